What follows belongs to an exercise in optimizing a design on an open flow for small area; a production flow would make more cautious choices. RTL that was checked went through simulation tests only; none was proved equivalent to the original. Order is by start time. A run may have started before the one above it ended, and the first run may already hold edits. The series may have gaps, and a smaller design here may also do less where the tests do not look. No functional check of the RTL was part of runs 3 to 5. Power and IR drop assume default switching activity.

==> design.v <==
localparam [5:0] INSTR_ADD   = 6'h01;
localparam [5:0] INSTR_SUB   = 6'h02;
localparam [5:0] INSTR_XOR   = 6'h03;
localparam [5:0] INSTR_OR    = 6'h04;
localparam [5:0] INSTR_AND   = 6'h05;
localparam [5:0] INSTR_SLL   = 6'h06;
localparam [5:0] INSTR_SRL   = 6'h07;
localparam [5:0] INSTR_SRA   = 6'h08;
localparam [5:0] INSTR_SLT   = 6'h09;
localparam [5:0] INSTR_SLTU  = 6'h0A;
localparam [5:0] INSTR_ADDI  = 6'h0B;
localparam [5:0] INSTR_XORI  = 6'h0C;
localparam [5:0] INSTR_ORI   = 6'h0D;
localparam [5:0] INSTR_ANDI  = 6'h0E;
localparam [5:0] INSTR_SLLI  = 6'h0F;
localparam [5:0] INSTR_SRLI  = 6'h10;
localparam [5:0] INSTR_SRAI  = 6'h11;
localparam [5:0] INSTR_SLTI  = 6'h12;
localparam [5:0] INSTR_SLTIU = 6'h13;
localparam [5:0] INSTR_LB    = 6'h14;
localparam [5:0] INSTR_LH    = 6'h15;
localparam [5:0] INSTR_LW    = 6'h16;
localparam [5:0] INSTR_LBU   = 6'h17;
localparam [5:0] INSTR_LHU   = 6'h18;
localparam [5:0] INSTR_SB    = 6'h19;
localparam [5:0] INSTR_SH    = 6'h1A;
localparam [5:0] INSTR_SW    = 6'h1B;
localparam [5:0] INSTR_BEQ   = 6'h1C;
localparam [5:0] INSTR_BNE   = 6'h1D;
localparam [5:0] INSTR_BLT   = 6'h1E;
localparam [5:0] INSTR_BGE   = 6'h1F;
localparam [5:0] INSTR_BLTU  = 6'h20;
localparam [5:0] INSTR_BGEU  = 6'h21;
localparam [5:0] INSTR_JAL   = 6'h22;
localparam [5:0] INSTR_JALR  = 6'h23;
localparam [5:0] INSTR_LUI   = 6'h24;
localparam [5:0] INSTR_AUIPC = 6'h25;
localparam [5:0] INSTR_FENCE_I = 6'h26;
localparam [5:0] INSTR_CSRRW  = 6'h27;
localparam [5:0] INSTR_CSRRS  = 6'h28;
localparam [5:0] INSTR_CSRRC  = 6'h29;
localparam [5:0] INSTR_CSRRWI = 6'h2A;
localparam [5:0] INSTR_CSRRSI = 6'h2B;
localparam [5:0] INSTR_CSRRCI = 6'h2C;
localparam [5:0] INSTR_MRET    = 6'h2D;
localparam [5:0] INSTR_ECALL   = 6'h2E;
localparam [5:0] INSTR_EBREAK  = 6'h2F;
localparam [5:0] INSTR_INVALID = 6'h00;
module pc(
   input clk,
   input rst,
   input j_signal,
   input stall,          
   input [31:0] jump,
   output[31:0] out
);
   reg [31:0] next_pc;
    always @ (posedge clk) begin
        if(rst)
            next_pc <= 32'b0;
        else if(j_signal) begin
            next_pc <= jump;
        end
        else if(stall) begin
            next_pc <= next_pc;
        end
        else begin
            next_pc <= next_pc + 32'h4;
        end
    end
    assign out = next_pc;
endmodule
module IF_ID(
    input wire clk,
    input wire rst,
    input wire [31:0] pc_in,
    input wire [31:0] instruction_in,
    input wire stall,                    
    output reg [31:0] pc_out,
    output reg [31:0] instruction_out
);
    always @(posedge clk or posedge rst) begin
        if (rst) begin
            pc_out <= 32'b0;
            instruction_out <= 32'b0;
        end else if (stall) begin
            pc_out <= pc_out;
            instruction_out <= instruction_out;
        end else begin
            pc_out <= pc_in;
            instruction_out <= instruction_in;
        end
    end
endmodule
`default_nettype none
module decoder (
    input  wire [31:0] instr,
    output wire [ 4:0] rs2,
    output wire [ 4:0] rs1,
    output wire [31:0] imm,
    output wire [ 4:0] rd,
    output wire rs1_valid,
    output wire rs2_valid,
    output wire rd_valid,
    output wire [6:0] opcode,
    output reg  [5:0] instr_id   
);
localparam [5:0] INSTR_ADD   = 6'h01;
localparam [5:0] INSTR_SUB   = 6'h02;
localparam [5:0] INSTR_XOR   = 6'h03;
localparam [5:0] INSTR_OR    = 6'h04;
localparam [5:0] INSTR_AND   = 6'h05;
localparam [5:0] INSTR_SLL   = 6'h06;
localparam [5:0] INSTR_SRL   = 6'h07;
localparam [5:0] INSTR_SRA   = 6'h08;
localparam [5:0] INSTR_SLT   = 6'h09;
localparam [5:0] INSTR_SLTU  = 6'h0A;
localparam [5:0] INSTR_ADDI  = 6'h0B;
localparam [5:0] INSTR_XORI  = 6'h0C;
localparam [5:0] INSTR_ORI   = 6'h0D;
localparam [5:0] INSTR_ANDI  = 6'h0E;
localparam [5:0] INSTR_SLLI  = 6'h0F;
localparam [5:0] INSTR_SRLI  = 6'h10;
localparam [5:0] INSTR_SRAI  = 6'h11;
localparam [5:0] INSTR_SLTI  = 6'h12;
localparam [5:0] INSTR_SLTIU = 6'h13;
localparam [5:0] INSTR_LB    = 6'h14;
localparam [5:0] INSTR_LH    = 6'h15;
localparam [5:0] INSTR_LW    = 6'h16;
localparam [5:0] INSTR_LBU   = 6'h17;
localparam [5:0] INSTR_LHU   = 6'h18;
localparam [5:0] INSTR_SB    = 6'h19;
localparam [5:0] INSTR_SH    = 6'h1A;
localparam [5:0] INSTR_SW    = 6'h1B;
localparam [5:0] INSTR_BEQ   = 6'h1C;
localparam [5:0] INSTR_BNE   = 6'h1D;
localparam [5:0] INSTR_BLT   = 6'h1E;
localparam [5:0] INSTR_BGE   = 6'h1F;
localparam [5:0] INSTR_BLTU  = 6'h20;
localparam [5:0] INSTR_BGEU  = 6'h21;
localparam [5:0] INSTR_JAL   = 6'h22;
localparam [5:0] INSTR_JALR  = 6'h23;
localparam [5:0] INSTR_LUI   = 6'h24;
localparam [5:0] INSTR_AUIPC = 6'h25;
localparam [5:0] INSTR_FENCE_I = 6'h26;
localparam [5:0] INSTR_CSRRW  = 6'h27;
localparam [5:0] INSTR_CSRRS  = 6'h28;
localparam [5:0] INSTR_CSRRC  = 6'h29;
localparam [5:0] INSTR_CSRRWI = 6'h2A;
localparam [5:0] INSTR_CSRRSI = 6'h2B;
localparam [5:0] INSTR_CSRRCI = 6'h2C;
localparam [5:0] INSTR_MRET    = 6'h2D;
localparam [5:0] INSTR_ECALL   = 6'h2E;
localparam [5:0] INSTR_EBREAK  = 6'h2F;
localparam [5:0] INSTR_INVALID = 6'h00;
    wire is_r_instr, is_u_instr, is_s_instr, is_b_instr, is_j_instr, is_i_instr, is_csr_instr;
    wire [2:0] func3;
    wire [6:0] func7;
    assign opcode = instr[6:0];
    assign is_i_instr = (opcode == 7'b0000011) || (opcode == 7'b0010011) || (opcode == 7'b1100111) ? 1'b1 : 1'b0;
    assign is_u_instr = (opcode == 7'b0010111) || (opcode == 7'b0110111) ? 1'b1 : 1'b0;
    assign is_b_instr = (opcode == 7'b1100011) ? 1'b1 : 1'b0;
    assign is_j_instr = (opcode == 7'b1101111) ? 1'b1 : 1'b0;
    assign is_s_instr = (opcode == 7'b0100011) ? 1'b1 : 1'b0;
    assign is_r_instr = (opcode == 7'b0110011) || (opcode == 7'b0100111) || (opcode == 7'b1010011) ? 1'b1 : 1'b0;
    assign is_csr_instr = (opcode == 7'b1110011) ? 1'b1 : 1'b0;   
    assign rs2 = (is_r_instr || is_s_instr || is_b_instr) ? instr[24:20] : 5'b0;
    assign rs1 = (is_r_instr || is_s_instr || is_b_instr || is_i_instr || is_csr_instr) ? instr[19:15] : 5'b0;
    assign rd = (is_r_instr || is_u_instr || is_j_instr || is_i_instr || is_csr_instr) ? instr[11:7] : 5'b0;
    assign func3 = instr[14:12];
    assign func7 = is_r_instr ? instr[31:25] : 7'b0;
    assign rs1_valid = is_r_instr || is_i_instr || is_s_instr || is_b_instr || 
                      (is_csr_instr && (func3[2] == 1'b0));   
    assign rs2_valid = is_r_instr || is_s_instr || is_b_instr;   
    assign rd_valid = is_r_instr || is_u_instr || is_j_instr || is_i_instr || is_csr_instr;   
    assign imm = 
        is_i_instr ? { {21{instr[31]}}, instr[30:20] } :
        is_s_instr ? { {21{instr[31]}}, instr[30:25], instr[11:7] } :
        is_b_instr ? { {20{instr[31]}}, instr[7], instr[30:25], instr[11:8], 1'b0 } :
        is_u_instr ? { instr[31:12], 12'b0 } :
        is_j_instr ? { {12{instr[31]}}, instr[19:12], instr[20], instr[30:25], instr[24:21], 1'b0 } :
        is_csr_instr ? { 20'b0, instr[31:20] } :   
        32'b0;
    always @(*) begin
        case (opcode)
            7'b0110011: begin   
                case ({
                    func7, func3
                })
                    {7'h00, 3'h0} : instr_id = INSTR_ADD;
                    {7'h20, 3'h0} : instr_id = INSTR_SUB;
                    {7'h00, 3'h4} : instr_id = INSTR_XOR;
                    {7'h00, 3'h6} : instr_id = INSTR_OR;
                    {7'h00, 3'h7} : instr_id = INSTR_AND;
                    {7'h00, 3'h1} : instr_id = INSTR_SLL;
                    {7'h00, 3'h5} : instr_id = INSTR_SRL;
                    {7'h20, 3'h5} : instr_id = INSTR_SRA;
                    {7'h00, 3'h2} : instr_id = INSTR_SLT;
                    {7'h00, 3'h3} : instr_id = INSTR_SLTU;
                    default:        instr_id = INSTR_INVALID;
                endcase
            end
            7'b0010011: begin   
                case (func3)
                    3'h0: instr_id = INSTR_ADDI;
                    3'h4: instr_id = INSTR_XORI;
                    3'h6: instr_id = INSTR_ORI;
                    3'h7: instr_id = INSTR_ANDI;
                    3'h1: instr_id = (imm[11:5] == 7'h00) ? INSTR_SLLI : INSTR_INVALID;
                    3'h5:
                    instr_id = (imm[11:5] == 7'h00) ? INSTR_SRLI : 
                              (imm[11:5] == 7'h20) ? INSTR_SRAI : INSTR_INVALID;
                    3'h2: instr_id = INSTR_SLTI;
                    3'h3: instr_id = INSTR_SLTIU;
                    default: instr_id = INSTR_INVALID;
                endcase
            end
            7'b0000011: begin   
                case (func3)
                    3'h0: instr_id = INSTR_LB;
                    3'h1: instr_id = INSTR_LH;
                    3'h2: instr_id = INSTR_LW;
                    3'h4: instr_id = INSTR_LBU;
                    3'h5: instr_id = INSTR_LHU;
                    default: instr_id = INSTR_INVALID;
                endcase
            end
            7'b0100011: begin   
                case (func3)
                    3'h0: instr_id = INSTR_SB;
                    3'h1: instr_id = INSTR_SH;
                    3'h2: instr_id = INSTR_SW;
                    default: instr_id = INSTR_INVALID;
                endcase
            end
            7'b1100011: begin   
                case (func3)
                    3'h0: instr_id = INSTR_BEQ;
                    3'h1: instr_id = INSTR_BNE;
                    3'h4: instr_id = INSTR_BLT;
                    3'h5: instr_id = INSTR_BGE;
                    3'h6: instr_id = INSTR_BLTU;
                    3'h7: instr_id = INSTR_BGEU;
                    default: instr_id = INSTR_INVALID;
                endcase
            end
            7'b1101111: instr_id = INSTR_JAL;
            7'b1100111: instr_id = INSTR_JALR;
            7'b0110111: instr_id = INSTR_LUI;
            7'b0010111: instr_id = INSTR_AUIPC;
            7'b0001111: begin
                case (func3)
                    3'h1: instr_id = INSTR_FENCE_I;
                    default: instr_id = INSTR_INVALID;
                endcase
            end
            7'b1110011: begin   
                if (instr == 32'h30200073) begin       
                    instr_id = INSTR_MRET;
                end else if (instr == 32'h00000073) begin   
                    instr_id = INSTR_ECALL;
                end else if (instr == 32'h00100073) begin   
                    instr_id = INSTR_EBREAK;
                end else begin
                    case (func3)
                        3'h1: instr_id = INSTR_CSRRW;
                        3'h2: instr_id = INSTR_CSRRS;
                        3'h3: instr_id = INSTR_CSRRC;
                        3'h5: instr_id = INSTR_CSRRWI;
                        3'h6: instr_id = INSTR_CSRRSI;
                        3'h7: instr_id = INSTR_CSRRCI;
                        default: instr_id = INSTR_INVALID;
                    endcase
                end
            end
            default:    instr_id = INSTR_INVALID;
        endcase
    end
endmodule
`default_nettype none
module load_use_detector (
    input wire [4:0] rs1_id,
    input wire [4:0] rs2_id,
    input wire rs1_valid_id,
    input wire rs2_valid_id,
    input wire [5:0] instr_id_ex,
    input wire [4:0] rd_ex,
    input wire rd_valid_ex,
    output reg stall_pipeline
);
localparam [5:0] INSTR_ADD   = 6'h01;
localparam [5:0] INSTR_SUB   = 6'h02;
localparam [5:0] INSTR_XOR   = 6'h03;
localparam [5:0] INSTR_OR    = 6'h04;
localparam [5:0] INSTR_AND   = 6'h05;
localparam [5:0] INSTR_SLL   = 6'h06;
localparam [5:0] INSTR_SRL   = 6'h07;
localparam [5:0] INSTR_SRA   = 6'h08;
localparam [5:0] INSTR_SLT   = 6'h09;
localparam [5:0] INSTR_SLTU  = 6'h0A;
localparam [5:0] INSTR_ADDI  = 6'h0B;
localparam [5:0] INSTR_XORI  = 6'h0C;
localparam [5:0] INSTR_ORI   = 6'h0D;
localparam [5:0] INSTR_ANDI  = 6'h0E;
localparam [5:0] INSTR_SLLI  = 6'h0F;
localparam [5:0] INSTR_SRLI  = 6'h10;
localparam [5:0] INSTR_SRAI  = 6'h11;
localparam [5:0] INSTR_SLTI  = 6'h12;
localparam [5:0] INSTR_SLTIU = 6'h13;
localparam [5:0] INSTR_LB    = 6'h14;
localparam [5:0] INSTR_LH    = 6'h15;
localparam [5:0] INSTR_LW    = 6'h16;
localparam [5:0] INSTR_LBU   = 6'h17;
localparam [5:0] INSTR_LHU   = 6'h18;
localparam [5:0] INSTR_SB    = 6'h19;
localparam [5:0] INSTR_SH    = 6'h1A;
localparam [5:0] INSTR_SW    = 6'h1B;
localparam [5:0] INSTR_BEQ   = 6'h1C;
localparam [5:0] INSTR_BNE   = 6'h1D;
localparam [5:0] INSTR_BLT   = 6'h1E;
localparam [5:0] INSTR_BGE   = 6'h1F;
localparam [5:0] INSTR_BLTU  = 6'h20;
localparam [5:0] INSTR_BGEU  = 6'h21;
localparam [5:0] INSTR_JAL   = 6'h22;
localparam [5:0] INSTR_JALR  = 6'h23;
localparam [5:0] INSTR_LUI   = 6'h24;
localparam [5:0] INSTR_AUIPC = 6'h25;
localparam [5:0] INSTR_FENCE_I = 6'h26;
localparam [5:0] INSTR_CSRRW  = 6'h27;
localparam [5:0] INSTR_CSRRS  = 6'h28;
localparam [5:0] INSTR_CSRRC  = 6'h29;
localparam [5:0] INSTR_CSRRWI = 6'h2A;
localparam [5:0] INSTR_CSRRSI = 6'h2B;
localparam [5:0] INSTR_CSRRCI = 6'h2C;
localparam [5:0] INSTR_MRET    = 6'h2D;
localparam [5:0] INSTR_ECALL   = 6'h2E;
localparam [5:0] INSTR_EBREAK  = 6'h2F;
localparam [5:0] INSTR_INVALID = 6'h00;
    wire is_load_in_ex;
    assign is_load_in_ex = (instr_id_ex == INSTR_LB) || 
                           (instr_id_ex == INSTR_LH) || 
                           (instr_id_ex == INSTR_LW) || 
                           (instr_id_ex == INSTR_LBU) || 
                           (instr_id_ex == INSTR_LHU);
    always @(*) begin
        stall_pipeline = 1'b0;
        if (is_load_in_ex && rd_valid_ex && (rd_ex != 5'b0)) begin
            if ((rs1_valid_id && (rs1_id == rd_ex)) || 
                (rs2_valid_id && (rs2_id == rd_ex))) begin
                stall_pipeline = 1'b1;
            end
        end
    end
endmodule
`default_nettype none
module registerfile (
    input wire clk,
    input wire rst,
    input wire [4:0] rs1,
    input wire [4:0] rs2,
    input wire rs1_valid,
    input wire rs2_valid,
    input wire [4:0] rd,
    input wire wr_en,
    input wire [31:0] rd_value,
    output reg [31:0] rs1_value,
    output reg [31:0] rs2_value
);
    reg [31:0] register_file[31:0];
    integer i;
    always @(*) begin
        if (rs1_valid) begin
            if (rs1 == rd && wr_en && rd != 5'b0) begin
                rs1_value = rd_value;  
            end else begin
                rs1_value = register_file[rs1];
            end
        end else begin
            rs1_value = 32'b0;
        end
        if (rs2_valid) begin
            if (rs2 == rd && wr_en && rd != 5'b0) begin
                rs2_value = rd_value;  
            end else begin
                rs2_value = register_file[rs2];
            end
        end else begin
            rs2_value = 32'b0;
        end
    end
    always @(posedge clk or posedge rst) begin
        if (rst) begin
            for (i = 0; i < 32; i = i + 1) begin
                register_file[i] <= 32'b0;
            end
        end else begin
            register_file[0] <= 32'b0;
            if (wr_en && rd != 5'b0) begin
                register_file[rd] <= rd_value;
            end
        end
    end
endmodule
module ID_EX(
    input wire clk,
    input wire rst,
    input wire rs1_valid_in,
    input wire rs2_valid_in,
    input wire rd_valid_in,
    input wire [31:0] imm_in,
    input wire [4:0] rs1_addr_in,
    input wire [4:0] rs2_addr_in,
    input wire [4:0] rd_addr_in,
    input wire [6:0] opcode_in,
    input wire [5:0] instr_id_in,
    input wire [31:0] pc_in,
    input wire [31:0] rs1_value_in,
    input wire [31:0] rs2_value_in,
    input wire stall,                
    output reg rs1_valid_out,
    output reg rs2_valid_out,
    output reg rd_valid_out,
    output reg [31:0] imm_out,
    output reg [4:0] rs1_addr_out,
    output reg [4:0] rs2_addr_out,
    output reg [4:0] rd_addr_out,
    output reg [6:0] opcode_out,
    output reg [5:0] instr_id_out,
    output reg [31:0] pc_out,
    output reg [31:0] rs1_value_out,
    output reg [31:0] rs2_value_out
);
    always @(posedge clk or posedge rst) begin
        if (rst) begin
            rs1_valid_out <= 1'b0;
            rs2_valid_out <= 1'b0;
            rd_valid_out <= 1'b0;
            imm_out <= 32'b0;
            rs1_addr_out <= 5'b0;
            rs2_addr_out <= 5'b0;
            rd_addr_out <= 5'b0;
            opcode_out <= 7'b0;
            instr_id_out <= 6'b0;
            pc_out <= 32'b0;
            rs1_value_out <= 32'b0;
            rs2_value_out <= 32'b0;
        end else if (stall) begin
            rs1_valid_out <= 1'b0;
            rs2_valid_out <= 1'b0;
            rd_valid_out <= 1'b0;
            imm_out <= 32'b0;
            rs1_addr_out <= 5'b0;
            rs2_addr_out <= 5'b0;
            rd_addr_out <= 5'b0;
            opcode_out <= 7'b0;
            instr_id_out <= 6'b0;
            pc_out <= pc_in;         
            rs1_value_out <= 32'b0;
            rs2_value_out <= 32'b0;
        end else begin
            rs1_valid_out <= rs1_valid_in;
            rs2_valid_out <= rs2_valid_in;
            rd_valid_out <= rd_valid_in;
            imm_out <= imm_in;
            rs1_addr_out <= rs1_addr_in;
            rs2_addr_out <= rs2_addr_in;
            rd_addr_out <= rd_addr_in;
            opcode_out <= opcode_in;
            instr_id_out <= instr_id_in;
            pc_out <= pc_in;
            rs1_value_out <= rs1_value_in;
            rs2_value_out <= rs2_value_in;
        end
    end
endmodule
`default_nettype none
module forwarding_unit (
    input wire [4:0] rs1_addr_ex,
    input wire [4:0] rs2_addr_ex,
    input wire rs1_valid_ex,
    input wire rs2_valid_ex,
    input wire [4:0] rd_addr_mem,
    input wire rd_valid_mem,
    input wire [5:0] instr_id_mem,
    input wire [4:0] rd_addr_wb,
    input wire rd_valid_wb,
    input wire wr_en_wb,
    output reg [1:0] forward_a,  
    output reg [1:0] forward_b   
);
localparam [5:0] INSTR_ADD   = 6'h01;
localparam [5:0] INSTR_SUB   = 6'h02;
localparam [5:0] INSTR_XOR   = 6'h03;
localparam [5:0] INSTR_OR    = 6'h04;
localparam [5:0] INSTR_AND   = 6'h05;
localparam [5:0] INSTR_SLL   = 6'h06;
localparam [5:0] INSTR_SRL   = 6'h07;
localparam [5:0] INSTR_SRA   = 6'h08;
localparam [5:0] INSTR_SLT   = 6'h09;
localparam [5:0] INSTR_SLTU  = 6'h0A;
localparam [5:0] INSTR_ADDI  = 6'h0B;
localparam [5:0] INSTR_XORI  = 6'h0C;
localparam [5:0] INSTR_ORI   = 6'h0D;
localparam [5:0] INSTR_ANDI  = 6'h0E;
localparam [5:0] INSTR_SLLI  = 6'h0F;
localparam [5:0] INSTR_SRLI  = 6'h10;
localparam [5:0] INSTR_SRAI  = 6'h11;
localparam [5:0] INSTR_SLTI  = 6'h12;
localparam [5:0] INSTR_SLTIU = 6'h13;
localparam [5:0] INSTR_LB    = 6'h14;
localparam [5:0] INSTR_LH    = 6'h15;
localparam [5:0] INSTR_LW    = 6'h16;
localparam [5:0] INSTR_LBU   = 6'h17;
localparam [5:0] INSTR_LHU   = 6'h18;
localparam [5:0] INSTR_SB    = 6'h19;
localparam [5:0] INSTR_SH    = 6'h1A;
localparam [5:0] INSTR_SW    = 6'h1B;
localparam [5:0] INSTR_BEQ   = 6'h1C;
localparam [5:0] INSTR_BNE   = 6'h1D;
localparam [5:0] INSTR_BLT   = 6'h1E;
localparam [5:0] INSTR_BGE   = 6'h1F;
localparam [5:0] INSTR_BLTU  = 6'h20;
localparam [5:0] INSTR_BGEU  = 6'h21;
localparam [5:0] INSTR_JAL   = 6'h22;
localparam [5:0] INSTR_JALR  = 6'h23;
localparam [5:0] INSTR_LUI   = 6'h24;
localparam [5:0] INSTR_AUIPC = 6'h25;
localparam [5:0] INSTR_FENCE_I = 6'h26;
localparam [5:0] INSTR_CSRRW  = 6'h27;
localparam [5:0] INSTR_CSRRS  = 6'h28;
localparam [5:0] INSTR_CSRRC  = 6'h29;
localparam [5:0] INSTR_CSRRWI = 6'h2A;
localparam [5:0] INSTR_CSRRSI = 6'h2B;
localparam [5:0] INSTR_CSRRCI = 6'h2C;
localparam [5:0] INSTR_MRET    = 6'h2D;
localparam [5:0] INSTR_ECALL   = 6'h2E;
localparam [5:0] INSTR_EBREAK  = 6'h2F;
localparam [5:0] INSTR_INVALID = 6'h00;
    localparam NO_FORWARDING = 2'b00;    
    localparam FORWARD_FROM_MEM = 2'b01;  
    localparam FORWARD_FROM_WB = 2'b10;   
    wire is_mem_load;
    assign is_mem_load = (instr_id_mem == INSTR_LB) || 
                         (instr_id_mem == INSTR_LH) || 
                         (instr_id_mem == INSTR_LW) || 
                         (instr_id_mem == INSTR_LBU) || 
                         (instr_id_mem == INSTR_LHU);
    always @(*) begin
        forward_a = NO_FORWARDING;
        forward_b = NO_FORWARDING;
        if (rs1_valid_ex) begin
            if (rd_valid_mem && (rd_addr_mem != 5'b0) && (rd_addr_mem == rs1_addr_ex) && !is_mem_load) begin
                forward_a = FORWARD_FROM_MEM;
            end
            else if (rd_valid_wb && wr_en_wb && (rd_addr_wb != 5'b0) && (rd_addr_wb == rs1_addr_ex)) begin
                forward_a = FORWARD_FROM_WB;
            end
        end
        if (rs2_valid_ex) begin
            if (rd_valid_mem && (rd_addr_mem != 5'b0) && (rd_addr_mem == rs2_addr_ex) && !is_mem_load) begin
                forward_b = FORWARD_FROM_MEM;
            end
            else if (rd_valid_wb && wr_en_wb && (rd_addr_wb != 5'b0) && (rd_addr_wb == rs2_addr_ex)) begin
                forward_b = FORWARD_FROM_WB;
            end
        end
    end
endmodule
`default_nettype none
module interrupt_controller (
    input wire clk,
    input wire rst,
    input wire timer_interrupt,
    input wire software_interrupt,
    input wire external_interrupt,
    input wire [31:0] mstatus,
    input wire [31:0] mie,
    input wire [31:0] mip,
    output reg interrupt_pending,
    output reg [31:0] interrupt_cause,
    input wire interrupt_taken,
    input wire [31:0] current_pc,
    output reg [31:0] interrupt_pc
);
    localparam MACHINE_SOFTWARE_INTERRUPT = 32'h80000003;
    localparam MACHINE_TIMER_INTERRUPT    = 32'h80000007;
    localparam MACHINE_EXTERNAL_INTERRUPT = 32'h8000000B;
    wire msie = mie[3];   
    wire mtie = mie[7];   
    wire meie = mie[11];  
    wire mie_global = mstatus[3];  
    wire msip = mip[3];   
    wire mtip = mip[7];   
    wire meip = mip[11];  
    always @(*) begin
        interrupt_pending = 1'b0;
        interrupt_cause = 32'b0;
        interrupt_pc = current_pc;
        if (mie_global) begin
            if (meip && meie) begin
                interrupt_pending = 1'b1;
                interrupt_cause = MACHINE_EXTERNAL_INTERRUPT;
            end else if (mtip && mtie) begin
                interrupt_pending = 1'b1;
                interrupt_cause = MACHINE_TIMER_INTERRUPT;
            end else if (msip && msie) begin
                interrupt_pending = 1'b1;
                interrupt_cause = MACHINE_SOFTWARE_INTERRUPT;
            end
        end
    end
endmodule
`default_nettype none
module csr_file (
    input wire clk,
    input wire rst,
    input wire [11:0] csr_addr,
    input wire [31:0] write_data,
    input wire write_enable,
    input wire read_enable,
    output reg [31:0] read_data,
    output wire csr_valid,
    input wire interrupt_pending,
    input wire [31:0] interrupt_cause_in,
    input wire [31:0] interrupt_pc_in,
    input wire interrupt_taken,
    input wire mret_instruction,
    input wire ecall_exception,
    input wire ebreak_exception,
    input wire timer_interrupt,
    input wire software_interrupt,
    input wire external_interrupt,
    output wire [31:0] mstatus_out,
    output wire [31:0] mie_out,
    output wire [31:0] mip_out,
    output wire [31:0] mtvec_out,
    output wire [31:0] mepc_out
);
    localparam CSR_MSTATUS   = 12'h300;
    localparam CSR_MISA      = 12'h301;
    localparam CSR_MIE       = 12'h304;
    localparam CSR_MTVEC     = 12'h305;
    localparam CSR_MSCRATCH  = 12'h340;
    localparam CSR_MEPC      = 12'h341;
    localparam CSR_MCAUSE    = 12'h342;
    localparam CSR_MTVAL     = 12'h343;
    localparam CSR_MIP       = 12'h344;
    localparam CSR_CYCLE     = 12'hC00;
    localparam CSR_CYCLEH    = 12'hC80;
    reg [31:0] mstatus;
    reg [31:0] misa;
    reg [31:0] mie;
    reg [31:0] mtvec;
    reg [31:0] mscratch;
    reg [31:0] mepc;
    reg [31:0] mcause;
    reg [31:0] mtval;
    reg [31:0] mip;
    reg [63:0] cycle_counter;
    assign mstatus_out = mstatus;
    assign mie_out = mie;
    assign mip_out = mip;
    assign mtvec_out = mtvec;
    assign mepc_out = mepc;
    assign csr_valid = (csr_addr == CSR_MSTATUS) || (csr_addr == CSR_MISA) ||
                       (csr_addr == CSR_MIE) || (csr_addr == CSR_MTVEC) ||
                       (csr_addr == CSR_MSCRATCH) || (csr_addr == CSR_MEPC) ||
                       (csr_addr == CSR_MCAUSE) || (csr_addr == CSR_MTVAL) ||
                       (csr_addr == CSR_MIP) || (csr_addr == CSR_CYCLE) ||
                       (csr_addr == CSR_CYCLEH);
    always @(posedge clk or posedge rst) begin
        if (rst) begin
            mstatus <= 32'h00001800;   
            misa <= 32'h40000100;      
            mie <= 32'h0;
            mtvec <= 32'h0;
            mscratch <= 32'h0;
            mepc <= 32'h0;
            mcause <= 32'h0;
            mtval <= 32'h0;
            mip <= 32'h0;
            cycle_counter <= 64'h0;
        end else begin
            cycle_counter <= cycle_counter + 1;
            mip[3] <= software_interrupt;   
            mip[7] <= timer_interrupt;      
            mip[11] <= external_interrupt;  
            if (interrupt_taken) begin
                mepc <= interrupt_pc_in;         
                mcause <= interrupt_cause_in;    
                mstatus[7] <= mstatus[3];         
                mstatus[3] <= 1'b0;               
            end
            else if (mret_instruction) begin
                mstatus[3] <= mstatus[7];         
                mstatus[7] <= 1'b1;               
            end
            else if (ecall_exception) begin
                mepc <= interrupt_pc_in;          
                mcause <= 32'h0000000B;           
                mstatus[7] <= mstatus[3];         
                mstatus[3] <= 1'b0;               
            end
            else if (ebreak_exception) begin
                mepc <= interrupt_pc_in;          
                mcause <= 32'h00000003;           
                mstatus[7] <= mstatus[3];         
                mstatus[3] <= 1'b0;               
            end
            else if (write_enable && csr_valid) begin
                case (csr_addr)
                    CSR_MSTATUS:  mstatus <= write_data;
                    CSR_MIE:      mie <= write_data;
                    CSR_MTVEC:    mtvec <= write_data;
                    CSR_MSCRATCH: mscratch <= write_data;
                    CSR_MEPC:     mepc <= write_data;
                    CSR_MCAUSE:   mcause <= write_data;
                    CSR_MTVAL:    mtval <= write_data;
                    CSR_MIP:      mip <= (mip & 32'h888) | (write_data & 32'h777);
                    default: ;
                endcase
            end
        end
    end
    always @(*) begin
        if (read_enable && csr_valid) begin
            case (csr_addr)
                CSR_MSTATUS:  read_data = mstatus;
                CSR_MISA:     read_data = misa;
                CSR_MIE:      read_data = mie;
                CSR_MTVEC:    read_data = mtvec;
                CSR_MSCRATCH: read_data = mscratch;
                CSR_MEPC:     read_data = mepc;
                CSR_MCAUSE:   read_data = mcause;
                CSR_MTVAL:    read_data = mtval;
                CSR_MIP:      read_data = mip;
                CSR_CYCLE:    read_data = cycle_counter[31:0];
                CSR_CYCLEH:   read_data = cycle_counter[63:32];
                default:      read_data = 32'h0;
            endcase
        end else begin
            read_data = 32'h0;
        end
    end
endmodule
`default_nettype none
module csr_exec (
    input wire [5:0] instr_id,
    input wire [31:0] rs1_value,
    input wire [4:0] rs1_addr,      
    input wire [31:0] csr_read_data,
    output reg [31:0] csr_write_data,
    output reg csr_write_enable,
    output reg [31:0] rd_value
);
localparam [5:0] INSTR_ADD   = 6'h01;
localparam [5:0] INSTR_SUB   = 6'h02;
localparam [5:0] INSTR_XOR   = 6'h03;
localparam [5:0] INSTR_OR    = 6'h04;
localparam [5:0] INSTR_AND   = 6'h05;
localparam [5:0] INSTR_SLL   = 6'h06;
localparam [5:0] INSTR_SRL   = 6'h07;
localparam [5:0] INSTR_SRA   = 6'h08;
localparam [5:0] INSTR_SLT   = 6'h09;
localparam [5:0] INSTR_SLTU  = 6'h0A;
localparam [5:0] INSTR_ADDI  = 6'h0B;
localparam [5:0] INSTR_XORI  = 6'h0C;
localparam [5:0] INSTR_ORI   = 6'h0D;
localparam [5:0] INSTR_ANDI  = 6'h0E;
localparam [5:0] INSTR_SLLI  = 6'h0F;
localparam [5:0] INSTR_SRLI  = 6'h10;
localparam [5:0] INSTR_SRAI  = 6'h11;
localparam [5:0] INSTR_SLTI  = 6'h12;
localparam [5:0] INSTR_SLTIU = 6'h13;
localparam [5:0] INSTR_LB    = 6'h14;
localparam [5:0] INSTR_LH    = 6'h15;
localparam [5:0] INSTR_LW    = 6'h16;
localparam [5:0] INSTR_LBU   = 6'h17;
localparam [5:0] INSTR_LHU   = 6'h18;
localparam [5:0] INSTR_SB    = 6'h19;
localparam [5:0] INSTR_SH    = 6'h1A;
localparam [5:0] INSTR_SW    = 6'h1B;
localparam [5:0] INSTR_BEQ   = 6'h1C;
localparam [5:0] INSTR_BNE   = 6'h1D;
localparam [5:0] INSTR_BLT   = 6'h1E;
localparam [5:0] INSTR_BGE   = 6'h1F;
localparam [5:0] INSTR_BLTU  = 6'h20;
localparam [5:0] INSTR_BGEU  = 6'h21;
localparam [5:0] INSTR_JAL   = 6'h22;
localparam [5:0] INSTR_JALR  = 6'h23;
localparam [5:0] INSTR_LUI   = 6'h24;
localparam [5:0] INSTR_AUIPC = 6'h25;
localparam [5:0] INSTR_FENCE_I = 6'h26;
localparam [5:0] INSTR_CSRRW  = 6'h27;
localparam [5:0] INSTR_CSRRS  = 6'h28;
localparam [5:0] INSTR_CSRRC  = 6'h29;
localparam [5:0] INSTR_CSRRWI = 6'h2A;
localparam [5:0] INSTR_CSRRSI = 6'h2B;
localparam [5:0] INSTR_CSRRCI = 6'h2C;
localparam [5:0] INSTR_MRET    = 6'h2D;
localparam [5:0] INSTR_ECALL   = 6'h2E;
localparam [5:0] INSTR_EBREAK  = 6'h2F;
localparam [5:0] INSTR_INVALID = 6'h00;
    wire [31:0] uimm = {27'b0, rs1_addr};  
    always @(*) begin
        csr_write_data = 32'b0;
        csr_write_enable = 1'b0;
        rd_value = csr_read_data;  
        case (instr_id)
            INSTR_CSRRW: begin
                csr_write_data = rs1_value;
                csr_write_enable = 1'b1;
            end
            INSTR_CSRRS: begin
                csr_write_data = csr_read_data | rs1_value;
                csr_write_enable = (rs1_addr != 5'b0);  
            end
            INSTR_CSRRC: begin
                csr_write_data = csr_read_data & (~rs1_value);
                csr_write_enable = (rs1_addr != 5'b0);  
            end
            INSTR_CSRRWI: begin
                csr_write_data = uimm;
                csr_write_enable = 1'b1;
            end
            INSTR_CSRRSI: begin
                csr_write_data = csr_read_data | uimm;
                csr_write_enable = (rs1_addr != 5'b0);  
            end
            INSTR_CSRRCI: begin
                csr_write_data = csr_read_data & (~uimm);
                csr_write_enable = (rs1_addr != 5'b0);  
            end
            default: begin
                csr_write_data = 32'b0;  
                csr_write_enable = 1'b0;  
            end
        endcase
    end
endmodule
`default_nettype none
module alu (
    input wire [31:0] rs1,
    input wire [31:0] rs2,
    input wire [31:0] imm,
    input wire [ 5:0] instr_id,
    input wire [31:0] pc_input,
    output reg [31:0] ALUoutput
);
localparam [5:0] INSTR_ADD   = 6'h01;
localparam [5:0] INSTR_SUB   = 6'h02;
localparam [5:0] INSTR_XOR   = 6'h03;
localparam [5:0] INSTR_OR    = 6'h04;
localparam [5:0] INSTR_AND   = 6'h05;
localparam [5:0] INSTR_SLL   = 6'h06;
localparam [5:0] INSTR_SRL   = 6'h07;
localparam [5:0] INSTR_SRA   = 6'h08;
localparam [5:0] INSTR_SLT   = 6'h09;
localparam [5:0] INSTR_SLTU  = 6'h0A;
localparam [5:0] INSTR_ADDI  = 6'h0B;
localparam [5:0] INSTR_XORI  = 6'h0C;
localparam [5:0] INSTR_ORI   = 6'h0D;
localparam [5:0] INSTR_ANDI  = 6'h0E;
localparam [5:0] INSTR_SLLI  = 6'h0F;
localparam [5:0] INSTR_SRLI  = 6'h10;
localparam [5:0] INSTR_SRAI  = 6'h11;
localparam [5:0] INSTR_SLTI  = 6'h12;
localparam [5:0] INSTR_SLTIU = 6'h13;
localparam [5:0] INSTR_LB    = 6'h14;
localparam [5:0] INSTR_LH    = 6'h15;
localparam [5:0] INSTR_LW    = 6'h16;
localparam [5:0] INSTR_LBU   = 6'h17;
localparam [5:0] INSTR_LHU   = 6'h18;
localparam [5:0] INSTR_SB    = 6'h19;
localparam [5:0] INSTR_SH    = 6'h1A;
localparam [5:0] INSTR_SW    = 6'h1B;
localparam [5:0] INSTR_BEQ   = 6'h1C;
localparam [5:0] INSTR_BNE   = 6'h1D;
localparam [5:0] INSTR_BLT   = 6'h1E;
localparam [5:0] INSTR_BGE   = 6'h1F;
localparam [5:0] INSTR_BLTU  = 6'h20;
localparam [5:0] INSTR_BGEU  = 6'h21;
localparam [5:0] INSTR_JAL   = 6'h22;
localparam [5:0] INSTR_JALR  = 6'h23;
localparam [5:0] INSTR_LUI   = 6'h24;
localparam [5:0] INSTR_AUIPC = 6'h25;
localparam [5:0] INSTR_FENCE_I = 6'h26;
localparam [5:0] INSTR_CSRRW  = 6'h27;
localparam [5:0] INSTR_CSRRS  = 6'h28;
localparam [5:0] INSTR_CSRRC  = 6'h29;
localparam [5:0] INSTR_CSRRWI = 6'h2A;
localparam [5:0] INSTR_CSRRSI = 6'h2B;
localparam [5:0] INSTR_CSRRCI = 6'h2C;
localparam [5:0] INSTR_MRET    = 6'h2D;
localparam [5:0] INSTR_ECALL   = 6'h2E;
localparam [5:0] INSTR_EBREAK  = 6'h2F;
localparam [5:0] INSTR_INVALID = 6'h00;
    always @(*) begin
        case (instr_id)
            INSTR_ADD:   ALUoutput = $signed(rs1) + $signed(rs2);    
            INSTR_SUB:   ALUoutput = $signed(rs1) - $signed(rs2);    
            INSTR_XOR:   ALUoutput = rs1 ^ rs2;    
            INSTR_OR:    ALUoutput = rs1 | rs2;    
            INSTR_AND:   ALUoutput = rs1 & rs2;    
            INSTR_SLL:   ALUoutput = rs1 << rs2[4:0];   
            INSTR_SRL:   ALUoutput = rs1 >> rs2[4:0];   
            INSTR_SRA:   ALUoutput = $signed(rs1) >>> rs2[4:0];   
            INSTR_SLT:   ALUoutput = {31'b0, $signed(rs1) < $signed(rs2)};   
            INSTR_SLTU:  ALUoutput = {31'b0, rs1 < rs2};   
            INSTR_ADDI:  ALUoutput = $signed(rs1) + $signed(imm);   
            INSTR_XORI:  ALUoutput = rs1 ^ imm;   
            INSTR_ORI:   ALUoutput = rs1 | imm;   
            INSTR_ANDI:  ALUoutput = rs1 & imm;   
            INSTR_SLLI:  ALUoutput = rs1 << imm[4:0];   
            INSTR_SRLI:  ALUoutput = rs1 >> imm[4:0];   
            INSTR_SRAI:  ALUoutput = $signed(rs1) >>> imm[4:0];   
            INSTR_SLTI:  ALUoutput = {31'b0, $signed(rs1) < $signed(imm)};   
            INSTR_SLTIU: ALUoutput = {31'b0, rs1 < imm};   
            default:     ALUoutput = 0;   
        endcase
    end
endmodule
`default_nettype none
module execution_unit(
    input wire [31:0] rs1,
    input wire [31:0] rs2,
    input wire [31:0] imm,
    input wire [4:0] rs1_addr,
    input wire [4:0] rs2_addr,
    input wire [6:0] opcode,
    input wire [5:0] instr_id,
    input wire rs1_valid,
    input wire rs2_valid,
    input wire [31:0] pc_input,
    input wire [1:0] forward_a,
    input wire [1:0] forward_b,
    input wire [31:0] ex_mem_result,
    input wire [31:0] mem_wb_result,
    input wire [31:0] csr_read_data,
    input wire csr_valid,
    output wire [11:0] csr_addr,
    output wire csr_read_enable,
    output wire [31:0] csr_write_data,
    output wire csr_write_enable,
    output reg [31:0] exec_output,
    output reg jump_signal,
    output reg [31:0] jump_addr,
    output reg [31:0] mem_addr,
    output reg [31:0] rs1_value_out,
    output reg [31:0] rs2_value_out,
    output reg flush_pipeline,
    input wire interrupt_pending,
    input wire [31:0] interrupt_cause,
    input wire [31:0] mtvec,
    input wire [31:0] mepc,
    output reg interrupt_taken,
    output reg mret_instruction,
    output reg ecall_exception,
    output reg ebreak_exception
);
localparam [5:0] INSTR_ADD   = 6'h01;
localparam [5:0] INSTR_SUB   = 6'h02;
localparam [5:0] INSTR_XOR   = 6'h03;
localparam [5:0] INSTR_OR    = 6'h04;
localparam [5:0] INSTR_AND   = 6'h05;
localparam [5:0] INSTR_SLL   = 6'h06;
localparam [5:0] INSTR_SRL   = 6'h07;
localparam [5:0] INSTR_SRA   = 6'h08;
localparam [5:0] INSTR_SLT   = 6'h09;
localparam [5:0] INSTR_SLTU  = 6'h0A;
localparam [5:0] INSTR_ADDI  = 6'h0B;
localparam [5:0] INSTR_XORI  = 6'h0C;
localparam [5:0] INSTR_ORI   = 6'h0D;
localparam [5:0] INSTR_ANDI  = 6'h0E;
localparam [5:0] INSTR_SLLI  = 6'h0F;
localparam [5:0] INSTR_SRLI  = 6'h10;
localparam [5:0] INSTR_SRAI  = 6'h11;
localparam [5:0] INSTR_SLTI  = 6'h12;
localparam [5:0] INSTR_SLTIU = 6'h13;
localparam [5:0] INSTR_LB    = 6'h14;
localparam [5:0] INSTR_LH    = 6'h15;
localparam [5:0] INSTR_LW    = 6'h16;
localparam [5:0] INSTR_LBU   = 6'h17;
localparam [5:0] INSTR_LHU   = 6'h18;
localparam [5:0] INSTR_SB    = 6'h19;
localparam [5:0] INSTR_SH    = 6'h1A;
localparam [5:0] INSTR_SW    = 6'h1B;
localparam [5:0] INSTR_BEQ   = 6'h1C;
localparam [5:0] INSTR_BNE   = 6'h1D;
localparam [5:0] INSTR_BLT   = 6'h1E;
localparam [5:0] INSTR_BGE   = 6'h1F;
localparam [5:0] INSTR_BLTU  = 6'h20;
localparam [5:0] INSTR_BGEU  = 6'h21;
localparam [5:0] INSTR_JAL   = 6'h22;
localparam [5:0] INSTR_JALR  = 6'h23;
localparam [5:0] INSTR_LUI   = 6'h24;
localparam [5:0] INSTR_AUIPC = 6'h25;
localparam [5:0] INSTR_FENCE_I = 6'h26;
localparam [5:0] INSTR_CSRRW  = 6'h27;
localparam [5:0] INSTR_CSRRS  = 6'h28;
localparam [5:0] INSTR_CSRRC  = 6'h29;
localparam [5:0] INSTR_CSRRWI = 6'h2A;
localparam [5:0] INSTR_CSRRSI = 6'h2B;
localparam [5:0] INSTR_CSRRCI = 6'h2C;
localparam [5:0] INSTR_MRET    = 6'h2D;
localparam [5:0] INSTR_ECALL   = 6'h2E;
localparam [5:0] INSTR_EBREAK  = 6'h2F;
localparam [5:0] INSTR_INVALID = 6'h00;
reg [31:0] rs1_value;
reg [31:0] rs2_value;
assign rs1_value_out = rs1_value;
assign rs2_value_out = rs2_value;
localparam NO_FORWARDING = 2'b00;
localparam FORWARD_FROM_MEM = 2'b01;
localparam FORWARD_FROM_WB = 2'b10;
assign csr_addr = imm[11:0];   
assign csr_read_enable = (instr_id == INSTR_CSRRW) || (instr_id == INSTR_CSRRS) || 
                        (instr_id == INSTR_CSRRC) || (instr_id == INSTR_CSRRWI) || 
                        (instr_id == INSTR_CSRRSI) || (instr_id == INSTR_CSRRCI);
wire [31:0] csr_rd_value;
csr_exec csr_exec_inst (
    .instr_id(instr_id),
    .rs1_value(rs1_value),
    .rs1_addr(rs1_addr),
    .csr_read_data(csr_read_data),
    .csr_write_data(csr_write_data),
    .csr_write_enable(csr_write_enable),
    .rd_value(csr_rd_value)
);
always @(*) begin
    case (forward_a)
        NO_FORWARDING: rs1_value = rs1;
        FORWARD_FROM_MEM: rs1_value = ex_mem_result;
        FORWARD_FROM_WB: rs1_value = mem_wb_result;
        default: rs1_value = rs1;
    endcase
    case (forward_b)
        NO_FORWARDING: rs2_value = rs2;
        FORWARD_FROM_MEM: rs2_value = ex_mem_result;
        FORWARD_FROM_WB: rs2_value = mem_wb_result;
        default: rs2_value = rs2;
    endcase
end
wire [31:0] alu_result;
alu alu_inst(
    .rs1(rs1_value),
    .rs2(rs2_value),
    .imm(imm),
    .instr_id(instr_id),
    .pc_input(jump_addr),
    .ALUoutput(alu_result)
);
always @(*) begin
    exec_output = 0;
    jump_signal = 0;
    jump_addr = 0;
    mem_addr = 0;
    flush_pipeline = 0;
    interrupt_taken = 0;
    mret_instruction = 0;
    ecall_exception = 0;
    ebreak_exception = 0;
    if (interrupt_pending) begin
        jump_signal = 1;
        jump_addr = mtvec;   
        flush_pipeline = 1;
        interrupt_taken = 1;
    end else begin
        case (opcode)
            7'b0110011: begin  
            exec_output = alu_result;
            end
            7'b0010011: begin  
            exec_output = alu_result;
            end
            7'b0000011: begin  
            mem_addr = rs1_value + imm;
            end
            7'b0100011: begin  
            mem_addr = rs1_value + imm;
            end
            7'b1100011: begin  
            case (instr_id)
                6'h1C: begin  
                    if (rs1_value == rs2_value) begin
                        jump_signal = 1;
                        jump_addr = pc_input + imm;
                        flush_pipeline = 1;
                    end
                end
                6'h1D: begin  
                    if (rs1_value != rs2_value) begin
                        jump_signal = 1;
                        jump_addr = pc_input + imm;
                        flush_pipeline = 1;
                    end
                end
                6'h1E: begin  
                    if ($signed(rs1_value) < $signed(rs2_value)) begin
                        jump_signal = 1;
                        jump_addr = pc_input + imm;
                        flush_pipeline = 1;
                    end
                end
                6'h1F: begin  
                    if ($signed(rs1_value) >= $signed(rs2_value)) begin
                        jump_signal = 1;
                        jump_addr = pc_input + imm;
                        flush_pipeline = 1;
                    end
                end
                6'h20: begin  
                    if (rs1_value < rs2_value) begin
                        jump_signal = 1;
                        jump_addr = pc_input + imm;
                        flush_pipeline = 1;
                    end
                end
                6'h21: begin  
                    if (rs1_value >= rs2_value) begin
                        jump_signal = 1;
                        jump_addr = pc_input + imm;
                        flush_pipeline = 1;
                    end
                end
                default: begin
                end
            endcase
            end
            7'b1101111: begin  
            jump_signal = 1;
            jump_addr = pc_input + imm;
            exec_output = pc_input + 4;
            flush_pipeline = 1;
            end
            7'b1100111: begin  
            jump_signal = 1;
            jump_addr = (rs1_value + imm) & 32'hFFFFFFFE;
            exec_output = pc_input + 4;
            flush_pipeline = 1;
            end
            7'b0110111: begin  
            exec_output = imm;
            end
            7'b0010111: begin  
            exec_output = pc_input + imm;
            end
            7'b1110011: begin  
            case (instr_id)
                INSTR_MRET: begin
                    jump_signal = 1;
                    jump_addr = mepc;   
                    flush_pipeline = 1;
                    mret_instruction = 1;
                end
                INSTR_ECALL: begin
                    jump_signal = 1;
                    jump_addr = mtvec;   
                    flush_pipeline = 1;
                    ecall_exception = 1;
                end
                INSTR_EBREAK: begin
                    jump_signal = 1;
                    jump_addr = mtvec;   
                    flush_pipeline = 1;
                    ebreak_exception = 1;
                end
                default: begin
                    exec_output = csr_rd_value;   
                end
            endcase
            end
            7'b0001111: begin  
            if (instr_id == INSTR_FENCE_I) begin
                flush_pipeline = 1;
            end
            end
            default: begin
            end
        endcase
    end
end
endmodule
module EX_MEM (
    input wire clk,
    input wire rst,
    input wire [4:0] rs1_addr_in,
    input wire [4:0] rs2_addr_in,
    input wire [4:0] rd_addr_in,
    input wire [31:0] rs1_value_in,
    input wire [31:0] rs2_value_in,
    input wire [31:0] pc_in,
    input wire [31:0] mem_addr_in,
    input wire [31:0] exec_output_in,
    input wire jump_signal_in,
    input wire [31:0] jump_addr_in,
    input wire [5:0] instr_id_in,
    input wire rd_valid_in,
    output reg [4:0] rs1_addr_out,
    output reg [4:0] rs2_addr_out,
    output reg [4:0] rd_addr_out,
    output reg [31:0] rs1_value_out,
    output reg [31:0] rs2_value_out,
    output reg [31:0] pc_out,
    output reg [31:0] mem_addr_out,
    output reg [31:0] exec_output_out,
    output reg jump_signal_out,
    output reg [31:0] jump_addr_out,
    output reg [5:0] instr_id_out,
    output reg rd_valid_out
);
    always @(posedge clk or posedge rst) begin
        if (rst) begin
            rs1_addr_out <= 5'b0;
            rs2_addr_out <= 5'b0;
            rd_addr_out <= 5'b0;
            rs1_value_out <= 32'b0;
            rs2_value_out <= 32'b0;
            pc_out <= 32'b0;
            mem_addr_out <= 32'b0;
            exec_output_out <= 32'b0;
            jump_signal_out <= 1'b0;
            jump_addr_out <= 32'b0;
            instr_id_out <= 6'b0;
            rd_valid_out <= 1'b0;
        end else begin
            rs1_addr_out <= rs1_addr_in;
            rs2_addr_out <= rs2_addr_in;
            rd_addr_out <= rd_addr_in;
            rs1_value_out <= rs1_value_in;
            rs2_value_out <= rs2_value_in;
            pc_out <= pc_in;
            mem_addr_out <= mem_addr_in;
            exec_output_out <= exec_output_in;
            jump_signal_out <= jump_signal_in;
            jump_addr_out <= jump_addr_in;
            instr_id_out <= instr_id_in;    
            rd_valid_out <= rd_valid_in;   
        end
    end
endmodule
`default_nettype none
module memory_unit (
    input wire [5:0] instr_id,
    input wire [31:0] rs2_value,
    input wire [31:0] mem_addr,
    output wire wr_enable,
    output wire read_enable,
    output wire [31:0] wr_data,
    output wire [31:0] read_addr,
    output wire [31:0] wr_addr,
    output wire [3:0] write_byte_enable,   
    output wire [2:0] load_type            
);
localparam [5:0] INSTR_ADD   = 6'h01;
localparam [5:0] INSTR_SUB   = 6'h02;
localparam [5:0] INSTR_XOR   = 6'h03;
localparam [5:0] INSTR_OR    = 6'h04;
localparam [5:0] INSTR_AND   = 6'h05;
localparam [5:0] INSTR_SLL   = 6'h06;
localparam [5:0] INSTR_SRL   = 6'h07;
localparam [5:0] INSTR_SRA   = 6'h08;
localparam [5:0] INSTR_SLT   = 6'h09;
localparam [5:0] INSTR_SLTU  = 6'h0A;
localparam [5:0] INSTR_ADDI  = 6'h0B;
localparam [5:0] INSTR_XORI  = 6'h0C;
localparam [5:0] INSTR_ORI   = 6'h0D;
localparam [5:0] INSTR_ANDI  = 6'h0E;
localparam [5:0] INSTR_SLLI  = 6'h0F;
localparam [5:0] INSTR_SRLI  = 6'h10;
localparam [5:0] INSTR_SRAI  = 6'h11;
localparam [5:0] INSTR_SLTI  = 6'h12;
localparam [5:0] INSTR_SLTIU = 6'h13;
localparam [5:0] INSTR_LB    = 6'h14;
localparam [5:0] INSTR_LH    = 6'h15;
localparam [5:0] INSTR_LW    = 6'h16;
localparam [5:0] INSTR_LBU   = 6'h17;
localparam [5:0] INSTR_LHU   = 6'h18;
localparam [5:0] INSTR_SB    = 6'h19;
localparam [5:0] INSTR_SH    = 6'h1A;
localparam [5:0] INSTR_SW    = 6'h1B;
localparam [5:0] INSTR_BEQ   = 6'h1C;
localparam [5:0] INSTR_BNE   = 6'h1D;
localparam [5:0] INSTR_BLT   = 6'h1E;
localparam [5:0] INSTR_BGE   = 6'h1F;
localparam [5:0] INSTR_BLTU  = 6'h20;
localparam [5:0] INSTR_BGEU  = 6'h21;
localparam [5:0] INSTR_JAL   = 6'h22;
localparam [5:0] INSTR_JALR  = 6'h23;
localparam [5:0] INSTR_LUI   = 6'h24;
localparam [5:0] INSTR_AUIPC = 6'h25;
localparam [5:0] INSTR_FENCE_I = 6'h26;
localparam [5:0] INSTR_CSRRW  = 6'h27;
localparam [5:0] INSTR_CSRRS  = 6'h28;
localparam [5:0] INSTR_CSRRC  = 6'h29;
localparam [5:0] INSTR_CSRRWI = 6'h2A;
localparam [5:0] INSTR_CSRRSI = 6'h2B;
localparam [5:0] INSTR_CSRRCI = 6'h2C;
localparam [5:0] INSTR_MRET    = 6'h2D;
localparam [5:0] INSTR_ECALL   = 6'h2E;
localparam [5:0] INSTR_EBREAK  = 6'h2F;
localparam [5:0] INSTR_INVALID = 6'h00;
assign read_enable = (instr_id == INSTR_LB) || (instr_id == INSTR_LH) || (instr_id == INSTR_LW) || (instr_id == INSTR_LBU) || (instr_id == INSTR_LHU) ? 1'b1 : 1'b0;
assign wr_enable = (instr_id == INSTR_SB) || (instr_id == INSTR_SH) || (instr_id == INSTR_SW) ? 1'b1 : 1'b0;
assign wr_addr = mem_addr;
assign read_addr = mem_addr;
assign write_byte_enable = 
    (instr_id == INSTR_SB) ? 4'b0001 :   
    (instr_id == INSTR_SH) ? (
        (mem_addr[0] == 1'b0) ? 4'b0011 : 4'b0000   
    ) :
    (instr_id == INSTR_SW) ? (
        (mem_addr[1:0] == 2'b00) ? 4'b1111 : 4'b0000   
    ) : 4'b0000;
assign load_type = 
    (instr_id == INSTR_LB)  ? 3'b000 :
    (instr_id == INSTR_LH)  ? 3'b001 :
    (instr_id == INSTR_LW)  ? 3'b010 :
    (instr_id == INSTR_LBU) ? 3'b100 :
    (instr_id == INSTR_LHU) ? 3'b101 :
    3'b111;
assign wr_data = 
    (instr_id == INSTR_SB) ? {24'b0, rs2_value[7:0]} :
    (instr_id == INSTR_SH) ? {16'b0, rs2_value[15:0]} :
    (instr_id == INSTR_SW) ? rs2_value :
    32'b0;
endmodule
`default_nettype none
module store_load_detector (
    input  wire [5:0] load_instr_id,
    input  wire [31:0] load_addr,
    input  wire [5:0] prev_store_instr_id,
    input  wire [31:0] prev_store_addr,
    input  wire [31:0] rs2_value,  
    output wire        store_load_hazard,
    output wire [31:0] forwarded_data
);
localparam [5:0] INSTR_ADD   = 6'h01;
localparam [5:0] INSTR_SUB   = 6'h02;
localparam [5:0] INSTR_XOR   = 6'h03;
localparam [5:0] INSTR_OR    = 6'h04;
localparam [5:0] INSTR_AND   = 6'h05;
localparam [5:0] INSTR_SLL   = 6'h06;
localparam [5:0] INSTR_SRL   = 6'h07;
localparam [5:0] INSTR_SRA   = 6'h08;
localparam [5:0] INSTR_SLT   = 6'h09;
localparam [5:0] INSTR_SLTU  = 6'h0A;
localparam [5:0] INSTR_ADDI  = 6'h0B;
localparam [5:0] INSTR_XORI  = 6'h0C;
localparam [5:0] INSTR_ORI   = 6'h0D;
localparam [5:0] INSTR_ANDI  = 6'h0E;
localparam [5:0] INSTR_SLLI  = 6'h0F;
localparam [5:0] INSTR_SRLI  = 6'h10;
localparam [5:0] INSTR_SRAI  = 6'h11;
localparam [5:0] INSTR_SLTI  = 6'h12;
localparam [5:0] INSTR_SLTIU = 6'h13;
localparam [5:0] INSTR_LB    = 6'h14;
localparam [5:0] INSTR_LH    = 6'h15;
localparam [5:0] INSTR_LW    = 6'h16;
localparam [5:0] INSTR_LBU   = 6'h17;
localparam [5:0] INSTR_LHU   = 6'h18;
localparam [5:0] INSTR_SB    = 6'h19;
localparam [5:0] INSTR_SH    = 6'h1A;
localparam [5:0] INSTR_SW    = 6'h1B;
localparam [5:0] INSTR_BEQ   = 6'h1C;
localparam [5:0] INSTR_BNE   = 6'h1D;
localparam [5:0] INSTR_BLT   = 6'h1E;
localparam [5:0] INSTR_BGE   = 6'h1F;
localparam [5:0] INSTR_BLTU  = 6'h20;
localparam [5:0] INSTR_BGEU  = 6'h21;
localparam [5:0] INSTR_JAL   = 6'h22;
localparam [5:0] INSTR_JALR  = 6'h23;
localparam [5:0] INSTR_LUI   = 6'h24;
localparam [5:0] INSTR_AUIPC = 6'h25;
localparam [5:0] INSTR_FENCE_I = 6'h26;
localparam [5:0] INSTR_CSRRW  = 6'h27;
localparam [5:0] INSTR_CSRRS  = 6'h28;
localparam [5:0] INSTR_CSRRC  = 6'h29;
localparam [5:0] INSTR_CSRRWI = 6'h2A;
localparam [5:0] INSTR_CSRRSI = 6'h2B;
localparam [5:0] INSTR_CSRRCI = 6'h2C;
localparam [5:0] INSTR_MRET    = 6'h2D;
localparam [5:0] INSTR_ECALL   = 6'h2E;
localparam [5:0] INSTR_EBREAK  = 6'h2F;
localparam [5:0] INSTR_INVALID = 6'h00;
    wire is_load = (load_instr_id == INSTR_LB)  ||
                   (load_instr_id == INSTR_LH)  ||
                   (load_instr_id == INSTR_LW)  ||
                   (load_instr_id == INSTR_LBU) ||
                   (load_instr_id == INSTR_LHU);
    wire is_store = (prev_store_instr_id == INSTR_SB) ||
                    (prev_store_instr_id == INSTR_SH) ||
                    (prev_store_instr_id == INSTR_SW);
    wire addr_match = (load_addr == prev_store_addr);
    wire byte_match =
        ((load_instr_id == INSTR_LB)  || (load_instr_id == INSTR_LBU)) &&
        (prev_store_instr_id == INSTR_SB);
    wire halfword_match =
        ((load_instr_id == INSTR_LH)  || (load_instr_id == INSTR_LHU)) &&
        (prev_store_instr_id == INSTR_SH);
    wire word_match =
        (load_instr_id == INSTR_LW) &&
        (prev_store_instr_id == INSTR_SW);
    wire type_match = byte_match || halfword_match || word_match;
    assign store_load_hazard = is_load && is_store && addr_match && type_match;
    wire [7:0]  byte_data     = rs2_value[7:0];
    wire [15:0] halfword_data = rs2_value[15:0];
    assign forwarded_data = store_load_hazard ? (
        (load_instr_id == INSTR_LB)  ? {{24{byte_data[7]}},     byte_data}      :
        (load_instr_id == INSTR_LBU) ? {24'h0,                 byte_data}      :
        (load_instr_id == INSTR_LH)  ? {{16{halfword_data[15]}}, halfword_data} :
        (load_instr_id == INSTR_LHU) ? {16'h0,                 halfword_data}  :
        (load_instr_id == INSTR_LW)  ? rs2_value                                   :
                                     32'h0
    ) : 32'h0;
endmodule
`default_nettype none
module MEM_WB (
    input wire clk,
    input wire rst,
    input wire [4:0] rs1_addr_in,
    input wire [4:0] rs2_addr_in,
    input wire [4:0] rd_addr_in,
    input wire [31:0] rs1_value_in,
    input wire [31:0] rs2_value_in,
    input wire [31:0] pc_in,
    input wire [31:0] mem_addr_in,
    input wire [31:0] exec_output_in,
    input wire jump_signal_in,
    input wire [31:0] jump_addr_in,
    input wire [5:0] instr_id_in,
    input wire rd_valid_in,
    input wire [31:0] mem_data_in,   
    output reg [4:0] rs1_addr_out,
    output reg [4:0] rs2_addr_out,
    output reg [4:0] rd_addr_out,
    output reg [31:0] rs1_value_out,
    output reg [31:0] rs2_value_out,
    output reg [31:0] pc_out,
    output reg [31:0] mem_addr_out,
    output reg [31:0] exec_output_out,
    output reg jump_signal_out,
    output reg [31:0] jump_addr_out,
    output reg [5:0] instr_id_out,
    output reg rd_valid_out,
    output reg [31:0] mem_data_out    
);
    always @(posedge clk or posedge rst) begin
        if (rst) begin
            rs1_addr_out <= 5'b0;
            rs2_addr_out <= 5'b0;
            rd_addr_out <= 5'b0;
            rs1_value_out <= 32'b0;
            rs2_value_out <= 32'b0;
            pc_out <= 32'b0;
            mem_addr_out <= 32'b0;
            exec_output_out <= 32'b0;
            jump_signal_out <= 1'b0;
            jump_addr_out <= 32'b0;
            instr_id_out <= 6'b0;
            rd_valid_out <= 1'b0;
            mem_data_out <= 32'b0;
        end
        else begin
            rs1_addr_out <= rs1_addr_in;
            rs2_addr_out <= rs2_addr_in;
            rd_addr_out <= rd_addr_in;
            rs1_value_out <= rs1_value_in;
            rs2_value_out <= rs2_value_in;
            pc_out <= pc_in;
            mem_addr_out <= mem_addr_in;
            exec_output_out <= exec_output_in;
            jump_signal_out <= jump_signal_in;
            jump_addr_out <= jump_addr_in;
            instr_id_out <= instr_id_in;
            rd_valid_out <= rd_valid_in;
            mem_data_out <= mem_data_in;
        end
    end
endmodule
`default_nettype none
module writeback (
    input wire rd_valid_in,
    input wire [4:0] rd_addr_in,
    input wire [31:0] rd_value_in,         
    input wire [31:0] mem_data_in,         
    input wire [5:0] instr_id_in,          
    output wire [4:0] rd_addr_out,
    output wire [31:0] rd_value_out,
    output wire wr_en_out
);
localparam [5:0] INSTR_ADD   = 6'h01;
localparam [5:0] INSTR_SUB   = 6'h02;
localparam [5:0] INSTR_XOR   = 6'h03;
localparam [5:0] INSTR_OR    = 6'h04;
localparam [5:0] INSTR_AND   = 6'h05;
localparam [5:0] INSTR_SLL   = 6'h06;
localparam [5:0] INSTR_SRL   = 6'h07;
localparam [5:0] INSTR_SRA   = 6'h08;
localparam [5:0] INSTR_SLT   = 6'h09;
localparam [5:0] INSTR_SLTU  = 6'h0A;
localparam [5:0] INSTR_ADDI  = 6'h0B;
localparam [5:0] INSTR_XORI  = 6'h0C;
localparam [5:0] INSTR_ORI   = 6'h0D;
localparam [5:0] INSTR_ANDI  = 6'h0E;
localparam [5:0] INSTR_SLLI  = 6'h0F;
localparam [5:0] INSTR_SRLI  = 6'h10;
localparam [5:0] INSTR_SRAI  = 6'h11;
localparam [5:0] INSTR_SLTI  = 6'h12;
localparam [5:0] INSTR_SLTIU = 6'h13;
localparam [5:0] INSTR_LB    = 6'h14;
localparam [5:0] INSTR_LH    = 6'h15;
localparam [5:0] INSTR_LW    = 6'h16;
localparam [5:0] INSTR_LBU   = 6'h17;
localparam [5:0] INSTR_LHU   = 6'h18;
localparam [5:0] INSTR_SB    = 6'h19;
localparam [5:0] INSTR_SH    = 6'h1A;
localparam [5:0] INSTR_SW    = 6'h1B;
localparam [5:0] INSTR_BEQ   = 6'h1C;
localparam [5:0] INSTR_BNE   = 6'h1D;
localparam [5:0] INSTR_BLT   = 6'h1E;
localparam [5:0] INSTR_BGE   = 6'h1F;
localparam [5:0] INSTR_BLTU  = 6'h20;
localparam [5:0] INSTR_BGEU  = 6'h21;
localparam [5:0] INSTR_JAL   = 6'h22;
localparam [5:0] INSTR_JALR  = 6'h23;
localparam [5:0] INSTR_LUI   = 6'h24;
localparam [5:0] INSTR_AUIPC = 6'h25;
localparam [5:0] INSTR_FENCE_I = 6'h26;
localparam [5:0] INSTR_CSRRW  = 6'h27;
localparam [5:0] INSTR_CSRRS  = 6'h28;
localparam [5:0] INSTR_CSRRC  = 6'h29;
localparam [5:0] INSTR_CSRRWI = 6'h2A;
localparam [5:0] INSTR_CSRRSI = 6'h2B;
localparam [5:0] INSTR_CSRRCI = 6'h2C;
localparam [5:0] INSTR_MRET    = 6'h2D;
localparam [5:0] INSTR_ECALL   = 6'h2E;
localparam [5:0] INSTR_EBREAK  = 6'h2F;
localparam [5:0] INSTR_INVALID = 6'h00;
    wire is_load_instr;
    assign is_load_instr = (instr_id_in == INSTR_LB) || 
                           (instr_id_in == INSTR_LH) || 
                           (instr_id_in == INSTR_LW) || 
                           (instr_id_in == INSTR_LBU) || 
                           (instr_id_in == INSTR_LHU);
    assign rd_addr_out = rd_addr_in;
    assign rd_value_out = is_load_instr ? mem_data_in : rd_value_in;
    assign wr_en_out = rd_valid_in;
endmodule
`default_nettype none
module riscv_cpu (
    input wire clk,
    input wire rst,
    input wire [31:0] module_instr_in,
    input wire [31:0] module_read_data_in,
    output wire [31:0] module_pc_out,
    output wire [31:0] module_wr_data_out,
    output wire module_mem_wr_en,
    output wire module_mem_rd_en,
    output wire [31:0] module_read_addr,
    output wire [31:0] module_write_addr,
    output wire [3:0] module_write_byte_enable,   
    output wire [2:0] module_load_type,           
    input wire timer_interrupt,
    input wire software_interrupt,
    input wire external_interrupt,
    input wire icache_stall,                      
    output wire fence_i_signal                    
);
localparam [5:0] INSTR_ADD   = 6'h01;
localparam [5:0] INSTR_SUB   = 6'h02;
localparam [5:0] INSTR_XOR   = 6'h03;
localparam [5:0] INSTR_OR    = 6'h04;
localparam [5:0] INSTR_AND   = 6'h05;
localparam [5:0] INSTR_SLL   = 6'h06;
localparam [5:0] INSTR_SRL   = 6'h07;
localparam [5:0] INSTR_SRA   = 6'h08;
localparam [5:0] INSTR_SLT   = 6'h09;
localparam [5:0] INSTR_SLTU  = 6'h0A;
localparam [5:0] INSTR_ADDI  = 6'h0B;
localparam [5:0] INSTR_XORI  = 6'h0C;
localparam [5:0] INSTR_ORI   = 6'h0D;
localparam [5:0] INSTR_ANDI  = 6'h0E;
localparam [5:0] INSTR_SLLI  = 6'h0F;
localparam [5:0] INSTR_SRLI  = 6'h10;
localparam [5:0] INSTR_SRAI  = 6'h11;
localparam [5:0] INSTR_SLTI  = 6'h12;
localparam [5:0] INSTR_SLTIU = 6'h13;
localparam [5:0] INSTR_LB    = 6'h14;
localparam [5:0] INSTR_LH    = 6'h15;
localparam [5:0] INSTR_LW    = 6'h16;
localparam [5:0] INSTR_LBU   = 6'h17;
localparam [5:0] INSTR_LHU   = 6'h18;
localparam [5:0] INSTR_SB    = 6'h19;
localparam [5:0] INSTR_SH    = 6'h1A;
localparam [5:0] INSTR_SW    = 6'h1B;
localparam [5:0] INSTR_BEQ   = 6'h1C;
localparam [5:0] INSTR_BNE   = 6'h1D;
localparam [5:0] INSTR_BLT   = 6'h1E;
localparam [5:0] INSTR_BGE   = 6'h1F;
localparam [5:0] INSTR_BLTU  = 6'h20;
localparam [5:0] INSTR_BGEU  = 6'h21;
localparam [5:0] INSTR_JAL   = 6'h22;
localparam [5:0] INSTR_JALR  = 6'h23;
localparam [5:0] INSTR_LUI   = 6'h24;
localparam [5:0] INSTR_AUIPC = 6'h25;
localparam [5:0] INSTR_FENCE_I = 6'h26;
localparam [5:0] INSTR_CSRRW  = 6'h27;
localparam [5:0] INSTR_CSRRS  = 6'h28;
localparam [5:0] INSTR_CSRRC  = 6'h29;
localparam [5:0] INSTR_CSRRWI = 6'h2A;
localparam [5:0] INSTR_CSRRSI = 6'h2B;
localparam [5:0] INSTR_CSRRCI = 6'h2C;
localparam [5:0] INSTR_MRET    = 6'h2D;
localparam [5:0] INSTR_ECALL   = 6'h2E;
localparam [5:0] INSTR_EBREAK  = 6'h2F;
localparam [5:0] INSTR_INVALID = 6'h00;
    wire [31:0] pc_inst0_out;
    wire pc_inst0_j_signal;
    wire [31:0] pc_inst0_jump;
    wire stall_pipeline;  
    wire combined_stall;
    assign combined_stall = stall_pipeline || icache_stall;
    assign fence_i_signal = (id_ex_inst0_instr_id_out == INSTR_FENCE_I);
    assign pc_inst0_j_signal = ex_inst0_jump_signal_out;
    assign pc_inst0_jump = ex_inst0_jump_addr_out;
    pc pc_inst0 (
        .clk(clk),
        .rst(rst),
        .j_signal(pc_inst0_j_signal),
        .jump(pc_inst0_jump),
        .stall(combined_stall),  
        .out(pc_inst0_out)
    );
    assign module_pc_out = pc_inst0_out;
    wire [31:0] if_id_pc_out;
    wire [31:0] if_id_instr_out;
    wire branch_flush;
    assign branch_flush = ex_inst0_jump_signal_out;
    wire if_id_stall;
    assign if_id_stall = combined_stall && !branch_flush;
    IF_ID if_id_inst0 (
        .clk(clk),
        .rst(rst),
        .pc_in(pc_inst0_out),
        .instruction_in(branch_flush ? 32'h13 : module_instr_in),
        .stall(if_id_stall),
        .pc_out(if_id_pc_out),
        .instruction_out(if_id_instr_out)
    );
    wire [4:0] decoder_inst0_rs1_out;
    wire [4:0] decoder_inst0_rs2_out;
    wire [4:0] decoder_inst0_rd_out;
    wire [31:0] decoder_inst0_imm_out;
    wire decoder_inst0_rs1_valid_out;
    wire decoder_inst0_rs2_valid_out;
    wire decoder_inst0_rd_valid_out;
    wire [6:0] decoder_inst0_opcode_out;
    wire [5:0] decoder_inst0_instr_id_out;
    decoder decoder_inst0 (
        .instr(if_id_instr_out),
        .rs2(decoder_inst0_rs2_out),
        .rs1(decoder_inst0_rs1_out),
        .imm(decoder_inst0_imm_out),
        .rd(decoder_inst0_rd_out),
        .rs1_valid(decoder_inst0_rs1_valid_out),
        .rs2_valid(decoder_inst0_rs2_valid_out),
        .rd_valid(decoder_inst0_rd_valid_out),
        .opcode(decoder_inst0_opcode_out),
        .instr_id(decoder_inst0_instr_id_out)
    );
    load_use_detector load_use_detector_inst0 (
        .rs1_id(decoder_inst0_rs1_out),
        .rs2_id(decoder_inst0_rs2_out),
        .rs1_valid_id(decoder_inst0_rs1_valid_out),
        .rs2_valid_id(decoder_inst0_rs2_valid_out),
        .instr_id_ex(id_ex_inst0_instr_id_out),
        .rd_ex(id_ex_inst0_rd_addr_out),
        .rd_valid_ex(id_ex_inst0_rd_valid_out),
        .stall_pipeline(stall_pipeline)
    );
    wire [31:0] rf_inst0_rs1_value_out;
    wire [31:0] rf_inst0_rs2_value_out;
    wire [4:0] rf_inst0_rd_in;
    wire rf_inst0_wr_en;
    wire [31:0] rf_inst0_rd_value_in;
    registerfile rf_inst0 (
        .clk(clk),
        .rst(rst),
        .rs1(decoder_inst0_rs1_out),
        .rs2(decoder_inst0_rs2_out),
        .rs1_valid(decoder_inst0_rs1_valid_out),
        .rs2_valid(decoder_inst0_rs2_valid_out),
        .rd(rf_inst0_rd_in),
        .wr_en(rf_inst0_wr_en),
        .rd_value(rf_inst0_rd_value_in),
        .rs1_value(rf_inst0_rs1_value_out),
        .rs2_value(rf_inst0_rs2_value_out)
    );
    wire id_ex_inst0_rs1_valid_out;
    wire id_ex_inst0_rs2_valid_out;
    wire id_ex_inst0_rd_valid_out;
    wire [31:0] id_ex_inst0_imm_out;
    wire [4:0] id_ex_inst0_rs1_addr_out;
    wire [4:0] id_ex_inst0_rs2_addr_out;
    wire [4:0] id_ex_inst0_rd_addr_out;
    wire [6:0] id_ex_inst0_opcode_out;
    wire [5:0] id_ex_inst0_instr_id_out;
    wire [31:0] id_ex_inst0_pc_out;
    wire [31:0] id_ex_inst0_rs1_value_out;
    wire [31:0] id_ex_inst0_rs2_value_out;
    wire execution_flush;
    wire pipeline_flush;
    assign pipeline_flush = branch_flush || execution_flush;
    ID_EX id_ex_inst0 (
        .clk(clk),
        .rst(rst),
        .rs1_valid_in(decoder_inst0_rs1_valid_out),
        .rs2_valid_in(decoder_inst0_rs2_valid_out),
        .rd_valid_in(decoder_inst0_rd_valid_out),
        .imm_in(decoder_inst0_imm_out),
        .rs1_addr_in(decoder_inst0_rs1_out),
        .rs2_addr_in(decoder_inst0_rs2_out),
        .rd_addr_in(decoder_inst0_rd_out),
        .opcode_in(decoder_inst0_opcode_out),
        .instr_id_in(decoder_inst0_instr_id_out),
        .pc_in(if_id_pc_out),
        .rs1_value_in(rf_inst0_rs1_value_out),
        .rs2_value_in(rf_inst0_rs2_value_out),
        .stall(pipeline_flush || combined_stall),  
        .rs1_valid_out(id_ex_inst0_rs1_valid_out),
        .rs2_valid_out(id_ex_inst0_rs2_valid_out),
        .rd_valid_out(id_ex_inst0_rd_valid_out),
        .imm_out(id_ex_inst0_imm_out),
        .rs1_addr_out(id_ex_inst0_rs1_addr_out),
        .rs2_addr_out(id_ex_inst0_rs2_addr_out),
        .rd_addr_out(id_ex_inst0_rd_addr_out),
        .opcode_out(id_ex_inst0_opcode_out),
        .instr_id_out(id_ex_inst0_instr_id_out),
        .pc_out(id_ex_inst0_pc_out),
        .rs1_value_out(id_ex_inst0_rs1_value_out),
        .rs2_value_out(id_ex_inst0_rs2_value_out)
    );
    wire [31:0] ex_inst0_exec_output_out;
    wire ex_inst0_jump_signal_out;
    wire [31:0] ex_inst0_jump_addr_out;
    wire [31:0] ex_inst0_mem_addr_out;
    wire [31:0] ex_inst0_rs1_value_out;
    wire [31:0] ex_inst0_rs2_value_out;
    wire [1:0] forward_a;
    wire [1:0] forward_b;
    forwarding_unit forwarding_unit_inst0 (
        .rs1_addr_ex(id_ex_inst0_rs1_addr_out),
        .rs2_addr_ex(id_ex_inst0_rs2_addr_out),
        .rs1_valid_ex(id_ex_inst0_rs1_valid_out),
        .rs2_valid_ex(id_ex_inst0_rs2_valid_out),
        .rd_addr_mem(ex_mem_inst0_rd_addr_out),
        .rd_valid_mem(ex_mem_inst0_rd_valid_out),
        .instr_id_mem(ex_mem_inst0_instr_id_out),
        .rd_addr_wb(mem_wb_inst0_rd_addr_out),
        .rd_valid_wb(mem_wb_inst0_rd_valid_out),
        .wr_en_wb(wb_inst0_wr_en_out),
        .forward_a(forward_a),
        .forward_b(forward_b)
    );
    wire [11:0] csr_addr;
    wire [31:0] csr_read_data;
    wire [31:0] csr_write_data;
    wire csr_write_enable;
    wire csr_read_enable;
    wire csr_valid;
    wire interrupt_pending;
    wire [31:0] interrupt_cause;
    wire [31:0] interrupt_pc;
    wire interrupt_taken;
    wire mret_instruction;
    wire ecall_exception;
    wire ebreak_exception;
    wire [31:0] csr_mstatus;
    wire [31:0] csr_mie;
    wire [31:0] csr_mip;
    wire [31:0] csr_mtvec;
    wire [31:0] csr_mepc;
    interrupt_controller int_ctrl_inst (
        .clk(clk),
        .rst(rst),
        .timer_interrupt(timer_interrupt),
        .software_interrupt(software_interrupt),
        .external_interrupt(external_interrupt),
        .mstatus(csr_mstatus),
        .mie(csr_mie),
        .mip(csr_mip),
        .interrupt_pending(interrupt_pending),
        .interrupt_cause(interrupt_cause),
        .interrupt_taken(interrupt_taken),
        .current_pc(pc_inst0_out),
        .interrupt_pc(interrupt_pc)
    );
    csr_file csr_file_inst (
        .clk(clk),
        .rst(rst),
        .csr_addr(csr_addr),
        .write_data(csr_write_data),
        .write_enable(csr_write_enable),
        .read_enable(csr_read_enable),
        .read_data(csr_read_data),
        .csr_valid(csr_valid),
        .interrupt_pending(interrupt_pending),
        .interrupt_cause_in(interrupt_cause),
        .interrupt_pc_in(interrupt_pc),
        .interrupt_taken(interrupt_taken),
        .mret_instruction(mret_instruction),
        .ecall_exception(ecall_exception),
        .ebreak_exception(ebreak_exception),
        .timer_interrupt(timer_interrupt),
        .software_interrupt(software_interrupt),
        .external_interrupt(external_interrupt),
        .mstatus_out(csr_mstatus),
        .mie_out(csr_mie),
        .mip_out(csr_mip),
        .mtvec_out(csr_mtvec),
        .mepc_out(csr_mepc)
    );
    execution_unit ex_unit_inst0 (
        .rs1(id_ex_inst0_rs1_value_out),
        .rs2(id_ex_inst0_rs2_value_out),
        .imm(id_ex_inst0_imm_out),
        .rs1_addr(id_ex_inst0_rs1_addr_out),
        .rs2_addr(id_ex_inst0_rs2_addr_out),
        .opcode(id_ex_inst0_opcode_out),
        .instr_id(id_ex_inst0_instr_id_out),
        .rs1_valid(id_ex_inst0_rs1_valid_out),
        .rs2_valid(id_ex_inst0_rs2_valid_out),
        .pc_input(id_ex_inst0_pc_out),
        .forward_a(forward_a),
        .forward_b(forward_b),
        .ex_mem_result(ex_mem_inst0_exec_output_out),
        .mem_wb_result(wb_inst0_rd_value_out),
        .csr_read_data(csr_read_data),
        .csr_valid(csr_valid),
        .csr_addr(csr_addr),
        .csr_read_enable(csr_read_enable),
        .csr_write_data(csr_write_data),
        .csr_write_enable(csr_write_enable),
        .exec_output(ex_inst0_exec_output_out),
        .jump_signal(ex_inst0_jump_signal_out),
        .jump_addr(ex_inst0_jump_addr_out),
        .mem_addr(ex_inst0_mem_addr_out),
        .rs1_value_out(ex_inst0_rs1_value_out),
        .rs2_value_out(ex_inst0_rs2_value_out),
        .flush_pipeline(execution_flush),
        .interrupt_pending(interrupt_pending),
        .interrupt_cause(interrupt_cause),
        .mtvec(csr_mtvec),
        .mepc(csr_mepc),
        .interrupt_taken(interrupt_taken),
        .mret_instruction(mret_instruction),
        .ecall_exception(ecall_exception),
        .ebreak_exception(ebreak_exception)
    );
    wire [4:0] ex_mem_inst0_rs1_addr_out;
    wire [4:0] ex_mem_inst0_rs2_addr_out;
    wire [4:0] ex_mem_inst0_rd_addr_out;
    wire [31:0] ex_mem_inst0_rs1_value_out;
    wire [31:0] ex_mem_inst0_rs2_value_out;
    wire [31:0] ex_mem_inst0_pc_out;
    wire [31:0] ex_mem_inst0_mem_addr_out;
    wire [31:0] ex_mem_inst0_exec_output_out;
    wire ex_mem_inst0_jump_signal_out;
    wire [31:0] ex_mem_inst0_jump_addr_out;
    wire [5:0] ex_mem_inst0_instr_id_out;
    wire ex_mem_inst0_rd_valid_out;
    EX_MEM ex_mem_inst0 (
        .clk(clk),
        .rst(rst),
        .rs1_addr_in(id_ex_inst0_rs1_addr_out),
        .rs2_addr_in(id_ex_inst0_rs2_addr_out),
        .rd_addr_in(id_ex_inst0_rd_addr_out),
        .rs1_value_in(ex_inst0_rs1_value_out),
        .rs2_value_in(ex_inst0_rs2_value_out),
        .pc_in(id_ex_inst0_pc_out),
        .mem_addr_in(ex_inst0_mem_addr_out),
        .exec_output_in(ex_inst0_exec_output_out),
        .jump_signal_in(ex_inst0_jump_signal_out),
        .jump_addr_in(ex_inst0_jump_addr_out),
        .instr_id_in(id_ex_inst0_instr_id_out),
        .rd_valid_in(id_ex_inst0_rd_valid_out),
        .rs1_addr_out(ex_mem_inst0_rs1_addr_out),
        .rs2_addr_out(ex_mem_inst0_rs2_addr_out),
        .rd_addr_out(ex_mem_inst0_rd_addr_out),
        .rs1_value_out(ex_mem_inst0_rs1_value_out),
        .rs2_value_out(ex_mem_inst0_rs2_value_out),
        .pc_out(ex_mem_inst0_pc_out),
        .mem_addr_out(ex_mem_inst0_mem_addr_out),
        .exec_output_out(ex_mem_inst0_exec_output_out),
        .jump_signal_out(ex_mem_inst0_jump_signal_out),
        .jump_addr_out(ex_mem_inst0_jump_addr_out),
        .instr_id_out(ex_mem_inst0_instr_id_out),
        .rd_valid_out(ex_mem_inst0_rd_valid_out)
    );
    wire mem_unit_inst0_wr_enable_out;
    wire mem_unit_inst0_read_enable_out;
    wire [31:0] mem_unit_inst0_wr_data_out;
    wire [31:0] mem_unit_inst0_read_addr_out;
    wire [31:0] mem_unit_inst0_wr_addr_out;
    wire [3:0] mem_unit_inst0_write_byte_enable_out;   
    wire [2:0] mem_unit_inst0_load_type_out;           
    assign module_mem_wr_en = mem_unit_inst0_wr_enable_out;
    assign module_mem_rd_en = mem_unit_inst0_read_enable_out;
    assign module_write_addr = mem_unit_inst0_wr_addr_out;
    assign module_read_addr = mem_unit_inst0_read_addr_out;
    assign module_wr_data_out = mem_unit_inst0_wr_data_out;
    assign module_write_byte_enable = mem_unit_inst0_write_byte_enable_out;
    assign module_load_type = mem_unit_inst0_load_type_out;
    memory_unit mem_unit_inst0 (
        .instr_id(ex_mem_inst0_instr_id_out),
        .rs2_value(ex_mem_inst0_rs2_value_out),
        .mem_addr(ex_mem_inst0_mem_addr_out),
        .wr_enable(mem_unit_inst0_wr_enable_out),
        .read_enable(mem_unit_inst0_read_enable_out),
        .wr_data(mem_unit_inst0_wr_data_out),
        .read_addr(mem_unit_inst0_read_addr_out),
        .wr_addr(mem_unit_inst0_wr_addr_out),
        .write_byte_enable(mem_unit_inst0_write_byte_enable_out),
        .load_type(mem_unit_inst0_load_type_out)
    );
    wire [4:0] mem_wb_inst0_rs1_addr_out;
    wire [4:0] mem_wb_inst0_rs2_addr_out;
    wire [4:0] mem_wb_inst0_rd_addr_out;
    wire [31:0] mem_wb_inst0_rs1_value_out;
    wire [31:0] mem_wb_inst0_rs2_value_out;
    wire [31:0] mem_wb_inst0_pc_out;
    wire [31:0] mem_wb_inst0_mem_addr_out;
    wire [31:0] mem_wb_inst0_exec_output_out;
    wire mem_wb_inst0_jump_signal_out;
    wire [31:0] mem_wb_inst0_jump_addr_out;
    wire [5:0] mem_wb_inst0_instr_id_out;
    wire mem_wb_inst0_rd_valid_out;
    wire [31:0] mem_wb_inst0_mem_data_out;
    wire store_load_hazard;
    wire [31:0] forwarded_store_data;
    store_load_detector store_load_detector_inst0 (
        .load_instr_id(ex_mem_inst0_instr_id_out),
        .load_addr(ex_mem_inst0_mem_addr_out),
        .prev_store_instr_id(mem_wb_inst0_instr_id_out),
        .prev_store_addr(mem_wb_inst0_mem_addr_out),
        .rs2_value(mem_wb_inst0_rs2_value_out),
        .store_load_hazard(store_load_hazard),
        .forwarded_data(forwarded_store_data)
    );
    wire [31:0] mem_data_to_wb;
    assign mem_data_to_wb = store_load_hazard ? forwarded_store_data : module_read_data_in;
    MEM_WB mem_wb_inst0 (
        .clk(clk),
        .rst(rst),
        .rs1_addr_in(ex_mem_inst0_rs1_addr_out),
        .rs2_addr_in(ex_mem_inst0_rs2_addr_out),
        .rd_addr_in(ex_mem_inst0_rd_addr_out),
        .rs1_value_in(ex_mem_inst0_rs1_value_out),
        .rs2_value_in(ex_mem_inst0_rs2_value_out),
        .pc_in(ex_mem_inst0_pc_out),
        .mem_addr_in(ex_mem_inst0_mem_addr_out),
        .exec_output_in(ex_mem_inst0_exec_output_out),
        .jump_signal_in(ex_mem_inst0_jump_signal_out),
        .jump_addr_in(ex_mem_inst0_jump_addr_out),
        .instr_id_in(ex_mem_inst0_instr_id_out),
        .rd_valid_in(ex_mem_inst0_rd_valid_out),
        .mem_data_in(mem_data_to_wb),
        .rs1_addr_out(mem_wb_inst0_rs1_addr_out),
        .rs2_addr_out(mem_wb_inst0_rs2_addr_out),
        .rd_addr_out(mem_wb_inst0_rd_addr_out),
        .rs1_value_out(mem_wb_inst0_rs1_value_out),
        .rs2_value_out(mem_wb_inst0_rs2_value_out),
        .pc_out(mem_wb_inst0_pc_out),
        .mem_addr_out(mem_wb_inst0_mem_addr_out),
        .exec_output_out(mem_wb_inst0_exec_output_out),
        .jump_signal_out(mem_wb_inst0_jump_signal_out),
        .jump_addr_out(mem_wb_inst0_jump_addr_out),
        .instr_id_out(mem_wb_inst0_instr_id_out),
        .rd_valid_out(mem_wb_inst0_rd_valid_out),
        .mem_data_out(mem_wb_inst0_mem_data_out)   
    );
    wire wb_inst0_wr_en_out;
    wire [4:0] wb_inst0_rd_addr_out;
    wire [31:0] wb_inst0_rd_value_out;
    assign rf_inst0_rd_in = wb_inst0_rd_addr_out;
    assign rf_inst0_wr_en = wb_inst0_wr_en_out;
    assign rf_inst0_rd_value_in = wb_inst0_rd_value_out;
    writeback wb_inst0 (
        .rd_valid_in(mem_wb_inst0_rd_valid_out),
        .rd_addr_in(mem_wb_inst0_rd_addr_out),
        .rd_value_in(mem_wb_inst0_exec_output_out),
        .mem_data_in(mem_wb_inst0_mem_data_out),   
        .instr_id_in(mem_wb_inst0_instr_id_out),
        .rd_addr_out(wb_inst0_rd_addr_out),
        .rd_value_out(wb_inst0_rd_value_out),
        .wr_en_out(wb_inst0_wr_en_out)
    );
endmodule
==> run.sh <==
#!/bin/bash
# synth_recipe.tcl (not shown) runs the flow's synth.tcl, then flattens the netlist and writes it again
# the make line also repeats each setting of config.mk as NAME=value (left out here)
make -C /OpenROAD-flow-scripts/flow DESIGN_CONFIG=/design/flow/config.mk WORK_HOME=/design/flow/orfs CLKGATE_MAP_FILE= SYNTH_SCRIPT=/design/flow/synth_recipe.tcl finish
==> config.mk <==
export PLATFORM = sky130hd
export DESIGN_NAME = riscv_cpu
export DESIGN_NICKNAME = riscv_cpu
export VERILOG_FILES = /design/flow/design.v
export SDC_FILE = /design/flow/constraint.sdc
export NUM_CORES = 4
export LEC_CHECK = 0
export CAP_MARGIN = 20
export CORE_MARGIN = 2
export CORE_UTILIZATION = 30
export SLEW_MARGIN = 20
==> constraint.sdc <==
create_clock -name core_clock -period 10.0 [get_ports {clk}]
set_input_delay 2.0000 -clock core_clock [delete_from_list [all_inputs] [get_ports {clk}]]
set_output_delay 2.0000 -clock core_clock [all_outputs]
set_load 0.01 [all_outputs]
==> flow_summary.ini, run 1 <==
[layout]
finish.instance_area_um2 = 117000
drive_above_1_share_pct = 10.4
fin_cells = 16000
largest_reg_flops = 1024
nets = 11500
final_common_cell = dfrtp_1
largestRegisters = rf_inst0.register_file x1024, csr_file_inst.cycle_counter x64
regMostFlops = rf_inst0.register_file
layout_common_cells = dfrtp_1, nand2_1, nor2_1
area_growth_pct = 15.4

[clocking]
postCtsSetupBuffers = 0
cts_tree = yes
root_buffer = clkbuf_16
cts_sinks = 1827
clockBufferDepth = 4
ctsResizeCount = 0
cts_made_buffers = 202
clk_pin_slew_ns = 0.07
insertion_delay_ns = 0.98
cts_hold_buf = 0
htreeDepth = 4

[synthesis]
synth_xor_area_share_pct = 2.74
synthesis.area_um2 = 101000
synthTopCellsByArea = dfrtp_1, o21ai_0, a21oi_1
synth_enable_flop_cells = 0
yosys_warnings = 17
yosysTopAreaCell = dfrtp_1
avgSynthCellArea_um2 = 8.91
syn_inst = 11400
yosysSeqAreaShare_pct = 45.0
ys.flop_type = dfrtp_1
synth-seq-cells = 1827
synth_cell_types = 113
async_flop_share_pct = 98.2
synth_top_family_by_area = compound AO/OA/AOI/OAI gates
yosys-mux-area-fraction_pct = 4.58
synth-adder-area-share_pct = 2.07
synth_top_area_share_pct = 44.4
synth-simple-area-share_pct = 15.0
synth_compound_area_share_pct = 26.1

[die]
die_h_um = 585
die_w_um = 585
design.die.area_um2 = 342000
row_count = 213
io_pins = 208
initial_core_util_pct = 30.1
core-area_um2 = 336000

[global_route]
grt_pass1_wl_um = 796000
grt.overflow.total = 0
first_global_vias = 94400
grtUsageTotal_pct = 33.1
grt_max_degree = 174
grt_antenna_before_repair = 73

[worst_setup_path]
slowest_stage = nor4_1
r2r_start = ex_mem_inst0.instr_id_out[1]
path_max_fanout = 52
crit_path_start_kind = register
reg2reg_setup_slack_ns = 0.57
path_cells = or4b_1 -> a21oi_4 -> nor4_1 -> nor4_1 -> inv_1 -> ha_1 -> a22oi_1 -> o21a_1 -> inv_1 -> ha_1 -> nand2_1 -> nor3_1 -> nand3_1 -> buf_4 -> or4_1 -> nor3_2 -> xnor2_1 -> nor3b_1 -> a211oi_4 -> nand3_2 -> buf_12 -> mux2_1
slowest_delay_ns = 0.84
endpoint = if_id_inst0.pc_out[27]
r2r-end = if_id_inst0.pc_out[27]
worstSetupPathType = reg2reg
crit_path_end_kind = register
critPathRequiredTime_ns = 10.76
startpoint = ex_mem_inst0.instr_id_out[1]
cp.arrival_ns = 10.19
r2r_cells = 22

[timing]
grt_setup_unrepaired = no
setup_slack_ns = 0.573
fin_crit_ns = 9.43
hold_violations = 0
slew_headroom_pct = 8.69
worst_slew_pin_slew_ns = 1.37
fin_skew_ns = 0.106
setup-tns-final_ns = 0
finalCritPeriodShare_pct = 94.3
fmax_mhz = 106
finalSetupViolCount = 0
maxSlewViolCount = 0

[power]
power.total_uw = 16900
p_leak_uw = 0.0488
vdd_drop_max_v = 0.000147
power-per-cell-area_nw_per_um2 = 145

[route]
avgRoutedWirePerCell_um = 36.7
route.detailed.drc = 0
drt_iter0_markers = 19100
vias = 102000
totalWireLength_um = 586000
ant_nets = 0
drt-pass1-iter-count = 10
viasPerCell = 6.41

[placed_design]
io_buffers = 207
place_hpwl_um = 395000
post-place-ws_ns = 1.06
dp.cells = 15600
gp_congestion = 1.06
placed_area_um2 = 110000

[min_path]
min_path_type = reg2reg
worstHoldPathCells = 0

[job]
cap_violations = 0

[run_status]
status = timing/DRC/antenna clean
per-layer routing:
layer	vias up	global-route usage, %	routed length (um)
met3	2114	11.3	80300
li1	41500	-	-
met1	50400	44.2	229000
met4	62	22.1	48500
met2	8275	44.8	228000
met5	-	0.0700	476
cells in the mapped netlist (63+ instances only):
cell / count
dfrtp_1: 1793
xor2_1: 88
a22oi_1: 547
mux2i_1: 301
nor2_1: 1181
a222oi_1: 91
a21oi_1: 993
a22o_1: 253
o211ai_1: 89
a221oi_1: 299
nand4_1: 242
nor3_1: 133
a31oi_1: 64
nand3_1: 185
o21ai_0: 1080
xnor2_1: 228
a21o_1: 74
nand2_1: 1277
a211oi_1: 63
inv_1: 156
and3_1: 79
mux2_2: 102
clkbuf_1: 829
ha_1: 161
how the worst min path moves through the flow:
stage                                       start                             to  slack (ns)
finish                      if_id_inst0.pc_out[0]          id_ex_inst0.pc_out[0]        0.34
global route               if_id_inst0.pc_out[17]         id_ex_inst0.pc_out[17]        0.36
CTS                        if_id_inst0.pc_out[17]         id_ex_inst0.pc_out[17]        0.34
detailed placement         if_id_inst0.pc_out[29]         id_ex_inst0.pc_out[29]        0.36
global placement    ex_mem_inst0.rs2_value_out[3]  mem_wb_inst0.rs2_value_out[3]        0.35
floorplan            ex_mem_inst0.instr_id_out[5]   mem_wb_inst0.instr_id_out[5]        0.35
cell families (layout without fill, tap and decap cells):
logic type / Yosys count / after routing
AO/OA/AOI/OAI: 4028 / 4028
buffers and inverters: 1151 / 1184
XOR/XNOR: 316 / 316
other: 1 / 82
adder cells (fa/ha/maj): 165 / 165
multiplexers: 428 / 428
AND/OR/NAND/NOR: 3434 / 3434
flip-flops: 1827 / 1827
worst max-delay path, delay by kind of cell (launching register included):
kind	cells	cell delay [ns]
mux	1	0.34
simple gates	10	4.02
buf+inv	4	0.94
xor+xnor	1	0.15
fa+ha+maj	2	1.01
flops	1	0.54
compound gates	4	2.10
power by group:
part | total (uW) | switching, uW | leakage (uW) | internal [uW]
Clock | 7960 | 3470 | 0.00338 | 4490
Combinational | 1300 | 936 | 0.0204 | 368
Sequential | 7620 | 156 | 0.0250 | 7470
stage by stage:
stage	utilization [%]	hold WS, ns
global route	34.7	0.356
global placement	32.6	0.353
CTS	34.7	0.345
detailed placement	32.6	0.357
floorplan	-	0.346
finish	34.7	0.345
final cells by class:
cell class                 count  area, um^2
fill                       34400      219000
inverter                     172         649
clock buffer                 278        5780
sequential                  1827       45600
clock inverter                96        1100
timing repair buffer         638        5480
multi-input combinational   8403       52300
antenna                       50         125
tap                         4515        5650
==> run 2, diff against run 1 <==
==> design.v (replaced) <==
localparam [5:0] INSTR_ADD   = 6'h01;
localparam [5:0] INSTR_SUB   = 6'h02;
localparam [5:0] INSTR_XOR   = 6'h03;
localparam [5:0] INSTR_OR    = 6'h04;
localparam [5:0] INSTR_AND   = 6'h05;
localparam [5:0] INSTR_SLL   = 6'h06;
localparam [5:0] INSTR_SRL   = 6'h07;
localparam [5:0] INSTR_SRA   = 6'h08;
localparam [5:0] INSTR_SLT   = 6'h09;
localparam [5:0] INSTR_SLTU  = 6'h0A;
localparam [5:0] INSTR_ADDI  = 6'h0B;
localparam [5:0] INSTR_XORI  = 6'h0C;
localparam [5:0] INSTR_ORI   = 6'h0D;
localparam [5:0] INSTR_ANDI  = 6'h0E;
localparam [5:0] INSTR_SLLI  = 6'h0F;
localparam [5:0] INSTR_SRLI  = 6'h10;
localparam [5:0] INSTR_SRAI  = 6'h11;
localparam [5:0] INSTR_SLTI  = 6'h12;
localparam [5:0] INSTR_SLTIU = 6'h13;
localparam [5:0] INSTR_LB    = 6'h14;
localparam [5:0] INSTR_LH    = 6'h15;
localparam [5:0] INSTR_LW    = 6'h16;
localparam [5:0] INSTR_LBU   = 6'h17;
localparam [5:0] INSTR_LHU   = 6'h18;
localparam [5:0] INSTR_SB    = 6'h19;
localparam [5:0] INSTR_SH    = 6'h1A;
localparam [5:0] INSTR_SW    = 6'h1B;
localparam [5:0] INSTR_BEQ   = 6'h1C;
localparam [5:0] INSTR_BNE   = 6'h1D;
localparam [5:0] INSTR_BLT   = 6'h1E;
localparam [5:0] INSTR_BGE   = 6'h1F;
localparam [5:0] INSTR_BLTU  = 6'h20;
localparam [5:0] INSTR_BGEU  = 6'h21;
localparam [5:0] INSTR_JAL   = 6'h22;
localparam [5:0] INSTR_JALR  = 6'h23;
localparam [5:0] INSTR_LUI   = 6'h24;
localparam [5:0] INSTR_AUIPC = 6'h25;
localparam [5:0] INSTR_FENCE_I = 6'h26;
localparam [5:0] INSTR_CSRRW  = 6'h27;
localparam [5:0] INSTR_CSRRS  = 6'h28;
localparam [5:0] INSTR_CSRRC  = 6'h29;
localparam [5:0] INSTR_CSRRWI = 6'h2A;
localparam [5:0] INSTR_CSRRSI = 6'h2B;
localparam [5:0] INSTR_CSRRCI = 6'h2C;
localparam [5:0] INSTR_MRET    = 6'h2D;
localparam [5:0] INSTR_ECALL   = 6'h2E;
localparam [5:0] INSTR_EBREAK  = 6'h2F;
localparam [5:0] INSTR_INVALID = 6'h00;
`default_nettype none
module rdsel (
    input wire [30:0] d,
    input wire [30:0] s,
    output wire y
);
    assign y = |(d & s);
endmodule
`default_nettype none
module bkadd #(parameter N = 32, parameter TOP = 16) (
    input wire [N-1:0] a,
    input wire [N-1:0] b,
    input wire ci,
    output wire [N-1:0] s
);
    localparam M = N + 1;
    reg [M-1:0] g, p, G, P;
    integer i, d;
    always @(*) begin
        g = {a & b, ci};
        p = {a ^ b, 1'b0};
        G = g;
        P = p;
        for (d = 1; d < M; d = d * 2)
            for (i = 2 * d - 1; i < M; i = i + 2 * d) begin
                G[i] = G[i] | (P[i] & G[i - d]);
                P[i] = P[i] & P[i - d];
            end
        for (d = TOP; d >= 1; d = d / 2)
            for (i = 3 * d - 1; i < M; i = i + 2 * d) begin
                G[i] = G[i] | (P[i] & G[i - d]);
                P[i] = P[i] & P[i - d];
            end
    end
    assign s = p[M-1:1] ^ G[M-2:0];
endmodule
module rinc #(parameter N = 30) (
    input wire [N-1:0] a,
    input wire ci,
    output reg [N-1:0] s
);
    reg c;
    integer i;
    always @(*) begin
        c = ci;
        for (i = 0; i < N; i = i + 1) begin
            s[i] = a[i] ^ c;
            c = a[i] & c;
        end
    end
endmodule
`default_nettype none
module riscv_cpu (
    input wire clk,
    input wire rst,
    input wire [31:0] module_instr_in,
    input wire [31:0] module_read_data_in,
    output wire [31:0] module_pc_out,
    output wire [31:0] module_wr_data_out,
    output wire module_mem_wr_en,
    output wire module_mem_rd_en,
    output wire [31:0] module_read_addr,
    output wire [31:0] module_write_addr,
    output wire [3:0] module_write_byte_enable,
    output wire [2:0] module_load_type,
    input wire timer_interrupt,
    input wire software_interrupt,
    input wire external_interrupt,
    input wire icache_stall,
    output wire fence_i_signal
);
    integer k;
    reg  [31:0] pc;           
    reg  [31:0] d_ins;        
    reg  [31:0] d_pc;         
    reg  [31:0] e_ins;        
    reg  [31:0] e_pc;         
    reg  [31:0] m_res;        
    reg  [31:0] m_sd;         
    reg  [4:0]  m_rd;         
    reg  [2:0]  m_lt;         
    reg         m_sv;         
    reg  [1:0]  m_sf;         
    reg         m_hit;        
    wire [6:0] dop = d_ins[6:0];
    wire d_r  = (dop == 7'b0110011) | (dop == 7'b0100111) | (dop == 7'b1010011);
    wire d_i  = (dop == 7'b0000011) | (dop == 7'b0010011) | (dop == 7'b1100111);
    wire d_s  = (dop == 7'b0100011);
    wire d_b  = (dop == 7'b1100011);
    wire d_c  = (dop == 7'b1110011);
    wire d_rs1v = d_r | d_i | d_s | d_b | (d_c & ~d_ins[14]);
    wire d_rs2v = d_r | d_s | d_b;
    wire [6:0] op = e_ins[6:0];
    wire [2:0] f3 = e_ins[14:12];
    wire [6:0] f7 = e_ins[31:25];
    wire [4:0] a1 = e_ins[19:15];
    wire [4:0] a2 = e_ins[24:20];
    wire e_rr   = (op == 7'b0110011);
    wire e_ri   = (op == 7'b0010011);
    wire e_ld   = (op == 7'b0000011);
    wire e_st   = (op == 7'b0100011);
    wire e_br   = (op == 7'b1100011);
    wire e_jal  = (op == 7'b1101111);
    wire e_jalr = (op == 7'b1100111);
    wire e_lui  = (op == 7'b0110111);
    wire e_aui  = (op == 7'b0010111);
    wire e_sys  = (op == 7'b1110011);
    wire e_misc = (op == 7'b0001111);
    wire e_rx   = e_rr | (op == 7'b0100111) | (op == 7'b1010011);
    wire e_rdv  = e_rx | e_aui | e_lui | e_jal | e_ld | e_ri | e_jalr | e_sys;
    wire e_ldv  = e_ld & (f3 != 3'd3) & (f3 != 3'd6) & (f3 != 3'd7);
    wire e_stv  = e_st & ~f3[2] & (f3[1:0] != 2'd3);
    wire e_fnc  = e_misc & (f3 == 3'd1);
    wire e_mret = (e_ins == 32'h30200073);
    wire e_ecal = (e_ins == 32'h00000073);
    wire e_ebrk = (e_ins == 32'h00100073);
    wire e_csr  = e_sys & (f3[1:0] != 2'd0);
    reg [31:0] imm;
    always @(*) begin
        if (e_st)
            imm = {{21{e_ins[31]}}, e_ins[30:25], e_ins[11:7]};
        else if (e_br)
            imm = {{20{e_ins[31]}}, e_ins[7], e_ins[30:25], e_ins[11:8], 1'b0};
        else if (e_lui | e_aui)
            imm = {e_ins[31:12], 12'b0};
        else if (e_jal)
            imm = {{12{e_ins[31]}}, e_ins[19:12], e_ins[20], e_ins[30:21], 1'b0};
        else
            imm = {{21{e_ins[31]}}, e_ins[30:20]};
    end
    wire alu_v = e_rr ? ((f7 == 7'h00) | ((f7 == 7'h20) & ((f3 == 3'd0) | (f3 == 3'd5))))
                      : ((f3 == 3'd1) ? (f7 == 7'h00) :
                         (f3 == 3'd5) ? ((f7 == 7'h00) | (f7 == 7'h20)) : 1'b1);
    reg [31:0] rf [1:31];
    reg [31:1] rfv;
    wire        rf_we = (m_rd != 5'd0);
    wire [31:0] rf_wd;
    always @(posedge clk) begin
        for (k = 1; k < 32; k = k + 1)
            if (m_rd == k) rf[k] <= rf_wd;
    end
    always @(posedge clk or posedge rst) begin
        if (rst) rfv <= 31'b0;
        else for (k = 1; k < 32; k = k + 1)
            if (m_rd == k) rfv[k] <= 1'b1;
    end
    reg [30:0] s1, s2;
    always @(*) begin
        for (k = 1; k < 32; k = k + 1) begin
            s1[k-1] = (a1 == k) & rfv[k];
            s2[k-1] = (a2 == k) & rfv[k];
        end
    end
    wire [31:0] r1, r2;
    genvar gb, gj;
    generate for (gb = 0; gb < 32; gb = gb + 1) begin : rd
        wire [30:0] col;
        for (gj = 1; gj < 32; gj = gj + 1) begin : c
            assign col[gj-1] = rf[gj][gb];
        end
        rdsel u1 (.d(col), .s(s1), .y(r1[gb]));
        rdsel u2 (.d(col), .s(s2), .y(r2[gb]));
    end endgenerate
    wire m_ld = ~(m_lt[1] & m_lt[0]);
    wire fa = rf_we & ~m_ld & (m_rd == a1);
    wire fb = rf_we & ~m_ld & (m_rd == a2);
    wire [31:0] rs1 = fa ? m_res : r1;
    wire [31:0] rs2 = fb ? m_res : r2;
    reg [31:0] mstatus, mie, mtvec, mscratch, mepc, mcause, mtval;
    reg [11:0] mip;
    reg [63:0] cycle;
    wire irq_e = mip[11] & mie[11];
    wire irq_t = mip[7] & mie[7];
    wire irq_s = mip[3] & mie[3];
    wire intr  = mstatus[3] & (irq_e | irq_t | irq_s);
    wire [11:0] caddr = e_ins[31:20];
    wire c_mstatus  = (caddr == 12'h300);
    wire c_misa     = (caddr == 12'h301);
    wire c_mie      = (caddr == 12'h304);
    wire c_mtvec    = (caddr == 12'h305);
    wire c_mscratch = (caddr == 12'h340);
    wire c_mepc     = (caddr == 12'h341);
    wire c_mcause   = (caddr == 12'h342);
    wire c_mtval    = (caddr == 12'h343);
    wire c_mip      = (caddr == 12'h344);
    wire c_cycle    = (caddr == 12'hC00);
    wire c_cycleh   = (caddr == 12'hC80);
    wire cval = c_mstatus | c_misa | c_mie | c_mtvec | c_mscratch | c_mepc |
                c_mcause | c_mtval | c_mip | c_cycle | c_cycleh;
    wire [31:0] crd = ({32{c_mstatus}}  & mstatus) |
                      ({32{c_misa}}     & 32'h40000100) |
                      ({32{c_mie}}      & mie) |
                      ({32{c_mtvec}}    & mtvec) |
                      ({32{c_mscratch}} & mscratch) |
                      ({32{c_mepc}}     & mepc) |
                      ({32{c_mcause}}   & mcause) |
                      ({32{c_mtval}}    & mtval) |
                      ({32{c_mip}}      & {20'b0, mip}) |
                      ({32{c_cycle}}    & cycle[31:0]) |
                      ({32{c_cycleh}}   & cycle[63:32]);
    wire [31:0] csrc    = f3[2] ? {27'b0, a1} : rs1;
    wire [31:0] csr_wd  = (f3[1:0] == 2'd1) ? csrc :
                          (f3[1:0] == 2'd2) ? (crd | csrc) : (crd & ~csrc);
    wire [31:0] wdr     = rst ? 32'b0 : csr_wd;
    wire t_mret = ~intr & e_mret;
    wire t_trap = intr | e_ecal | e_ebrk;
    wire cw = e_csr & ((f3[1:0] == 2'd1) | (a1 != 5'd0)) & ~intr;
    always @(posedge clk) begin
        if (rst | (cw & c_mie))      mie      <= wdr;
        if (rst | (cw & c_mtvec))    mtvec    <= wdr;
        if (rst | (cw & c_mscratch)) mscratch <= wdr;
        if (rst | (cw & c_mtval))    mtval    <= wdr;
        if (rst | t_trap | (cw & c_mepc))
            mepc <= rst ? 32'b0 : t_trap ? pc : csr_wd;
        if (rst | t_trap | (cw & c_mcause))
            mcause <= rst ? 32'b0 :
                      ~t_trap ? csr_wd :
                      intr ? {1'b1, 27'b0, irq_e ? 4'hB : irq_t ? 4'h7 : 4'h3} :
                      e_ecal ? 32'h0000000B : 32'h00000003;
        if (rst | (cw & c_mstatus)) begin
            mstatus[31:8] <= rst ? 24'h000018 : csr_wd[31:8];
            mstatus[6:4]  <= wdr[6:4];
            mstatus[2:0]  <= wdr[2:0];
        end
        if (rst)
            {mstatus[7], mstatus[3]} <= 2'b00;
        else if (t_trap)
            {mstatus[7], mstatus[3]} <= {mstatus[3], 1'b0};
        else if (t_mret)
            {mstatus[7], mstatus[3]} <= {1'b1, mstatus[7]};
        else if (cw & c_mstatus)
            {mstatus[7], mstatus[3]} <= {csr_wd[7], csr_wd[3]};
        if (rst)
            {mip[11], mip[7], mip[3]} <= 3'b000;
        else if (!(cw & c_mip))
            {mip[11], mip[7], mip[3]} <= {external_interrupt, timer_interrupt, software_interrupt};
        if (rst | (cw & c_mip)) begin
            mip[10:8] <= wdr[10:8];
            mip[6:4]  <= wdr[6:4];
            mip[2:0]  <= wdr[2:0];
        end
    end
    wire [31:0] cyc_lo, cyc_hi;
    rinc #(32) cinc_lo (.a(cycle[31:0]), .ci(1'b1), .s(cyc_lo));
    rinc #(32) cinc_hi (.a(cycle[63:32]), .ci(&cycle[31:0]), .s(cyc_hi));
    always @(posedge clk or posedge rst) begin
        if (rst) cycle <= 64'h0;
        else cycle <= {cyc_hi, cyc_lo};
    end
    wire use_rs2 = e_rr | e_br;
    wire [31:0] opb = use_rs2 ? rs2 : imm;
    wire is_sub = e_br | ((e_rr | e_ri) & (f3[2:1] == 2'b01)) | (e_rr & (f3 == 3'd0) & f7[5]);
    wire sgn    = e_br ? ~f3[1] : ~f3[0];
    wire [32:0] sum;
    bkadd #(33) addr_main (.a({sgn & rs1[31], rs1}),
                           .b({sgn & opb[31], opb} ^ {33{is_sub}}),
                           .ci(is_sub), .s(sum));
    wire lt = sum[32];
    wire eq = (sum[31:0] == 32'b0);
    wire shl = (f3 == 3'd1);
    reg  [31:0] shin, shout;
    always @(*) begin
        for (k = 0; k < 32; k = k + 1) shin[k] = shl ? rs1[31-k] : rs1[k];
    end
    wire [31:0] shr = $signed({f7[5] & ~shl & rs1[31], shin}) >>> opb[4:0];
    always @(*) begin
        for (k = 0; k < 32; k = k + 1) shout[k] = shl ? shr[31-k] : shr[k];
    end
    wire [31:0] alu = ({32{f3 == 3'd0}} & sum[31:0]) |
                      ({32{f3[1:0] == 2'd1}} & shout) |
                      ({32{f3[2:1] == 2'b01}} & {31'b0, lt}) |
                      ({32{f3 == 3'd4}} & (rs1 ^ opb)) |
                      ({32{f3 == 3'd6}} & (rs1 | opb)) |
                      ({32{f3 == 3'd7}} & (rs1 & opb));
    wire [31:0] pc_imm;
    bkadd #(32) addr_pc (.a(e_pc), .b(imm), .ci(1'b0), .s(pc_imm));
    wire [29:0] link_hi;
    rinc #(30) inc_link (.a(e_pc[31:2]), .ci(1'b1), .s(link_hi));
    wire [31:0] pc_four = {link_hi, e_pc[1:0]};
    reg br_t;
    always @(*) begin
        case (f3)
            3'd0: br_t = eq;
            3'd1: br_t = ~eq;
            3'd4: br_t = lt;
            3'd5: br_t = ~lt;
            3'd6: br_t = lt;
            3'd7: br_t = ~lt;
            default: br_t = 1'b0;
        endcase
    end
    wire j_vec = intr | e_ecal | e_ebrk;
    wire jump  = j_vec | (e_br & br_t) | e_jal | e_jalr | e_mret;
    wire [31:0] jaddr = ({32{j_vec}} & mtvec) |
                        ({32{~j_vec & e_mret}} & mepc) |
                        ({32{~j_vec & e_jalr}} & {sum[31:1], 1'b0}) |
                        ({32{~j_vec & (e_br | e_jal)}} & pc_imm);
    wire x_alu = ~intr & (e_rr | e_ri) & alu_v;
    wire x_adr = ~intr & (e_ldv | e_stv);
    wire x_lnk = ~intr & (e_jal | e_jalr);
    wire x_lui = ~intr & e_lui;
    wire x_aui = ~intr & e_aui;
    wire x_csr = ~intr & e_csr;
    wire [31:0] res = ({32{x_alu}} & alu) |
                      ({32{x_adr}} & sum[31:0]) |
                      ({32{x_lnk}} & pc_four) |
                      ({32{x_lui}} & imm) |
                      ({32{x_aui}} & pc_imm) |
                      ({32{x_csr}} & crd);
    assign fence_i_signal = e_fnc;
    wire stall_lu = e_ldv & (e_ins[11:7] != 5'd0) &
                    ((d_rs1v & (d_ins[19:15] == e_ins[11:7])) |
                     (d_rs2v & (d_ins[24:20] == e_ins[11:7])));
    wire cstall = stall_lu | icache_stall;
    wire [29:0] pc_next;
    rinc #(30) inc_pc (.a(pc[31:2]), .ci(1'b1), .s(pc_next));
    always @(posedge clk) begin
        if (rst) pc <= 32'b0;
        else if (jump) pc <= jaddr;
        else if (!cstall) pc <= {pc_next, pc[1:0]};
    end
    assign module_pc_out = pc;
    always @(posedge clk or posedge rst) begin
        if (rst) d_ins <= 32'b0;
        else if (jump) d_ins <= 32'h00000013;
        else if (!cstall) d_ins <= module_instr_in;
    end
    always @(posedge clk) begin
        if (jump | ~cstall) d_pc <= pc;
    end
    always @(posedge clk or posedge rst) begin
        if (rst) e_ins <= 32'b0;
        else if (jump | e_fnc | cstall) e_ins <= 32'b0;
        else e_ins <= d_ins;
    end
    always @(posedge clk) e_pc <= d_pc;
    wire hit = e_ldv & m_sv & (m_sf == f3[1:0]) & (res == m_res);
    always @(posedge clk or posedge rst) begin
        if (rst) begin
            m_rd  <= 5'b0;
            m_lt[1:0] <= 2'b11;
            m_sv  <= 1'b0;
            m_hit <= 1'b0;
        end else begin
            m_rd  <= e_rdv ? e_ins[11:7] : 5'b0;
            m_lt[1:0] <= e_ldv ? f3[1:0] : 2'b11;
            m_sv  <= e_stv;
            m_hit <= hit;
        end
    end
    always @(posedge clk) begin
        m_lt[2] <= f3[2];
        m_sf  <= f3[1:0];
        m_res <= res;
        if (e_stv) m_sd <= rs2;
    end
    assign module_mem_wr_en = m_sv;
    assign module_mem_rd_en = m_ld;
    assign module_read_addr = m_res;
    assign module_write_addr = m_res;
    assign module_load_type = m_lt;
    assign module_write_byte_enable =
        (m_sf == 2'd0) ? 4'b0001 :
        (m_sf == 2'd1) ? (m_res[0] ? 4'b0000 : 4'b0011) :
                         ((m_res[1:0] == 2'b00) ? 4'b1111 : 4'b0000);
    assign module_wr_data_out = {m_sf[1] ? m_sd[31:16] : 16'b0,
                                 (m_sf != 2'd0) ? m_sd[15:8] : 8'b0,
                                 m_sd[7:0]};
    wire [31:0] fwd = (m_lt[1:0] == 2'd0) ? {{24{m_sd[7] & ~m_lt[2]}}, m_sd[7:0]} :
                      (m_lt[1:0] == 2'd1) ? {{16{m_sd[15] & ~m_lt[2]}}, m_sd[15:0]} :
                                            m_sd;
    wire [31:0] ldata = m_hit ? fwd : module_read_data_in;
    assign rf_wd = m_ld ? ldata : m_res;
endmodule
--- a/config.mk
+++ b/config.mk
@@ -9,3 +9,4 @@
 export CORE_MARGIN = 2
 export CORE_UTILIZATION = 30
 export SLEW_MARGIN = 20
+export SYNTH_HIERARCHICAL = 1
==> flow_summary.ini, run 2 <==
[route]
vias = 61200
drt-pass1-iter-count = 13
totalWireLength_um = 328000
viasPerCell = 6.17
ant_nets = 0
route.detailed.drc = 0
avgRoutedWirePerCell_um = 33.0
drt_iter0_markers = 10500

[worst_setup_path]
worstSetupPathType = reg2reg
path_max_fanout = 45
crit_path_end_kind = register
slowest_delay_ns = 0.86
cp.arrival_ns = 10.43
cp_common_cell = inv_1
critPathRequiredTime_ns = 10.73
startpoint = e_ins[22]
slowest_stage = nor4_1
crit_path_start_kind = register
r2r_start = e_ins[22]

[global_route]
first_global_vias = 57700
grt_pass1_wl_um = 452000
grtUsageTotal_pct = 24.3
grtUsageMet2_pct = 38.7
grt.overflow.total = 0
grt_antenna_before_repair = 21
grt_max_degree = 66
gr-max-usage-layer = met2
grt_use_met1_pct = 31.0
gr-usage-met3_pct = 5.54

[layout]
drive_above_1_share_pct = 12.3
nFillCells = 24400
area_growth_pct = 17.9
seq_area_um2 = 44900
largest_reg_flops = 992
post-route-util_pct = 35.6
finish.instance_area_um2 = 90300
final_common_cell = edfxtp_1
multi_input_area_um2 = 30400
largestRegisters = rf x992, cycle x64
nets = 6758
regMostFlops = rf
layout_common_cells = edfxtp_1, a22oi_1, mux2i_1

[power]
power-per-cell-area_nw_per_um2 = 166
pwr-share-clk_pct = 41.4
vdd_drop_max_v = 0.000162
p_sw_share_pct = 26.6
p_int_uw = 11000
p_leak_uw = 0.0338
p_sw_uw = 3990
sequentialPowerShare_pct = 48.2
comb_power_share_pct = 10.4

[timing]
fin_crit_ns = 9.69
fin_skew_ns = 0.0898
hold_violations = 0
worst_slew_pin_slew_ns = 1.20
slew_headroom_pct = 20.0
finalCritPeriodShare_pct = 96.9
setup-tns-final_ns = 0
finalSetupViolCount = 0
grt_setup_unrepaired = no
fmax_mhz = 103
maxSlewViolCount = 0

[synthesis]
synthesis.area_um2 = 76600
synth.most_common_cell = edfxtp_1
ys.flop_type = edfxtp_1
synth-seq-cells = 1559
netlist_top_cells_count = edfxtp_1, a22oi_1, mux2i_1
async_flop_share_pct = 10.8
synth_enable_flop_cells = 1287
synth_top_area_share_pct = 50.5
synth_cell_types = 107
syn_inst = 6031
yosys_warnings = 12
avgSynthCellArea_um2 = 12.7
synthTopCellsByArea = edfxtp_1, a22oi_1, dfrtp_1
yosysTopAreaCell = edfxtp_1
yosysSeqAreaShare_pct = 58.7

[clocking]
root_buffer = clkbuf_16
cts_sinks = 1559
htreeDepth = 4
ctsResizeCount = 0
clk_pin_slew_ns = 0.07
postCtsSetupBuffers = 0
cts_hold_buf = 0
clockBufferDepth = 3
insertion_delay_ns = 0.91
cts_tree = yes
cts_made_buffers = 166

[die]
io_pins = 208
initial_core_util_pct = 30.2
row_count = 185
core-area_um2 = 254000
die_w_um = 509
design.die.area_um2 = 259000
die_h_um = 509

[job]
cap_violations = 0

[placed_design]
place_hpwl_um = 236000
gp_congestion = 1.02
io_buffers = 207
placed_area_um2 = 84800

[run_status]
status = timing/DRC/antenna clean

[min_path]
hold_path.startpoint = d_pc[27]
min_path_type = reg2reg
==> run 2: cell count changes after synthesis, sizes merged, moves of 220 or more <==
cell | before | now
dfrtp | 1793 | 166
edfxtp | 0 | 1287
nand2 | 1277 | 256
o21ai | 1105 | 158
nor2 | 1183 | 269
a21oi | 996 | 205
clkbuf | 829 | 192
a22oi | 547 | 872
a221oi | 300 | 80
==> run 2: area by class of cell <==
| type | count | share of cell area (%) |
|---|---|---|
| well taps | 3366 | 4.66 |
| inverters | 204 | 0.856 |
| repair buffers | 494 | 5.02 |
| clock buffers | 216 | 4.89 |
| clock inverters | 90 | 1.15 |
| multi-input cells | 3987 | 33.6 |
| diodes | 6 | 0.0166 |
| flip-flops and latches | 1559 | 49.8 |
==> run 2: Yosys stat by module, one instance, submodules excluded, a selection <==
module | cells inside | area [um^2] | flip-flops and latches | copies in the design
riscv_cpu | 4301 | 62400 | 1559 | 1
rdsel | 20 | 154 | 0 | 64
==> run 2: cell families (layout without fill, tap and decap cells) <==
| kind of cell | Yosys count | in the layout | share of synthesized area (%) |
|---|---|---|---|
| compound gates | 1920 | 1920 | 19.2 |
| flops | 1559 | 1559 | 58.7 |
| simple gates | 1377 | 1377 | 9.40 |
| buf+inv | 487 | 1004 | 2.65 |
| mux | 295 | 295 | 3.90 |
| fa+ha+maj | 276 | 276 | 4.83 |
| xor+xnor | 115 | 115 | 1.31 |
| other cells | 2 | 10 | 0.00980 |
==> run 2: routing by layer <==
| metal | share of wire, % | wire (um) |
|---|---|---|
| met2 | 46 | 150000 |
| met4 | 5.8 | 19000 |
| met1 | 38 | 125000 |
| met3 | 10 | 33500 |
| met5 | 0.016 | 52 |
==> run 2: worst max-delay path, delay by kind of cell (launching register included) <==
family / cells / cell delay, ns
AND/OR/NAND/NOR: 11 / 4.21
AO/OA/AOI/OAI: 11 / 2.99
adder cells (fa/ha/maj): 2 / 0.96
flip-flops: 1 / 0.56
buffers and inverters: 4 / 0.49
XOR/XNOR: 2 / 0.33
==> run 2: power groups by stage <==
stage / Combinational [uW] / Clock, uW / Sequential [uW]
3_5_place_dp: 1500 / 0 / 7370
4_1_cts: 1510 / 6280 / 7230
5_1_grt: 1620 / 6530 / 7240
3_3_place_gp: 1490 / 0 / 7360
6_report: 1560 / 6210 / 7240
2_1_floorplan: 833 / 0 / 7300
==> run 2: final timing paths <==
kind | endpoint | slack [ns] | cells past startpoint
hold reg to reg | e_pc[27] | 0.31 | 0
min in group asynchronous | cycle[31] | 1.31 | 2
setup reg to reg | pc[16] | 0.31 | 30
max in group asynchronous | rfv[13] | 7.24 | 3
setup / recovery | pc[16] | 0.31 | 30
hold / removal | e_pc[27] | 0.31 | 0
==> run 2: through the flow <==
step	setup WS (ns)	std cells	hold slack [ns]	total power [uW]
CTS	0.603	9913	0.307	15000
global placement	0.667	9606	0.325	8850
global route	0.0382	9916	0.328	15400
floorplan	0.0608	6033	0.323	8140
finish	0.307	9922	0.310	15000
detailed placement	0.582	9607	0.328	8870
==> run 3, diff against run 2 <==
--- a/design.v
+++ b/design.v
@@ -52,14 +52,35 @@
     input wire [30:0] s,
     output wire y
 );
-    assign y = |(d & s);
+    wire [10:0] n;
+    genvar i;
+    generate for (i = 0; i < 10; i = i + 1) begin : g
+        aoi3 u (.d(d[3*i+2:3*i]), .s(s[3*i+2:3*i]), .y(n[i]));
+    end endgenerate
+    assign n[10] = ~(d[30] & s[30]);
+    nand11 r (.n(n), .y(y));
+endmodule
+module aoi3 (
+    input wire [2:0] d,
+    input wire [2:0] s,
+    output wire y
+);
+    assign y = ~|(d & s);
+endmodule
+module nand11 (
+    input wire [10:0] n,
+    output wire y
+);
+    assign y = ~&n;
 endmodule
 `default_nettype none
 module bkadd #(parameter N = 32, parameter TOP = 16) (
     input wire [N-1:0] a,
     input wire [N-1:0] b,
     input wire ci,
-    output wire [N-1:0] s
+    output wire [N-1:0] s,
+    output wire [N-1:0] pv,
+    output wire [N-1:0] gv
 );
     localparam M = N + 1;
     reg [M-1:0] g, p, G, P;
@@ -81,6 +102,8 @@
             end
     end
     assign s = p[M-1:1] ^ G[M-2:0];
+    assign pv = p[M-1:1];
+    assign gv = g[M-1:1];
 endmodule
 module rinc #(parameter N = 30) (
     input wire [N-1:0] a,
@@ -97,6 +120,20 @@
         end
     end
 endmodule
+module rdec #(parameter N = 29) (
+    input wire [N-1:0] a,
+    output reg [N-1:0] s
+);
+    reg b;
+    integer i;
+    always @(*) begin
+        b = 1'b1;
+        for (i = 0; i < N; i = i + 1) begin
+            s[i] = a[i] ^ b;
+            b = ~a[i] & b;
+        end
+    end
+endmodule
 `default_nettype none
 module riscv_cpu (
     input wire clk,
@@ -120,9 +157,7 @@
     integer k;
     reg  [31:0] pc;           
     reg  [31:0] d_ins;        
-    reg  [31:0] d_pc;         
     reg  [31:0] e_ins;        
-    reg  [31:0] e_pc;         
     reg  [31:0] m_res;        
     reg  [31:0] m_sd;         
     reg  [4:0]  m_rd;         
@@ -299,12 +334,12 @@
     wire [31:0] opb = use_rs2 ? rs2 : imm;
     wire is_sub = e_br | ((e_rr | e_ri) & (f3[2:1] == 2'b01)) | (e_rr & (f3 == 3'd0) & f7[5]);
     wire sgn    = e_br ? ~f3[1] : ~f3[0];
-    wire [32:0] sum;
+    wire [32:0] sum, sump, sumg;
     bkadd #(33) addr_main (.a({sgn & rs1[31], rs1}),
                            .b({sgn & opb[31], opb} ^ {33{is_sub}}),
-                           .ci(is_sub), .s(sum));
+                           .ci(is_sub), .s(sum), .pv(sump), .gv(sumg));
     wire lt = sum[32];
-    wire eq = (sum[31:0] == 32'b0);
+    wire eq = &sump[31:0];
     wire shl = (f3 == 3'd1);
     reg  [31:0] shin, shout;
     always @(*) begin
@@ -317,14 +352,14 @@
     wire [31:0] alu = ({32{f3 == 3'd0}} & sum[31:0]) |
                       ({32{f3[1:0] == 2'd1}} & shout) |
                       ({32{f3[2:1] == 2'b01}} & {31'b0, lt}) |
-                      ({32{f3 == 3'd4}} & (rs1 ^ opb)) |
-                      ({32{f3 == 3'd6}} & (rs1 | opb)) |
-                      ({32{f3 == 3'd7}} & (rs1 & opb));
+                      ({32{f3[2] & ~f3[0]}} & sump[31:0]) |
+                      ({32{f3[2] & f3[1]}} & sumg[31:0]);
+    wire [28:0] pcm8;
+    rdec #(29) dec_pc (.a(pc[31:3]), .s(pcm8));
+    wire [31:0] e_pc = {pcm8, pc[2:0]};
     wire [31:0] pc_imm;
-    bkadd #(32) addr_pc (.a(e_pc), .b(imm), .ci(1'b0), .s(pc_imm));
-    wire [29:0] link_hi;
-    rinc #(30) inc_link (.a(e_pc[31:2]), .ci(1'b1), .s(link_hi));
-    wire [31:0] pc_four = {link_hi, e_pc[1:0]};
+    bkadd #(32) addr_pc (.a(e_pc), .b(imm), .ci(1'b0), .s(pc_imm), .pv(), .gv());
+    wire [31:0] pc_four = {pc[2] ? {pc[31:3], 1'b0} : {pcm8, 1'b1}, pc[1:0]};
     reg br_t;
     always @(*) begin
         case (f3)
@@ -368,20 +403,16 @@
         else if (!cstall) pc <= {pc_next, pc[1:0]};
     end
     assign module_pc_out = pc;
-    always @(posedge clk or posedge rst) begin
+    always @(posedge clk) begin
         if (rst) d_ins <= 32'b0;
         else if (jump) d_ins <= 32'h00000013;
         else if (!cstall) d_ins <= module_instr_in;
     end
-    always @(posedge clk) begin
-        if (jump | ~cstall) d_pc <= pc;
-    end
     always @(posedge clk or posedge rst) begin
         if (rst) e_ins <= 32'b0;
         else if (jump | e_fnc | cstall) e_ins <= 32'b0;
         else e_ins <= d_ins;
     end
-    always @(posedge clk) e_pc <= d_pc;
     wire hit = e_ldv & m_sv & (m_sf == f3[1:0]) & (res == m_res);
     always @(posedge clk or posedge rst) begin
         if (rst) begin
--- a/config.mk
+++ b/config.mk
@@ -8,5 +8,7 @@
 export CAP_MARGIN = 20
 export CORE_MARGIN = 2
 export CORE_UTILIZATION = 30
+export CTS_CLUSTER_DIAMETER = 60
+export CTS_CLUSTER_SIZE = 20
 export SLEW_MARGIN = 20
 export SYNTH_HIERARCHICAL = 1
==> flow_summary.ini, run 3 <==
[run_status]
status = timing/DRC/antenna clean

[layout]
largestRegisters = rf x992, cycle x64
layout_common_cells = edfxtp_1, a222oi_1, nand2_1
area_growth_pct = 15.3
nets = 6297
final_common_cell = edfxtp_1
regMostFlops = rf
largest_reg_flops = 992
nFillCells = 23600
drive_above_1_share_pct = 11.8

[job]
cap_violations = 0

[timing]
slew_headroom_pct = 10.7
fin_skew_ns = 0.0596
setup-tns-final_ns = 0
finalSetupViolCount = 0
maxSlewViolCount = 0
worst_slew_pin_slew_ns = 1.33
grt_setup_unrepaired = no
finalCritPeriodShare_pct = 94.1
fin_crit_ns = 9.41
fmax_mhz = 106
hold_violations = 0
setup_slack_ns = 0.593

[clocking]
clk_pin_slew_ns = 0.09
postCtsSetupBuffers = 0
clockBufferDepth = 3
cts_hold_buf = 0
cts_tree = yes
cts_made_buffers = 106
insertion_delay_ns = 0.81
cts_sinks = 1495
root_buffer = clkbuf_16
htreeDepth = 3
ctsResizeCount = 0

[route]
vias = 60600
totalWireLength_um = 333000
ant_nets = 0
drt-pass1-iter-count = 13
viasPerCell = 6.52
route.detailed.drc = 0
drt_iter0_markers = 13300
avgRoutedWirePerCell_um = 35.8

[die]
io_pins = 208
initial_core_util_pct = 30.1
core-area_um2 = 243000
die_w_um = 498
row_count = 181
design.die.area_um2 = 248000
die_h_um = 498

[worst_setup_path]
crit_path_start_kind = register
r2r_start = e_ins[20]
cp.arrival_ns = 10.12
startpoint = e_ins[20]
crit_path_end_kind = register
path_max_fanout = 19
endpoint = m_hit
r2r_cells = 26
critPathRequiredTime_ns = 10.71
worstSetupPathType = reg2reg
r2r-end = m_hit
reg2reg_setup_slack_ns = 0.59

[global_route]
grt.overflow.total = 0
grtUsageTotal_pct = 25.6
grt_antenna_before_repair = 28
first_global_vias = 56700
grt_pass1_wl_um = 455000
grt_max_degree = 69

[synthesis]
syn_inst = 5716
avgSynthCellArea_um2 = 12.8
synthesis.area_um2 = 73200
yosys_warnings = 13

[power]
vdd_drop_max_v = 0.000133
power-per-cell-area_nw_per_um2 = 143
p_leak_uw = 0.0307

[placed_design]
place_hpwl_um = 228000
post-place-ws_ns = 0.957
gp_congestion = 1.00
io_buffers = 207

[min_path]
min_path_type = reg2reg
## run 3: through the flow
step / cells / hold WS, ns / utilization, % / power [uW] / instance area [um^2]
5_1_grt: 9293 / 0.493 / 34.7 / 12300 / 84400
2_1_floorplan: 5717 / 0.342 / - / 7310 / 73200
6_report: 9301 / 0.464 / 34.7 / 12000 / 84400
3_5_place_dp: 9106 / 0.457 / 33.3 / 7590 / 80900
4_1_cts: 9291 / 0.471 / 34.7 / 12000 / 84400
3_3_place_gp: 9106 / 0.454 / 33.3 / 7590 / 80900
## run 3: how the worst min path moves through the flow
| stage | startpoint | endpoint | cells after the start |
|---|---|---|---|
| 6_report | cycle[63] | cycle[63] | 1 |
| 5_1_grt | cycle[63] | cycle[63] | 1 |
| 4_1_cts | cycle[63] | cycle[63] | 1 |
| 3_5_place_dp | cycle[63] | cycle[63] | 1 |
| 3_3_place_gp | cycle[63] | cycle[63] | 1 |
| 2_1_floorplan | e_ins[12] | m_sf[0] | 0 |
## run 3: cell type report
type,instances,area [um^2],share of cell area (%)
timing repair buffer,496,4400,5.21
antenna,10,25.0,0.0296
tap,3202,4010,4.75
sequential,1495,43200,51.1
inverter,155,589,0.698
clock inverter,52,621,0.735
clock buffer,133,2850,3.38
multi-input combinational,3758,28700,34.1
## run 3: report_power, final
part,internal [uW],leakage [uW],switching [uW],total (uW)
registers,6740,0.0146,51.8,6790
clock network,2150,0.00167,2410,4570
logic,226,0.0144,457,682
total,9110,0.0307,2920,12000
## run 3: critical path: stages (launching register included)
cell       delay, ns
dfrtp_1         0.65
nor2_1          0.61
and3_1          1.14
a222oi_1        0.23
nand4_1         0.24
or3_1           0.22
o31ai_1         0.13
and3_1          0.31
or2_2           0.54
xnor2_1         0.21
ha_1            0.42
o211ai_2        0.12
a21oi_2         0.14
o2111ai_2       0.23
o41ai_4         0.44
o21ai_2         0.18
fa_1            0.41
xnor2_1         0.24
a2bb2oi_1       0.21
o21ai_0         0.14
a2111oi_1       0.72
buf_4           0.27
o221ai_1        0.19
xor2_1          0.24
a2111oi_2       0.54
nand4_1         0.19
nor4_2          0.30
## run 3: metal layers
layer	up-vias	track usage, %	routed length (um)
met4	14	15.6	24300
li1	24300	-	-
met5	-	0.212	84
met3	955	6.76	41800
met2	4921	39.8	149000
met1	30400	31.8	118000
==> run 4, diff against run 3 <==
--- a/design.v
+++ b/design.v
@@ -157,7 +157,9 @@
     integer k;
     reg  [31:0] pc;           
     reg  [31:0] d_ins;        
+    reg         d_v;          
     reg  [31:0] e_ins;        
+    reg         e_v;          
     reg  [31:0] m_res;        
     reg  [31:0] m_sd;         
     reg  [4:0]  m_rd;         
@@ -171,32 +173,32 @@
     wire d_s  = (dop == 7'b0100011);
     wire d_b  = (dop == 7'b1100011);
     wire d_c  = (dop == 7'b1110011);
-    wire d_rs1v = d_r | d_i | d_s | d_b | (d_c & ~d_ins[14]);
-    wire d_rs2v = d_r | d_s | d_b;
+    wire d_rs1v = d_v & (d_r | d_i | d_s | d_b | (d_c & ~d_ins[14]));
+    wire d_rs2v = d_v & (d_r | d_s | d_b);
     wire [6:0] op = e_ins[6:0];
     wire [2:0] f3 = e_ins[14:12];
     wire [6:0] f7 = e_ins[31:25];
     wire [4:0] a1 = e_ins[19:15];
     wire [4:0] a2 = e_ins[24:20];
-    wire e_rr   = (op == 7'b0110011);
-    wire e_ri   = (op == 7'b0010011);
-    wire e_ld   = (op == 7'b0000011);
-    wire e_st   = (op == 7'b0100011);
-    wire e_br   = (op == 7'b1100011);
-    wire e_jal  = (op == 7'b1101111);
-    wire e_jalr = (op == 7'b1100111);
-    wire e_lui  = (op == 7'b0110111);
-    wire e_aui  = (op == 7'b0010111);
-    wire e_sys  = (op == 7'b1110011);
-    wire e_misc = (op == 7'b0001111);
-    wire e_rx   = e_rr | (op == 7'b0100111) | (op == 7'b1010011);
+    wire e_rr   = e_v & (op == 7'b0110011);
+    wire e_ri   = e_v & (op == 7'b0010011);
+    wire e_ld   = e_v & (op == 7'b0000011);
+    wire e_st   = e_v & (op == 7'b0100011);
+    wire e_br   = e_v & (op == 7'b1100011);
+    wire e_jal  = e_v & (op == 7'b1101111);
+    wire e_jalr = e_v & (op == 7'b1100111);
+    wire e_lui  = e_v & (op == 7'b0110111);
+    wire e_aui  = e_v & (op == 7'b0010111);
+    wire e_sys  = e_v & (op == 7'b1110011);
+    wire e_misc = e_v & (op == 7'b0001111);
+    wire e_rx   = e_rr | (e_v & ((op == 7'b0100111) | (op == 7'b1010011)));
     wire e_rdv  = e_rx | e_aui | e_lui | e_jal | e_ld | e_ri | e_jalr | e_sys;
     wire e_ldv  = e_ld & (f3 != 3'd3) & (f3 != 3'd6) & (f3 != 3'd7);
     wire e_stv  = e_st & ~f3[2] & (f3[1:0] != 2'd3);
     wire e_fnc  = e_misc & (f3 == 3'd1);
-    wire e_mret = (e_ins == 32'h30200073);
-    wire e_ecal = (e_ins == 32'h00000073);
-    wire e_ebrk = (e_ins == 32'h00100073);
+    wire e_mret = e_v & (e_ins == 32'h30200073);
+    wire e_ecal = e_v & (e_ins == 32'h00000073);
+    wire e_ebrk = e_v & (e_ins == 32'h00100073);
     wire e_csr  = e_sys & (f3[1:0] != 2'd0);
     reg [31:0] imm;
     always @(*) begin
@@ -404,15 +406,17 @@
     end
     assign module_pc_out = pc;
     always @(posedge clk) begin
-        if (rst) d_ins <= 32'b0;
-        else if (jump) d_ins <= 32'h00000013;
-        else if (!cstall) d_ins <= module_instr_in;
+        if (rst | jump) d_v <= 1'b0;
+        else if (!cstall) d_v <= 1'b1;
+    end
+    always @(posedge clk) begin
+        if (!cstall) d_ins <= module_instr_in;
     end
     always @(posedge clk or posedge rst) begin
-        if (rst) e_ins <= 32'b0;
-        else if (jump | e_fnc | cstall) e_ins <= 32'b0;
-        else e_ins <= d_ins;
+        if (rst) e_v <= 1'b0;
+        else e_v <= d_v & ~(jump | e_fnc | cstall);
     end
+    always @(posedge clk) e_ins <= d_ins;
     wire hit = e_ldv & m_sv & (m_sf == f3[1:0]) & (res == m_res);
     always @(posedge clk or posedge rst) begin
         if (rst) begin
==> config.mk (replaced) <==
export PLATFORM = sky130hd
export DESIGN_NAME = riscv_cpu
export DESIGN_NICKNAME = riscv_cpu
export VERILOG_FILES = /design/flow/design.v
export SDC_FILE = /design/flow/constraint.sdc
export NUM_CORES = 4
export LEC_CHECK = 0
export CAP_MARGIN = 0
export CORE_MARGIN = 2
export CORE_UTILIZATION = 30
export CTS_CLUSTER_DIAMETER = 70
export CTS_CLUSTER_SIZE = 30
export SLEW_MARGIN = 0
export SYNTH_HIERARCHICAL = 1
==> flow_summary.ini, run 4 <==
[timing]
maxSlewViolCount = 0
fin_skew_ns = 0.0902
fmax_mhz = 103
finalCritPeriodShare_pct = 96.8
finalSetupViolCount = 0
slew_headroom_pct = 1.61
hold_violations = 0
whs_ns = 0.343
setup-tns-final_ns = 0
fin_crit_ns = 9.68
grt_setup_unrepaired = no
worst_slew_pin_slew_ns = 1.43

[clocking]
htreeDepth = 3
clk_pin_slew_ns = 0.11
cts_made_buffers = 91
cts_sinks = 1497
cts_hold_buf = 0
cts_tree = yes
insertion_delay_ns = 0.81
root_buffer = clkbuf_16
clockBufferDepth = 3
postCtsSetupBuffers = 0

[route]
ant_nets = 0
viasPerCell = 6.35
totalWireLength_um = 304000
avgRoutedWirePerCell_um = 33.3
vias = 57900
route.detailed.drc = 0
drt_iter0_markers = 12700
drt-pass1-iter-count = 13

[synthesis]
yosys_warnings = 13
avgSynthCellArea_um2 = 13.0
synthesis.area_um2 = 72100
syn_inst = 5552

[run_status]
status = timing/DRC/antenna clean

[worst_setup_path]
crit_path_start_kind = register
path_max_fanout = 22
critPathRequiredTime_ns = 10.62
cp.arrival_ns = 10.30
crit_path_end_kind = register
worstSetupPathType = reg2reg

[global_route]
first_global_vias = 54300
grt_antenna_before_repair = 19
grt_max_degree = 68
grtUsageTotal_pct = 23.8
grt_pass1_wl_um = 420000
grt.overflow.total = 0

[die]
core-area_um2 = 240000
io_pins = 208
design.die.area_um2 = 244000
die_w_um = 494
initial_core_util_pct = 30.1
die_h_um = 494
row_count = 180

[layout]
largestRegisters = rf x992, cycle x64
drive_above_1_share_pct = 11.5
nFillCells = 23300
largest_reg_flops = 992
final_common_cell = edfxtp_1
regMostFlops = rf
area_growth_pct = 15.6
nets = 6128
layout_common_cells = edfxtp_1, a222oi_1, nand2_1

[placed_design]
place_hpwl_um = 217000
gp_congestion = 1.04
io_buffers = 207

[power]
power.total_uw = 12600
p_leak_uw = 0.0301
vdd_drop_max_v = 0.000125
power-per-cell-area_nw_per_um2 = 151

[min_path]
min_path_type = reg2reg

[job]
cap_violations = 0
[run 4: repair_timing]
action,4_1_cts,5_1_grt
setup endpoints to repair,0,1
hold endpoints to repair,0,0
resized for setup,0,1
[run 4: area by class of cell]
| cell class | count | area (um^2) | area share [%] |
|---|---|---|---|
| clock inverter | 77 | 1290 | 1.54 |
| multi-input combinational | 3589 | 27500 | 32.9 |
| inverter | 179 | 674 | 0.809 |
| antenna | 12 | 30.0 | 0.0360 |
| timing repair buffer | 485 | 4230 | 5.07 |
| tap | 3185 | 3990 | 4.78 |
| sequential | 1497 | 43400 | 52.0 |
| clock buffer | 94 | 2320 | 2.78 |
[run 4: report_power, final]
part | switching, uW | total [uW] | leakage [uW] | internal (uW)
Sequential | 77.9 | 6870 | 0.0145 | 6800
Combinational | 736 | 1090 | 0.0139 | 350
Clock | 2590 | 4600 | 0.00171 | 2010
Total | 3410 | 12600 | 0.0301 | 9150
[run 4: path summary, 6_finish.rpt]
kind / start / end / slack, ns / cells past startpoint
setup / recovery: e_ins[22] / m_hit / 0.32 / 27
hold / removal: d_ins[8] / e_ins[8] / 0.34 / 0
setup reg to reg: e_ins[22] / m_hit / 0.32 / 27
hold reg to reg: d_ins[8] / e_ins[8] / 0.34 / 0
max in group asynchronous: rst / m_hit / 7.05 / 3
min in group asynchronous: rst / m_rd[1] / 1.46 / 2
[run 4: worst max-delay path, stage by stage, from the launching register on]
cell and delay, ns:
dfxtp_1 0.68, nor2_1 0.24, and2_1 0.38, and3_1 0.56, buf_12 0.31, a222oi_1 0.35
nand4_1 0.36, or3_1 0.56, a311oi_2 0.29, a211o_2 0.39, xnor2_1 0.11, ha_1 0.41
o211ai_1 0.14, a21oi_2 0.18, o2111ai_2 0.24, o41ai_4 0.47, o21ai_1 0.26, fa_1 0.53
inv_1 0.07, a21oi_1 0.23, nor2_1 0.14, a2111oi_1 0.94, o21ai_0 0.23, nor4_1 0.23
o211ai_1 0.13, nor4_1 0.52, nand4_1 0.18, nor4_1 0.32
[run 4: routing by layer]
metal	wire length (um)	global-route usage [%]	part of all wire [%]	vias up
met1	111000	30.5	37	28900
met3	35800	5.34	12	710
li1	-	-	-	23700
met5	53	0	0.017	-
met2	136000	37.3	45	4567
met4	20100	12.7	6.6	10
[run 4: stage by stage]
stage          utilization [%]  cell area, um^2  cells  worst slack [ns]
2_1_floorplan                -            72100   5553              2.03
3_3_place_gp              33.2            79700   8932             0.688
3_5_place_dp              33.2            79700   8932             0.637
4_1_cts                   34.7            83300   9103             0.503
5_1_grt                   34.8            83400   9108             0.228
6_report                  34.8            83400   9118             0.323
==> run 5, diff against run 4 <==
--- a/design.v
+++ b/design.v
@@ -349,10 +349,11 @@
     end
     wire [31:0] shr = $signed({f7[5] & ~shl & rs1[31], shin}) >>> opb[4:0];
     always @(*) begin
-        for (k = 0; k < 32; k = k + 1) shout[k] = shl ? shr[31-k] : shr[k];
+        for (k = 0; k < 32; k = k + 1) shout[k] = shr[31-k];
     end
     wire [31:0] alu = ({32{f3 == 3'd0}} & sum[31:0]) |
-                      ({32{f3[1:0] == 2'd1}} & shout) |
+                      ({32{f3 == 3'd1}} & shout) |
+                      ({32{f3 == 3'd5}} & shr) |
                       ({32{f3[2:1] == 2'b01}} & {31'b0, lt}) |
                       ({32{f3[2] & ~f3[0]}} & sump[31:0]) |
                       ({32{f3[2] & f3[1]}} & sumg[31:0]);
==> flow/run.sh (new file) <==
#!/bin/bash
# The standard layout (standard.sh, standard synthesis unchanged) with
# three changes after synthesis:
#  - port buffers use the smallest buffer cell instead of clkdlybuf4s50_1;
#  - CTS clusters up to 30 sinks within 80 um and inserts no dummy loads;
#  - power recovery after global routing downsizes cells on paths with slack.
# The make output of every step goes to run_std.log here; each ORFS tool keeps
# its own log under orfs/logs/.
set -euo pipefail
bash standard.sh \
  "BUFFER_PORTS_ARGS=-buffer_cell sky130_fd_sc_hd__buf_1" \
  "CTS_ARGS=-sink_clustering_enable -repair_clock_nets -sink_clustering_size 30 -sink_clustering_max_diameter 80 -dont_use_dummy_load" \
  "RECOVER_POWER=100" \
  finish > run_std.log 2>&1
==> standard.sh (new file) <==
#!/bin/bash
# synth_recipe.tcl (not shown) runs the flow's synth.tcl, then flattens the netlist and writes it again
# the make line also repeats each setting of config.mk as NAME=value (left out here)
make -C /OpenROAD-flow-scripts/flow DESIGN_CONFIG=/design/flow/config.mk WORK_HOME=/design/flow/orfs CLKGATE_MAP_FILE= SYNTH_SCRIPT=/design/flow/synth_recipe.tcl "${@:-finish}"
==> config.mk (replaced) <==
export PLATFORM = sky130hd
export DESIGN_NAME = riscv_cpu
export DESIGN_NICKNAME = riscv_cpu
export VERILOG_FILES = /design/flow/design.v
export SDC_FILE = /design/flow/constraint.sdc
export NUM_CORES = 4
export LEC_CHECK = 0
export CAP_MARGIN = 20
export CORE_MARGIN = 2
export CORE_UTILIZATION = 30
export SLEW_MARGIN = 20
export SYNTH_HIERARCHICAL = 1
removed: run.sh
==> flow_summary.ini, run 5 <==
[timing]
setup_slack_ns = 0.372
fin_crit_ns = 9.63
slew_headroom_pct = -221
fmax_mhz = 104
grt_setup_unrepaired = no
finalCritPeriodShare_pct = 96.3
worst_slew_pin_slew_ns = 4.76
setup-tns-final_ns = 0
finalSetupViolCount = 0
fin_skew_ns = 0.150
hold_violations = 0
maxSlewViolCount = 2349

[worst_setup_path]
r2r-end = m_hit
r2r_cells = 27
cpLargestDelayFamily = simple AND/OR/NAND/NOR gates
path_max_fanout = 18
cp_num_cells = 27
slowest_delay_ns = 1.16
critPathRequiredTime_ns = 10.56
worstSetupPathType = reg2reg
r2r_start = e_ins[16]
slowest_stage = and3_1
crit_path_start_kind = register
cp.arrival_ns = 10.18
crit_path_end_kind = register
critPathBufInv = 4
reg2reg_setup_slack_ns = 0.37

[layout]
area_growth_pct = 10.8
layout_common_cells = edfxtp_1, a222oi_1, nand2_1
finish.instance_area_um2 = 80600
largestRegisters = rf x992, cycle x64
final_common_cell = edfxtp_1
seq_area_um2 = 43400
multi_input_area_um2 = 27900
nets = 6221
nFillCells = 23700
largest_reg_flops = 992
regMostFlops = rf
drive_above_1_share_pct = 7.16
post-route-util_pct = 33.5

[power]
power-per-cell-area_nw_per_um2 = 140
comb_power_share_pct = 9.7
p_sw_uw = 2820
pwr-share-clk_pct = 29.3
p_int_uw = 8470
p_leak_uw = 0.0282
p_sw_share_pct = 25.0
sequentialPowerShare_pct = 61.0
power.total_uw = 11300
vdd_drop_max_v = 0.000141

[global_route]
gr-max-usage-layer = met2
gr-usage-met3_pct = 5.86
grt_max_degree = 68
grt_pass1_wl_um = 438000
grt_antenna_before_repair = 35
grt_use_met1_pct = 32.5
grt.overflow.total = 0
first_global_vias = 54800
grtUsageTotal_pct = 24.9
grtUsageMet2_pct = 39.2

[clocking]
postCtsSetupBuffers = 0
insertion_delay_ns = 0.79
ctsResizeCount = 0
cts_sinks = 1497
clockBufferDepth = 3
cts_tree = yes
cts_made_buffers = 75
root_buffer = clkbuf_16
clk_pin_slew_ns = 0.11
htreeDepth = 3
cts_hold_buf = 0

[placed_design]
gp_congestion = 0.984
io_buffers = 207
placed_area_um2 = 79300
post-place-ws_ns = 0.774
place_hpwl_um = 222000

[synthesis]
syn_inst = 5666
synthesis.area_um2 = 72800
yosys_warnings = 13
avgSynthCellArea_um2 = 12.8

[die]
core-area_um2 = 241000
io_pins = 208
design.die.area_um2 = 246000
row_count = 180
initial_core_util_pct = 30.2
die_w_um = 496
die_h_um = 496

[min_path]
worstHoldPathCells = 0
hold_path.startpoint = d_ins[10]
holdPathEnd = e_ins[10]
min_path_type = reg2reg

[route]
vias = 59900
totalWireLength_um = 321000
route.detailed.drc = 0
drt_iter0_markers = 14100
drt-pass1-iter-count = 13
viasPerCell = 6.55
avgRoutedWirePerCell_um = 35.1
ant_nets = 0

[run_status]
status = complete, but fails checks
so.violations = capacitance limit, slew limit

[job]
cap_violations = 72
run 5: how the worst max path moves through the flow:
stage | startpoint | to | slack (ns)
final | e_ins[16] | m_hit | 0.37
after global routing | e_ins[22] | m_hit | 0.14
after CTS | pc[3] | m_hit | 0.67
after detailed placement | pc[3] | m_hit | 0.77
after global placement | pc[3] | m_hit | 0.74
after floorplan | rst | mstatus[0] | 0.48
run 5: area by class of cell:
type                            count  share of cell area (%)
Sequential cell                  1497                    53.8
Multi-Input combinational cell   3696                    34.6
Clock buffer                       75                    2.33
Antenna cell                       18                  0.0559
Inverter                          173                   0.807
Timing Repair Buffer              493                    3.50
Tap cell                         3185                    4.94
run 5: power groups by stage:
stage,Sequential (uW),Combinational [uW],Clock (uW)
2_1_floorplan,6980,642,0
3_3_place_gp,7020,1040,0
3_5_place_dp,7020,1050,0
4_1_cts,6880,1050,3330
5_1_grt,6900,1140,3530
6_report,6890,1090,3310
run 5: through the flow:
stage / std cells / hold slack [ns]
after floorplan: 5667 / 0.323
final: 9137 / 0.323
after detailed placement: 9042 / 0.330
after global routing: 9120 / 0.327
after global placement: 9041 / 0.330
after CTS: 9117 / 0.323
run 5: routing by layer:
layer / vias to the layer above / share of wire (%)
met5: - / 0.061
met4: 14 / 5.9
met3: 895 / 13
met2: 5020 / 45
met1: 29900 / 36
li1: 24100 / -
==> run 6, diff against run 5 <==
--- a/design.v
+++ b/design.v
@@ -48,8 +48,8 @@
 localparam [5:0] INSTR_INVALID = 6'h00;
 `default_nettype none
 module rdsel (
-    input wire [30:0] d,
-    input wire [30:0] s,
+    input wire [31:0] d,
+    input wire [31:0] s,
     output wire y
 );
     wire [10:0] n;
@@ -57,7 +57,7 @@
     generate for (i = 0; i < 10; i = i + 1) begin : g
         aoi3 u (.d(d[3*i+2:3*i]), .s(s[3*i+2:3*i]), .y(n[i]));
     end endgenerate
-    assign n[10] = ~(d[30] & s[30]);
+    assign n[10] = ~((d[30] & s[30]) | (d[31] & s[31]));
     nand11 r (.n(n), .y(y));
 endmodule
 module aoi3 (
@@ -229,28 +229,26 @@
         else for (k = 1; k < 32; k = k + 1)
             if (m_rd == k) rfv[k] <= 1'b1;
     end
+    wire m_ld = ~(m_lt[1] & m_lt[0]);
+    wire fa = rf_we & ~m_ld & (m_rd == a1);
+    wire fb = rf_we & ~m_ld & (m_rd == a2);
     reg [30:0] s1, s2;
     always @(*) begin
         for (k = 1; k < 32; k = k + 1) begin
-            s1[k-1] = (a1 == k) & rfv[k];
-            s2[k-1] = (a2 == k) & rfv[k];
+            s1[k-1] = (a1 == k) & rfv[k] & ~fa;
+            s2[k-1] = (a2 == k) & rfv[k] & ~fb;
         end
     end
-    wire [31:0] r1, r2;
+    wire [31:0] rs1, rs2;
     genvar gb, gj;
     generate for (gb = 0; gb < 32; gb = gb + 1) begin : rd
         wire [30:0] col;
         for (gj = 1; gj < 32; gj = gj + 1) begin : c
             assign col[gj-1] = rf[gj][gb];
         end
-        rdsel u1 (.d(col), .s(s1), .y(r1[gb]));
-        rdsel u2 (.d(col), .s(s2), .y(r2[gb]));
+        rdsel u1 (.d({m_res[gb], col}), .s({fa, s1}), .y(rs1[gb]));
+        rdsel u2 (.d({m_res[gb], col}), .s({fb, s2}), .y(rs2[gb]));
     end endgenerate
-    wire m_ld = ~(m_lt[1] & m_lt[0]);
-    wire fa = rf_we & ~m_ld & (m_rd == a1);
-    wire fb = rf_we & ~m_ld & (m_rd == a2);
-    wire [31:0] rs1 = fa ? m_res : r1;
-    wire [31:0] rs2 = fb ? m_res : r2;
     reg [31:0] mstatus, mie, mtvec, mscratch, mepc, mcause, mtval;
     reg [11:0] mip;
     reg [63:0] cycle;
@@ -418,7 +416,8 @@
         else e_v <= d_v & ~(jump | e_fnc | cstall);
     end
     always @(posedge clk) e_ins <= d_ins;
-    wire hit = e_ldv & m_sv & (m_sf == f3[1:0]) & (res == m_res);
+    wire hit = e_ldv & m_sv & (m_sf == f3[1:0]) &
+               (intr ? (m_res == 32'b0) : (sum[31:0] == m_res));
     always @(posedge clk or posedge rst) begin
         if (rst) begin
             m_rd  <= 5'b0;
==> flow/run.sh (replaced) <==
#!/bin/bash
# The standard layout (standard.sh, standard synthesis unchanged) with
# two changes after synthesis:
#  - port buffers use the smallest buffer cell instead of clkdlybuf4s50_1;
#  - CTS clusters up to 30 sinks within 75 um and inserts no dummy loads.
# The make output of every step goes to run_std.log here; each ORFS tool keeps
# its own log under orfs/logs/.
set -euo pipefail
bash standard.sh \
  "BUFFER_PORTS_ARGS=-buffer_cell sky130_fd_sc_hd__buf_1" \
  "CTS_ARGS=-sink_clustering_enable -repair_clock_nets -sink_clustering_size 30 -sink_clustering_max_diameter 75 -dont_use_dummy_load" \
  finish > run_std.log 2>&1
--- a/config.mk
+++ b/config.mk
@@ -5,8 +5,8 @@
 export SDC_FILE = /design/flow/constraint.sdc
 export NUM_CORES = 4
 export LEC_CHECK = 0
-export CAP_MARGIN = 20
+export CAP_MARGIN = 10
 export CORE_MARGIN = 2
 export CORE_UTILIZATION = 30
-export SLEW_MARGIN = 20
+export SLEW_MARGIN = 10
 export SYNTH_HIERARCHICAL = 1
==> flow_summary.ini, run 6 <==
[run_status]
status = timing/DRC/antenna clean

[timing]
maxSlewViolCount = 0
fin_skew_ns = 0.151
hold_violations = 0
grt_setup_unrepaired = no
finalSetupViolCount = 0
worst_slew_pin_slew_ns = 1.30
setup-tns-final_ns = 0
fin_crit_ns = 9.32
slew_headroom_pct = 13.2
fmax_mhz = 107
finalCritPeriodShare_pct = 93.2

[layout]
regMostFlops = rf
nets = 5923
final_common_cell = edfxtp_1
layout_common_cells = edfxtp_1, a222oi_1, buf_4
area_growth_pct = 12.0
fin_cells = 8839
largestRegisters = rf x992, cycle x64
largest_reg_flops = 992
finish.instance_area_um2 = 80500
drive_above_1_share_pct = 12.8
nFillCells = 23200

[clocking]
ctsResizeCount = 0
postCtsSetupBuffers = 0
clk_pin_slew_ns = 0.12
cts_sinks = 1497
htreeDepth = 3
cts_tree = yes
cts_made_buffers = 85
insertion_delay_ns = 0.83
cts_hold_buf = 0
clockBufferDepth = 3
root_buffer = clkbuf_16

[route]
drt-pass1-iter-count = 15
viasPerCell = 6.55
vias = 57900
totalWireLength_um = 329000
route.detailed.drc = 0
ant_nets = 0
avgRoutedWirePerCell_um = 37.2
drt_iter0_markers = 13600

[die]
initial_core_util_pct = 30.2
row_count = 179
io_pins = 208
design.die.area_um2 = 244000
die_w_um = 494
core-area_um2 = 238000
die_h_um = 494

[worst_setup_path]
cp.arrival_ns = 9.92
r2r_start = m_rd[1]
r2r_cells = 30
path_max_fanout = 66
r2r-end = pc[5]
slowest_stage = or3_1
reg2reg_setup_slack_ns = 0.68
critPathRequiredTime_ns = 10.61
worstSetupPathType = reg2reg
crit_path_start_kind = register
slowest_delay_ns = 0.58
crit_path_end_kind = register

[min_path]
worstHoldPathCells = 0
hold_path.startpoint = d_ins[26]
holdPathEnd = e_ins[26]
min_path_type = reg2reg

[global_route]
grt_pass1_wl_um = 445000
grt_antenna_before_repair = 48
first_global_vias = 53500
grtUsageTotal_pct = 25.9
grt.overflow.total = 0
grt_max_degree = 71

[power]
vdd_drop_max_v = 0.000149
power-per-cell-area_nw_per_um2 = 143
power.total_uw = 11600
p_leak_uw = 0.0280

[synthesis]
yosys_warnings = 13
syn_inst = 5316
avgSynthCellArea_um2 = 13.5
synthesis.area_um2 = 71900

[job]
cap_violations = 0

[placed_design]
io_buffers = 207
gp_congestion = 1.00
place_hpwl_um = 231000
dp.cells = 8718
placed_area_um2 = 78300
[run 6: changes by cell type in the layout (fill, tap and decap cells not counted), sizes merged, moves of 32 or more]
cell / before / now
a21oi: 151 / 194
a22o: 14 / 54
clkbuf: 196 / 86
nand3: 145 / 113
a22oi: 121 / 180
nand2: 501 / 231
buf: 372 / 505
xnor2: 61 / 93
o21ai: 181 / 117
mux2i: 236 / 130
[run 6: worst max-delay path: cells and delay by family (launching register included)]
kind | cells | cell delay (ns)
buffers and inverters | 3 | 0.62
AND/OR/NAND/NOR | 11 | 3.43
XOR/XNOR | 3 | 0.56
adder cells (fa/ha/maj) | 2 | 0.70
flip-flops | 1 | 0.48
AO/OA/AOI/OAI | 11 | 3.27
[run 6: through the flow]
step | util [%] | setup slack, ns | hold slack [ns]
floorplan | - | 0.412 | 0.323
global placement | 32.9 | 1.25 | 0.331
global route | 33.8 | 0.268 | 0.341
detailed placement | 32.9 | 1.07 | 0.328
finish | 33.8 | 0.685 | 0.343
CTS | 33.8 | 0.913 | 0.342
[run 6: layout make-up]
type	instances	area, um^2	share of cell area, %
flip-flops and latches	1497	43400	53.9
repair buffers	506	3040	3.77
well taps	3167	3960	4.92
diodes	36	90.1	0.112
inverters	163	617	0.766
clock buffers	85	2130	2.64
multi-input cells	3385	27300	33.9
[run 6: report_power, final]
part | leakage [uW] | internal (uW) | switching, uW | total, uW
Clock | 0.00105 | 1510 | 2020 | 3530
Sequential | 0.0145 | 6800 | 89.2 | 6890
Combinational | 0.0125 | 338 | 799 | 1140
Total | 0.0280 | 8640 | 2910 | 11600
[run 6: worst max path at each step]
stage | startpoint | to | slack [ns] | depth (start not counted)
after floorplan | rst | mstatus[0] | 0.41 | 5
after CTS | m_rd[1] | pc[4] | 0.91 | 30
final | m_rd[1] | pc[5] | 0.68 | 30
after global routing | m_rd[1] | pc[3] | 0.27 | 30
after global placement | m_rd[0] | pc[26] | 1.25 | 30
after detailed placement | m_rd[1] | pc[25] | 1.07 | 30
[run 6: routing by layer]
metal / track usage [%] / part of all wire [%]
met5: 0 / 0.014
met4: 14.2 / 6.8
met3: 6.63 / 13
met2: 39.6 / 44
met1: 33.3 / 36
==> run 7, diff against run 6 <==
--- a/flow/run.sh
+++ b/flow/run.sh
@@ -8,5 +8,5 @@
 set -euo pipefail
 bash standard.sh \
   "BUFFER_PORTS_ARGS=-buffer_cell sky130_fd_sc_hd__buf_1" \
-  "CTS_ARGS=-sink_clustering_enable -repair_clock_nets -sink_clustering_size 30 -sink_clustering_max_diameter 75 -dont_use_dummy_load" \
+  "CTS_ARGS=-sink_clustering_enable -repair_clock_nets -sink_clustering_size 16 -sink_clustering_max_diameter 50 -dont_use_dummy_load -buf_list sky130_fd_sc_hd__clkbuf_8" \
   finish > run_std.log 2>&1
==> flow_summary.ini, run 7 <==
[run_status]
status = timing/DRC/antenna clean

[timing]
fmax_mhz = 108
worst_slew_pin_slew_ns = 1.39
fin_skew_ns = 0.164
grt_setup_unrepaired = no
slew_headroom_pct = 7.63
hold_violations = 0
setup-tns-final_ns = 0
fin_crit_ns = 9.29
finalSetupViolCount = 0
maxSlewViolCount = 0
finalCritPeriodShare_pct = 92.9

[layout]
largest_reg_flops = 992
nFillCells = 23300
nets = 5983
area_growth_pct = 11.8
regMostFlops = rf
largestRegisters = rf x992, cycle x64
drive_above_1_share_pct = 13.6
layout_common_cells = edfxtp_1, a222oi_1, buf_4
final_common_cell = edfxtp_1

[die]
die_h_um = 494
row_count = 179
initial_core_util_pct = 30.2
core-area_um2 = 238000
io_pins = 208
design.die.area_um2 = 244000
die_w_um = 494

[placed_design]
io_buffers = 207
place_hpwl_um = 231000
gp_congestion = 1.00

[global_route]
grt.overflow.total = 0
grt_antenna_before_repair = 53
first_global_vias = 54000
grt_max_degree = 71
grtUsageTotal_pct = 25.9
grt_pass1_wl_um = 446000

[worst_setup_path]
slowest_stage = or3_1
critPathRequiredTime_ns = 10.74
slowest_delay_ns = 0.59
worstSetupPathType = reg2reg
crit_path_end_kind = register
crit_path_start_kind = register
cp.arrival_ns = 10.03
reg2reg_setup_slack_ns = 0.71
path_max_fanout = 66

[clocking]
cts_tree = yes
postCtsSetupBuffers = 0
clockBufferDepth = 3
cts_sinks = 1497
root_buffer = clkbuf_8
insertion_delay_ns = 1.00
cts_made_buffers = 145
ctsResizeCount = 0
cts_hold_buf = 0
htreeDepth = 4
clk_pin_slew_ns = 0.09

[synthesis]
synthesis.area_um2 = 71900
syn_inst = 5316
yosys_warnings = 13
avgSynthCellArea_um2 = 13.5

[job]
cap_violations = 0

[route]
drt-pass1-iter-count = 14
viasPerCell = 6.52
route.detailed.drc = 0
avgRoutedWirePerCell_um = 37.1
drt_iter0_markers = 13600
ant_nets = 0
totalWireLength_um = 330000
vias = 58000

[power]
power.total_uw = 11400
power-per-cell-area_nw_per_um2 = 142
p_leak_uw = 0.0280
vdd_drop_max_v = 0.000107

[min_path]
min_path_type = reg2reg
run 7: cell types whose count changed in the layout (fill, tap and decap cells not counted), sizes merged:
cell and change:
clkbuf +60, diode -4
run 7: per-stage QoR:
stage	hold WS (ns)	util (%)	worst slack, ns	instances	instance area [um^2]
6_report	0.334	33.8	0.707	8895	80400
4_1_cts	0.335	33.7	0.976	8863	80300
2_1_floorplan	0.323	-	0.412	5317	71900
5_1_grt	0.354	33.7	0.329	8877	80300
3_5_place_dp	0.328	32.9	1.07	8718	78300
3_3_place_gp	0.331	32.9	1.25	8718	78300
run 7: critical path, delay by kind of cell (launching register included):
| family | cells | cell delay (ns) |
|---|---|---|
| buf+inv | 3 | 0.63 |
| fa+ha+maj | 2 | 0.69 |
| xor+xnor | 3 | 0.56 |
| compound gates | 11 | 3.25 |
| flops | 1 | 0.47 |
| simple gates | 11 | 3.47 |
run 7: per-layer routing:
metal  vias to the layer above  track usage, %  part of all wire, %
met4                        16            15.0                  6.6
met1                     29300            33.3                   37
li1                      23300               -                    -
met5                         -               0                0.076
met2                      4696            39.3                   44
met3                       754            6.98                   13
run 7: worst paths after layout:
check	start	end	cells past startpoint
hold reg to reg	d_ins[26]	e_ins[26]	0
setup reg to reg	m_rd[1]	pc[3]	30
min in group asynchronous	rst	cycle[40]	2
setup / recovery	m_rd[1]	pc[3]	30
max in group asynchronous	rst	m_hit	3
hold / removal	d_ins[26]	e_ins[26]	0
run 7: area by class of cell:
cell class                 instances  area, um^2  share of cell area, %
clock buffer                     145        2000                   2.48
inverter                         163         617                  0.767
tap                             3167        3960                   4.93
timing repair buffer             506        3040                   3.78
antenna                           32        80.1                 0.0996
multi-input combinational       3385       27300                   34.0
sequential                      1497       43400                   54.0
run 7: power breakdown:
group,leakage [uW],total [uW],internal (uW),switching (uW)
Clock,0.00104,3350,1290,2060
Sequential,0.0145,6890,6800,89.8
Combinational,0.0125,1140,337,799
==> run 8, diff against run 7 <==
--- a/design.v
+++ b/design.v
@@ -163,9 +163,9 @@
     reg  [31:0] m_res;        
     reg  [31:0] m_sd;         
     reg  [4:0]  m_rd;         
-    reg  [2:0]  m_lt;         
+    reg         m_lv;         
     reg         m_sv;         
-    reg  [1:0]  m_sf;         
+    reg  [2:0]  m_f3;         
     reg         m_hit;        
     wire [6:0] dop = d_ins[6:0];
     wire d_r  = (dop == 7'b0110011) | (dop == 7'b0100111) | (dop == 7'b1010011);
@@ -229,7 +229,7 @@
         else for (k = 1; k < 32; k = k + 1)
             if (m_rd == k) rfv[k] <= 1'b1;
     end
-    wire m_ld = ~(m_lt[1] & m_lt[0]);
+    wire m_ld = m_lv;
     wire fa = rf_we & ~m_ld & (m_rd == a1);
     wire fb = rf_we & ~m_ld & (m_rd == a2);
     reg [30:0] s1, s2;
@@ -416,24 +416,23 @@
         else e_v <= d_v & ~(jump | e_fnc | cstall);
     end
     always @(posedge clk) e_ins <= d_ins;
-    wire hit = e_ldv & m_sv & (m_sf == f3[1:0]) &
+    wire hit = e_ldv & m_sv & (m_f3[1:0] == f3[1:0]) &
                (intr ? (m_res == 32'b0) : (sum[31:0] == m_res));
     always @(posedge clk or posedge rst) begin
         if (rst) begin
             m_rd  <= 5'b0;
-            m_lt[1:0] <= 2'b11;
+            m_lv  <= 1'b0;
             m_sv  <= 1'b0;
             m_hit <= 1'b0;
         end else begin
             m_rd  <= e_rdv ? e_ins[11:7] : 5'b0;
-            m_lt[1:0] <= e_ldv ? f3[1:0] : 2'b11;
+            m_lv  <= e_ldv;
             m_sv  <= e_stv;
             m_hit <= hit;
         end
     end
     always @(posedge clk) begin
-        m_lt[2] <= f3[2];
-        m_sf  <= f3[1:0];
+        m_f3  <= f3;
         m_res <= res;
         if (e_stv) m_sd <= rs2;
     end
@@ -441,16 +440,16 @@
     assign module_mem_rd_en = m_ld;
     assign module_read_addr = m_res;
     assign module_write_addr = m_res;
-    assign module_load_type = m_lt;
+    assign module_load_type = m_f3;
     assign module_write_byte_enable =
-        (m_sf == 2'd0) ? 4'b0001 :
-        (m_sf == 2'd1) ? (m_res[0] ? 4'b0000 : 4'b0011) :
+        (m_f3[1:0] == 2'd0) ? 4'b0001 :
+        (m_f3[1:0] == 2'd1) ? (m_res[0] ? 4'b0000 : 4'b0011) :
                          ((m_res[1:0] == 2'b00) ? 4'b1111 : 4'b0000);
-    assign module_wr_data_out = {m_sf[1] ? m_sd[31:16] : 16'b0,
-                                 (m_sf != 2'd0) ? m_sd[15:8] : 8'b0,
+    assign module_wr_data_out = {m_f3[1] ? m_sd[31:16] : 16'b0,
+                                 (m_f3[1:0] != 2'd0) ? m_sd[15:8] : 8'b0,
                                  m_sd[7:0]};
-    wire [31:0] fwd = (m_lt[1:0] == 2'd0) ? {{24{m_sd[7] & ~m_lt[2]}}, m_sd[7:0]} :
-                      (m_lt[1:0] == 2'd1) ? {{16{m_sd[15] & ~m_lt[2]}}, m_sd[15:0]} :
+    wire [31:0] fwd = (m_f3[1:0] == 2'd0) ? {{24{m_sd[7] & ~m_f3[2]}}, m_sd[7:0]} :
+                      (m_f3[1:0] == 2'd1) ? {{16{m_sd[15] & ~m_f3[2]}}, m_sd[15:0]} :
                                             m_sd;
     wire [31:0] ldata = m_hit ? fwd : module_read_data_in;
     assign rf_wd = m_ld ? ldata : m_res;
--- a/flow/run.sh
+++ b/flow/run.sh
@@ -2,7 +2,7 @@
 # The standard layout (standard.sh, standard synthesis unchanged) with
 # two changes after synthesis:
 #  - port buffers use the smallest buffer cell instead of clkdlybuf4s50_1;
-#  - CTS clusters up to 30 sinks within 75 um and inserts no dummy loads.
+#  - CTS uses clkbuf_8, clusters up to 16 sinks within 50 um, and inserts no dummy loads.
 # The make output of every step goes to run_std.log here; each ORFS tool keeps
 # its own log under orfs/logs/.
 set -euo pipefail
--- a/config.mk
+++ b/config.mk
@@ -8,5 +8,6 @@
 export CAP_MARGIN = 10
 export CORE_MARGIN = 2
 export CORE_UTILIZATION = 30
+export PLACE_DENSITY = 0.75
 export SLEW_MARGIN = 10
 export SYNTH_HIERARCHICAL = 1
==> flow_summary.ini, run 8 <==
[layout]
regMostFlops = rf
layout_common_cells = edfxtp_1, a222oi_1, buf_4
largest_reg_flops = 992
area_growth_pct = 11.2
finish.instance_area_um2 = 79000
final_common_cell = edfxtp_1
drive_above_1_share_pct = 11.9
nets = 5813
largestRegisters = rf x992, cycle x64

[synthesis]
synthesis.area_um2 = 71100
yosys_warnings = 13
avgSynthCellArea_um2 = 13.7
syn_inst = 5192

[min_path]
worstHoldPathCells = 0
min_path_type = reg2reg
hold_path.startpoint = d_ins[27]
holdPathEnd = e_ins[27]

[worst_setup_path]
cp_common_cell = xor2_1
slowest_stage = dfxtp_1
crit_path_end_kind = register
critPathRequiredTime_ns = 10.85
reg2reg_setup_slack_ns = 0.54
r2r_start = e_ins[22]
cp.arrival_ns = 10.31
r2r_cells = 31
r2r-end = pc[16]
worstSetupPathType = reg2reg
slowest_delay_ns = 0.74
path_max_fanout = 64
crit_path_start_kind = register

[timing]
finalSetupViolCount = 0
fin_crit_ns = 9.46
setup-tns-final_ns = 0
slew_headroom_pct = -1.39
fmax_mhz = 106
hold_violations = 0
finalCritPeriodShare_pct = 94.6
fin_skew_ns = 0.159
grt_setup_unrepaired = no
worst_slew_pin_slew_ns = 1.52
maxSlewViolCount = 18

[global_route]
grt.overflow.total = 0
grt_pass1_wl_um = 421000
grt_max_degree = 71
grt_antenna_before_repair = 42
grtUsageTotal_pct = 24.3
first_global_vias = 54600

[route]
totalWireLength_um = 308000
drt-pass1-iter-count = 17
viasPerCell = 6.67
vias = 58000
drt_iter0_markers = 14300
route.detailed.drc = 0
ant_nets = 0
avgRoutedWirePerCell_um = 35.4

[placed_design]
io_buffers = 207
gp_congestion = 1.04
placed_area_um2 = 77000
place_hpwl_um = 207000

[run_status]
status = complete, but fails checks
so.violations = capacitance limit, slew limit

[die]
die_w_um = 491
die_h_um = 491
design.die.area_um2 = 241000
initial_core_util_pct = 30.2
core-area_um2 = 235000
row_count = 178
io_pins = 208

[power]
vdd_drop_max_v = 0.000201
power.total_uw = 11300
power-per-cell-area_nw_per_um2 = 143
p_leak_uw = 0.0258

[clocking]
cts_made_buffers = 138
ctsResizeCount = 0
cts_tree = yes
htreeDepth = 4
cts_sinks = 1496
postCtsSetupBuffers = 0
clk_pin_slew_ns = 0.10
insertion_delay_ns = 1.05
clockBufferDepth = 3
cts_hold_buf = 0
root_buffer = clkbuf_8

[job]
cap_violations = 1
[run 8: cell count changes in the layout (fill, tap and decap cells not counted), moves of 20 or more]
cell       before  now
nand2_1       228  171
buf_4         298  244
nor2_1        195  158
o221ai_1       27   53
a2111oi_0       2   27
a221oi_1       63   40
a21oi_1       178  158
a22o_1         53   73
[run 8: how the worst max path moves through the flow]
stage / startpoint / end / cells after the start
CTS: e_ins[22] / pc[16] / 31
finish: e_ins[22] / pc[16] / 31
detailed placement: e_ins[22] / pc[16] / 31
floorplan: rst / mstatus[0] / 4
global route: e_ins[22] / pc[16] / 31
global placement: e_ins[22] / pc[20] / 31
[run 8: layout make-up]
type / count / area (um^2)
Fill cell: 22900 / 156000
Sequential cell: 1496 / 43400
Multi-Input combinational cell: 3260 / 26400
Tap cell: 3150 / 3940
Timing Repair Buffer: 456 / 2710
Clock buffer: 138 / 1900
Inverter: 176 / 663
Antenna cell: 13 / 32.5
[run 8: stage by stage]
step                instances  utilization, %  setup slack (ns)  hold slack [ns]
floorplan                5193               -             0.537            0.323
global placement         8536            32.7             0.997            0.329
detailed placement       8536            32.7             0.843            0.328
CTS                      8674            33.5             0.796            0.330
global route             8679            33.6             0.210            0.327
finish                   8689            33.6             0.538            0.314
[run 8: where the power goes]
group          total [uW]  leakage (uW)  switching (uW)  internal, uW
clock network        3260      0.000992            2040          1230
logic                1180        0.0125             822           356
registers            6890        0.0123            87.7          6800
total               11300        0.0258            2950          8390
[run 8: routing by layer]
layer	share of wire (%)	global-route usage, %	up-vias	wire [um]
met5	0.058	0.0397	-	177
met4	7.8	15.2	18	24100
met3	15	8.19	1136	46900
met2	43	37.1	5621	133000
met1	34	29.5	28400	103000
li1	-	-	22800	-
[run 8: critical path: cells and delay by family (launching register included)]
kind / cells / cell delay (ns)
AND/OR/NAND/NOR: 10 / 3.21
XOR/XNOR: 4 / 0.67
buffers and inverters: 4 / 1.27
adder cells (fa/ha/maj): 2 / 0.64
flip-flops: 1 / 0.74
AO/OA/AOI/OAI: 11 / 2.76
==> run 9, diff against run 8 <==
--- a/design.v
+++ b/design.v
@@ -349,12 +349,6 @@
     always @(*) begin
         for (k = 0; k < 32; k = k + 1) shout[k] = shr[31-k];
     end
-    wire [31:0] alu = ({32{f3 == 3'd0}} & sum[31:0]) |
-                      ({32{f3 == 3'd1}} & shout) |
-                      ({32{f3 == 3'd5}} & shr) |
-                      ({32{f3[2:1] == 2'b01}} & {31'b0, lt}) |
-                      ({32{f3[2] & ~f3[0]}} & sump[31:0]) |
-                      ({32{f3[2] & f3[1]}} & sumg[31:0]);
     wire [28:0] pcm8;
     rdec #(29) dec_pc (.a(pc[31:3]), .s(pcm8));
     wire [31:0] e_pc = {pcm8, pc[2:0]};
@@ -385,8 +379,13 @@
     wire x_lui = ~intr & e_lui;
     wire x_aui = ~intr & e_aui;
     wire x_csr = ~intr & e_csr;
-    wire [31:0] res = ({32{x_alu}} & alu) |
-                      ({32{x_adr}} & sum[31:0]) |
+    wire x_sum = (x_alu & (f3 == 3'd0)) | x_adr;
+    wire [31:0] res = ({32{x_sum}} & sum[31:0]) |
+                      ({32{x_alu & (f3 == 3'd1)}} & shout) |
+                      ({32{x_alu & (f3 == 3'd5)}} & shr) |
+                      ({32{x_alu & (f3[2:1] == 2'b01)}} & {31'b0, lt}) |
+                      ({32{x_alu & f3[2] & ~f3[0]}} & sump[31:0]) |
+                      ({32{x_alu & f3[2] & f3[1]}} & sumg[31:0]) |
                       ({32{x_lnk}} & pc_four) |
                       ({32{x_lui}} & imm) |
                       ({32{x_aui}} & pc_imm) |
==> flow_summary.ini, run 9 <==
[die]
die_w_um = 491
die_h_um = 491
initial_core_util_pct = 30.2
design.die.area_um2 = 241000
core-area_um2 = 235000
row_count = 178
io_pins = 208

[synthesis]
avgSynthCellArea_um2 = 13.7
syn_inst = 5203
yosys_warnings = 13
synthesis.area_um2 = 71100

[clocking]
htreeDepth = 4
cts_hold_buf = 0
root_buffer = clkbuf_8
cts_tree = yes
clk_pin_slew_ns = 0.09
insertion_delay_ns = 0.93
clockBufferDepth = 3
postCtsSetupBuffers = 0
cts_sinks = 1496
cts_made_buffers = 136
ctsResizeCount = 0

[route]
vias = 58500
route.detailed.drc = 0
totalWireLength_um = 326000
drt-met1-wl_um = 114000
drt-pass1-iter-count = 21
avgRoutedWirePerCell_um = 37.3
viasPerCell = 6.68
ant_nets = 0
wl_met2_um = 139000
highest-signal-layer = met5
met3_length_um = 50000
drt_iter0_markers = 15900

[timing]
worst_slew_pin_slew_ns = 1.40
finalCritPeriodShare_pct = 91.3
fin_crit_ns = 9.13
finalSetupViolCount = 0
maxSlewViolCount = 0
setup-tns-final_ns = 0
fmax_mhz = 109
fin_skew_ns = 0.149
setup_slack_ns = 0.867
hold_violations = 0
slew_headroom_pct = 6.74
grt_setup_unrepaired = no

[layout]
largest_reg_flops = 992
layout_common_cells = edfxtp_1, a222oi_1, buf_4
regMostFlops = rf
largestRegisters = rf x992, cycle x64
nFillCells = 22900
area_growth_pct = 11.4
drive_above_1_share_pct = 12.5
final_common_cell = edfxtp_1
nets = 5865
seq_area_um2 = 43400
multi_input_area_um2 = 26400

[worst_setup_path]
crit_path_end_kind = register
cp.arrival_ns = 9.94
slowest_stage = buf_4
path_max_fanout = 65
worstSetupPathType = reg2reg
critPathRequiredTime_ns = 10.81
slowest_delay_ns = 0.63
crit_path_start_kind = register

[job]
cap_violations = 0

[min_path]
min_path_type = reg2reg

[global_route]
grtUsageTotal_pct = 25.8
grt_max_degree = 66
first_global_vias = 53800
grt.overflow.total = 0
grt_antenna_before_repair = 49
grt_pass1_wl_um = 442000

[placed_design]
gp_congestion = 1.04
post-place-ws_ns = 1.13
place_hpwl_um = 228000
io_buffers = 207

[run_status]
status = timing/DRC/antenna clean

[power]
sequentialPowerShare_pct = 60.7
p_sw_share_pct = 26.2
p_leak_uw = 0.0264
power-per-cell-area_nw_per_um2 = 143
comb_power_share_pct = 10.8
vdd_drop_max_v = 0.000137
p_sw_uw = 2960
p_int_uw = 8370
pwr-share-clk_pct = 28.5
==> run 9: changes by cell type in the layout (fill, tap and decap cells not counted), moves of 14 or more <==
| cell | before | now |
|---|---|---|
| a2111oi_0 | 27 | 4 |
| mux2i_1 | 127 | 141 |
| o21ai_0 | 109 | 68 |
| a22oi_1 | 111 | 140 |
| nor2_1 | 158 | 197 |
| a22o_1 | 73 | 7 |
| buf_4 | 244 | 278 |
| a21o_1 | 29 | 43 |
| a2bb2oi_1 | 29 | 1 |
| or3_1 | 94 | 73 |
| a21oi_1 | 158 | 176 |
| nand3_1 | 108 | 138 |
==> run 9: per-stage QoR <==
stage / power, uW / hold WS, ns / utilization (%) / std cells / instance area (um^2)
after detailed placement: 8180 / 0.329 / 32.8 / 8592 / 77200
after global placement: 8180 / 0.327 / 32.8 / 8592 / 77200
after floorplan: 7670 / 0.323 / - / 5204 / 71100
after CTS: 11300 / 0.349 / 33.6 / 8728 / 79100
after global routing: 11600 / 0.358 / 33.6 / 8740 / 79200
final: 11300 / 0.347 / 33.6 / 8754 / 79200
==> run 9: worst max-delay path, delay by kind of cell, from the launching register on <==
kind	cells	cell delay (ns)
AO/OA/AOI/OAI	12	3.31
AND/OR/NAND/NOR	10	2.64
buffers and inverters	3	1.29
flip-flops	1	0.45
XOR/XNOR	3	0.43
adder cells (fa/ha/maj)	2	0.80
==> run 9: power groups by stage <==
stage | Combinational (uW) | Sequential [uW] | Clock (uW)
2_1_floorplan | 690 | 6980 | 0
3_3_place_gp | 1160 | 7020 | 0
5_1_grt | 1260 | 6890 | 3430
3_5_place_dp | 1160 | 7020 | 0
6_report | 1220 | 6880 | 3230
4_1_cts | 1170 | 6880 | 3210
==> run 9: final cells by class <==
type	count	share of cell area, %
Antenna cell	26	0.0822
Clock buffer	136	2.36
Inverter	177	0.842
Multi-Input combinational cell	3283	33.3
Sequential cell	1496	54.8
Tap cell	3150	4.98
Timing Repair Buffer	486	3.65
==> run 9: metal layers <==
layer | up-vias | global-route usage [%]
li1 | 22900 | -
met1 | 28900 | 33.1
met2 | 5619 | 38.5
met3 | 981 | 8.38
met4 | 46 | 14.0
met5 | - | 0
==> run 9: final timing paths <==
check | start | end | slack, ns | cells past startpoint
setup reg to reg | m_rd[4] | pc[14] | 0.87 | 30
max in group asynchronous | rst | cycle[5] | 6.90 | 3
hold / removal | d_ins[8] | e_ins[8] | 0.35 | 0
hold reg to reg | d_ins[8] | e_ins[8] | 0.35 | 0
setup / recovery | m_rd[4] | pc[14] | 0.87 | 30
min in group asynchronous | rst | cycle[61] | 1.75 | 2
==> run 10, diff against run 9 <==
--- a/config.mk
+++ b/config.mk
@@ -5,9 +5,9 @@
 export SDC_FILE = /design/flow/constraint.sdc
 export NUM_CORES = 4
 export LEC_CHECK = 0
-export CAP_MARGIN = 10
+export CAP_MARGIN = 20
 export CORE_MARGIN = 2
 export CORE_UTILIZATION = 30
-export PLACE_DENSITY = 0.75
-export SLEW_MARGIN = 10
+export PLACE_DENSITY = 0.85
+export SLEW_MARGIN = 20
 export SYNTH_HIERARCHICAL = 1
==> flow_summary.ini, run 10 <==
[route]
viasPerCell = 6.87
route.detailed.drc = 0
vias = 60000
totalWireLength_um = 329000
drt-pass1-iter-count = 28
avgRoutedWirePerCell_um = 37.8
ant_nets = 0
drt_iter0_markers = 17200

[worst_setup_path]
critPathRequiredTime_ns = 10.82
slowest_stage = nand4_1
crit_path_start_kind = register
critPathBufInv = 2
endpoint = pc[19]
startpoint = m_rd[1]
r2r_cells = 31
path_max_fanout = 65
cp_num_cells = 31
cpLargestDelayFamily = simple AND/OR/NAND/NOR gates
slowest_delay_ns = 0.73
cp.arrival_ns = 10.51
r2r_start = m_rd[1]
reg2reg_setup_slack_ns = 0.31
crit_path_end_kind = register
worstSetupPathType = reg2reg
r2r-end = pc[19]

[timing]
setup-tns-final_ns = 0
fmax_mhz = 103
setup_slack_ns = 0.308
grt_setup_unrepaired = no
finalSetupViolCount = 0
hold_violations = 0
fin_skew_ns = 0.158
slew_headroom_pct = 12.4
worst_slew_pin_slew_ns = 1.31
maxSlewViolCount = 0
finalCritPeriodShare_pct = 96.9
whs_ns = 0.337
fin_crit_ns = 9.69

[synthesis]
synthesis.area_um2 = 71100
yosys_warnings = 13
syn_inst = 5203
avgSynthCellArea_um2 = 13.7

[layout]
nets = 5842
largestRegisters = rf x992, cycle x64
largest_reg_flops = 992
layout_common_cells = edfxtp_1, a222oi_1, buf_4
regMostFlops = rf
final_common_cell = edfxtp_1
drive_above_1_share_pct = 12.3
area_growth_pct = 11.5

[clocking]
cts_made_buffers = 132
htreeDepth = 4
cts_tree = yes
ctsResizeCount = 0
clockBufferDepth = 3
cts_hold_buf = 0
postCtsSetupBuffers = 0
insertion_delay_ns = 0.98
root_buffer = clkbuf_8
cts_sinks = 1496
clk_pin_slew_ns = 0.10

[power]
sequentialPowerShare_pct = 60.8
p_sw_uw = 2990
vdd_drop_max_v = 0.000118
pwr-share-clk_pct = 28.2
p_int_uw = 8330
power.total_uw = 11300
p_leak_uw = 0.0264
p_sw_share_pct = 26.4
comb_power_share_pct = 11.0
power-per-cell-area_nw_per_um2 = 143

[die]
initial_core_util_pct = 30.2
row_count = 178
core-area_um2 = 235000
design.die.area_um2 = 241000
io_pins = 208
die_h_um = 491
die_w_um = 491

[min_path]
min_path_type = reg2reg

[global_route]
grtUsageTotal_pct = 26.0
first_global_vias = 55700
grt.overflow.total = 0
grt_max_degree = 74
grt_antenna_before_repair = 51
grt_pass1_wl_um = 445000

[placed_design]
post-place-ws_ns = 1.21
place_hpwl_um = 230000
io_buffers = 207
gp_congestion = 1.08

[job]
cap_violations = 0

[run_status]
status = timing/DRC/antenna clean
==> run 10: worst register-to-register path, delay by kind of cell, from the launching register on <==
| family | cells | cell delay [ns] |
|---|---|---|
| compound gates | 12 | 2.99 |
| xor+xnor | 3 | 0.53 |
| fa+ha+maj | 2 | 0.79 |
| buf+inv | 2 | 0.75 |
| flops | 1 | 0.55 |
| simple gates | 12 | 3.97 |
==> run 10: final cells by class <==
type | instances | area, um^2
flip-flops and latches | 1496 | 43400
multi-input cells | 3283 | 26400
diodes | 20 | 50.0
inverters | 177 | 667
fillers | 22800 | 156000
well taps | 3150 | 3940
repair buffers | 467 | 2920
clock buffers | 132 | 1820
==> run 10: power by group through the flow <==
| stage | sequential [uW] | combinational [uW] | clock [uW] |
|---|---|---|---|
| after floorplan | 6980 | 690 | 0 |
| after global placement | 7020 | 1160 | 0 |
| after detailed placement | 7020 | 1170 | 0 |
| after CTS | 6880 | 1170 | 3170 |
| after global routing | 6890 | 1270 | 3370 |
| final | 6890 | 1250 | 3190 |
==> run 10: worst min path at each step <==
stage / startpoint / endpoint / slack [ns] / cells past startpoint
floorplan: d_ins[10] / e_ins[10] / 0.32 / 0
global placement: d_ins[7] / e_ins[7] / 0.33 / 0
detailed placement: d_ins[7] / e_ins[7] / 0.33 / 0
CTS: d_ins[11] / e_ins[11] / 0.34 / 0
global route: d_ins[11] / e_ins[11] / 0.35 / 0
finish: d_ins[11] / e_ins[11] / 0.34 / 0
==> run 10: per-layer routing <==
layer / routed length, um / share of wire, % / GRT usage, % / vias to the layer above
met4: 27200 / 8.2 / 16.0 / 34
li1: - / - / - / 22800
met1: 107000 / 32 / 31.0 / 29100
met5: 246 / 0.075 / 0 / -
met2: 137000 / 42 / 38.2 / 6607
met3: 58100 / 18 / 11.5 / 1429
==> run 10: stage by stage <==
step / util (%) / cells / area [um^2]
2_1_floorplan: - / 5204 / 71100
3_3_place_gp: 32.7 / 8564 / 77100
3_5_place_dp: 32.8 / 8570 / 77200
4_1_cts: 33.6 / 8702 / 79100
5_1_grt: 33.6 / 8708 / 79200
6_report: 33.6 / 8725 / 79200

## what the ideal ports hide
In the flow no input, the clock included, has a driving cell. The finished layouts below were timed again as built, in two steps.
Step 1 sets driving cells, clkbuf_16 on the clock port and buf_2 on the other inputs (assumed; they add their load-dependent delay and slew).
Step 2 times the ports against the registers' clock, not the clock port: input delays grow and output delays shrink by t, the midpoint of the rising clock arrivals with the driver on.
a / b / c = ideal / step 1 / step 2; a / b = the first two.
| run | t (ns) | setup slack, ns | worst hold slack (ns) | latest minus earliest clock arrival (ns) | worst register clock-pin slew, ns |
|---|---|---|---|---|---|
| run 1 | 1.018 | 0.573 / 0.573 / 0.573 | 0.345 / 0.345 / 0.345 | 0.109 / 0.109 | 0.09 / 0.09 |
| run 2 | 0.966 | 0.307 / 0.307 / 0.307 | 0.310 / 0.310 / 0.310 | 0.091 / 0.090 | 0.08 / 0.08 |
| run 3 | 0.877 | 0.593 / 0.593 / 0.593 | 0.464 / 0.464 / 0.464 | 0.059 / 0.060 | 0.09 / 0.09 |
| run 4 | 0.862 | 0.323 / 0.323 / 0.323 | 0.343 / 0.343 / 0.343 | 0.090 / 0.090 | 0.12 / 0.12 |
| run 5 | 0.808 | 0.372 / 0.372 / 0.372 | 0.323 / 0.323 / 0.323 | 0.150 / 0.150 | 0.12 / 0.12 |
| run 6 | 0.837 | 0.685 / 0.685 / 0.685 | 0.343 / 0.343 / 0.343 | 0.155 / 0.155 | 0.12 / 0.12 |
| run 7 | 1.000 | 0.707 / 0.707 / 0.707 | 0.334 / 0.334 / 0.334 | 0.171 / 0.171 | 0.11 / 0.11 |
| run 8 | 1.050 | 0.538 / 0.538 / 0.538 | 0.314 / 0.314 / 0.314 | 0.163 / 0.163 | 0.11 / 0.11 |
| run 9 | 0.946 | 0.867 / 0.867 / 0.867 | 0.347 / 0.347 / 0.347 | 0.182 / 0.181 | 0.11 / 0.11 |
| run 10 | 0.980 | 0.308 / 0.308 / 0.308 | 0.337 / 0.337 / 0.337 | 0.158 / 0.158 | 0.11 / 0.11 |
